What follows belongs to an exercise in optimizing a design on an open flow for small area and a short achievable clock period; a production flow would make more cautious choices.
At most, simulation tests tie the RTL to the original design; equivalence was not proved.
The runs stand in the order in which they began. Some may have run side by side, so a run need not build on the results above it, and the first need not be the original design.
Not every run is shown, and edits may drop behaviour that the tests do not exercise.
The RTL of runs 1, 2, 4, 6, 19 and 20 was laid out without a check of its function.
The clock cells of runs 10 to 18 and 20 to 26 come from the design's own scripts or RTL, not from TritonCTS.
The clock input has no modelled driver; a real chip could not lean on it and would need a root buffer or a full tree.
Power figures rest on the tool's default switching activity, not on a simulated workload.

### flow/design.v
`timescale 1ns / 1ps
module alu_top (
	input clk,
	input [31:0] a, b,
	input cin, binv, sel1, sel0,
	output reg [31:0] result,
	output reg co, zero, ovr);
	reg [31:0] a_q, b_q;
	reg cin_q, binv_q, sel1_q, sel0_q;
	wire [31:0] result_d;
	wire co_d, zero_d, ovr_d;
	always @(posedge clk) begin
		a_q <= a;
		b_q <= b;
		cin_q <= cin;
		binv_q <= binv;
		sel1_q <= sel1;
		sel0_q <= sel0;
		result <= result_d;
		co <= co_d;
		zero <= zero_d;
		ovr <= ovr_d;
	end
	DRAP_ALU u_alu (.result(result_d), .co(co_d), .zero(zero_d), .ovr(ovr_d),
		.a(a_q), .b(b_q), .cin(cin_q), .binv(binv_q), .sel1(sel1_q), .sel0(sel0_q));
endmodule

`timescale 1ns / 1ps
module mux2_1 (
output bmux,
input binv, b);
wire w1, w2, binv_n, bn;
not M1 (bn, b);
not M2 (binv_n, binv);
and M3 (w1, b, binv_n);
and M4 (w2, bn, binv);
or M5 (bmux, w1, w2);
endmodule
`timescale 1ns / 1ps
module mux4_1 (
output result,
input and0, or0, sum, less, sel1, sel0);
wire sel1n, sel0n, mux0, mux1, mux2, mux3;
not M1 (sel1n, sel1);
not M2 (sel0n, sel0);
and M3 (mux0, and0, sel1n, sel0n);
and M4 (mux1, or0, sel1n, sel0);
and M5 (mux2, sum, sel1, sel0n);
and M6 (mux3, less, sel1, sel0);
or M7 (result, mux0, mux1, mux2, mux3);
endmodule
`timescale 1ns / 1ps
module full_adder (
output sum, co,
input a, bmux, cin);
assign {co, sum} = {1'b0, a} + {1'b0, bmux} + {1'b0, cin};
endmodule
`timescale 1ns / 1ps
module alu_1bit (
output result, co,
input a, b, cin, binv, less, sel1, sel0);
wire bmux, sum, and0, or0;
mux2_1 M1 (bmux, binv, b);
and M2 (and0, a, bmux);
or M3 (or0, a, bmux);
full_adder M4 (sum, co, a, bmux, cin);
mux4_1 M5 (result, and0, or0, sum, less, sel1, sel0);
endmodule
`timescale 1ns / 1ps
module alu_last_bit (
output result, co, set,
input a, b, cin, binv, less, sel1, sel0);
wire bmux, sum, and0, or0;
mux2_1 M1 (bmux, binv, b);
and M2 (and0, a, bmux);
or M3 (or0, a, bmux);
full_adder M4 (sum, co, a, bmux, cin);
mux4_1 M5 (result, and0, or0, sum, less, sel1, sel0);
assign set = sum;
endmodule
`timescale 1ns / 1ps
module alu_4bit (
output [3:0] result,
output co,
input [3:0] a, b,
input cin, binv,  
input [3:0] less,
input sel1, sel0);
wire cin1, cin2, cin3;
alu_1bit M1 ( result[0], cin1, a[0], b[0], cin, binv, less[0], sel1, sel0);
alu_1bit M2 ( result[1], cin2, a[1], b[1], cin1, binv, less[1], sel1, sel0);
alu_1bit M3 ( result[2], cin3, a[2], b[2], cin2, binv, less[2], sel1, sel0);
alu_1bit M4 ( result[3], co, a[3], b[3], cin3, binv, less[3], sel1, sel0);
endmodule
`timescale 1ns / 1ps
module alu_4bit_upper (
output [3:0] result,
output co, set, ovr,
input [3:0] a, b,
input [3:0] less,
input cin, binv, sel1, sel0 );
wire cin1, cin2, cin3,cin4;
alu_1bit M1 ( result[0], cin1, a[0], b[0], cin, binv, less[0], sel1, sel0);
alu_1bit M2 ( result[1], cin2, a[1], b[1], cin1, binv, less[1], sel1, sel0);
alu_1bit M3 ( result[2], cin3, a[2], b[2], cin2, binv, less[2], sel1, sel0);
alu_last_bit M4 ( result[3], cin4, set, a[3], b[3], cin3, binv, less[3], sel1, sel0);
xor M5 (ovr, cin3, cin4);
assign co = cin4;
endmodule
`timescale 1ns / 1ps
module alu_8bit (
output [7:0] result,
output co,
input [7:0] a, b,
input cin, binv,
input [7:0]less,
input sel1, sel0
);
wire cin1;
alu_4bit M1 ( result[3:0], cin1, a[3:0], b[3:0], cin, binv, less[3:0], sel1, sel0);
alu_4bit M2 ( result[7:4], co, a[7:4], b[7:4], cin1, binv, less[7:4], sel1, sel0);
endmodule
`timescale 1ns / 1ps
module alu_16bit (
output [15:0] result, output co, input [15:0] a, b,
input cin, binv,
input [15:0] less,
input sel1, sel0);
wire cin1;
alu_8bit M1 ( result[7:0], cin1, a[7:0], b[7:0], cin, binv, less[7:0], sel1, sel0);
alu_8bit M2 ( result[15:8], co, a[15:8], b[15:8], cin1, binv, less[15:8], sel1, sel0);
endmodule
`timescale 1ns / 1ps
module alu_24bit (
output [23:0] result,
output co,
input [23:0] a, b,
input cin, binv,
input [23:0] less,
input sel1, sel0);
wire cin1;
alu_16bit M1 ( result[15:0], cin1, a[15:0], b[15:0], cin, binv, less[15:0], sel1, sel0);
alu_8bit M2 ( result[23:16], co, a[23:16], b[23:16], cin1, binv, less[23:16], sel1, sel0);
endmodule
`timescale 1ns / 1ps
module alu_32bit (
	output [31:0] result,
	output co, set, ovr,
	input [31:0] a, b,
	input cin, binv,
	input [31:0] less,
	input sel1, sel0);
	wire cin1, cin2;
	alu_24bit M1 ( result[23:0], cin1, a[23:0], b[23:0], cin, binv, less[23:0], sel1, sel0);
	alu_4bit M2 ( result[27:24], cin2, a[27:24], b[27:24], cin1, binv, less[27:24], sel1, sel0);
	alu_4bit_upper M3 ( result[31:28], co, set, ovr, a[31:28], b[31:28], less[31:28], cin2, binv, sel1, sel0);
endmodule
`timescale 1ns / 1ps
module DRAP_ALU (
output [31:0] result,
output co, zero, ovr,
input [31:0] a, b,
input cin, binv,
input sel1, sel0);
wire [31:0]less;
wire set;
assign less[31:1] = 31'b0;
alu_32bit M1 (result[31:0], co, set, ovr, a[31:0] , b[31:0] , cin, binv, less[31:0], sel1, sel0);
assign less[0] = set;
nor M2 (zero,result[31],result[30],result[29],result[28],result[27],result[26],result[25],
result[24],result[23],result[22],result[21],result[20],result[19],
result[18],result[17],result[16],result[15],result[14],result[13],result[12],
result[11],result[10],result[9],result[8],result[7],result[6],result[5],result[4],
result[3],result[2],result[1],result[0]);
endmodule
### flow/constraint.sdc
create_clock -name core_clock -period 16.0 [get_ports {clk}]
set_input_delay 3.2000 -clock core_clock [delete_from_list [all_inputs] [get_ports {clk}]]
set_output_delay 3.2000 -clock core_clock [all_outputs]
set_load 0.01 [all_outputs]
### flow/config.mk
export PLATFORM = sky130hd
export DESIGN_NAME = alu_top
export DESIGN_NICKNAME = alu_top
export VERILOG_FILES = /design/flow/design.v
export SDC_FILE = /design/flow/constraint.sdc
export NUM_CORES = 4
export LEC_CHECK = 0
export CAP_MARGIN = 20
export CORE_MARGIN = 2
export CORE_UTILIZATION = 40
export SLEW_MARGIN = 20
### flow/run.sh
#!/bin/bash
# synth_recipe.tcl (not shown) runs the flow's synth.tcl, then flattens the netlist and writes it again
# the make line also repeats each setting of config.mk as NAME=value (left out here)
make -C /OpenROAD-flow-scripts/flow DESIGN_CONFIG=/design/flow/config.mk WORK_HOME=/design/flow/orfs CLKGATE_MAP_FILE= SYNTH_SCRIPT=/design/flow/synth_recipe.tcl finish
==> implementation parameters, run 1 <==
Parameter                              Value

Logic synthesis
  Netlist area before placement    3780 um2
  Async set or reset register ratio after synthesis    0
  Most frequently used cell type in the post-synthesis netlist    sky130_fd_sc_hd__dfxtp_1
  Number of register bits inferred by synthesis    103
  Area leader, netlist    sky130_fd_sc_hd__dfxtp_1
  List of most frequent post-synthesis cells    sky130_fd_sc_hd__dfxtp_1 (103), sky130_fd_sc_hd__xor2_1 (33), sky130_fd_sc_hd__fa_1 (32)
  Syn Nets    377
  Top area cells in the synthesized netlist    sky130_fd_sc_hd__dfxtp_1 (54%), sky130_fd_sc_hd__fa_1 (17%), sky130_fd_sc_hd__xor2_1 (7.6%)
  Number of distinct library cell variants in the gate-level netlist after synthesis    24
  Primary flip-flop cell chosen by synthesis mapping    sky130_fd_sc_hd__dfxtp_1
  Synthesized instance count    276
  Per-instance average area after synthesis    13.7 um2
  Synth warnings    1
  Post-synth EDFFs    0
  Sequential share of the synthesized area    0.545
  Area share of the leading cell type in the synthesized netlist    0.545

Routing
  First-pass iteration count of the detailed router    4
  Routed len/inst    15.1 um
  Post-detailed-route via-to-cell ratio    4.70
  Final wirelength    7530 um
  Met3 WL post-DR    378 um
  Top layer reached by signal wires    met4
  ANT nets after route    0
  Met2 routed wirelength    3720 um
  Via count    2347
  Length of routed wiring on met1    3330 um
  Number of DRC violations after detailed-routing iteration 0    38
  Number of remaining DRC errors    0

Clock tree
  Clock latency reported for the late side of the worst-skew pair    0.36 ns
  Clk Tree Root Cell    sky130_fd_sc_hd__clkbuf_8
  Total of hold buffers inserted after clock tree synthesis    0
  Post-CTS Setup Bufs    0
  TritonCTS clock tree    done
  Maximum level of the CTS H-tree    3
  Clock transition at path regs    0.09 ns
  Number of clock sinks seen by CTS    103
  Number of buffers added by the clock tree synthesis step    9
  Maximum clock insertion buffer count    2

Die
  Io pins    104
  Chip Width    101 um
  Std cell rows    35
  Starting utilization of the core area    0.412
  Full die area    10300 um2
  Y dimension of the die    101 um
  Placeable Area    9200 um2

Setup path
  Critical Path Fanout Max    2
  CP required    16.28 ns
  Cell seen most often among critical-path stages    sky130_fd_sc_hd__fa_2
  Arrival time of the worst setup path    15.64 ns
  Startpoint kind of the worst setup timing path    flop
  Sort of element at the end of the critical path    flop
  Master of the slowest instance on the critical path    sky130_fd_sc_hd__or4_1
  Delay-heaviest family, CP    adder cells
  Worst Setup Path Type    reg2reg
  Critical path buffers and inverters    2
  Delay of the slowest cell on the worst path    0.51 ns

Global route
  Maximum number of pins on one net before global-route repair    32
  Overall Global Routing Usage    0.156
  Antenna violations before repair    0
  Via count of the first global-routing pass    2489
  First-pass GRT wire length    12000 um
  Global route total overflow    0

Placement
  Gp weighted congestion    0.749
  Post-Place Cell Area    4930 um2
  Estimated wirelength of the detail-placed design    5500 um
  Port Buffers    103

Run
  Maximum capacitance violations    0

Pwr
  Part of the power in combinational logic    0.219
  Clk pwr share    0.281
  Sequential power share    0.500
  P_int    425 uW
  P_leak    0.00201 uW
  Switching power    153 uW
  Power density of the placed cells    111 nW/um2
  Net Sw Frac    0.264
  Peak supply drop    59.1 uV

STA
  Final clock period utilization by the worst path    0.960
  Final hold vios    0
  RSZ-0062 raised after global routing    false
  Fmax    0.0651 GHz
  Total of endpoints with negative setup slack in the final report    0
  Post-route worst hold slack    0.576 ns
  Total negative slack for setup checks    0 ns
  Actual transition at the worst max-transition pin    0.760 ns
  Slew Limit Headroom    0.491
  Final count of pins violating max slew    0
  Min Tclk post-route    15.36 ns
  Clock Skews    0.00785 ns

Layout
  ANT cells    0
  Final cell area excluding filler cells    5180 um2
  Share of layout cells above drive strength 1    0.121
  Nets@finish    484
  Area growth, synth to finish    36.9%
  Share of the core filled with cells    0.563

Worst hold path
  Min-delay worst type    reg2reg

Outcome
  Run status    finished clean
==> path summary, 6_finish.rpt <==
check | from | endpoint | slack, ns | depth (start not counted)
max reg2reg | binv_q | zero | 0.64 | 41
max | binv_q | zero | 0.64 | 41
min reg2reg | a_q[8] | result[8] | 0.58 | 2
min | a_q[8] | result[8] | 0.58 | 2
==> metal layers <==
layer,vias to the layer above,GRT usage
li1,1163,-
met1,1112,0.195
met2,62,0.262
met3,10,0.0469
met4,0,0.0468
met5,-,0
==> state kept, by name, indices dropped and copies added, names as in the netlist <==
signal  flops
result     32
sel1_q      1
co          1
sel0_q      1
binv_q      1
ovr         1
b_q        32
cin_q       1
a_q        32
zero        1
==> stage by stage <==
| step | cells | power, uW | setup WS (ns) |
|---|---|---|---|
| floorplan | 276 | 361 | 0.0238 |
| global placement | 482 | 418 | -0.204 |
| detailed placement | 482 | 420 | -0.310 |
| CTS | 498 | 585 | 0.000604 |
| global route | 499 | 611 | 0.0213 |
| finish | 499 | 577 | 0.639 |
==> final cells by class <==
type	instances	area, um2
well taps	111	139
fillers	793	4020
flip-flops and latches	103	2060
clock inverters	7	77.6
multi-input cells	154	1670
repair buffers	110	1090
inverters	5	18.8
clock buffers	9	124
==> repair_timing <==
item                                    4_1_cts  5_1_grt
endpoints found under the setup margin        1        1
pin swaps                                     0        1
resized for setup                             6        8
==> power groups by stage <==
stage                     sequential [uW]  clock (uW)  combinational (uW)
after floorplan                       300           0                61.2
after global placement                294           0                 124
after detailed placement              295           0                 126
after CTS                             289         169                 127
after global routing                  291         178                 142
final                                 289         163                 126
==> cell usage in the layout, fill, tap and decap left out <==
cell / n
sky130_fd_sc_hd__clkinvlp_4: 1
sky130_fd_sc_hd__bufinv_16: 1
sky130_fd_sc_hd__nand2_1: 12
sky130_fd_sc_hd__buf_8: 1
sky130_fd_sc_hd__a32oi_1: 8
sky130_fd_sc_hd__a22o_1: 22
sky130_fd_sc_hd__a22oi_1: 1
sky130_fd_sc_hd__clkinv_4: 1
sky130_fd_sc_hd__maj3_2: 3
sky130_fd_sc_hd__nor2b_2: 1
sky130_fd_sc_hd__fa_1: 14
sky130_fd_sc_hd__maj3_1: 19
sky130_fd_sc_hd__nor2b_1: 1
sky130_fd_sc_hd__o311ai_0: 1
sky130_fd_sc_hd__clkinv_2: 1
sky130_fd_sc_hd__or4_1: 2
sky130_fd_sc_hd__fa_2: 18
sky130_fd_sc_hd__nand4_1: 1
sky130_fd_sc_hd__clkbuf_8: 9
sky130_fd_sc_hd__buf_4: 6
sky130_fd_sc_hd__dfxtp_2: 1
sky130_fd_sc_hd__nor4_2: 1
sky130_fd_sc_hd__nor4_1: 6
sky130_fd_sc_hd__inv_1: 5
sky130_fd_sc_hd__o21ai_0: 10
sky130_fd_sc_hd__inv_6: 3
sky130_fd_sc_hd__xor2_1: 33
sky130_fd_sc_hd__clkdlybuf4s50_1: 103
sky130_fd_sc_hd__o211ai_1: 1
sky130_fd_sc_hd__dfxtp_1: 102
==> cell families after synthesis <==
logic type / after synthesis / share of synthesized area
AND/OR/NAND/NOR: 24 / 0.0340
AO/OA/AOI/OAI: 43 / 0.0889
flip-flops: 103 / 0.545
buffers and inverters: 19 / 0.0274
XOR/XNOR: 33 / 0.0764
adder cells (fa/ha/maj): 54 / 0.228
==> tightest hold or removal path: stages (launching register included) <==
cell,delay (ns)
sky130_fd_sc_hd__dfxtp_1,0.37
sky130_fd_sc_hd__a32oi_1,0.10
sky130_fd_sc_hd__nand2_1,0.07
==> run 2: changes to the inputs <==
==> flow/design.v (replaced) <==
`timescale 1ns / 1ps
module alu_top (
	input clk,
	input [31:0] a, b,
	input cin, binv, sel1, sel0,
	output reg [31:0] result,
	output reg co, zero, ovr);
	reg [31:0] a_q, b_q;
	reg cin_q, binv_q, sel1_q, sel0_q;
	wire [31:0] result_d;
	wire co_d, zero_d, ovr_d;
	always @(posedge clk) begin
		a_q <= a;
		b_q <= b;
		cin_q <= cin;
		binv_q <= binv;
		sel1_q <= sel1;
		sel0_q <= sel0;
		result <= result_d;
		co <= co_d;
		zero <= zero_d;
		ovr <= ovr_d;
	end
	DRAP_ALU u_alu (.result(result_d), .co(co_d), .zero(zero_d), .ovr(ovr_d),
		.a(a_q), .b(b_q), .cin(cin_q), .binv(binv_q), .sel1(sel1_q), .sel0(sel0_q));
endmodule

`timescale 1ns / 1ps
module DRAP_ALU (
output [31:0] result,
output co, zero, ovr,
input [31:0] a, b,
input cin, binv,
input sel1, sel0);
wire [31:0] bm = b ^ {32{binv}};
wire [32:0] s = {1'b0, a} + {1'b0, bm} + {32'b0, cin};
wire [31:0] sum = s[31:0];
wire set = sum[31];
wire c31 = a[31] ^ bm[31] ^ sum[31];
assign co = s[32];
assign ovr = c31 ^ co;
assign result = sel1 ? (sel0 ? {31'b0, set} : sum) : (sel0 ? (a | bm) : (a & bm));
assign zero = ~|result;
endmodule
==> implementation parameters, run 2 <==
Parameter                              Value

Global route
  First-pass GRT wire length    20700 um (was 12000 um)
  Maximum number of pins on one net before global-route repair    37 (was 32)
  Via count of the first global-routing pass    4215 (was 2489)
  Antenna violations before repair    0 (unchanged)
  Overall Global Routing Usage    0.182 (was 0.156)
  Global route total overflow    0 (unchanged)

Routing
  Via count    4419 (was 2347)
  ANT nets after route    0 (unchanged)
  Post-detailed-route via-to-cell ratio    5.11 (was 4.70)
  Final wirelength    13200 um (was 7530 um)
  Number of remaining DRC errors    0 (unchanged)
  Number of DRC violations after detailed-routing iteration 0    234 (was 38)
  First-pass iteration count of the detailed router    5 (was 4)
  Routed len/inst    15.3 um (was 15.1 um)

Setup path
  Startpoint kind of the worst setup timing path    flop (unchanged)
  Worst setup slack for register-to-register paths    10.93 ns (was 0.64 ns)
  Launching point of the worst reg2reg path    binv_q (unchanged)
  Logic depth of the worst register-to-register path    16 (was 41)
  Critical Path Fanout Max    32 (was 2)
  Endpoint of the worst register-to-register path    zero (unchanged)
  Arrival time of the worst setup path    5.34 ns (was 15.64 ns)
  CP required    16.28 ns (about the same)
  Sort of element at the end of the critical path    flop (unchanged)
  Worst Setup Path Type    reg2reg (unchanged)

Worst hold path
  Hold Path Stages    3 (was 2)
  Start point of the worst hold path    a_q[28] (was a_q[8])
  Worst hold path endpoint    result[28] (was result[8])
  Min-delay worst type    reg2reg (unchanged)

Clock tree
  TritonCTS clock tree    done (unchanged)
  # resized after CTS    0 (was 6)
  Total of hold buffers inserted after clock tree synthesis    0 (unchanged)
  Number of clock sinks seen by CTS    103 (unchanged)
  Clk Tree Root Cell    sky130_fd_sc_hd__clkbuf_16 (was sky130_fd_sc_hd__clkbuf_8)
  Maximum clock insertion buffer count    2 (unchanged)
  Clock latency reported for the late side of the worst-skew pair    0.36 ns (about the same)
  Clock transition at path regs    0.07 ns (was 0.09 ns)
  Number of buffers added by the clock tree synthesis step    9 (unchanged)
  Post-CTS Setup Bufs    0 (unchanged)
  Maximum level of the CTS H-tree    3 (unchanged)

Pwr
  Power density of the placed cells    105 nW/um2 (was 111 nW/um2)
  Tot Pwr    735 uW (was 577 uW)
  P_leak    0.00327 uW (was 0.00201 uW)
  Peak supply drop    49.2 uV (was 59.1 uV)

Die
  Starting utilization of the core area    0.412 (about the same)
  Chip Width    121 um (was 101 um)
  Full die area    14700 um2 (was 10300 um2)
  Placeable Area    13300 um2 (was 9200 um2)
  Y dimension of the die    121 um (was 101 um)
  Io pins    104 (unchanged)
  Std cell rows    42 (was 35)

STA
  Final count of pins violating max slew    0 (unchanged)
  Final clock period utilization by the worst path    0.317 (was 0.960)
  Total negative slack for setup checks    0 ns (unchanged)
  Min Tclk post-route    5.07 ns (was 15.36 ns)
  RSZ-0062 raised after global routing    false (unchanged)
  Total of endpoints with negative setup slack in the final report    0 (unchanged)
  Post-route worst hold slack    0.671 ns (was 0.576 ns)
  Fmax    0.197 GHz (was 0.0651 GHz)
  Slew Limit Headroom    0.576 (was 0.491)
  Final hold vios    0 (unchanged)
  Actual transition at the worst max-transition pin    0.628 ns (was 0.760 ns)
  Clock Skews    0.00699 ns (was 0.00785 ns)

Logic synthesis
  Number of register bits inferred by synthesis    103 (unchanged)
  Syn Nets    722 (was 377)
  List of most frequent post-synthesis cells    sky130_fd_sc_hd__dfxtp_1 (103), sky130_fd_sc_hd__inv_1 (74), sky130_fd_sc_hd__ha_1 (64) (was sky130_fd_sc_hd__dfxtp_1 (103), sky130_fd_sc_hd__xor2_1 (33), sky130_fd_sc_hd__fa_1 (32))
  Most frequently used cell type in the post-synthesis netlist    sky130_fd_sc_hd__dfxtp_1 (unchanged)
  Number of distinct library cell variants in the gate-level netlist after synthesis    61 (was 24)
  Area leader, netlist    sky130_fd_sc_hd__dfxtp_1 (unchanged)
  Top area cells in the synthesized netlist    sky130_fd_sc_hd__dfxtp_1 (37%), sky130_fd_sc_hd__ha_1 (15%), sky130_fd_sc_hd__xor2_1 (7.0%) (was sky130_fd_sc_hd__dfxtp_1 (54%), sky130_fd_sc_hd__fa_1 (17%), sky130_fd_sc_hd__xor2_1 (7.6%))
  Async set or reset register ratio after synthesis    0 (unchanged)
  Synthesized instance count    587 (was 276)
  Sequential share of the synthesized area    0.375 (was 0.545)
  Primary flip-flop cell chosen by synthesis mapping    sky130_fd_sc_hd__dfxtp_1 (unchanged)
  Area share of the leading cell type in the synthesized netlist    0.375 (was 0.545)
  Netlist area before placement    5500 um2 (was 3780 um2)
  Post-synth EDFFs    0 (unchanged)
  Per-instance average area after synthesis    9.37 um2 (was 13.7 um2)
  Synth warnings    1 (unchanged)

Layout
  Number of fill cells in the layout    1260 (was 793)
  Area growth, synth to finish    27.4% (was 36.9%)
  Area used by multi-input combinational logic    3080 um2 (was 1670 um2)
  ANT cells    0 (unchanged)
  Leading cell type in the layout, fill and taps excluded    sky130_fd_sc_hd__clkdlybuf4s50_1 (unchanged)
  Share of layout cells above drive strength 1    0.0464 (was 0.121)
  Most frequent cells in the layout    sky130_fd_sc_hd__clkdlybuf4s50_1 (103), sky130_fd_sc_hd__dfxtp_1 (102), sky130_fd_sc_hd__inv_1 (74) (was sky130_fd_sc_hd__clkdlybuf4s50_1 (103), sky130_fd_sc_hd__dfxtp_1 (102), sky130_fd_sc_hd__xor2_1 (33))
  Nets@finish    820 (was 484)
  Top flop regs    a_q x32, b_q x32, result x32 (unchanged)
  Area taken by flip-flops and latches    2060 um2 (unchanged)
  Final standard cell count with taps included and fillers excluded    865 (was 499)

Placement
  Port Buffers    103 (unchanged)
  Total instance count after detailed placement    850 (was 482)
  Gp weighted congestion    0.896 (was 0.749)
  Estimated wirelength of the detail-placed design    9920 um (was 5500 um)

Outcome
  Run status    finished clean (unchanged)

Run
  Maximum capacitance violations    0 (unchanged)
run 2: cell families (layout without fill, tap and decap cells):
logic type	after synthesis	after routing	share of synthesized area
AND/OR/NAND/NOR	109	109	0.101
AO/OA/AOI/OAI	136	136	0.176
adder cells (fa/ha/maj)	66	66	0.153
flip-flops	103	103	0.375
multiplexers	18	18	0.0350
XOR/XNOR	59	59	0.0939
buffers and inverters	96	198	0.0657
run 2: worst max-delay path by stage:
stage	depth (start not counted)	slack, ns	to	start
after floorplan	17	11.29	zero	binv_q
after global routing	16	10.70	zero	binv_q
after global placement	16	11.13	zero	binv_q
after CTS	16	10.94	zero	binv_q
final	16	10.93	zero	binv_q
after detailed placement	16	10.98	zero	binv_q
run 2: per-stage QoR:
stage          cell area [um2]  setup WS (ns)  utilization
6_report                  7010          10.93        0.525
5_1_grt                   7010          10.70        0.525
4_1_cts                   7010          10.94        0.525
3_5_place_dp              6710          10.98        0.503
3_3_place_gp              6710          11.13        0.503
2_1_floorplan             5500          11.29            -
run 2: report_power, final:
part           total (uW)  internal (uW)  switching [uW]
logic                 226            109             116
clock network         220            129            91.9
registers             289            280            9.28
total                 735            518             217
run 2: layout make-up:
type / count / share of cell area
Clock buffer: 12 / 0.0366
Clock inverter: 3 / 0.00607
Sequential cell: 103 / 0.294
Multi-Input combinational cell: 388 / 0.439
Timing Repair Buffer: 108 / 0.152
Tap cell: 176 / 0.0314
Inverter: 75 / 0.0402
run 2: critical path: stages, from the launching register on:
cell	delay [ns]
sky130_fd_sc_hd__dfxtp_2	0.31
sky130_fd_sc_hd__buf_4	0.42
sky130_fd_sc_hd__xor2_1	0.34
sky130_fd_sc_hd__fa_1	0.26
sky130_fd_sc_hd__inv_1	0.06
sky130_fd_sc_hd__fa_1	0.41
sky130_fd_sc_hd__nor2b_1	0.22
sky130_fd_sc_hd__o2111ai_2	0.16
sky130_fd_sc_hd__a21oi_1	0.45
sky130_fd_sc_hd__o21ai_1	0.13
sky130_fd_sc_hd__nor2b_1	0.17
sky130_fd_sc_hd__xnor2_1	0.13
sky130_fd_sc_hd__a221o_1	0.31
sky130_fd_sc_hd__or4_1	0.52
sky130_fd_sc_hd__or4_1	0.47
sky130_fd_sc_hd__or4_1	0.42
sky130_fd_sc_hd__nor4_2	0.13
run 2: layer usage:
layer / share of wire / track usage / vias to the layer above
met5: 0 / 0 / -
met1: 0.45 / 0.225 / 2074
met2: 0.48 / 0.306 / 117
met3: 0.052 / 0.0343 / 19
met4: 0.020 / 0.0812 / 0
li1: - / - / 2209
==> run 3: changes to the inputs <==
==> flow/design.v (replaced) <==
`timescale 1ns / 1ps
module alu_top (
	input clk,
	input [31:0] a, b,
	input cin, binv, sel1, sel0,
	output reg [31:0] result,
	output reg co, zero, ovr);
	reg [31:0] a_q, b_q;
	reg cin_q, binv_q, sel1_q, sel0_q;
	wire [31:0] result_d;
	wire co_d, zero_d, ovr_d;
	always @(posedge clk) begin
		a_q <= a;
		b_q <= b;
		cin_q <= cin;
		binv_q <= binv;
		sel1_q <= sel1;
		sel0_q <= sel0;
		result <= result_d;
		co <= co_d;
		zero <= zero_d;
		ovr <= ovr_d;
	end
	DRAP_ALU u_alu (.result(result_d), .co(co_d), .zero(zero_d), .ovr(ovr_d),
		.a(a_q), .b(b_q), .cin(cin_q), .binv(binv_q), .sel1(sel1_q), .sel0(sel0_q));
endmodule

`timescale 1ns / 1ps
module DRAP_ALU (
output [31:0] result,
output co, zero, ovr,
input [31:0] a, b,
input cin, binv,
input sel1, sel0);
wire isadd, isslt, nsand, nsor;
alu_dec u_dec (isadd, isslt, nsand, nsor, sel1, sel0);
wire [31:0] bm, gn, tn, p, lg, sum;
alu_xor2  u_bm [31:0] (bm, b, {32{binv}});    
alu_nand2 u_gn [31:0] (gn, a, bm);            
alu_nor2  u_tn [31:0] (tn, a, bm);            
alu_andn  u_p  [31:0] (p, gn, tn);            
alu_oai22 u_lg [31:0] (lg, nsand, gn, nsor, tn);  
wire n1;
alu_inv u_n1 (n1, cin);
wire G2;
alu_oai21 u_G2 (G2, gn[0], tn[0], n1);
wire G3;
alu_oai21 u_G3 (G3, gn[2], tn[2], gn[1]);
wire T4;
alu_nor2 u_T4 (T4, tn[2], tn[1]);
wire G5;
alu_oai21 u_G5 (G5, gn[4], tn[4], gn[3]);
wire T6;
alu_nor2 u_T6 (T6, tn[4], tn[3]);
wire G7;
alu_oai21 u_G7 (G7, gn[6], tn[6], gn[5]);
wire T8;
alu_nor2 u_T8 (T8, tn[6], tn[5]);
wire G9;
alu_oai21 u_G9 (G9, gn[8], tn[8], gn[7]);
wire T10;
alu_nor2 u_T10 (T10, tn[8], tn[7]);
wire G11;
alu_oai21 u_G11 (G11, gn[10], tn[10], gn[9]);
wire T12;
alu_nor2 u_T12 (T12, tn[10], tn[9]);
wire G13;
alu_oai21 u_G13 (G13, gn[12], tn[12], gn[11]);
wire T14;
alu_nor2 u_T14 (T14, tn[12], tn[11]);
wire G15;
alu_oai21 u_G15 (G15, gn[14], tn[14], gn[13]);
wire T16;
alu_nor2 u_T16 (T16, tn[14], tn[13]);
wire G17;
alu_oai21 u_G17 (G17, gn[16], tn[16], gn[15]);
wire T18;
alu_nor2 u_T18 (T18, tn[16], tn[15]);
wire G19;
alu_oai21 u_G19 (G19, gn[18], tn[18], gn[17]);
wire T20;
alu_nor2 u_T20 (T20, tn[18], tn[17]);
wire G21;
alu_oai21 u_G21 (G21, gn[20], tn[20], gn[19]);
wire T22;
alu_nor2 u_T22 (T22, tn[20], tn[19]);
wire G23;
alu_oai21 u_G23 (G23, gn[22], tn[22], gn[21]);
wire T24;
alu_nor2 u_T24 (T24, tn[22], tn[21]);
wire G25;
alu_oai21 u_G25 (G25, gn[24], tn[24], gn[23]);
wire T26;
alu_nor2 u_T26 (T26, tn[24], tn[23]);
wire G27;
alu_oai21 u_G27 (G27, gn[26], tn[26], gn[25]);
wire T28;
alu_nor2 u_T28 (T28, tn[26], tn[25]);
wire G29;
alu_oai21 u_G29 (G29, gn[28], tn[28], gn[27]);
wire T30;
alu_nor2 u_T30 (T30, tn[28], tn[27]);
wire G31;
alu_oai21 u_G31 (G31, gn[30], tn[30], gn[29]);
wire T32;
alu_nor2 u_T32 (T32, tn[30], tn[29]);
wire G33;
alu_aoi21 u_G33 (G33, G3, T4, G2);
wire G34;
alu_aoi21 u_G34 (G34, G7, T8, G5);
wire T35;
alu_nand2 u_T35 (T35, T8, T6);
wire G36;
alu_aoi21 u_G36 (G36, G11, T12, G9);
wire T37;
alu_nand2 u_T37 (T37, T12, T10);
wire G38;
alu_aoi21 u_G38 (G38, G15, T16, G13);
wire T39;
alu_nand2 u_T39 (T39, T16, T14);
wire G40;
alu_aoi21 u_G40 (G40, G19, T20, G17);
wire T41;
alu_nand2 u_T41 (T41, T20, T18);
wire G42;
alu_aoi21 u_G42 (G42, G23, T24, G21);
wire T43;
alu_nand2 u_T43 (T43, T24, T22);
wire G44;
alu_aoi21 u_G44 (G44, G27, T28, G25);
wire T45;
alu_nand2 u_T45 (T45, T28, T26);
wire G46;
alu_aoi21 u_G46 (G46, G31, T32, G29);
wire T47;
alu_nand2 u_T47 (T47, T32, T30);
wire G48;
alu_oai21 u_G48 (G48, G34, T35, G33);
wire G49;
alu_oai21 u_G49 (G49, G38, T39, G36);
wire T50;
alu_nor2 u_T50 (T50, T39, T37);
wire G51;
alu_oai21 u_G51 (G51, G42, T43, G40);
wire T52;
alu_nor2 u_T52 (T52, T43, T41);
wire G53;
alu_oai21 u_G53 (G53, G46, T47, G44);
wire T54;
alu_nor2 u_T54 (T54, T47, T45);
wire G55;
alu_aoi21 u_G55 (G55, G49, T50, G48);
wire G56;
alu_aoi21 u_G56 (G56, G53, T54, G51);
wire T57;
alu_nand2 u_T57 (T57, T54, T52);
wire G58;
alu_oai21 u_G58 (G58, G56, T57, G55);
wire n59;
alu_inv u_n59 (n59, G55);
wire G60;
alu_aoi21 u_G60 (G60, G51, T52, n59);
wire n61;
alu_inv u_n61 (n61, G48);
wire G62;
alu_oai21 u_G62 (G62, G36, T37, n61);
wire G63;
alu_oai21 u_G63 (G63, G40, T41, G55);
wire G64;
alu_oai21 u_G64 (G64, G44, T45, G60);
wire n65;
alu_inv u_n65 (n65, G33);
wire G66;
alu_aoi21 u_G66 (G66, G5, T6, n65);
wire G67;
alu_aoi21 u_G67 (G67, G9, T10, G48);
wire G68;
alu_aoi21 u_G68 (G68, G13, T14, G62);
wire G69;
alu_aoi21 u_G69 (G69, G17, T18, n59);
wire G70;
alu_aoi21 u_G70 (G70, G21, T22, G63);
wire n71;
alu_inv u_n71 (n71, G60);
wire G72;
alu_aoi21 u_G72 (G72, G25, T26, n71);
wire G73;
alu_aoi21 u_G73 (G73, G29, T30, G64);
wire n74;
alu_inv u_n74 (n74, G2);
wire G75;
alu_oai21 u_G75 (G75, gn[1], tn[1], n74);
wire G76;
alu_oai21 u_G76 (G76, gn[3], tn[3], G33);
wire G77;
alu_oai21 u_G77 (G77, gn[5], tn[5], G66);
wire G78;
alu_oai21 u_G78 (G78, gn[7], tn[7], n61);
wire G79;
alu_oai21 u_G79 (G79, gn[9], tn[9], G67);
wire n80;
alu_inv u_n80 (n80, G62);
wire G81;
alu_oai21 u_G81 (G81, gn[11], tn[11], n80);
wire G82;
alu_oai21 u_G82 (G82, gn[13], tn[13], G68);
wire G83;
alu_oai21 u_G83 (G83, gn[15], tn[15], G55);
wire G84;
alu_oai21 u_G84 (G84, gn[17], tn[17], G69);
wire n85;
alu_inv u_n85 (n85, G63);
wire G86;
alu_oai21 u_G86 (G86, gn[19], tn[19], n85);
wire G87;
alu_oai21 u_G87 (G87, gn[21], tn[21], G70);
wire G88;
alu_oai21 u_G88 (G88, gn[23], tn[23], G60);
wire G89;
alu_oai21 u_G89 (G89, gn[25], tn[25], G72);
wire n90;
alu_inv u_n90 (n90, G64);
wire G91;
alu_oai21 u_G91 (G91, gn[27], tn[27], n90);
wire G92;
alu_oai21 u_G92 (G92, gn[29], tn[29], G73);
alu_xor2 u_s0 (sum[0], p[0], cin);
alu_xor2 u_s1 (sum[1], p[1], G2);
alu_xor2 u_s2 (sum[2], p[2], G75);
alu_xnor2 u_s3 (sum[3], p[3], G33);
alu_xor2 u_s4 (sum[4], p[4], G76);
alu_xnor2 u_s5 (sum[5], p[5], G66);
alu_xor2 u_s6 (sum[6], p[6], G77);
alu_xor2 u_s7 (sum[7], p[7], G48);
alu_xor2 u_s8 (sum[8], p[8], G78);
alu_xnor2 u_s9 (sum[9], p[9], G67);
alu_xor2 u_s10 (sum[10], p[10], G79);
alu_xor2 u_s11 (sum[11], p[11], G62);
alu_xor2 u_s12 (sum[12], p[12], G81);
alu_xnor2 u_s13 (sum[13], p[13], G68);
alu_xor2 u_s14 (sum[14], p[14], G82);
alu_xnor2 u_s15 (sum[15], p[15], G55);
alu_xor2 u_s16 (sum[16], p[16], G83);
alu_xnor2 u_s17 (sum[17], p[17], G69);
alu_xor2 u_s18 (sum[18], p[18], G84);
alu_xor2 u_s19 (sum[19], p[19], G63);
alu_xor2 u_s20 (sum[20], p[20], G86);
alu_xnor2 u_s21 (sum[21], p[21], G70);
alu_xor2 u_s22 (sum[22], p[22], G87);
alu_xnor2 u_s23 (sum[23], p[23], G60);
alu_xor2 u_s24 (sum[24], p[24], G88);
alu_xnor2 u_s25 (sum[25], p[25], G72);
alu_xor2 u_s26 (sum[26], p[26], G89);
alu_xor2 u_s27 (sum[27], p[27], G64);
alu_xor2 u_s28 (sum[28], p[28], G91);
alu_xnor2 u_s29 (sum[29], p[29], G73);
alu_xor2 u_s30 (sum[30], p[30], G92);
alu_xor2 u_s31 (sum[31], p[31], G58);
alu_ao21 u_r1 (result[1], isadd, sum[1], lg[1]);
alu_ao21 u_r2 (result[2], isadd, sum[2], lg[2]);
alu_ao21 u_r3 (result[3], isadd, sum[3], lg[3]);
alu_ao21 u_r4 (result[4], isadd, sum[4], lg[4]);
alu_ao21 u_r5 (result[5], isadd, sum[5], lg[5]);
alu_ao21 u_r6 (result[6], isadd, sum[6], lg[6]);
alu_ao21 u_r7 (result[7], isadd, sum[7], lg[7]);
alu_ao21 u_r8 (result[8], isadd, sum[8], lg[8]);
alu_ao21 u_r9 (result[9], isadd, sum[9], lg[9]);
alu_ao21 u_r10 (result[10], isadd, sum[10], lg[10]);
alu_ao21 u_r11 (result[11], isadd, sum[11], lg[11]);
alu_ao21 u_r12 (result[12], isadd, sum[12], lg[12]);
alu_ao21 u_r13 (result[13], isadd, sum[13], lg[13]);
alu_ao21 u_r14 (result[14], isadd, sum[14], lg[14]);
alu_ao21 u_r15 (result[15], isadd, sum[15], lg[15]);
alu_ao21 u_r16 (result[16], isadd, sum[16], lg[16]);
alu_ao21 u_r17 (result[17], isadd, sum[17], lg[17]);
alu_ao21 u_r18 (result[18], isadd, sum[18], lg[18]);
alu_ao21 u_r19 (result[19], isadd, sum[19], lg[19]);
alu_ao21 u_r20 (result[20], isadd, sum[20], lg[20]);
alu_ao21 u_r21 (result[21], isadd, sum[21], lg[21]);
alu_ao21 u_r22 (result[22], isadd, sum[22], lg[22]);
alu_ao21 u_r23 (result[23], isadd, sum[23], lg[23]);
alu_ao21 u_r24 (result[24], isadd, sum[24], lg[24]);
alu_ao21 u_r25 (result[25], isadd, sum[25], lg[25]);
alu_ao21 u_r26 (result[26], isadd, sum[26], lg[26]);
alu_ao21 u_r27 (result[27], isadd, sum[27], lg[27]);
alu_ao21 u_r28 (result[28], isadd, sum[28], lg[28]);
alu_ao21 u_r29 (result[29], isadd, sum[29], lg[29]);
alu_ao21 u_r30 (result[30], isadd, sum[30], lg[30]);
alu_ao21 u_r31 (result[31], isadd, sum[31], lg[31]);
alu_ao221 u_r0 (result[0], isadd, sum[0], isslt, sum[31], lg[0]);
wire g31, t31;
alu_inv u_g31 (g31, gn[31]);
alu_inv u_t31 (t31, tn[31]);
alu_ao21 u_co (co, t31, G58, g31);
alu_mux2 u_ov (ovr, g31, tn[31], G58);
alu_zero32 u_zero (zero, result);
endmodule
module alu_dec (output isadd, isslt, nsand, nsor, input sel1, sel0);
assign isadd = sel1 & ~sel0;
assign isslt = sel1 & sel0;
assign nsand = sel1 | sel0;
assign nsor = sel1 | ~sel0;
endmodule
module alu_inv (output y, input a);
assign y = ~a;
endmodule
module alu_nand2 (output y, input a, b);
assign y = ~(a & b);
endmodule
module alu_nor2 (output y, input a, b);
assign y = ~(a | b);
endmodule
module alu_xor2 (output y, input a, b);
assign y = a ^ b;
endmodule
module alu_xnor2 (output y, input a, b);
assign y = ~(a ^ b);
endmodule
module alu_andn (output y, input gn, tn);
assign y = gn & ~tn;
endmodule
module alu_oai22 (output y, input a1, a2, b1, b2);
assign y = ~((a1 | a2) & (b1 | b2));
endmodule
module alu_aoi21 (output y, input gh, th, gl);
assign y = ~(gh | (th & gl));
endmodule
module alu_oai21 (output y, input ghn, thn, gln);
assign y = ~(ghn & (thn | gln));
endmodule
module alu_ao21 (output y, input a1, a2, b1);
assign y = (a1 & a2) | b1;
endmodule
module alu_ao221 (output y, input a1, a2, b1, b2, c1);
assign y = (a1 & a2) | (b1 & b2) | c1;
endmodule
module alu_mux2 (output y, input d0, d1, s);
assign y = s ? d1 : d0;
endmodule
module alu_zero32 (output z, input [31:0] r);
assign z = ~|r;
endmodule
==> flow/flow/run.sh (new file) <==
#!/bin/bash
# Layout flow: the standard ORFS flow (standard.sh, unchanged synthesis) with
#  - every non-sequential cell set to its smallest size right after synthesis, so that
#    the resizer sizes up only what timing needs (flow/downsize.tcl, before floorplan);
#  - port buffers buf_1 on inputs and buf_2 on outputs instead of the default cell
#    (flow/ports.tcl, before global placement; DONT_BUFFER_PORTS skips the default call);
#  - a setup margin for the resizer's timing repair (the clock and constraints are the standard flow's).
set -euo pipefail
HERE=$(pwd)
source "$HERE/flow/settings.sh"
export PRE_FLOORPLAN_TCL="$HERE/flow/downsize.tcl"
export PRE_GLOBAL_PLACE_TCL="$HERE/flow/ports.tcl"
export DONT_BUFFER_PORTS=1
bash standard.sh > "$HERE/standard_flow.log" 2>&1
==> flow/flow/downsize.tcl (new file) <==
# Set every combinational cell to the smallest drive strength of its kind that the
# library offers and the platform allows; flip-flops are left as synthesis made them.
set n 0
foreach inst [[ord::get_db_block] getInsts] {
  set m [[$inst getMaster] getName]
  if {![regexp {^(sky130_fd_sc_hd__)([a-z0-9]+)_(\d+)$} $m -> pre fn sz]} { continue }
  if {[string match "df*" $fn] || [string match "conb" $fn]} { continue }
  foreach s {0 1 2} {
    if {$s >= $sz} { break }
    set cand ${pre}${fn}_$s
    if {[lsearch -exact $::env(DONT_USE_CELLS) $cand] >= 0} { continue }
    if {[get_lib_cells -quiet */$cand] eq ""} { continue }
    replace_cell [$inst getName] $cand
    incr n
    break
  }
}
puts "downsize.tcl: $n cells set to a smaller size"
==> flow/flow/ports.tcl (new file) <==
# Buffer every input and output port (as the standard flow does), with a small cell.
buffer_ports -inputs -buffer_cell sky130_fd_sc_hd__buf_1
buffer_ports -outputs -buffer_cell sky130_fd_sc_hd__buf_2
==> flow/flow/settings.sh (new file) <==
export SETUP_SLACK_MARGIN=12.2
==> flow/standard.sh (new file) <==
#!/bin/bash
# synth_recipe.tcl (not shown) runs the flow's synth.tcl, then flattens the netlist and writes it again
# the make line also repeats each setting of config.mk as NAME=value (left out here)
make -C /OpenROAD-flow-scripts/flow DESIGN_CONFIG=/design/flow/config.mk WORK_HOME=/design/flow/orfs CLKGATE_MAP_FILE= SYNTH_SCRIPT=/design/flow/synth_recipe.tcl "${@:-finish}"
--- a/flow/config.mk
+++ b/flow/config.mk
@@ -9,3 +9,4 @@
 export CORE_MARGIN = 2
 export CORE_UTILIZATION = 40
 export SLEW_MARGIN = 20
+export SYNTH_HIERARCHICAL = 1
removed: flow/run.sh
==> implementation parameters, run 3 <==
Parameter                              Value

Die
  Y dimension of the die    105 um (was 121 um)
  Std cell rows    36 (was 42)
  Starting utilization of the core area    0.413 (was 0.412)
  Io pins    104 (unchanged)
  Placeable Area    9770 um2 (was 13300 um2)
  Full die area    10900 um2 (was 14700 um2)
  Chip Width    105 um (was 121 um)

Layout
  Most frequent cells in the layout    sky130_fd_sc_hd__dfxtp_1 (67), sky130_fd_sc_hd__xor2_1 (54), sky130_fd_sc_hd__nor2_1 (51) (was sky130_fd_sc_hd__clkdlybuf4s50_1 (103), sky130_fd_sc_hd__dfxtp_1 (102), sky130_fd_sc_hd__inv_1 (74))
  Top flop regs    a_q x32, b_q x32, result x32 (unchanged)
  Leading cell type in the layout, fill and taps excluded    sky130_fd_sc_hd__dfxtp_1 (was sky130_fd_sc_hd__clkdlybuf4s50_1)
  Nets@finish    524 (was 820)
  Share of the core filled with cells    0.469 (was 0.525)
  Number of fill cells in the layout    968 (was 1260)
  ANT cells    0 (unchanged)
  Share of layout cells above drive strength 1    0.135 (was 0.0464)
  Final cell area excluding filler cells    4580 um2 (was 7010 um2)

Routing
  First-pass iteration count of the detailed router    4 (was 5)
  Number of remaining DRC errors    0 (unchanged)
  Routed len/inst    14.6 um (was 15.3 um)
  Post-detailed-route via-to-cell ratio    5.01 (was 5.11)
  Final wirelength    8660 um (was 13200 um)
  Via count    2965 (was 4419)
  Number of DRC violations after detailed-routing iteration 0    82 (was 234)
  ANT nets after route    0 (unchanged)

Clock tree
  Maximum clock insertion buffer count    2 (unchanged)
  Clk Tree Root Cell    sky130_fd_sc_hd__clkbuf_8 (was sky130_fd_sc_hd__clkbuf_16)
  Total of hold buffers inserted after clock tree synthesis    0 (unchanged)
  Clock latency reported for the late side of the worst-skew pair    0.38 ns (was 0.36 ns)
  Number of buffers added by the clock tree synthesis step    9 (unchanged)
  Maximum level of the CTS H-tree    3 (unchanged)
  Clock transition at path regs    0.10 ns (was 0.07 ns)
  TritonCTS clock tree    done (unchanged)
  Number of clock sinks seen by CTS    103 (unchanged)

STA
  Total negative slack for setup checks    0 ns (unchanged)
  Final count of pins violating max slew    0 (unchanged)
  Slew Limit Headroom    0.694 (was 0.576)
  Post-route worst hold slack    0.626 ns (was 0.671 ns)
  RSZ-0062 raised after global routing    true (was false)
  Min Tclk post-route    3.95 ns (was 5.07 ns)
  Fmax    0.253 GHz (was 0.197 GHz)
  Final hold vios    0 (unchanged)
  Total of endpoints with negative setup slack in the final report    0 (unchanged)
  Clock Skews    0.0131 ns (was 0.00699 ns)
  Final clock period utilization by the worst path    0.247 (was 0.317)
  Actual transition at the worst max-transition pin    0.455 ns (was 0.628 ns)

Setup path
  Worst Setup Path Type    reg2out (was reg2reg)
  Worst setup slack for register-to-register paths    12.39 ns (was 10.93 ns)
  Critical Path Fanout Max    1 (was 32)
  Startpoint kind of the worst setup timing path    flop (unchanged)
  Sort of element at the end of the critical path    primary output (was flop)
  CP required    12.80 ns (was 16.28 ns)
  Arrival time of the worst setup path    0.75 ns (was 5.34 ns)

Logic synthesis
  Syn Nets    507 (was 722)
  Synthesized instance count    438 (was 587)
  Synth warnings    7 (was 1)

Pwr
  P_leak    0.00199 uW (was 0.00327 uW)
  Peak supply drop    60.5 uV (was 49.2 uV)
  Tot Pwr    596 uW (was 735 uW)
  Power density of the placed cells    130 nW/um2 (was 105 nW/um2)

Global route
  Maximum number of pins on one net before global-route repair    33 (was 37)
  Global route total overflow    0 (unchanged)
  Antenna violations before repair    1 (was 0)
  Overall Global Routing Usage    0.161 (was 0.182)
  First-pass GRT wire length    13800 um (was 20700 um)
  Via count of the first global-routing pass    2859 (was 4215)

Outcome
  Run status    finished clean (unchanged)

Placement
  Gp weighted congestion    0.803 (was 0.896)
  Estimated wirelength of the detail-placed design    6160 um (was 9920 um)
  Port Buffers    103 (unchanged)
  Post-Place Cell Area    4240 um2 (was 6710 um2)

Run
  Maximum capacitance violations    0 (unchanged)

Worst hold path
  Min-delay worst type    reg2reg (unchanged)
-- run 3: final timing paths --
kind,from,end,cells after the start
max,zero,zero,0
min,a_q[31],co,3
max reg2reg,binv_q,zero,17
min reg2reg,a_q[31],co,3
-- run 3: final cells by class --
type	count	area (um2)	share of cell area
clock buffers	10	138	0.0300
clock inverters	5	106	0.0232
inverters	11	41.3	0.00901
multi-input cells	324	1950	0.427
flip-flops and latches	103	2120	0.462
well taps	133	166	0.0363
repair buffers	6	57.6	0.0126
-- run 3: power breakdown --
part | total [uW] | internal [uW] | switching (uW)
registers | 299 | 282 | 16.6
logic | 106 | 43.6 | 62.5
clock network | 192 | 107 | 84.3
total | 596 | 433 | 163
-- run 3: stage by stage --
stage	setup WS, ns	std cells
2_1_floorplan	12.25	438
4_1_cts	12.01	590
5_1_grt	12.01	592
3_5_place_dp	11.60	575
3_3_place_gp	11.83	575
6_report	12.05	592
-- run 3: what timing repair did --
| action | CTS | global route |
|---|---|---|
| setup buffers | 0 | 2 |
| pin swaps | 0 | 1 |
| gates resized for setup | 42 | 6 |
| hold endpoints to repair | 0 | 0 |
| setup endpoints to repair | 37 | 36 |
-- run 3: per-layer routing --
layer / vias to the layer above / part of all wire / track usage / routed length [um]
met4: 2 / 0.016 / 0.0560 / 142
met5: - / 0.0015 / 0 / 13
met1: 1334 / 0.45 / 0.184 / 3890
li1: 1527 / - / - / -
met3: 15 / 0.068 / 0.0733 / 589
met2: 87 / 0.46 / 0.265 / 4020
==> run 4: changes to the inputs <==
--- a/flow/design.v
+++ b/flow/design.v
@@ -107,155 +107,253 @@
 wire G33;
 alu_aoi21 u_G33 (G33, G3, T4, G2);
 wire G34;
-alu_aoi21 u_G34 (G34, G7, T8, G5);
+alu_aoi21 u_G34 (G34, G5, T6, G3);
 wire T35;
-alu_nand2 u_T35 (T35, T8, T6);
+alu_nand2 u_T35 (T35, T6, T4);
 wire G36;
-alu_aoi21 u_G36 (G36, G11, T12, G9);
+alu_aoi21 u_G36 (G36, G7, T8, G5);
 wire T37;
-alu_nand2 u_T37 (T37, T12, T10);
+alu_nand2 u_T37 (T37, T8, T6);
 wire G38;
-alu_aoi21 u_G38 (G38, G15, T16, G13);
+alu_aoi21 u_G38 (G38, G9, T10, G7);
 wire T39;
-alu_nand2 u_T39 (T39, T16, T14);
+alu_nand2 u_T39 (T39, T10, T8);
 wire G40;
-alu_aoi21 u_G40 (G40, G19, T20, G17);
+alu_aoi21 u_G40 (G40, G11, T12, G9);
 wire T41;
-alu_nand2 u_T41 (T41, T20, T18);
+alu_nand2 u_T41 (T41, T12, T10);
 wire G42;
-alu_aoi21 u_G42 (G42, G23, T24, G21);
+alu_aoi21 u_G42 (G42, G13, T14, G11);
 wire T43;
-alu_nand2 u_T43 (T43, T24, T22);
+alu_nand2 u_T43 (T43, T14, T12);
 wire G44;
-alu_aoi21 u_G44 (G44, G27, T28, G25);
+alu_aoi21 u_G44 (G44, G15, T16, G13);
 wire T45;
-alu_nand2 u_T45 (T45, T28, T26);
+alu_nand2 u_T45 (T45, T16, T14);
 wire G46;
-alu_aoi21 u_G46 (G46, G31, T32, G29);
+alu_aoi21 u_G46 (G46, G17, T18, G15);
 wire T47;
-alu_nand2 u_T47 (T47, T32, T30);
+alu_nand2 u_T47 (T47, T18, T16);
 wire G48;
-alu_oai21 u_G48 (G48, G34, T35, G33);
-wire G49;
-alu_oai21 u_G49 (G49, G38, T39, G36);
-wire T50;
-alu_nor2 u_T50 (T50, T39, T37);
-wire G51;
-alu_oai21 u_G51 (G51, G42, T43, G40);
-wire T52;
-alu_nor2 u_T52 (T52, T43, T41);
-wire G53;
-alu_oai21 u_G53 (G53, G46, T47, G44);
-wire T54;
-alu_nor2 u_T54 (T54, T47, T45);
-wire G55;
-alu_aoi21 u_G55 (G55, G49, T50, G48);
+alu_aoi21 u_G48 (G48, G19, T20, G17);
+wire T49;
+alu_nand2 u_T49 (T49, T20, T18);
+wire G50;
+alu_aoi21 u_G50 (G50, G21, T22, G19);
+wire T51;
+alu_nand2 u_T51 (T51, T22, T20);
+wire G52;
+alu_aoi21 u_G52 (G52, G23, T24, G21);
+wire T53;
+alu_nand2 u_T53 (T53, T24, T22);
+wire G54;
+alu_aoi21 u_G54 (G54, G25, T26, G23);
+wire T55;
+alu_nand2 u_T55 (T55, T26, T24);
 wire G56;
-alu_aoi21 u_G56 (G56, G53, T54, G51);
+alu_aoi21 u_G56 (G56, G27, T28, G25);
 wire T57;
-alu_nand2 u_T57 (T57, T54, T52);
+alu_nand2 u_T57 (T57, T28, T26);
 wire G58;
-alu_oai21 u_G58 (G58, G56, T57, G55);
-wire n59;
-alu_inv u_n59 (n59, G55);
+alu_aoi21 u_G58 (G58, G29, T30, G27);
+wire T59;
+alu_nand2 u_T59 (T59, T30, T28);
 wire G60;
-alu_aoi21 u_G60 (G60, G51, T52, n59);
-wire n61;
-alu_inv u_n61 (n61, G48);
-wire G62;
-alu_oai21 u_G62 (G62, G36, T37, n61);
+alu_aoi21 u_G60 (G60, G31, T32, G29);
+wire T61;
+alu_nand2 u_T61 (T61, T32, T30);
+wire n62;
+alu_inv u_n62 (n62, G2);
 wire G63;
-alu_oai21 u_G63 (G63, G40, T41, G55);
+alu_oai21 u_G63 (G63, G34, T35, n62);
 wire G64;
-alu_oai21 u_G64 (G64, G44, T45, G60);
-wire n65;
-alu_inv u_n65 (n65, G33);
-wire G66;
-alu_aoi21 u_G66 (G66, G5, T6, n65);
+alu_oai21 u_G64 (G64, G36, T37, G33);
+wire G65;
+alu_oai21 u_G65 (G65, G38, T39, G34);
+wire T66;
+alu_nor2 u_T66 (T66, T39, T35);
 wire G67;
-alu_aoi21 u_G67 (G67, G9, T10, G48);
-wire G68;
-alu_aoi21 u_G68 (G68, G13, T14, G62);
+alu_oai21 u_G67 (G67, G40, T41, G36);
+wire T68;
+alu_nor2 u_T68 (T68, T41, T37);
 wire G69;
-alu_aoi21 u_G69 (G69, G17, T18, n59);
-wire G70;
-alu_aoi21 u_G70 (G70, G21, T22, G63);
-wire n71;
-alu_inv u_n71 (n71, G60);
-wire G72;
-alu_aoi21 u_G72 (G72, G25, T26, n71);
+alu_oai21 u_G69 (G69, G42, T43, G38);
+wire T70;
+alu_nor2 u_T70 (T70, T43, T39);
+wire G71;
+alu_oai21 u_G71 (G71, G44, T45, G40);
+wire T72;
+alu_nor2 u_T72 (T72, T45, T41);
 wire G73;
-alu_aoi21 u_G73 (G73, G29, T30, G64);
-wire n74;
-alu_inv u_n74 (n74, G2);
+alu_oai21 u_G73 (G73, G46, T47, G42);
+wire T74;
+alu_nor2 u_T74 (T74, T47, T43);
 wire G75;
-alu_oai21 u_G75 (G75, gn[1], tn[1], n74);
-wire G76;
-alu_oai21 u_G76 (G76, gn[3], tn[3], G33);
+alu_oai21 u_G75 (G75, G48, T49, G44);
+wire T76;
+alu_nor2 u_T76 (T76, T49, T45);
 wire G77;
-alu_oai21 u_G77 (G77, gn[5], tn[5], G66);
-wire G78;
-alu_oai21 u_G78 (G78, gn[7], tn[7], n61);
+alu_oai21 u_G77 (G77, G50, T51, G46);
+wire T78;
+alu_nor2 u_T78 (T78, T51, T47);
 wire G79;
-alu_oai21 u_G79 (G79, gn[9], tn[9], G67);
-wire n80;
-alu_inv u_n80 (n80, G62);
+alu_oai21 u_G79 (G79, G52, T53, G48);
+wire T80;
+alu_nor2 u_T80 (T80, T53, T49);
 wire G81;
-alu_oai21 u_G81 (G81, gn[11], tn[11], n80);
-wire G82;
-alu_oai21 u_G82 (G82, gn[13], tn[13], G68);
+alu_oai21 u_G81 (G81, G54, T55, G50);
+wire T82;
+alu_nor2 u_T82 (T82, T55, T51);
 wire G83;
-alu_oai21 u_G83 (G83, gn[15], tn[15], G55);
-wire G84;
-alu_oai21 u_G84 (G84, gn[17], tn[17], G69);
-wire n85;
-alu_inv u_n85 (n85, G63);
-wire G86;
-alu_oai21 u_G86 (G86, gn[19], tn[19], n85);
+alu_oai21 u_G83 (G83, G56, T57, G52);
+wire T84;
+alu_nor2 u_T84 (T84, T57, T53);
+wire G85;
+alu_oai21 u_G85 (G85, G58, T59, G54);
+wire T86;
+alu_nor2 u_T86 (T86, T59, T55);
 wire G87;
-alu_oai21 u_G87 (G87, gn[21], tn[21], G70);
-wire G88;
-alu_oai21 u_G88 (G88, gn[23], tn[23], G60);
+alu_oai21 u_G87 (G87, G60, T61, G56);
+wire T88;
+alu_nor2 u_T88 (T88, T61, T57);
 wire G89;
-alu_oai21 u_G89 (G89, gn[25], tn[25], G72);
+alu_aoi21 u_G89 (G89, G65, T66, G2);
 wire n90;
-alu_inv u_n90 (n90, G64);
+alu_inv u_n90 (n90, G33);
 wire G91;
-alu_oai21 u_G91 (G91, gn[27], tn[27], n90);
+alu_aoi21 u_G91 (G91, G67, T68, n90);
 wire G92;
-alu_oai21 u_G92 (G92, gn[29], tn[29], G73);
+alu_aoi21 u_G92 (G92, G69, T70, G63);
+wire G93;
+alu_aoi21 u_G93 (G93, G71, T72, G64);
+wire G94;
+alu_aoi21 u_G94 (G94, G73, T74, G65);
+wire T95;
+alu_nand2 u_T95 (T95, T74, T66);
+wire G96;
+alu_aoi21 u_G96 (G96, G75, T76, G67);
+wire T97;
+alu_nand2 u_T97 (T97, T76, T68);
+wire G98;
+alu_aoi21 u_G98 (G98, G77, T78, G69);
+wire T99;
+alu_nand2 u_T99 (T99, T78, T70);
+wire G100;
+alu_aoi21 u_G100 (G100, G79, T80, G71);
+wire T101;
+alu_nand2 u_T101 (T101, T80, T72);
+wire G102;
+alu_aoi21 u_G102 (G102, G81, T82, G73);
+wire T103;
+alu_nand2 u_T103 (T103, T82, T74);
+wire G104;
+alu_aoi21 u_G104 (G104, G83, T84, G75);
+wire T105;
+alu_nand2 u_T105 (T105, T84, T76);
+wire G106;
+alu_aoi21 u_G106 (G106, G85, T86, G77);
+wire T107;
+alu_nand2 u_T107 (T107, T86, T78);
+wire G108;
+alu_aoi21 u_G108 (G108, G87, T88, G79);
+wire T109;
+alu_nand2 u_T109 (T109, T88, T80);
+wire G110;
+alu_oai21 u_G110 (G110, G94, T95, n62);
+wire G111;
+alu_oai21 u_G111 (G111, G96, T97, G33);
+wire n112;
+alu_inv u_n112 (n112, G63);
+wire G113;
+alu_oai21 u_G113 (G113, G98, T99, n112);
+wire n114;
+alu_inv u_n114 (n114, G64);
+wire G115;
+alu_oai21 u_G115 (G115, G100, T101, n114);
+wire G116;
+alu_oai21 u_G116 (G116, G102, T103, G89);
+wire G117;
+alu_oai21 u_G117 (G117, G104, T105, G91);
+wire G118;
+alu_oai21 u_G118 (G118, G106, T107, G92);
+wire G119;
+alu_oai21 u_G119 (G119, G108, T109, G93);
+wire G120;
+alu_oai21 u_G120 (G120, gn[1], tn[1], n62);
+wire G121;
+alu_oai21 u_G121 (G121, gn[3], tn[3], G33);
+wire G122;
+alu_oai21 u_G122 (G122, gn[5], tn[5], n112);
+wire G123;
+alu_oai21 u_G123 (G123, gn[7], tn[7], n114);
+wire G124;
+alu_oai21 u_G124 (G124, gn[9], tn[9], G89);
+wire G125;
+alu_oai21 u_G125 (G125, gn[11], tn[11], G91);
+wire G126;
+alu_oai21 u_G126 (G126, gn[13], tn[13], G92);
+wire G127;
+alu_oai21 u_G127 (G127, gn[15], tn[15], G93);
+wire n128;
+alu_inv u_n128 (n128, G110);
+wire G129;
+alu_oai21 u_G129 (G129, gn[17], tn[17], n128);
+wire n130;
+alu_inv u_n130 (n130, G111);
+wire G131;
+alu_oai21 u_G131 (G131, gn[19], tn[19], n130);
+wire n132;
+alu_inv u_n132 (n132, G113);
+wire G133;
+alu_oai21 u_G133 (G133, gn[21], tn[21], n132);
+wire n134;
+alu_inv u_n134 (n134, G115);
+wire G135;
+alu_oai21 u_G135 (G135, gn[23], tn[23], n134);
+wire n136;
+alu_inv u_n136 (n136, G116);
+wire G137;
+alu_oai21 u_G137 (G137, gn[25], tn[25], n136);
+wire n138;
+alu_inv u_n138 (n138, G117);
+wire G139;
+alu_oai21 u_G139 (G139, gn[27], tn[27], n138);
+wire n140;
+alu_inv u_n140 (n140, G118);
+wire G141;
+alu_oai21 u_G141 (G141, gn[29], tn[29], n140);
 alu_xor2 u_s0 (sum[0], p[0], cin);
 alu_xor2 u_s1 (sum[1], p[1], G2);
-alu_xor2 u_s2 (sum[2], p[2], G75);
+alu_xor2 u_s2 (sum[2], p[2], G120);
 alu_xnor2 u_s3 (sum[3], p[3], G33);
-alu_xor2 u_s4 (sum[4], p[4], G76);
-alu_xnor2 u_s5 (sum[5], p[5], G66);
-alu_xor2 u_s6 (sum[6], p[6], G77);
-alu_xor2 u_s7 (sum[7], p[7], G48);
-alu_xor2 u_s8 (sum[8], p[8], G78);
-alu_xnor2 u_s9 (sum[9], p[9], G67);
-alu_xor2 u_s10 (sum[10], p[10], G79);
-alu_xor2 u_s11 (sum[11], p[11], G62);
-alu_xor2 u_s12 (sum[12], p[12], G81);
-alu_xnor2 u_s13 (sum[13], p[13], G68);
-alu_xor2 u_s14 (sum[14], p[14], G82);
-alu_xnor2 u_s15 (sum[15], p[15], G55);
-alu_xor2 u_s16 (sum[16], p[16], G83);
-alu_xnor2 u_s17 (sum[17], p[17], G69);
-alu_xor2 u_s18 (sum[18], p[18], G84);
-alu_xor2 u_s19 (sum[19], p[19], G63);
-alu_xor2 u_s20 (sum[20], p[20], G86);
-alu_xnor2 u_s21 (sum[21], p[21], G70);
-alu_xor2 u_s22 (sum[22], p[22], G87);
-alu_xnor2 u_s23 (sum[23], p[23], G60);
-alu_xor2 u_s24 (sum[24], p[24], G88);
-alu_xnor2 u_s25 (sum[25], p[25], G72);
-alu_xor2 u_s26 (sum[26], p[26], G89);
-alu_xor2 u_s27 (sum[27], p[27], G64);
-alu_xor2 u_s28 (sum[28], p[28], G91);
-alu_xnor2 u_s29 (sum[29], p[29], G73);
-alu_xor2 u_s30 (sum[30], p[30], G92);
-alu_xor2 u_s31 (sum[31], p[31], G58);
+alu_xor2 u_s4 (sum[4], p[4], G121);
+alu_xor2 u_s5 (sum[5], p[5], G63);
+alu_xor2 u_s6 (sum[6], p[6], G122);
+alu_xor2 u_s7 (sum[7], p[7], G64);
+alu_xor2 u_s8 (sum[8], p[8], G123);
+alu_xnor2 u_s9 (sum[9], p[9], G89);
+alu_xor2 u_s10 (sum[10], p[10], G124);
+alu_xnor2 u_s11 (sum[11], p[11], G91);
+alu_xor2 u_s12 (sum[12], p[12], G125);
+alu_xnor2 u_s13 (sum[13], p[13], G92);
+alu_xor2 u_s14 (sum[14], p[14], G126);
+alu_xnor2 u_s15 (sum[15], p[15], G93);
+alu_xor2 u_s16 (sum[16], p[16], G127);
+alu_xor2 u_s17 (sum[17], p[17], G110);
+alu_xor2 u_s18 (sum[18], p[18], G129);
+alu_xor2 u_s19 (sum[19], p[19], G111);
+alu_xor2 u_s20 (sum[20], p[20], G131);
+alu_xor2 u_s21 (sum[21], p[21], G113);
+alu_xor2 u_s22 (sum[22], p[22], G133);
+alu_xor2 u_s23 (sum[23], p[23], G115);
+alu_xor2 u_s24 (sum[24], p[24], G135);
+alu_xor2 u_s25 (sum[25], p[25], G116);
+alu_xor2 u_s26 (sum[26], p[26], G137);
+alu_xor2 u_s27 (sum[27], p[27], G117);
+alu_xor2 u_s28 (sum[28], p[28], G139);
+alu_xor2 u_s29 (sum[29], p[29], G118);
+alu_xor2 u_s30 (sum[30], p[30], G141);
+alu_xor2 u_s31 (sum[31], p[31], G119);
 alu_ao21 u_r1 (result[1], isadd, sum[1], lg[1]);
 alu_ao21 u_r2 (result[2], isadd, sum[2], lg[2]);
 alu_ao21 u_r3 (result[3], isadd, sum[3], lg[3]);
@@ -291,9 +389,16 @@
 wire g31, t31;
 alu_inv u_g31 (g31, gn[31]);
 alu_inv u_t31 (t31, tn[31]);
-alu_ao21 u_co (co, t31, G58, g31);
-alu_mux2 u_ov (ovr, g31, tn[31], G58);
-alu_zero32 u_zero (zero, result);
+alu_ao21 u_co (co, t31, G119, g31);
+alu_mux2 u_ov (ovr, g31, tn[31], G119);
+wire [31:0] zx;
+alu_xnor2 u_zx [31:0] (zx, p, {tn[30:0], ~cin});   
+wire zadd, zlog, zoth, s31n;
+alu_zero32 u_zadd (zadd, zx);
+alu_zero32 u_zlog (zlog, lg);
+alu_mux2 u_zoth (zoth, zlog, zadd, isadd);
+alu_inv u_s31n (s31n, sum[31]);
+alu_mux2 u_z (zero, zoth, s31n, isslt);
 endmodule
 module alu_dec (output isadd, isslt, nsand, nsor, input sel1, sel0);
 assign isadd = sel1 & ~sel0;
==> implementation parameters, run 4 <==
Parameter                              Value

Worst hold path
  Hold Path Stages    3 (unchanged)
  Start point of the worst hold path    a_q[31] (unchanged)
  Worst hold path endpoint    co (unchanged)
  Min-delay worst type    reg2reg (unchanged)

Routing
  Final wirelength    11600 um (was 8660 um)
  Number of remaining DRC errors    0 (unchanged)
  First-pass iteration count of the detailed router    4 (unchanged)
  Post-detailed-route via-to-cell ratio    5.29 (was 5.01)
  Number of DRC violations after detailed-routing iteration 0    204 (was 82)
  ANT nets after route    0 (unchanged)
  Via count    3683 (was 2965)
  Routed len/inst    16.6 um (was 14.6 um)

Layout
  Final standard cell count with taps included and fillers excluded    696 (was 592)
  Top flop regs    a_q x32, b_q x32, result x32 (unchanged)
  Nets@finish    617 (was 524)
  Share of layout cells above drive strength 1    0.101 (was 0.135)
  Final cell area excluding filler cells    5210 um2 (was 4580 um2)
  ANT cells    0 (unchanged)
  Most frequent cells in the layout    sky130_fd_sc_hd__dfxtp_1 (67), sky130_fd_sc_hd__nor2_1 (61), sky130_fd_sc_hd__xor2_1 (59) (was sky130_fd_sc_hd__dfxtp_1 (67), sky130_fd_sc_hd__xor2_1 (54), sky130_fd_sc_hd__nor2_1 (51))
  Leading cell type in the layout, fill and taps excluded    sky130_fd_sc_hd__dfxtp_1 (unchanged)
  Number of fill cells in the layout    1152 (was 968)

Placement
  Port Buffers    103 (unchanged)
  Total instance count after detailed placement    680 (was 575)
  Estimated wirelength of the detail-placed design    8640 um (was 6160 um)
  Post-Place Cell Area    4830 um2 (was 4240 um2)
  Worst slack at placement    11.93 ns (was 11.60 ns)
  Gp weighted congestion    0.848 (was 0.803)

Die
  Starting utilization of the core area    0.407 (was 0.413)
  Chip Width    112 um (was 105 um)
  Placeable Area    11400 um2 (was 9770 um2)
  Y dimension of the die    112 um (was 105 um)
  Std cell rows    39 (was 36)
  Full die area    12500 um2 (was 10900 um2)
  Io pins    104 (unchanged)

STA
  Total negative slack for setup checks    0 ns (unchanged)
  Min Tclk post-route    3.90 ns (was 3.95 ns)
  Clock Skews    0.00820 ns (was 0.0131 ns)
  Total of endpoints with negative setup slack in the final report    0 (unchanged)
  Setup slack after layout    12.10 ns (was 12.05 ns)
  Actual transition at the worst max-transition pin    0.559 ns (was 0.455 ns)
  Final count of pins violating max slew    0 (unchanged)
  Slew Limit Headroom    0.624 (was 0.694)
  Final clock period utilization by the worst path    0.244 (was 0.247)
  Final hold vios    0 (unchanged)
  Fmax    0.256 GHz (was 0.253 GHz)
  RSZ-0062 raised after global routing    true (unchanged)

Setup path
  Sort of element at the end of the critical path    primary output (unchanged)
  Critical Path Fanout Max    1 (unchanged)
  Worst Setup Path Type    reg2out (unchanged)
  Worst setup slack for register-to-register paths    12.61 ns (was 12.39 ns)
  Logic depth of the worst register-to-register path    10 (was 17)
  Arrival time of the worst setup path    0.70 ns (was 0.75 ns)
  Launching point of the worst reg2reg path    binv_q (unchanged)
  Endpoint of the worst register-to-register path    zero (unchanged)
  Startpoint kind of the worst setup timing path    flop (unchanged)
  CP required    12.80 ns (about the same)

Pwr
  P_int    482 uW (was 433 uW)
  Part of the power in combinational logic    0.210 (was 0.178)
  Sequential power share    0.444 (was 0.501)
  Switching power    196 uW (was 163 uW)
  Clk pwr share    0.346 (was 0.321)
  Power density of the placed cells    130 nW/um2 (about the same)
  Net Sw Frac    0.289 (was 0.274)
  Tot Pwr    678 uW (was 596 uW)
  P_leak    0.00220 uW (was 0.00199 uW)
  Peak supply drop    92.2 uV (was 60.5 uV)

Clock tree
  Number of clock sinks seen by CTS    103 (unchanged)
  Clock transition at path regs    0.06 ns (was 0.10 ns)
  Clock latency reported for the late side of the worst-skew pair    0.35 ns (was 0.38 ns)
  Total of hold buffers inserted after clock tree synthesis    0 (unchanged)
  Number of buffers added by the clock tree synthesis step    9 (unchanged)
  Maximum level of the CTS H-tree    3 (unchanged)
  Maximum clock insertion buffer count    2 (unchanged)
  Clk Tree Root Cell    sky130_fd_sc_hd__clkbuf_16 (was sky130_fd_sc_hd__clkbuf_8)
  TritonCTS clock tree    done (unchanged)
  Post-CTS Setup Bufs    0 (unchanged)

Global route
  Global route total overflow    0 (unchanged)
  First-pass GRT wire length    18300 um (was 13800 um)
  Antenna violations before repair    0 (was 1)
  Via count of the first global-routing pass    3709 (was 2859)
  Maximum number of pins on one net before global-route repair    34 (was 33)
  Overall Global Routing Usage    0.188 (was 0.161)

Logic synthesis
  Synth warnings    7 (unchanged)
  Synthesized instance count    534 (was 438)
  Syn Nets    603 (was 507)

Run
  Maximum capacitance violations    0 (unchanged)

Outcome
  Run status    finished clean (unchanged)
run 4: worst max path at each step:
| stage | cells after the start | from | slack (ns) | end |
|---|---|---|---|---|
| 2_1_floorplan | 10 | binv_q | 12.41 | zero |
| 3_3_place_gp | 10 | binv_q | 12.19 | zero |
| 3_5_place_dp | 10 | binv_q | 11.93 | zero |
| 4_1_cts | 0 | ovr | 12.08 | ovr |
| 5_1_grt | 0 | ovr | 12.07 | ovr |
| 6_report | 0 | ovr | 12.10 | ovr |
run 4: power groups by stage:
| stage | registers [uW] | logic (uW) | clock network (uW) |
|---|---|---|---|
| global route | 304 | 159 | 250 |
| finish | 301 | 143 | 235 |
| detailed placement | 304 | 141 | 0 |
| CTS | 302 | 142 | 240 |
| floorplan | 301 | 110 | 0 |
| global placement | 304 | 140 | 0 |
run 4: through the flow:
stage / util / hold slack, ns
after floorplan: - / 0.528
after global placement: 0.425 / 0.584
after detailed placement: 0.425 / 0.601
after CTS: 0.459 / 0.615
after global routing: 0.459 / 0.651
final: 0.459 / 0.607
run 4: repair_timing:
action | in CTS | in global routing
endpoints found under the hold margin | 0 | 0
gates resized for setup | 36 | 2
setup endpoints to repair | 38 | 39
run 4: layout make-up:
class / count / area (um2) / area share
Multi-Input combinational cell: 415 / 2510 / 0.481
Sequential cell: 103 / 2110 / 0.405
Clock buffer: 11 / 253 / 0.0485
Tap cell: 143 / 179 / 0.0343
Clock inverter: 5 / 80.1 / 0.0154
Inverter: 16 / 60.1 / 0.0115
Timing Repair Buffer: 3 / 22.5 / 0.00432
run 4: routing by layer:
| metal | track usage | routed length [um] |
|---|---|---|
| met5 | 0 | 0 |
| met4 | 0.0881 | 335 |
| met2 | 0.304 | 5410 |
| met1 | 0.232 | 5280 |
| met3 | 0.0539 | 537 |
==> run 5: changes to the inputs <==
==> flow/design.v: back to that of run 3 <==
==> flow/flow/run.sh (replaced) <==
#!/bin/bash
# Layout flow: the standard ORFS flow (standard.sh, unchanged synthesis) with
#  - every non-sequential cell set to its smallest size right after synthesis, so that
#    the resizer sizes up only what timing needs (flow/downsize.tcl, before floorplan);
#  - port buffers buf_1 on inputs (BUFFER_PORTS_ARGS) and buf_2 on outputs
#    (flow/outbuf.tcl, right after global placement) instead of the default cell;
#  - a setup margin for the resizer's timing repair (the clock and constraints are the standard flow's).
set -euo pipefail
HERE=$(pwd)
source "$HERE/flow/settings.sh"
export PRE_FLOORPLAN_TCL="$HERE/flow/downsize.tcl"
export BUFFER_PORTS_ARGS="-inputs -buffer_cell sky130_fd_sc_hd__buf_1"
export POST_GLOBAL_PLACE_TCL="$HERE/flow/outbuf.tcl"
bash standard.sh > "$HERE/standard_flow.log" 2>&1
==> flow/flow/outbuf.tcl (new file) <==
# Buffer every output port (the inputs were buffered just before global placement).
buffer_ports -outputs -buffer_cell sky130_fd_sc_hd__buf_2
removed: flow/flow/ports.tcl
==> implementation parameters, run 5 <==
Parameter                              Value

Routing
  ANT nets after route    0 (unchanged)
  First-pass iteration count of the detailed router    4 (unchanged)
  Routed len/inst    12.8 um (was 16.6 um)
  Final wirelength    8930 um (was 11600 um)
  Post-detailed-route via-to-cell ratio    4.74 (was 5.29)
  Number of remaining DRC errors    0 (unchanged)
  Via count    3297 (was 3683)
  Number of DRC violations after detailed-routing iteration 0    100 (was 204)

Die
  Placeable Area    9770 um2 (was 11400 um2)
  Io pins    104 (unchanged)
  Chip Width    105 um (was 112 um)
  Std cell rows    36 (was 39)
  Starting utilization of the core area    0.413 (was 0.407)
  Y dimension of the die    105 um (was 112 um)
  Full die area    10900 um2 (was 12500 um2)

STA
  Total of endpoints with negative setup slack in the final report    0 (unchanged)
  Setup slack after layout    11.98 ns (was 12.10 ns)
  Total negative slack for setup checks    0 ns (unchanged)
  Fmax    0.249 GHz (was 0.256 GHz)
  Final clock period utilization by the worst path    0.251 (was 0.244)
  Min Tclk post-route    4.02 ns (was 3.90 ns)
  Slew Limit Headroom    0.710 (was 0.624)
  Clock Skews    0.00973 ns (was 0.00820 ns)
  Final hold vios    0 (unchanged)
  Actual transition at the worst max-transition pin    0.431 ns (was 0.559 ns)
  RSZ-0062 raised after global routing    true (unchanged)
  Final count of pins violating max slew    0 (unchanged)

Clock tree
  TritonCTS clock tree    done (unchanged)
  Number of clock sinks seen by CTS    103 (unchanged)
  Clock latency reported for the late side of the worst-skew pair    0.36 ns (was 0.35 ns)
  Clock transition at path regs    0.09 ns (was 0.06 ns)
  Maximum clock insertion buffer count    2 (unchanged)
  Number of buffers added by the clock tree synthesis step    9 (unchanged)
  Clk Tree Root Cell    sky130_fd_sc_hd__clkbuf_8 (was sky130_fd_sc_hd__clkbuf_16)
  Maximum level of the CTS H-tree    3 (unchanged)

Placement
  Estimated wirelength of the detail-placed design    6380 um (was 8640 um)
  Port Buffers    103 (unchanged)
  Total instance count after detailed placement    678 (was 680)
  Worst slack at placement    11.63 ns (was 11.93 ns)
  Post-Place Cell Area    4670 um2 (was 4830 um2)

Pwr
  Peak supply drop    56.6 uV (was 92.2 uV)
  P_leak    0.00222 uW (was 0.00220 uW)
  Power density of the placed cells    115 nW/um2 (was 130 nW/um2)

Setup path
  Cell chain of the critical path    buf_6
  Critical path buffers and inverters    1
  Arrival time of the worst setup path    0.82 ns (was 0.70 ns)
  Startpoint kind of the worst setup timing path    flop (unchanged)
  Sort of element at the end of the critical path    primary output (unchanged)
  Worst Setup Path Type    reg2out (unchanged)
  Critical Path Fanout Max    1 (unchanged)
  Master of the slowest instance on the critical path    sky130_fd_sc_hd__dfxtp_2
  Delay of the slowest cell on the worst path    0.34 ns
  Delay-heaviest family, CP    flip-flops
  CP required    12.80 ns (about the same)

Layout
  Leading cell type in the layout, fill and taps excluded    sky130_fd_sc_hd__dfxtp_1 (unchanged)
  Number of fill cells in the layout    957 (was 1152)
  Top flop regs    a_q x32, b_q x32, result x32 (unchanged)
  ANT cells    0 (unchanged)
  Nets@finish    626 (was 617)
  Final cell area excluding filler cells    5030 um2 (was 5210 um2)
  Most frequent cells in the layout    sky130_fd_sc_hd__dfxtp_1 (84), sky130_fd_sc_hd__buf_1 (68), sky130_fd_sc_hd__xor2_1 (54) (was sky130_fd_sc_hd__dfxtp_1 (67), sky130_fd_sc_hd__nor2_1 (61), sky130_fd_sc_hd__xor2_1 (59))
  Share of layout cells above drive strength 1    0.141 (was 0.101)
  Final standard cell count with taps included and fillers excluded    695 (was 696)

Global route
  First-pass GRT wire length    14700 um (was 18300 um)
  Via count of the first global-routing pass    3261 (was 3709)
  Global route total overflow    0 (unchanged)
  Maximum number of pins on one net before global-route repair    33 (was 34)
  Overall Global Routing Usage    0.167 (was 0.188)
  Antenna violations before repair    0 (unchanged)

Outcome
  Run status    finished clean (unchanged)

Logic synthesis
  Syn Nets    507 (was 603)
  Synth warnings    7 (unchanged)
  Synthesized instance count    438 (was 534)

Run
  Maximum capacitance violations    0 (unchanged)

Worst hold path
  Min-delay worst type    reg2reg (unchanged)
==> run 5: final cells by class <==
cell class / count / area (um2) / area share
Clock buffer: 12 / 165 / 0.0329
Clock inverter: 4 / 28.8 / 0.00573
Inverter: 11 / 41.3 / 0.00822
Multi-Input combinational cell: 324 / 1950 / 0.388
Sequential cell: 103 / 2090 / 0.415
Tap cell: 133 / 166 / 0.0331
Timing Repair Buffer: 108 / 588 / 0.117
==> run 5: through the flow <==
stage	hold slack [ns]	total power [uW]	utilization
after global placement	0.633	408	0.460
after detailed placement	0.643	420	0.478
after floorplan	0.528	381	-
after global routing	0.687	615	0.514
after CTS	0.660	578	0.507
final	0.636	580	0.514
==> run 5: routing by layer <==
layer	part of all wire	global-route usage	wire [um]	vias up
met2	0.47	0.287	4230	85
met4	0.015	0.0598	136	0
met1	0.46	0.202	4110	1473
li1	-	-	-	1730
met5	0	0	0	-
met3	0.051	0.0432	453	9
==> run 5: what timing repair did <==
item                                    4_1_cts  5_1_grt
endpoints found under the setup margin       37       37
buffers inserted                              0        1
hold buffers                                  0        0
gates cloned                                  0        0
gates resized for setup                      24       22
endpoints found under the hold margin         0        0
pin swaps                                     0        1
==> run 5: final timing paths <==
kind                               from  endpoint  cells past startpoint  slack, ns
worst min-delay path            a_q[31]        co                      3       0.64
worst max-delay path               zero      zero                      1      11.98
worst max register to register   binv_q      zero                     17      12.34
worst min register to register  a_q[31]        co                      3       0.64
==> run 5: power breakdown <==
group / total, uW / switching (uW) / leakage (uW) / internal (uW)
clock: 152 / 82.8 / 0.0000946 / 69.3
combinational: 139 / 76.3 / 0.00126 / 62.3
sequential: 289 / 9.11 / 0.000871 / 280
==> run 6: changes to the inputs <==
--- a/flow/design.v
+++ b/flow/design.v
@@ -293,7 +293,14 @@
 alu_inv u_t31 (t31, tn[31]);
 alu_ao21 u_co (co, t31, G58, g31);
 alu_mux2 u_ov (ovr, g31, tn[31], G58);
-alu_zero32 u_zero (zero, result);
+wire [31:0] zx;
+alu_xnor2 u_zx [31:0] (zx, p, {tn[30:0], ~cin});   
+wire zadd, zlog, zoth, s31n;
+alu_zero32 u_zadd (zadd, zx);
+alu_zero32 u_zlog (zlog, lg);
+alu_mux2 u_zoth (zoth, zlog, zadd, isadd);
+alu_inv u_s31n (s31n, sum[31]);
+alu_mux2 u_z (zero, zoth, s31n, isslt);
 endmodule
 module alu_dec (output isadd, isslt, nsand, nsor, input sel1, sel0);
 assign isadd = sel1 & ~sel0;
==> flow/flow/settings.sh (replaced) <==
export SETUP_SLACK_MARGIN=12.0
==> implementation parameters, run 6 <==
Parameter                              Value

Outcome
  Run status    finished clean (unchanged)

Worst hold path
  Worst hold path endpoint    co (unchanged)
  Hold Path Stages    3 (unchanged)
  Start point of the worst hold path    a_q[31] (unchanged)
  Min-delay worst type    reg2reg (unchanged)

Setup path
  Endpoint of the worst register-to-register path    result[30] (was zero)
  Sort of element at the end of the critical path    primary output (unchanged)
  Master of the slowest instance on the critical path    sky130_fd_sc_hd__dfxtp_2 (unchanged)
  Launching point of the worst reg2reg path    binv_q (unchanged)
  Worst setup slack for register-to-register paths    12.39 ns (was 12.34 ns)
  Logic depth of the worst register-to-register path    13 (was 17)
  Delay-heaviest family, CP    flip-flops (unchanged)
  Critical Path Fanout Max    1 (unchanged)
  CP required    12.80 ns (about the same)
  Worst Setup Path Type    reg2out (unchanged)
  Arrival time of the worst setup path    0.82 ns (about the same)
  Cell chain of the critical path    buf_6 (unchanged)
  Startpoint kind of the worst setup timing path    flop (unchanged)
  Delay of the slowest cell on the worst path    0.34 ns (about the same)
  Critical path buffers and inverters    1 (unchanged)

Global route
  Overall Global Routing Usage    0.170 (was 0.167)
  Via count of the first global-routing pass    3505 (was 3261)
  First-pass GRT wire length    15600 um (was 14700 um)
  Antenna violations before repair    0 (unchanged)
  Maximum number of pins on one net before global-route repair    34 (was 33)
  Global route total overflow    0 (unchanged)

Routing
  Routed len/inst    13.3 um (was 12.8 um)
  Via count    3612 (was 3297)
  Number of DRC violations after detailed-routing iteration 0    151 (was 100)
  ANT nets after route    0 (unchanged)
  Final wirelength    9930 um (was 8930 um)
  Post-detailed-route via-to-cell ratio    4.84 (was 4.74)
  First-pass iteration count of the detailed router    4 (unchanged)
  Number of remaining DRC errors    0 (unchanged)

Clock tree
  Clock transition at path regs    0.09 ns (about the same)
  TritonCTS clock tree    done (unchanged)
  Number of buffers added by the clock tree synthesis step    9 (unchanged)
  Clk Tree Root Cell    sky130_fd_sc_hd__clkbuf_8 (unchanged)
  Total of hold buffers inserted after clock tree synthesis    0 (unchanged)
  Maximum level of the CTS H-tree    3 (unchanged)
  Maximum clock insertion buffer count    2 (unchanged)
  Clock latency reported for the late side of the worst-skew pair    0.37 ns (was 0.36 ns)
  Number of clock sinks seen by CTS    103 (unchanged)

Die
  Full die area    11900 um2 (was 10900 um2)
  Io pins    104 (unchanged)
  Chip Width    109 um (was 105 um)
  Starting utilization of the core area    0.409 (was 0.413)
  Std cell rows    38 (was 36)
  Y dimension of the die    109 um (was 105 um)
  Placeable Area    10800 um2 (was 9770 um2)

STA
  Total of endpoints with negative setup slack in the final report    0 (unchanged)
  Clock Skews    0.00554 ns (was 0.00973 ns)
  Final clock period utilization by the worst path    0.251 (about the same)
  Final count of pins violating max slew    0 (unchanged)
  Fmax    0.249 GHz (about the same)
  Actual transition at the worst max-transition pin    0.713 ns (was 0.431 ns)
  RSZ-0062 raised after global routing    true (unchanged)
  Slew Limit Headroom    0.525 (was 0.710)
  Min Tclk post-route    4.02 ns (about the same)
  Final hold vios    0 (unchanged)
  Total negative slack for setup checks    0 ns (unchanged)

Layout
  Share of the core filled with cells    0.504 (was 0.514)
  Share of layout cells above drive strength 1    0.125 (was 0.141)
  ANT cells    0 (unchanged)
  Final cell area excluding filler cells    5440 um2 (was 5030 um2)
  Leading cell type in the layout, fill and taps excluded    sky130_fd_sc_hd__dfxtp_1 (unchanged)
  Most frequent cells in the layout    sky130_fd_sc_hd__dfxtp_1 (84), sky130_fd_sc_hd__buf_1 (68), sky130_fd_sc_hd__xor2_1 (54) (unchanged)
  Number of fill cells in the layout    1034 (was 957)
  Top flop regs    a_q x32, b_q x32, result x32 (unchanged)
  Nets@finish    671 (was 626)

Logic synthesis
  Synthesized instance count    485 (was 438)
  Syn Nets    554 (was 507)
  Synth warnings    7 (unchanged)

Placement
  Estimated wirelength of the detail-placed design    7240 um (was 6380 um)
  Post-Place Cell Area    5040 um2 (was 4670 um2)
  Port Buffers    103 (unchanged)

Run
  Maximum capacitance violations    0 (unchanged)

Pwr
  Peak supply drop    81.8 uV (was 56.6 uV)
  Tot Pwr    626 uW (was 580 uW)
  Power density of the placed cells    115 nW/um2 (about the same)
  P_leak    0.00232 uW (was 0.00222 uW)
[run 6: power by group]
group          internal [uW]  total, uW  leakage [uW]  switching (uW)
clock network           92.7        178      0.000105            85.1
logic                   72.1        158       0.00134            85.5
registers                280        291      0.000871            10.6
[run 6: through the flow]
stage / hold slack, ns / setup WS [ns] / cells
3_5_place_dp: 0.638 / 11.75 / 730
6_report: 0.659 / 11.98 / 747
5_1_grt: 0.718 / 11.95 / 747
4_1_cts: 0.672 / 11.95 / 746
2_1_floorplan: 0.528 / 12.11 / 485
3_3_place_gp: 0.652 / 11.92 / 695
[run 6: timing repair]
item,CTS,global route
endpoints found under the setup margin,39,41
setup buffers,0,1
gates resized for setup,15,23
[run 6: area by class of cell]
class                   count  area, um2  share of cell area
clock buffers              10        138              0.0253
clock inverters             6       91.3              0.0168
multi-input cells         369       2310               0.425
well taps                 140        175              0.0322
repair buffers            106        586               0.108
inverters                  13       48.8             0.00897
flip-flops and latches    103       2090               0.384
[run 6: per-layer routing]
metal / global-route usage / wire [um] / vias up
li1: - / - / 1888
met1: 0.216 / 4640 / 1600
met5: 0 / 0 / -
met3: 0.0424 / 565 / 15
met2: 0.279 / 4570 / 109
met4: 0.0586 / 151 / 0
[run 6: worst max-delay path by stage]
stage / startpoint / end / slack [ns] / cells past startpoint
after CTS: zero / zero / 11.95 / 1
after floorplan: binv_q / result[30] / 12.11 / 13
final: zero / zero / 11.98 / 1
after global routing: zero / zero / 11.95 / 1
after detailed placement: binv_q / result[30] / 11.75 / 13
after global placement: binv_q / result[30] / 11.92 / 13
==> run 7: changes to the inputs <==
--- a/flow/design.v
+++ b/flow/design.v
@@ -293,14 +293,7 @@
 alu_inv u_t31 (t31, tn[31]);
 alu_ao21 u_co (co, t31, G58, g31);
 alu_mux2 u_ov (ovr, g31, tn[31], G58);
-wire [31:0] zx;
-alu_xnor2 u_zx [31:0] (zx, p, {tn[30:0], ~cin});   
-wire zadd, zlog, zoth, s31n;
-alu_zero32 u_zadd (zadd, zx);
-alu_zero32 u_zlog (zlog, lg);
-alu_mux2 u_zoth (zoth, zlog, zadd, isadd);
-alu_inv u_s31n (s31n, sum[31]);
-alu_mux2 u_z (zero, zoth, s31n, isslt);
+alu_zero32 u_zero (zero, result);
 endmodule
 module alu_dec (output isadd, isslt, nsand, nsor, input sel1, sel0);
 assign isadd = sel1 & ~sel0;
==> flow/flow/settings.sh (replaced) <==
export SETUP_SLACK_MARGIN=11.8
==> implementation parameters, run 7 <==
Parameter                              Value

STA
  Setup slack after layout    11.94 ns (was 11.98 ns)
  Post-route worst hold slack    0.631 ns (was 0.659 ns)
  Min Tclk post-route    4.06 ns (was 4.02 ns)
  RSZ-0062 raised after global routing    false (was true)
  Fmax    0.246 GHz (was 0.249 GHz)
  Final clock period utilization by the worst path    0.254 (was 0.251)
  Total negative slack for setup checks    0 ns (unchanged)
  Clock Skews    0.00880 ns (was 0.00554 ns)
  Final count of pins violating max slew    0 (unchanged)
  Final hold vios    0 (unchanged)
  Total of endpoints with negative setup slack in the final report    0 (unchanged)
  Actual transition at the worst max-transition pin    0.444 ns (was 0.713 ns)
  Slew Limit Headroom    0.701 (was 0.525)

Placement
  Port Buffers    103 (unchanged)
  Total instance count after detailed placement    678 (was 730)
  Estimated wirelength of the detail-placed design    6380 um (was 7240 um)
  Post-Place Cell Area    4670 um2 (was 5040 um2)
  Worst slack at placement    11.63 ns (was 11.75 ns)

Die
  Io pins    104 (unchanged)
  Y dimension of the die    105 um (was 109 um)
  Starting utilization of the core area    0.413 (was 0.409)
  Placeable Area    9770 um2 (was 10800 um2)
  Std cell rows    36 (was 38)
  Full die area    10900 um2 (was 11900 um2)
  Chip Width    105 um (was 109 um)

Pwr
  Peak supply drop    56.5 uV (was 81.8 uV)
  Power density of the placed cells    116 nW/um2 (was 115 nW/um2)
  Switching power    166 uW (was 181 uW)
  Sequential power share    0.504 (was 0.465)
  P_int    402 uW (was 445 uW)
  Net Sw Frac    0.292 (was 0.289)
  Clk pwr share    0.268 (was 0.284)
  P_leak    0.00219 uW (was 0.00232 uW)
  Part of the power in combinational logic    0.229 (was 0.252)

Routing
  Number of remaining DRC errors    0 (unchanged)
  Final wirelength    8890 um (was 9930 um)
  Via count    3285 (was 3612)
  Routed len/inst    12.8 um (was 13.3 um)
  First-pass iteration count of the detailed router    4 (unchanged)
  Number of DRC violations after detailed-routing iteration 0    110 (was 151)
  Post-detailed-route via-to-cell ratio    4.73 (was 4.84)
  ANT nets after route    0 (unchanged)

Logic synthesis
  Synth warnings    7 (unchanged)
  Synthesized instance count    438 (was 485)
  Syn Nets    507 (was 554)

Clock tree
  Number of buffers added by the clock tree synthesis step    9 (unchanged)
  Number of clock sinks seen by CTS    103 (unchanged)
  Maximum clock insertion buffer count    2 (unchanged)
  Post-CTS Setup Bufs    0 (unchanged)
  Maximum level of the CTS H-tree    3 (unchanged)
  Clock transition at path regs    0.09 ns (about the same)
  Clock latency reported for the late side of the worst-skew pair    0.36 ns (was 0.37 ns)
  TritonCTS clock tree    done (unchanged)
  Clk Tree Root Cell    sky130_fd_sc_hd__clkbuf_8 (unchanged)

Layout
  Final standard cell count with taps included and fillers excluded    694 (was 747)
  Share of layout cells above drive strength 1    0.107 (was 0.125)
  Top flop regs    a_q x32, b_q x32, result x32 (unchanged)
  ANT cells    0 (unchanged)
  Most frequent cells in the layout    sky130_fd_sc_hd__dfxtp_1 (102), sky130_fd_sc_hd__buf_1 (68), sky130_fd_sc_hd__xor2_1 (54) (was sky130_fd_sc_hd__dfxtp_1 (84), sky130_fd_sc_hd__buf_1 (68), sky130_fd_sc_hd__xor2_1 (54))
  Nets@finish    625 (was 671)
  Final cell area excluding filler cells    4880 um2 (was 5440 um2)
  Leading cell type in the layout, fill and taps excluded    sky130_fd_sc_hd__dfxtp_1 (unchanged)

Setup path
  Sort of element at the end of the critical path    primary output (unchanged)
  Critical path buffers and inverters    1 (unchanged)
  Delay of the slowest cell on the worst path    0.36 ns (was 0.34 ns)
  Arrival time of the worst setup path    0.86 ns (was 0.82 ns)
  Cell chain of the critical path    buf_2 (was buf_6)
  Startpoint kind of the worst setup timing path    flop (unchanged)
  Master of the slowest instance on the critical path    sky130_fd_sc_hd__dfxtp_1 (was sky130_fd_sc_hd__dfxtp_2)
  Critical Path Fanout Max    1 (unchanged)
  Launching point of the worst reg2reg path    binv_q (unchanged)
  Worst setup path start    zero (unchanged)
  Delay-heaviest family, CP    flip-flops (unchanged)
  Worst Setup Path Type    reg2out (unchanged)
  CP required    12.80 ns (about the same)

Global route
  Antenna violations before repair    0 (unchanged)
  Via count of the first global-routing pass    3254 (was 3505)
  First-pass GRT wire length    14600 um (was 15600 um)
  Overall Global Routing Usage    0.167 (was 0.170)
  Global route total overflow    0 (unchanged)
  Maximum number of pins on one net before global-route repair    33 (was 34)

Worst hold path
  Start point of the worst hold path    a_q[31] (unchanged)
  Min-delay worst type    reg2reg (unchanged)

Run
  Maximum capacitance violations    0 (unchanged)

Outcome
  Run status    finished clean (unchanged)
==> run 7: final cells by class <==
class	instances	area [um2]
Fill cell	972	4890
Sequential cell	103	2060
Multi-Input combinational cell	324	1950
Timing Repair Buffer	107	467
Tap cell	133	166
Clock buffer	12	165
Inverter	11	41.3
Clock inverter	4	28.8
==> run 7: what timing repair did <==
| action | in CTS | in global routing |
|---|---|---|
| gates resized for setup | 3 | 4 |
| setup endpoints to repair | 1 | 1 |
| hold buffers | 0 | 0 |
| pin swaps | 0 | 0 |
==> run 7: metrics by stage <==
step | power [uW] | utilization
5_1_grt | 602 | 0.499
6_report | 569 | 0.499
4_1_cts | 573 | 0.498
3_5_place_dp | 420 | 0.478
3_3_place_gp | 408 | 0.460
2_1_floorplan | 381 | -
==> run 7: power groups by stage <==
stage               Sequential, uW  Clock (uW)  Combinational (uW)
finish                         286         152                 130
global route                   289         168                 145
CTS                            287         157                 129
detailed placement             292           0                 128
global placement               302           0                 106
floorplan                      300           0                81.2
==> run 7: metal layers <==
metal / vias up / share of wire / GRT usage
met1: 1473 / 0.46 / 0.201
met3: 9 / 0.048 / 0.0432
met2: 76 / 0.47 / 0.285
li1: 1727 / - / -
met4: 0 / 0.015 / 0.0598
met5: - / 0 / 0
==> run 7: final timing paths <==
path | slack [ns] | depth (start not counted) | end
worst max-delay path | 11.94 | 1 | zero
worst min-delay path | 0.63 | 3 | co
worst max register to register | 12.20 | 17 | zero
worst min register to register | 0.63 | 3 | co
==> run 8: changes to the inputs <==
--- a/flow/flow/run.sh
+++ b/flow/flow/run.sh
@@ -4,6 +4,8 @@
 #    the resizer sizes up only what timing needs (flow/downsize.tcl, before floorplan);
 #  - port buffers buf_1 on inputs (BUFFER_PORTS_ARGS) and buf_2 on outputs
 #    (flow/outbuf.tcl, right after global placement) instead of the default cell;
+#  - a one-level clock tree: the clock port drives 4 clock buffers, each driving a
+#    cluster of flip-flops (flow/clocktree.tcl, right after CTS);
 #  - a setup margin for the resizer's timing repair (the clock and constraints are the standard flow's).
 set -euo pipefail
 HERE=$(pwd)
@@ -11,4 +13,5 @@
 export PRE_FLOORPLAN_TCL="$HERE/flow/downsize.tcl"
 export BUFFER_PORTS_ARGS="-inputs -buffer_cell sky130_fd_sc_hd__buf_1"
 export POST_GLOBAL_PLACE_TCL="$HERE/flow/outbuf.tcl"
+export POST_CTS_TCL="$HERE/flow/clocktree.tcl"
 bash standard.sh > "$HERE/standard_flow.log" 2>&1
==> flow/flow/clocktree.tcl (new file) <==
set nbuf 4
if {[info exists ::env(CLK_NBUF)]} { set nbuf $::env(CLK_NBUF) }
set bufcell sky130_fd_sc_hd__clkbuf_8
if {[info exists ::env(CLK_BUFCELL)]} { set bufcell $::env(CLK_BUFCELL) }
set block [ord::get_db_block]
set db [ord::get_db]
set clknet [$block findNet clk]
# walk the tree from the port: collect buffers, nets and flip-flop clock pins
set bufs {}
set nets {}
set sinks {}
set todo [list $clknet]
while {[llength $todo]} {
  set net [lindex $todo 0]
  set todo [lrange $todo 1 end]
  foreach it [$net getITerms] {
    if {![$it isInputSignal]} { continue }
    set inst [$it getInst]
    set m [[$inst getMaster] getName]
    if {[string match "*clkbuf*" $m] || [string match "*__buf_*" $m] || [string match "*clkinv*" $m] || [string match "*__inv_*" $m]} {
      if {[string match "*inv*" $m]} { error "clocktree.tcl: inverter $m in the clock tree" }
      lappend bufs $inst
      foreach o [$inst getITerms] {
        if {[$o isOutputSignal] && [$o getNet] ne "NULL"} { lappend todo [$o getNet]; lappend nets [$o getNet] }
      }
    } else {
      lappend sinks $it
    }
  }
}
puts "clocktree.tcl: [llength $bufs] clock buffers, [llength $sinks] sinks"
foreach it $sinks {
  if {![string match "*dfxtp*" [[[$it getInst] getMaster] getName]]} { error "clocktree.tcl: unexpected clock sink [[$it getInst] getName]" }
}
# remove the old tree
foreach it $sinks { $it disconnect }
foreach inst $bufs { odb::dbInst_destroy $inst }
foreach net $nets { odb::dbNet_destroy $net }
# k-means on sink locations
set pts {}
foreach it $sinks {
  set bb [[$it getInst] getBBox]
  lappend pts [list [expr {([$bb xMin] + [$bb xMax]) / 2.0}] [expr {([$bb yMin] + [$bb yMax]) / 2.0}]]
}
set n [llength $pts]
set cent {}
set sorted [lsort -real -index 0 $pts]
for {set k 0} {$k < $nbuf} {incr k} { lappend cent [lindex $sorted [expr {int(($k + 0.5) * $n / $nbuf)}]] }
for {set iter 0} {$iter < 50} {incr iter} {
  set asg {}
  foreach p $pts {
    set best 0; set bd 1e30
    for {set k 0} {$k < $nbuf} {incr k} {
      set c [lindex $cent $k]
      set d [expr {pow([lindex $p 0] - [lindex $c 0], 2) + pow([lindex $p 1] - [lindex $c 1], 2)}]
      if {$d < $bd} { set bd $d; set best $k }
    }
    lappend asg $best
  }
  set nc {}
  for {set k 0} {$k < $nbuf} {incr k} {
    set sx 0; set sy 0; set c 0
    foreach p $pts a $asg { if {$a == $k} { set sx [expr {$sx + [lindex $p 0]}]; set sy [expr {$sy + [lindex $p 1]}]; incr c } }
    if {$c} { lappend nc [list [expr {$sx / $c}] [expr {$sy / $c}]] } else { lappend nc [lindex $cent $k] }
  }
  set cent $nc
}
set master [$db findMaster $bufcell]
for {set k 0} {$k < $nbuf} {incr k} {
  set inst [odb::dbInst_create $block $master "clkbuf_flat_$k"]
  set net [odb::dbNet_create $block "clknet_flat_$k"]
  $net setSigType CLOCK
  [$inst findITerm A] connect $clknet
  [$inst findITerm X] connect $net
  set c [lindex $cent $k]
  $inst setLocation [expr {int([lindex $c 0])}] [expr {int([lindex $c 1])}]
  $inst setPlacementStatus PLACED
  set cnt 0
  foreach it $sinks a $asg { if {$a == $k} { $it connect $net; incr cnt } }
  puts "clocktree.tcl: buffer $k at [lindex $c 0] [lindex $c 1] drives $cnt flip-flops"
}
detailed_placement
check_placement -verbose
estimate_parasitics -placement
report_clock_skew
report_worst_slack -max
report_worst_slack -min
==> flow/flow/settings.sh (replaced) <==
export SETUP_SLACK_MARGIN=12.1
export CLK_BUFCELL=sky130_fd_sc_hd__clkbuf_8
==> implementation parameters, run 8 <==
Parameter                              Value

Outcome
  First error    Error: cts.tcl, 90 clocktree.tcl: inverter sky130_fd_sc_hd__clkinvlp_4 in the clock tree
  Run status    aborted with a tool error (was finished clean)
  Last stage reached    clock tree synthesis (4_1_cts)

Logic synthesis
  Syn Nets    507 (unchanged)
  Synthesized instance count    438 (unchanged)
  Synth warnings    7 (unchanged)

Placement
  Port Buffers    103 (unchanged)
  Estimated wirelength of the detail-placed design    6380 um (unchanged)
  Total instance count after detailed placement    678 (unchanged)

Die
  Y dimension of the die    105 um (unchanged)
  Io pins    104 (unchanged)
  Std cell rows    36 (unchanged)
  Starting utilization of the core area    0.413 (unchanged)
  Chip Width    105 um (unchanged)
-- run 8: how the worst max path moves through the flow --
stage | startpoint | end | slack, ns
after floorplan | binv_q | zero | 12.25
after global placement | binv_q | zero | 11.87
after detailed placement | binv_q | zero | 11.63
-- run 8: power by group through the flow --
stage                     Sequential [uW]  Combinational, uW  Clock (uW)
after detailed placement              292                128           0
after global placement                302                106           0
after floorplan                       300               81.2           0
-- run 8: through the flow --
step | worst slack [ns] | hold WS (ns) | power (uW) | instance area [um2]
after detailed placement | 11.63 | 0.643 | 420 | 4670
after floorplan | 12.25 | 0.528 | 381 | 4040
after global placement | 11.87 | 0.633 | 408 | 4500
==> run 9: changes to the inputs <==
==> flow/flow/settings.sh (replaced) <==
export SETUP_SLACK_MARGIN=12.1
export CLK_BUFCELL=sky130_fd_sc_hd__clkbuf_16
==> implementation parameters, run 9 <==
Parameter                              Value

Logic synthesis
  Synthesized instance count    438 (unchanged)
  Synth warnings    7 (unchanged)
  Syn Nets    507 (unchanged)

Outcome
  Last stage reached    clock tree synthesis (4_1_cts) (unchanged)
  First error    Error: cts.tcl, 90 clocktree.tcl: inverter sky130_fd_sc_hd__clkinvlp_4 in the clock tree (unchanged)
  Run status    aborted with a tool error (unchanged)

Placement
  Estimated wirelength of the detail-placed design    6380 um (unchanged)
  Post-Place Cell Area    4670 um2 (unchanged)
  Port Buffers    103 (unchanged)

Die
  Chip Width    105 um (unchanged)
  Starting utilization of the core area    0.413 (unchanged)
  Y dimension of the die    105 um (unchanged)
  Io pins    104 (unchanged)
  Std cell rows    36 (unchanged)
[run 9: how the worst min path moves through the flow]
stage | end | slack, ns | cells after the start
floorplan | co | 0.53 | 3
global placement | co | 0.63 | 3
detailed placement | co | 0.64 | 3
[run 9: through the flow]
step                 util  worst slack, ns  cells  power, uW
floorplan               -            12.25    438        381
detailed placement  0.478            11.63    678        420
global placement    0.460            11.87    643        408
[run 9: power by group through the flow]
stage	clock (uW)	sequential [uW]	combinational, uW
after detailed placement	0	292	128
after global placement	0	302	106
after floorplan	0	300	81.2
==> run 10: changes to the inputs <==
--- a/flow/flow/clocktree.tcl
+++ b/flow/flow/clocktree.tcl
@@ -18,7 +18,11 @@
     set inst [$it getInst]
     set m [[$inst getMaster] getName]
     if {[string match "*clkbuf*" $m] || [string match "*__buf_*" $m] || [string match "*clkinv*" $m] || [string match "*__inv_*" $m]} {
-      if {[string match "*inv*" $m]} { error "clocktree.tcl: inverter $m in the clock tree" }
+      set drives 0
+      foreach o [$inst getITerms] {
+        if {[$o isOutputSignal] && [$o getNet] ne "NULL"} { set drives 1 }
+      }
+      if {[string match "*inv*" $m] && $drives} { error "clocktree.tcl: inverter $m in the clock tree" }
       lappend bufs $inst
       foreach o [$inst getITerms] {
         if {[$o isOutputSignal] && [$o getNet] ne "NULL"} { lappend todo [$o getNet]; lappend nets [$o getNet] }
==> implementation parameters, run 10 <==
Parameter                              Value

Setup path
  Launching point of the worst reg2reg path    binv_q
  Startpoint kind of the worst setup timing path    flop
  Arrival time of the worst setup path    0.62 ns
  Delay-heaviest family, CP    flip-flops
  Logic depth of the worst register-to-register path    17
  Sort of element at the end of the critical path    primary output
  Delay of the slowest cell on the worst path    0.35 ns
  Critical path buffers and inverters    1
  Cell chain of the critical path    buf_6
  Master of the slowest instance on the critical path    sky130_fd_sc_hd__dfxtp_2
  Worst Setup Path Type    reg2out
  Worst setup slack for register-to-register paths    12.38 ns
  Critical Path Fanout Max    1
  CP required    12.80 ns
  Endpoint of the worst register-to-register path    zero
  Instance count on the critical path    1

STA
  Slew Limit Headroom    0.705
  Fmax    0.262 GHz
  Actual transition at the worst max-transition pin    0.439 ns
  Total negative slack for setup checks    0 ns
  Final clock period utilization by the worst path    0.239
  Final count of pins violating max slew    0
  Total of endpoints with negative setup slack in the final report    0
  Min Tclk post-route    3.82 ns
  RSZ-0062 raised after global routing    false
  Clock Skews    0.0127 ns
  Setup slack after layout    12.18 ns
  Final hold vios    0

Die
  Chip Width    105 um (unchanged)
  Io pins    104 (unchanged)
  Std cell rows    36 (unchanged)
  Placeable Area    9770 um2
  Full die area    10900 um2
  Starting utilization of the core area    0.413 (unchanged)
  Y dimension of the die    105 um (unchanged)

Logic synthesis
  Syn Nets    507 (unchanged)
  Synthesized instance count    438 (unchanged)
  Synth warnings    7 (unchanged)

Routing
  Routed len/inst    12.8 um
  Post-detailed-route via-to-cell ratio    4.75
  Number of DRC violations after detailed-routing iteration 0    97
  First-pass iteration count of the detailed router    4
  ANT nets after route    0
  Final wirelength    8790 um
  Via count    3250
  Number of remaining DRC errors    0

Layout
  Share of the core filled with cells    0.500
  Most frequent cells in the layout    sky130_fd_sc_hd__dfxtp_1 (92), sky130_fd_sc_hd__buf_1 (68), sky130_fd_sc_hd__xor2_1 (54)
  Nets@finish    622
  Area taken by flip-flops and latches    2080 um2
  Leading cell type in the layout, fill and taps excluded    sky130_fd_sc_hd__dfxtp_1
  Final cell area excluding filler cells    4890 um2
  Area used by multi-input combinational logic    1950 um2
  Top flop regs    a_q x32, b_q x32, result x32
  Number of fill cells in the layout    954
  ANT cells    0
  Final standard cell count with taps included and fillers excluded    684
  Share of layout cells above drive strength 1    0.111

Worst hold path
  Min-delay worst type    reg2reg
  Hold Path Stages    3
  Worst hold path endpoint    co
  Start point of the worst hold path    a_q[31]

Global route
  Overall Global Routing Usage    0.163
  Maximum number of pins on one net before global-route repair    33
  First-pass GRT wire length    14500 um
  Antenna violations before repair    0
  Via count of the first global-routing pass    3208
  Global route total overflow    0

Run
  Maximum capacitance violations    0

Clock tree
  Clock latency reported for the late side of the worst-skew pair    0.16 ns
  Number of clock sinks seen by CTS    103
  Clock transition at path regs    0.10 ns

Placement
  Port Buffers    103 (unchanged)
  Post-Place Cell Area    4670 um2 (unchanged)
  Estimated wirelength of the detail-placed design    6380 um (unchanged)
  Total instance count after detailed placement    678 (unchanged)
  Worst slack at placement    11.63 ns (unchanged)

Pwr
  P_leak    0.00217 uW
  Peak supply drop    58.4 uV
  Power density of the placed cells    108 nW/um2

Outcome
  Run status    finished clean (was aborted with a tool error)
[run 10: worst reg2reg max path, delay by kind of cell (launching register included)]
kind                   cells  cell delay, ns
AND/OR/NAND/NOR            4            0.68
buffers and inverters      2            0.33
XOR/XNOR                   2            0.35
flip-flops                 1            0.35
AO/OA/AOI/OAI              9            1.86
[run 10: power by group]
group	total, uW	switching [uW]	internal, uW
Combinational	136	76.1	59.6
Sequential	288	8.57	279
Clock	105	59.1	45.8
[run 10: how the worst max path moves through the flow]
stage / to / from
global route: zero / binv_q
floorplan: zero / binv_q
detailed placement: zero / binv_q
finish: zero / zero
global placement: zero / binv_q
[run 10: final cells by class]
class | count | share of cell area
sequential | 103 | 0.425
multi-input combinational | 324 | 0.400
timing repair buffer | 109 | 0.113
tap | 133 | 0.0341
buffer | 4 | 0.0205
inverter | 11 | 0.00845
[run 10: stage by stage]
stage          power [uW]  hold WS, ns
2_1_floorplan         381        0.528
3_3_place_gp          408        0.633
3_5_place_dp          420        0.643
5_1_grt               560        0.708
6_report              529        0.660
[run 10: layer usage]
| metal | share of wire | routed length (um) | GRT usage | vias up |
|---|---|---|---|---|
| met1 | 0.47 | 4100 | 0.204 | 1446 |
| met3 | 0.052 | 457 | 0.0401 | 7 |
| met2 | 0.47 | 4130 | 0.280 | 76 |
| met4 | 0.012 | 103 | 0.0405 | 0 |
| met5 | 0 | 0 | 0 | - |
| li1 | - | - | - | 1721 |
==> run 11: changes to the inputs <==
--- a/flow/flow/run.sh
+++ b/flow/flow/run.sh
@@ -14,4 +14,6 @@
 export BUFFER_PORTS_ARGS="-inputs -buffer_cell sky130_fd_sc_hd__buf_1"
 export POST_GLOBAL_PLACE_TCL="$HERE/flow/outbuf.tcl"
 export POST_CTS_TCL="$HERE/flow/clocktree.tcl"
+# timing is repaired after the clock tree is replaced (global route step), not before
+export SKIP_CTS_REPAIR_TIMING=1
 bash standard.sh > "$HERE/standard_flow.log" 2>&1
--- a/flow/flow/clocktree.tcl
+++ b/flow/flow/clocktree.tcl
@@ -1,6 +1,6 @@
 set nbuf 4
 if {[info exists ::env(CLK_NBUF)]} { set nbuf $::env(CLK_NBUF) }
-set bufcell sky130_fd_sc_hd__clkbuf_8
+set bufcell sky130_fd_sc_hd__clkbuf_16
 if {[info exists ::env(CLK_BUFCELL)]} { set bufcell $::env(CLK_BUFCELL) }
 set block [ord::get_db_block]
 set db [ord::get_db]
==> flow/flow/settings.sh (replaced) <==
export SETUP_SLACK_MARGIN=12.15
==> implementation parameters, run 11 <==
Parameter                              Value

Outcome
  Run status    finished clean (unchanged)

Layout
  Area taken by flip-flops and latches    2070 um2 (was 2080 um2)
  Share of layout cells above drive strength 1    0.103 (was 0.111)
  Nets@finish    622 (unchanged)
  Leading cell type in the layout, fill and taps excluded    sky130_fd_sc_hd__dfxtp_1 (unchanged)
  Top flop regs    a_q x32, b_q x32, result x32 (unchanged)
  Most frequent cells in the layout    sky130_fd_sc_hd__dfxtp_1 (96), sky130_fd_sc_hd__buf_1 (68), sky130_fd_sc_hd__xor2_1 (54) (was sky130_fd_sc_hd__dfxtp_1 (92), sky130_fd_sc_hd__buf_1 (68), sky130_fd_sc_hd__xor2_1 (54))
  Area used by multi-input combinational logic    1950 um2 (unchanged)
  Number of fill cells in the layout    977 (was 954)
  ANT cells    0 (unchanged)

STA
  Total negative slack for setup checks    0 ns (unchanged)
  Setup slack after layout    12.17 ns (was 12.18 ns)
  Actual transition at the worst max-transition pin    0.440 ns (was 0.439 ns)
  Fmax    0.261 GHz (was 0.262 GHz)
  Clock Skews    0.0142 ns (was 0.0127 ns)
  Final clock period utilization by the worst path    0.239 (about the same)
  Final hold vios    0 (unchanged)
  Final count of pins violating max slew    0 (unchanged)
  Slew Limit Headroom    0.704 (was 0.705)
  Total of endpoints with negative setup slack in the final report    0 (unchanged)
  RSZ-0062 raised after global routing    true (was false)
  Min Tclk post-route    3.83 ns (was 3.82 ns)

Pwr
  Peak supply drop    57.0 uV (was 58.4 uV)
  P_leak    0.00216 uW (was 0.00217 uW)
  Clk pwr share    0.199 (about the same)
  Sequential power share    0.548 (was 0.545)
  P_int    382 uW (was 385 uW)
  Switching power    142 uW (was 144 uW)
  Part of the power in combinational logic    0.253 (was 0.257)
  Power density of the placed cells    108 nW/um2 (about the same)
  Net Sw Frac    0.272 (about the same)

Setup path
  Cell chain of the critical path    buf_2 (was buf_6)
  Sort of element at the end of the critical path    primary output (unchanged)
  Arrival time of the worst setup path    0.63 ns (was 0.62 ns)
  Delay of the slowest cell on the worst path    0.35 ns (about the same)
  Endpoint of the worst register-to-register path    zero (unchanged)
  Delay-heaviest family, CP    flip-flops (unchanged)
  Critical path buffers and inverters    1 (unchanged)
  Worst setup slack for register-to-register paths    12.41 ns (was 12.38 ns)
  Startpoint kind of the worst setup timing path    flop (unchanged)
  Critical Path Fanout Max    1 (unchanged)
  CP required    12.80 ns (about the same)
  Launching point of the worst reg2reg path    binv_q (unchanged)
  Master of the slowest instance on the critical path    sky130_fd_sc_hd__dfxtp_2 (unchanged)
  Worst Setup Path Type    reg2out (unchanged)
  Logic depth of the worst register-to-register path    17 (unchanged)

Logic synthesis
  Syn Nets    507 (unchanged)
  Synth warnings    7 (unchanged)
  Synthesized instance count    438 (unchanged)

Routing
  Via count    3268 (was 3250)
  Routed len/inst    12.7 um (was 12.8 um)
  Final wirelength    8720 um (was 8790 um)
  Number of remaining DRC errors    0 (unchanged)
  Post-detailed-route via-to-cell ratio    4.78 (was 4.75)
  ANT nets after route    0 (unchanged)
  Number of DRC violations after detailed-routing iteration 0    135 (was 97)
  First-pass iteration count of the detailed router    5 (was 4)

Die
  Placeable Area    9770 um2 (unchanged)
  Starting utilization of the core area    0.413 (unchanged)
  Y dimension of the die    105 um (unchanged)
  Chip Width    105 um (unchanged)
  Full die area    10900 um2 (unchanged)
  Io pins    104 (unchanged)
  Std cell rows    36 (unchanged)

Global route
  First-pass GRT wire length    14400 um (was 14500 um)
  Global route total overflow    0 (unchanged)
  Antenna violations before repair    0 (unchanged)
  Maximum number of pins on one net before global-route repair    33 (unchanged)
  Overall Global Routing Usage    0.162 (was 0.163)
  Via count of the first global-routing pass    3175 (was 3208)

Placement
  Port Buffers    103 (unchanged)
  Worst slack at placement    11.63 ns (unchanged)
  Estimated wirelength of the detail-placed design    6380 um (unchanged)

Clock tree
  Clock latency reported for the late side of the worst-skew pair    0.16 ns (about the same)
  Number of clock sinks seen by CTS    103 (unchanged)
  Clock transition at path regs    0.10 ns (about the same)

Worst hold path
  Start point of the worst hold path    a_q[31] (unchanged)
  Hold Path Stages    3 (unchanged)
  Min-delay worst type    reg2reg (unchanged)
  Worst hold path endpoint    co (unchanged)

Run
  Maximum capacitance violations    0 (unchanged)
## run 11: power groups by stage
stage | Combinational, uW | Clock [uW] | Sequential [uW]
floorplan | 81.2 | 0 | 300
global placement | 106 | 0 | 302
detailed placement | 128 | 0 | 292
global route | 148 | 118 | 290
finish | 132 | 104 | 287
## run 11: cell type report
cell class / instances / share of cell area
sequential: 103 / 0.428
multi-input combinational: 324 / 0.404
timing repair buffer: 109 / 0.105
tap: 133 / 0.0344
buffer: 4 / 0.0207
inverter: 11 / 0.00853
## run 11: stage by stage
stage | instances | util | total power, uW | hold slack [ns] | cell area, um2
2_1_floorplan | 438 | - | 381 | 0.528 | 4040
5_1_grt | 684 | 0.495 | 555 | 0.704 | 4840
3_5_place_dp | 678 | 0.478 | 420 | 0.643 | 4670
3_3_place_gp | 643 | 0.460 | 408 | 0.633 | 4500
6_report | 684 | 0.495 | 524 | 0.659 | 4840
## run 11: tightest hold or removal path, delay by kind of cell (launching register included)
kind / cells / cell delay [ns]
buffers and inverters: 1 / 0.07
AND/OR/NAND/NOR: 1 / 0.09
AO/OA/AOI/OAI: 1 / 0.10
flip-flops: 1 / 0.36
## run 11: worst max-delay path by stage
stage / from / cells past startpoint / endpoint
after floorplan: binv_q / 16 / zero
after global placement: binv_q / 17 / zero
after detailed placement: binv_q / 17 / zero
after global routing: binv_q / 17 / zero
final: result[0] / 1 / result[0]
## run 11: routing by layer
layer / vias to the layer above / GRT usage / part of all wire
li1: 1723 / - / -
met3: 7 / 0.0414 / 0.048
met5: - / 0 / 0
met2: 81 / 0.278 / 0.47
met4: 0 / 0.0396 / 0.013
met1: 1457 / 0.202 / 0.47
==> run 12: changes to the inputs <==
--- a/flow/config.mk
+++ b/flow/config.mk
@@ -7,6 +7,6 @@
 export LEC_CHECK = 0
 export CAP_MARGIN = 20
 export CORE_MARGIN = 2
-export CORE_UTILIZATION = 40
+export CORE_UTILIZATION = 60
 export SLEW_MARGIN = 20
 export SYNTH_HIERARCHICAL = 1
==> implementation parameters, run 12 <==
Parameter                              Value

Outcome
  Run status    finished clean (unchanged)

STA
  Final count of pins violating max slew    0 (unchanged)
  Total negative slack for setup checks    0 ns (unchanged)
  Final hold vios    0 (unchanged)
  RSZ-0062 raised after global routing    false (was true)
  Total of endpoints with negative setup slack in the final report    0 (unchanged)
  Final clock period utilization by the worst path    0.239 (about the same)
  Fmax    0.261 GHz (about the same)
  Slew Limit Headroom    0.478 (was 0.704)
  Min Tclk post-route    3.82 ns (was 3.83 ns)
  Actual transition at the worst max-transition pin    0.782 ns (was 0.440 ns)
  Clock Skews    0.0143 ns (was 0.0142 ns)

Routing
  Number of remaining DRC errors    0 (unchanged)
  First-pass iteration count of the detailed router    4 (was 5)
  Via count    3393 (was 3268)
  Number of DRC violations after detailed-routing iteration 0    120 (was 135)
  Final wirelength    8850 um (was 8720 um)
  Post-detailed-route via-to-cell ratio    5.39 (was 4.78)
  ANT nets after route    0 (unchanged)
  Routed len/inst    14.1 um (was 12.7 um)

Placement
  Post-Place Cell Area    4590 um2 (was 4670 um2)
  Port Buffers    103 (unchanged)
  Estimated wirelength of the detail-placed design    6270 um (was 6380 um)
  Total instance count after detailed placement    620 (was 678)

Global route
  Global route total overflow    0 (unchanged)
  First-pass GRT wire length    14000 um (was 14400 um)
  Via count of the first global-routing pass    3162 (was 3175)
  Antenna violations before repair    0 (unchanged)
  Overall Global Routing Usage    0.238 (was 0.162)
  Maximum number of pins on one net before global-route repair    33 (unchanged)

Layout
  Area taken by flip-flops and latches    2070 um2 (about the same)
  Final standard cell count with taps included and fillers excluded    629 (was 684)
  Area used by multi-input combinational logic    1950 um2 (about the same)
  Share of the core filled with cells    0.746 (was 0.495)
  Top flop regs    a_q x32, b_q x32, result x32 (unchanged)
  Most frequent cells in the layout    sky130_fd_sc_hd__dfxtp_1 (96), sky130_fd_sc_hd__buf_1 (68), sky130_fd_sc_hd__xor2_1 (54) (unchanged)
  Number of fill cells in the layout    512 (was 977)
  Share of layout cells above drive strength 1    0.107 (was 0.103)
  Final cell area excluding filler cells    4790 um2 (was 4840 um2)
  Leading cell type in the layout, fill and taps excluded    sky130_fd_sc_hd__dfxtp_1 (unchanged)
  ANT cells    0 (unchanged)
  Nets@finish    623 (was 622)

Setup path
  Master of the slowest instance on the critical path    sky130_fd_sc_hd__dfxtp_2 (unchanged)
  Logic depth of the worst register-to-register path    13 (was 17)
  Critical Path Fanout Max    1 (unchanged)
  Delay-heaviest family, CP    flip-flops (unchanged)
  Critical path buffers and inverters    1 (unchanged)
  Startpoint kind of the worst setup timing path    flop (unchanged)
  Instance count on the critical path    1 (unchanged)
  Cell chain of the critical path    buf_6 (was buf_2)
  Delay of the slowest cell on the worst path    0.36 ns (was 0.35 ns)
  Worst Setup Path Type    reg2out (unchanged)
  CP required    12.80 ns (about the same)
  Arrival time of the worst setup path    0.62 ns (was 0.63 ns)
  Sort of element at the end of the critical path    primary output (unchanged)

Logic synthesis
  Synthesized instance count    438 (unchanged)
  Synth warnings    7 (unchanged)
  Syn Nets    507 (unchanged)

Die
  Y dimension of the die    86.1 um (was 105 um)
  Full die area    7410 um2 (was 10900 um2)
  Std cell rows    29 (was 36)
  Chip Width    86.1 um (was 105 um)
  Placeable Area    6420 um2 (was 9770 um2)
  Io pins    104 (unchanged)
  Starting utilization of the core area    0.629 (was 0.413)

Pwr
  P_leak    0.00217 uW (was 0.00216 uW)
  Tot Pwr    529 uW (was 524 uW)
  Peak supply drop    86.8 uV (was 57.0 uV)
  Power density of the placed cells    110 nW/um2 (was 108 nW/um2)

Clock tree
  Clock latency reported for the late side of the worst-skew pair    0.16 ns (about the same)
  Number of clock sinks seen by CTS    103 (unchanged)
  Clock transition at path regs    0.10 ns (about the same)

Worst hold path
  Hold Path Stages    3 (unchanged)
  Min-delay worst type    reg2reg (unchanged)

Run
  Maximum capacitance violations    0 (unchanged)
## run 12: area by class of cell
class	count	share of cell area
plain buffers	4	0.0209
flip-flops and latches	103	0.433
well taps	77	0.0201
multi-input cells	324	0.408
repair buffers	110	0.110
inverters	11	0.00861
## run 12: final timing paths
check / slack [ns] / end / start
min reg2reg: 0.61 / co / a_q[31]
max reg2reg: 12.50 / zero / binv_q
min: 0.61 / co / a_q[31]
max: 12.18 / result[27] / result[27]
## run 12: power breakdown
part | switching [uW] | internal, uW
clock | 60.0 | 45.9
combinational | 77.0 | 57.7
sequential | 9.32 | 279
total | 146 | 383
## run 12: stage by stage
stage               setup slack [ns]  hold WS [ns]
global route                   12.14         0.641
floorplan                      12.25         0.528
detailed placement             11.41         0.572
finish                         12.18         0.612
global placement               11.57         0.568
## run 12: routing by layer
layer  share of wire  up-vias  global-route usage
li1                -     1729                   -
met5               0        -                   0
met2            0.49      117               0.409
met4           0.018        0              0.0909
met3           0.053       12              0.0318
met1            0.44     1535               0.303
==> run 13: changes to the inputs <==
==> flow/flow/settings.sh (replaced) <==
export SETUP_SLACK_MARGIN=12.0
--- a/flow/config.mk
+++ b/flow/config.mk
@@ -7,6 +7,6 @@
 export LEC_CHECK = 0
 export CAP_MARGIN = 20
 export CORE_MARGIN = 2
-export CORE_UTILIZATION = 60
+export CORE_UTILIZATION = 40
 export SLEW_MARGIN = 20
 export SYNTH_HIERARCHICAL = 1
==> implementation parameters, run 13 <==
Parameter                              Value

Outcome
  Run status    finished clean (unchanged)

Clock tree
  Clock latency reported for the late side of the worst-skew pair    0.16 ns (about the same)
  Number of clock sinks seen by CTS    103 (unchanged)
  Clock transition at path regs    0.10 ns (about the same)

STA
  RSZ-0062 raised after global routing    false (unchanged)
  Actual transition at the worst max-transition pin    0.426 ns (was 0.782 ns)
  Total of endpoints with negative setup slack in the final report    0 (unchanged)
  Clock Skews    0.0149 ns (was 0.0143 ns)
  Post-route worst hold slack    0.662 ns (was 0.612 ns)
  Final hold vios    0 (unchanged)
  Min Tclk post-route    3.86 ns (was 3.82 ns)
  Slew Limit Headroom    0.714 (was 0.478)
  Final clock period utilization by the worst path    0.241 (was 0.239)
  Total negative slack for setup checks    0 ns (unchanged)
  Fmax    0.259 GHz (was 0.261 GHz)
  Final count of pins violating max slew    0 (unchanged)

Global route
  Via count of the first global-routing pass    3175 (was 3162)
  Overall Global Routing Usage    0.162 (was 0.238)
  Antenna violations before repair    0 (unchanged)
  Global route total overflow    0 (unchanged)
  First-pass GRT wire length    14400 um (was 14000 um)
  Maximum number of pins on one net before global-route repair    33 (unchanged)

Layout
  Leading cell type in the layout, fill and taps excluded    sky130_fd_sc_hd__dfxtp_1 (unchanged)
  Top flop regs    a_q x32, b_q x32, result x32 (unchanged)
  Nets@finish    621 (was 623)
  Most frequent cells in the layout    sky130_fd_sc_hd__dfxtp_1 (102), sky130_fd_sc_hd__buf_1 (68), sky130_fd_sc_hd__xor2_1 (54) (was sky130_fd_sc_hd__dfxtp_1 (96), sky130_fd_sc_hd__buf_1 (68), sky130_fd_sc_hd__xor2_1 (54))
  Share of layout cells above drive strength 1    0.0891 (was 0.107)
  ANT cells    0 (unchanged)
  Final standard cell count with taps included and fillers excluded    683 (was 629)

Routing
  ANT nets after route    0 (unchanged)
  Post-detailed-route via-to-cell ratio    4.78 (was 5.39)
  Final wirelength    8670 um (was 8850 um)
  Via count    3262 (was 3393)
  Number of DRC violations after detailed-routing iteration 0    100 (was 120)
  First-pass iteration count of the detailed router    5 (was 4)
  Routed len/inst    12.7 um (was 14.1 um)
  Number of remaining DRC errors    0 (unchanged)

Logic synthesis
  Synthesized instance count    438 (unchanged)
  Syn Nets    507 (unchanged)
  Synth warnings    7 (unchanged)

Die
  Chip Width    105 um (was 86.1 um)
  Starting utilization of the core area    0.413 (was 0.629)
  Io pins    104 (unchanged)
  Full die area    10900 um2 (was 7410 um2)
  Std cell rows    36 (was 29)
  Y dimension of the die    105 um (was 86.1 um)
  Placeable Area    9770 um2 (was 6420 um2)

Setup path
  Master of the slowest instance on the critical path    sky130_fd_sc_hd__dfxtp_1 (was sky130_fd_sc_hd__dfxtp_2)
  Delay-heaviest family, CP    flip-flops (unchanged)
  Instance count on the critical path    1 (unchanged)
  Arrival time of the worst setup path    0.66 ns (was 0.62 ns)
  Delay of the slowest cell on the worst path    0.36 ns (about the same)
  Startpoint kind of the worst setup timing path    flop (unchanged)
  Sort of element at the end of the critical path    primary output (unchanged)
  Cell chain of the critical path    buf_2 (was buf_6)
  Worst Setup Path Type    reg2out (unchanged)
  CP required    12.80 ns (about the same)
  Logic depth of the worst register-to-register path    17 (was 13)
  Critical Path Fanout Max    1 (unchanged)
  Critical path buffers and inverters    1 (unchanged)

Placement
  Estimated wirelength of the detail-placed design    6380 um (was 6270 um)
  Total instance count after detailed placement    678 (was 620)
  Port Buffers    103 (unchanged)

Run
  Maximum capacitance violations    0 (unchanged)

Worst hold path
  Min-delay worst type    reg2reg (unchanged)
  Hold Path Stages    3 (unchanged)

Pwr
  Peak supply drop    64.6 uV (was 86.8 uV)
  P_leak    0.00215 uW (was 0.00217 uW)
  Power density of the placed cells    109 nW/um2 (was 110 nW/um2)
run 13: changes by cell type in the layout (fill, tap and decap cells not counted):
cell | before | now
sky130_fd_sc_hd__buf_16 | 1 | 0
sky130_fd_sc_hd__buf_2 | 31 | 35
sky130_fd_sc_hd__buf_4 | 6 | 4
sky130_fd_sc_hd__buf_6 | 4 | 0
sky130_fd_sc_hd__buf_8 | 0 | 1
sky130_fd_sc_hd__dfxtp_1 | 96 | 102
sky130_fd_sc_hd__dfxtp_2 | 6 | 1
sky130_fd_sc_hd__dfxtp_4 | 1 | 0
sky130_fd_sc_hd__o21ai_0 | 36 | 34
sky130_fd_sc_hd__o21ai_1 | 2 | 5
sky130_fd_sc_hd__o21ai_2 | 1 | 0
sky130_fd_sc_hd__or2_1 | 0 | 1
sky130_fd_sc_hd__or2_2 | 1 | 0
run 13: final cells by class:
type / count / area (um2)
sequential: 103 / 2060
fill: 975 / 4980
inverter: 11 / 41.3
tap: 133 / 166
multi-input combinational: 324 / 1950
timing repair buffer: 108 / 475
buffer: 4 / 100
run 13: per-stage QoR:
step | setup slack (ns) | power (uW) | instance area (um2) | util
after floorplan | 12.25 | 381 | 4040 | -
after global placement | 11.87 | 408 | 4500 | 0.460
after detailed placement | 11.63 | 420 | 4670 | 0.478
after global routing | 11.99 | 553 | 4800 | 0.491
final | 12.14 | 521 | 4800 | 0.491
run 13: tightest hold or removal path: stages, from the launching register on:
cell	delay, ns
sky130_fd_sc_hd__dfxtp_1	0.36
sky130_fd_sc_hd__nor2_1	0.08
sky130_fd_sc_hd__inv_1	0.06
sky130_fd_sc_hd__a21o_1	0.12
run 13: worst paths after layout:
path	start	to	slack (ns)
worst max-delay path	zero	zero	12.14
worst min-delay path	a_q[31]	co	0.66
worst max register to register	binv_q	zero	12.34
worst min register to register	a_q[31]	co	0.66
run 13: report_power, final:
part           internal (uW)  switching, uW  total, uW  leakage, uW
sequential               279           7.78        287     0.000867
clock                   45.8           58.1        104    0.0000493
combinational           55.1           75.6        131      0.00123
run 13: per-layer routing:
| metal | vias to the layer above | track usage | routed length, um |
|---|---|---|---|
| li1 | 1720 | - | - |
| met1 | 1446 | 0.202 | 3980 |
| met2 | 89 | 0.278 | 4130 |
| met3 | 7 | 0.0414 | 450 |
| met4 | 0 | 0.0396 | 109 |
| met5 | - | 0 | 0 |
==> run 14: changes to the inputs <==
==> flow/flow/settings.sh (replaced) <==
export SETUP_SLACK_MARGIN=12.25
==> implementation parameters, run 14 <==
Parameter                              Value

Outcome
  Run status    finished clean (unchanged)

Layout
  Top flop regs    a_q x32, b_q x32, result x32 (unchanged)
  Leading cell type in the layout, fill and taps excluded    sky130_fd_sc_hd__dfxtp_1 (unchanged)
  Nets@finish    625 (was 621)
  Most frequent cells in the layout    sky130_fd_sc_hd__dfxtp_1 (87), sky130_fd_sc_hd__buf_1 (68), sky130_fd_sc_hd__xor2_1 (54) (was sky130_fd_sc_hd__dfxtp_1 (102), sky130_fd_sc_hd__buf_1 (68), sky130_fd_sc_hd__xor2_1 (54))
  Share of layout cells above drive strength 1    0.123 (was 0.0891)
  Final standard cell count with taps included and fillers excluded    687 (was 683)
  ANT cells    0 (unchanged)

STA
  Total of endpoints with negative setup slack in the final report    0 (unchanged)
  Final count of pins violating max slew    0 (unchanged)
  Actual transition at the worst max-transition pin    0.423 ns (was 0.426 ns)
  Total negative slack for setup checks    0 ns (unchanged)
  Min Tclk post-route    3.82 ns (was 3.86 ns)
  Clock Skews    0.0174 ns (was 0.0149 ns)
  Slew Limit Headroom    0.715 (was 0.714)
  Final clock period utilization by the worst path    0.239 (was 0.241)
  Setup slack after layout    12.18 ns (was 12.14 ns)
  RSZ-0062 raised after global routing    true (was false)
  Fmax    0.262 GHz (was 0.259 GHz)
  Final hold vios    0 (unchanged)

Pwr
  P_leak    0.00220 uW (was 0.00215 uW)
  Power density of the placed cells    107 nW/um2 (was 109 nW/um2)
  Peak supply drop    74.7 uV (was 64.6 uV)
  Tot Pwr    531 uW (was 521 uW)

Setup path
  Cell chain of the critical path    buf_6 (was buf_2)
  Launching point of the worst reg2reg path    binv_q (unchanged)
  Delay of the slowest cell on the worst path    0.36 ns (about the same)
  Worst setup path start    result[30] (was zero)
  Arrival time of the worst setup path    0.62 ns (was 0.66 ns)
  Startpoint kind of the worst setup timing path    flop (unchanged)
  Critical Path Fanout Max    1 (unchanged)
  CP required    12.80 ns (about the same)
  Sort of element at the end of the critical path    primary output (unchanged)
  Delay-heaviest family, CP    flip-flops (unchanged)
  Worst Setup Path Type    reg2out (unchanged)
  Master of the slowest instance on the critical path    sky130_fd_sc_hd__dfxtp_2 (was sky130_fd_sc_hd__dfxtp_1)
  Critical path buffers and inverters    1 (unchanged)

Logic synthesis
  Synth warnings    7 (unchanged)
  Syn Nets    507 (unchanged)
  Synthesized instance count    438 (unchanged)

Routing
  ANT nets after route    0 (unchanged)
  Routed len/inst    12.7 um (about the same)
  Post-detailed-route via-to-cell ratio    4.76 (was 4.78)
  Final wirelength    8760 um (was 8670 um)
  Number of remaining DRC errors    0 (unchanged)
  First-pass iteration count of the detailed router    4 (was 5)
  Number of DRC violations after detailed-routing iteration 0    149 (was 100)
  Via count    3270 (was 3262)

Die
  Y dimension of the die    105 um (unchanged)
  Io pins    104 (unchanged)
  Full die area    10900 um2 (unchanged)
  Placeable Area    9770 um2 (unchanged)
  Std cell rows    36 (unchanged)
  Starting utilization of the core area    0.413 (unchanged)
  Chip Width    105 um (unchanged)

Clock tree
  Number of clock sinks seen by CTS    103 (unchanged)
  Clock transition at path regs    0.10 ns (about the same)
  Clock latency reported for the late side of the worst-skew pair    0.16 ns (about the same)

Global route
  Maximum number of pins on one net before global-route repair    33 (unchanged)
  Global route total overflow    0 (unchanged)
  Antenna violations before repair    0 (unchanged)
  Overall Global Routing Usage    0.161 (was 0.162)
  Via count of the first global-routing pass    3200 (was 3175)
  First-pass GRT wire length    14300 um (was 14400 um)

Placement
  Estimated wirelength of the detail-placed design    6310 um (was 6380 um)
  Port Buffers    103 (unchanged)
  Total instance count after detailed placement    677 (was 678)
  Worst slack at placement    11.67 ns (was 11.63 ns)

Worst hold path
  Start point of the worst hold path    a_q[31] (unchanged)
  Min-delay worst type    reg2reg (unchanged)

Run
  Maximum capacitance violations    0 (unchanged)
==> run 14: worst min-delay path, delay by kind of cell, from the launching register on <==
family,cells,cell delay (ns)
DFF,1,0.36
AOI/OAI and AO/OA,1,0.11
and+or+nand+nor,1,0.09
buffers and inverters,1,0.07
==> run 14: per-stage QoR <==
stage	utilization	area (um2)	hold WS, ns
after detailed placement	0.477	4670	0.633
after global routing	0.508	4970	0.685
final	0.508	4970	0.638
after floorplan	-	4040	0.528
after global placement	0.459	4490	0.633
==> run 14: final cells by class <==
| type | count | area (um2) |
|---|---|---|
| buffer | 4 | 100 |
| fill | 942 | 4810 |
| inverter | 11 | 41.3 |
| multi-input combinational | 324 | 1950 |
| sequential | 103 | 2080 |
| tap | 133 | 166 |
| timing repair buffer | 112 | 624 |
==> run 14: final timing paths <==
check | slack [ns] | cells past startpoint | endpoint
setup / recovery | 12.18 | 1 | result[30]
hold / removal | 0.64 | 3 | co
setup reg to reg | 12.49 | 15 | zero
hold reg to reg | 0.64 | 3 | co
==> run 14: metal layers <==
layer,share of wire,wire length (um),track usage,vias to the layer above
met5,0,0,0,-
met4,0.0096,84,0.0396,0
met3,0.043,375,0.0382,5
met2,0.47,4160,0.283,59
met1,0.47,4140,0.198,1483
li1,-,-,-,1723
==> run 14: power breakdown <==
part / internal [uW] / switching [uW] / leakage [uW]
clock network: 45.8 / 58.0 / 0.0000493
registers: 280 / 9.71 / 0.000870
logic: 62.7 / 75.1 / 0.00128
total: 388 / 143 / 0.00220
==> run 15: changes to the inputs <==
==> flow/design.v (replaced) <==
`timescale 1ns / 1ps
module alu_top (
	input clk,
	input [31:0] a, b,
	input cin, binv, sel1, sel0,
	output reg [31:0] result,
	output reg co, zero, ovr);
	reg [31:0] a_q, b_q;
	reg cin_q, binv_q, sel1_q, sel0_q;
	wire [31:0] result_d;
	wire co_d, zero_d, ovr_d;
	always @(posedge clk) begin
		a_q <= a;
		b_q <= b;
		cin_q <= cin;
		binv_q <= binv;
		sel1_q <= sel1;
		sel0_q <= sel0;
		result <= result_d;
		co <= co_d;
		zero <= zero_d;
		ovr <= ovr_d;
	end
	DRAP_ALU u_alu (.result(result_d), .co(co_d), .zero(zero_d), .ovr(ovr_d),
		.a(a_q), .b(b_q), .cin(cin_q), .binv(binv_q), .sel1(sel1_q), .sel0(sel0_q));
endmodule

`timescale 1ns / 1ps
module DRAP_ALU (
output [31:0] result,
output co, zero, ovr,
input [31:0] a, b,
input cin, binv,
input sel1, sel0);
wire isadd, isslt, nisadd, nsel1, sor;
alu_dec u_dec (isadd, isslt, nisadd, nsel1, sor, sel1, sel0);
wire [31:0] bm, g, p, lgn, sumn;
alu_xor2  u_bm [31:0] (bm, b, {32{binv}});    
alu_ha    u_pg [31:0] (p, g, a, bm);          
alu_aoi22 u_lg [31:0] (lgn, nsel1, g, sor, p);  
wire G1;
alu_aoi21 u_G1 (G1, g[0], p[0], cin);
wire G2;
alu_aoi21 u_G2 (G2, g[2], p[2], g[1]);
wire T3;
alu_nand2 u_T3 (T3, p[2], p[1]);
wire G4;
alu_aoi21 u_G4 (G4, g[4], p[4], g[3]);
wire T5;
alu_nand2 u_T5 (T5, p[4], p[3]);
wire G6;
alu_aoi21 u_G6 (G6, g[6], p[6], g[5]);
wire T7;
alu_nand2 u_T7 (T7, p[6], p[5]);
wire G8;
alu_aoi21 u_G8 (G8, g[8], p[8], g[7]);
wire T9;
alu_nand2 u_T9 (T9, p[8], p[7]);
wire G10;
alu_aoi21 u_G10 (G10, g[10], p[10], g[9]);
wire T11;
alu_nand2 u_T11 (T11, p[10], p[9]);
wire G12;
alu_aoi21 u_G12 (G12, g[12], p[12], g[11]);
wire T13;
alu_nand2 u_T13 (T13, p[12], p[11]);
wire G14;
alu_aoi21 u_G14 (G14, g[14], p[14], g[13]);
wire T15;
alu_nand2 u_T15 (T15, p[14], p[13]);
wire G16;
alu_aoi21 u_G16 (G16, g[16], p[16], g[15]);
wire T17;
alu_nand2 u_T17 (T17, p[16], p[15]);
wire G18;
alu_aoi21 u_G18 (G18, g[18], p[18], g[17]);
wire T19;
alu_nand2 u_T19 (T19, p[18], p[17]);
wire G20;
alu_aoi21 u_G20 (G20, g[20], p[20], g[19]);
wire T21;
alu_nand2 u_T21 (T21, p[20], p[19]);
wire G22;
alu_aoi21 u_G22 (G22, g[22], p[22], g[21]);
wire T23;
alu_nand2 u_T23 (T23, p[22], p[21]);
wire G24;
alu_aoi21 u_G24 (G24, g[24], p[24], g[23]);
wire T25;
alu_nand2 u_T25 (T25, p[24], p[23]);
wire G26;
alu_aoi21 u_G26 (G26, g[26], p[26], g[25]);
wire T27;
alu_nand2 u_T27 (T27, p[26], p[25]);
wire G28;
alu_aoi21 u_G28 (G28, g[28], p[28], g[27]);
wire T29;
alu_nand2 u_T29 (T29, p[28], p[27]);
wire G30;
alu_aoi21 u_G30 (G30, g[30], p[30], g[29]);
wire T31;
alu_nand2 u_T31 (T31, p[30], p[29]);
wire G32;
alu_oai21 u_G32 (G32, G2, T3, G1);
wire G33;
alu_oai21 u_G33 (G33, G6, T7, G4);
wire T34;
alu_nor2 u_T34 (T34, T7, T5);
wire G35;
alu_oai21 u_G35 (G35, G10, T11, G8);
wire T36;
alu_nor2 u_T36 (T36, T11, T9);
wire G37;
alu_oai21 u_G37 (G37, G14, T15, G12);
wire T38;
alu_nor2 u_T38 (T38, T15, T13);
wire G39;
alu_oai21 u_G39 (G39, G18, T19, G16);
wire T40;
alu_nor2 u_T40 (T40, T19, T17);
wire G41;
alu_oai21 u_G41 (G41, G22, T23, G20);
wire T42;
alu_nor2 u_T42 (T42, T23, T21);
wire G43;
alu_oai21 u_G43 (G43, G26, T27, G24);
wire T44;
alu_nor2 u_T44 (T44, T27, T25);
wire G45;
alu_oai21 u_G45 (G45, G30, T31, G28);
wire T46;
alu_nor2 u_T46 (T46, T31, T29);
wire G47;
alu_aoi21 u_G47 (G47, G33, T34, G32);
wire G48;
alu_aoi21 u_G48 (G48, G37, T38, G35);
wire T49;
alu_nand2 u_T49 (T49, T38, T36);
wire G50;
alu_aoi21 u_G50 (G50, G41, T42, G39);
wire T51;
alu_nand2 u_T51 (T51, T42, T40);
wire G52;
alu_aoi21 u_G52 (G52, G45, T46, G43);
wire T53;
alu_nand2 u_T53 (T53, T46, T44);
wire G54;
alu_oai21 u_G54 (G54, G48, T49, G47);
wire G55;
alu_oai21 u_G55 (G55, G52, T53, G50);
wire T56;
alu_nor2 u_T56 (T56, T53, T51);
wire G57;
alu_aoi21 u_G57 (G57, G55, T56, G54);
wire n58;
alu_inv u_n58 (n58, G54);
wire G59;
alu_oai21 u_G59 (G59, G50, T51, n58);
wire n60;
alu_inv u_n60 (n60, G47);
wire G61;
alu_aoi21 u_G61 (G61, G35, T36, n60);
wire G62;
alu_aoi21 u_G62 (G62, G39, T40, G54);
wire G63;
alu_aoi21 u_G63 (G63, G43, T44, G59);
wire n64;
alu_inv u_n64 (n64, G32);
wire G65;
alu_oai21 u_G65 (G65, G4, T5, n64);
wire G66;
alu_oai21 u_G66 (G66, G8, T9, G47);
wire G67;
alu_oai21 u_G67 (G67, G12, T13, G61);
wire G68;
alu_oai21 u_G68 (G68, G16, T17, n58);
wire G69;
alu_oai21 u_G69 (G69, G20, T21, G62);
wire n70;
alu_inv u_n70 (n70, G59);
wire G71;
alu_oai21 u_G71 (G71, G24, T25, n70);
wire G72;
alu_oai21 u_G72 (G72, G28, T29, G63);
wire n73;
alu_inv u_n73 (n73, G1);
wire G74;
alu_aoi21 u_G74 (G74, g[1], p[1], n73);
wire G75;
alu_aoi21 u_G75 (G75, g[3], p[3], G32);
wire G76;
alu_aoi21 u_G76 (G76, g[5], p[5], G65);
wire G77;
alu_aoi21 u_G77 (G77, g[7], p[7], n60);
wire G78;
alu_aoi21 u_G78 (G78, g[9], p[9], G66);
wire n79;
alu_inv u_n79 (n79, G61);
wire G80;
alu_aoi21 u_G80 (G80, g[11], p[11], n79);
wire G81;
alu_aoi21 u_G81 (G81, g[13], p[13], G67);
wire G82;
alu_aoi21 u_G82 (G82, g[15], p[15], G54);
wire G83;
alu_aoi21 u_G83 (G83, g[17], p[17], G68);
wire n84;
alu_inv u_n84 (n84, G62);
wire G85;
alu_aoi21 u_G85 (G85, g[19], p[19], n84);
wire G86;
alu_aoi21 u_G86 (G86, g[21], p[21], G69);
wire G87;
alu_aoi21 u_G87 (G87, g[23], p[23], G59);
wire G88;
alu_aoi21 u_G88 (G88, g[25], p[25], G71);
wire n89;
alu_inv u_n89 (n89, G63);
wire G90;
alu_aoi21 u_G90 (G90, g[27], p[27], n89);
wire G91;
alu_aoi21 u_G91 (G91, g[29], p[29], G72);
alu_xnor2 u_s0 (sumn[0], p[0], cin);
alu_xor2 u_s1 (sumn[1], p[1], G1);
alu_xor2 u_s2 (sumn[2], p[2], G74);
alu_xnor2 u_s3 (sumn[3], p[3], G32);
alu_xor2 u_s4 (sumn[4], p[4], G75);
alu_xnor2 u_s5 (sumn[5], p[5], G65);
alu_xor2 u_s6 (sumn[6], p[6], G76);
alu_xor2 u_s7 (sumn[7], p[7], G47);
alu_xor2 u_s8 (sumn[8], p[8], G77);
alu_xnor2 u_s9 (sumn[9], p[9], G66);
alu_xor2 u_s10 (sumn[10], p[10], G78);
alu_xor2 u_s11 (sumn[11], p[11], G61);
alu_xor2 u_s12 (sumn[12], p[12], G80);
alu_xnor2 u_s13 (sumn[13], p[13], G67);
alu_xor2 u_s14 (sumn[14], p[14], G81);
alu_xnor2 u_s15 (sumn[15], p[15], G54);
alu_xor2 u_s16 (sumn[16], p[16], G82);
alu_xnor2 u_s17 (sumn[17], p[17], G68);
alu_xor2 u_s18 (sumn[18], p[18], G83);
alu_xor2 u_s19 (sumn[19], p[19], G62);
alu_xor2 u_s20 (sumn[20], p[20], G85);
alu_xnor2 u_s21 (sumn[21], p[21], G69);
alu_xor2 u_s22 (sumn[22], p[22], G86);
alu_xnor2 u_s23 (sumn[23], p[23], G59);
alu_xor2 u_s24 (sumn[24], p[24], G87);
alu_xnor2 u_s25 (sumn[25], p[25], G71);
alu_xor2 u_s26 (sumn[26], p[26], G88);
alu_xor2 u_s27 (sumn[27], p[27], G63);
alu_xor2 u_s28 (sumn[28], p[28], G90);
alu_xnor2 u_s29 (sumn[29], p[29], G72);
alu_xor2 u_s30 (sumn[30], p[30], G91);
alu_xor2 u_s31 (sumn[31], p[31], G57);
alu_oai21 u_r1 (result[1], lgn[1], nisadd, sumn[1]);
alu_oai21 u_r2 (result[2], lgn[2], nisadd, sumn[2]);
alu_oai21 u_r3 (result[3], lgn[3], nisadd, sumn[3]);
alu_oai21 u_r4 (result[4], lgn[4], nisadd, sumn[4]);
alu_oai21 u_r5 (result[5], lgn[5], nisadd, sumn[5]);
alu_oai21 u_r6 (result[6], lgn[6], nisadd, sumn[6]);
alu_oai21 u_r7 (result[7], lgn[7], nisadd, sumn[7]);
alu_oai21 u_r8 (result[8], lgn[8], nisadd, sumn[8]);
alu_oai21 u_r9 (result[9], lgn[9], nisadd, sumn[9]);
alu_oai21 u_r10 (result[10], lgn[10], nisadd, sumn[10]);
alu_oai21 u_r11 (result[11], lgn[11], nisadd, sumn[11]);
alu_oai21 u_r12 (result[12], lgn[12], nisadd, sumn[12]);
alu_oai21 u_r13 (result[13], lgn[13], nisadd, sumn[13]);
alu_oai21 u_r14 (result[14], lgn[14], nisadd, sumn[14]);
alu_oai21 u_r15 (result[15], lgn[15], nisadd, sumn[15]);
alu_oai21 u_r16 (result[16], lgn[16], nisadd, sumn[16]);
alu_oai21 u_r17 (result[17], lgn[17], nisadd, sumn[17]);
alu_oai21 u_r18 (result[18], lgn[18], nisadd, sumn[18]);
alu_oai21 u_r19 (result[19], lgn[19], nisadd, sumn[19]);
alu_oai21 u_r20 (result[20], lgn[20], nisadd, sumn[20]);
alu_oai21 u_r21 (result[21], lgn[21], nisadd, sumn[21]);
alu_oai21 u_r22 (result[22], lgn[22], nisadd, sumn[22]);
alu_oai21 u_r23 (result[23], lgn[23], nisadd, sumn[23]);
alu_oai21 u_r24 (result[24], lgn[24], nisadd, sumn[24]);
alu_oai21 u_r25 (result[25], lgn[25], nisadd, sumn[25]);
alu_oai21 u_r26 (result[26], lgn[26], nisadd, sumn[26]);
alu_oai21 u_r27 (result[27], lgn[27], nisadd, sumn[27]);
alu_oai21 u_r28 (result[28], lgn[28], nisadd, sumn[28]);
alu_oai21 u_r29 (result[29], lgn[29], nisadd, sumn[29]);
alu_oai21 u_r30 (result[30], lgn[30], nisadd, sumn[30]);
alu_oai21 u_r31 (result[31], lgn[31], nisadd, sumn[31]);
wire sum0, sum31, lg0;
alu_inv u_sum0 (sum0, sumn[0]);
alu_inv u_sum31 (sum31, sumn[31]);
alu_inv u_lg0 (lg0, lgn[0]);
alu_ao221 u_r0 (result[0], isadd, sum0, isslt, sum31, lg0);
wire nt31;
alu_nor2 u_nt31 (nt31, g[31], p[31]);
wire gn31, pn31;
alu_inv u_gn31 (gn31, g[31]);
alu_inv u_pn31 (pn31, p[31]);
alu_oai21 u_co (co, gn31, pn31, G57);
alu_mux2 u_ov (ovr, nt31, g[31], G57);
alu_zero32 u_zero (zero, result);
endmodule
module alu_dec (output isadd, isslt, nisadd, nsel1, sor, input sel1, sel0);
assign isadd = sel1 & ~sel0;
assign isslt = sel1 & sel0;
assign nisadd = ~sel1 | sel0;
assign nsel1 = ~sel1;
assign sor = ~sel1 & sel0;
endmodule
module alu_ha (output s, c, input a, b);
assign s = a ^ b;
assign c = a & b;
endmodule
module alu_aoi22 (output y, input a1, a2, b1, b2);
assign y = ~((a1 & a2) | (b1 & b2));
endmodule
module alu_inv (output y, input a);
assign y = ~a;
endmodule
module alu_nand2 (output y, input a, b);
assign y = ~(a & b);
endmodule
module alu_nor2 (output y, input a, b);
assign y = ~(a | b);
endmodule
module alu_xor2 (output y, input a, b);
assign y = a ^ b;
endmodule
module alu_xnor2 (output y, input a, b);
assign y = ~(a ^ b);
endmodule
module alu_andn (output y, input gn, tn);
assign y = gn & ~tn;
endmodule
module alu_oai22 (output y, input a1, a2, b1, b2);
assign y = ~((a1 | a2) & (b1 | b2));
endmodule
module alu_aoi21 (output y, input gh, th, gl);
assign y = ~(gh | (th & gl));
endmodule
module alu_oai21 (output y, input ghn, thn, gln);
assign y = ~(ghn & (thn | gln));
endmodule
module alu_ao21 (output y, input a1, a2, b1);
assign y = (a1 & a2) | b1;
endmodule
module alu_ao221 (output y, input a1, a2, b1, b2, c1);
assign y = (a1 & a2) | (b1 & b2) | c1;
endmodule
module alu_mux2 (output y, input d0, d1, s);
assign y = s ? d1 : d0;
endmodule
module alu_zero32 (output z, input [31:0] r);
assign z = ~|r;
endmodule
==> flow/flow/settings.sh (replaced) <==
export SETUP_SLACK_MARGIN=12.0
==> implementation parameters, run 15 <==
Parameter                              Value

Layout
  Most frequent cells in the layout    sky130_fd_sc_hd__dfxtp_1 (102), sky130_fd_sc_hd__buf_1 (68), sky130_fd_sc_hd__xor2_1 (53) (was sky130_fd_sc_hd__dfxtp_1 (87), sky130_fd_sc_hd__buf_1 (68), sky130_fd_sc_hd__xor2_1 (54))
  ANT cells    0 (unchanged)
  Share of the core filled with cells    0.486 (was 0.508)
  Top flop regs    a_q x32, b_q x32, result x32 (unchanged)
  Share of layout cells above drive strength 1    0.0986 (was 0.123)
  Nets@finish    590 (was 625)
  Leading cell type in the layout, fill and taps excluded    sky130_fd_sc_hd__dfxtp_1 (unchanged)
  Number of fill cells in the layout    926 (was 942)

STA
  Final hold vios    0 (unchanged)
  Total of endpoints with negative setup slack in the final report    0 (unchanged)
  Actual transition at the worst max-transition pin    1.11 ns (was 0.423 ns)
  Min Tclk post-route    3.87 ns (was 3.82 ns)
  Final clock period utilization by the worst path    0.242 (was 0.239)
  Final count of pins violating max slew    0 (unchanged)
  Slew Limit Headroom    0.261 (was 0.715)
  RSZ-0062 raised after global routing    false (was true)
  Total negative slack for setup checks    0 ns (unchanged)
  Clock Skews    0.0224 ns (was 0.0174 ns)
  Fmax    0.258 GHz (was 0.262 GHz)

Logic synthesis
  Synthesized instance count    378 (was 438)
  Synth warnings    7 (unchanged)
  Syn Nets    479 (was 507)

Routing
  Post-detailed-route via-to-cell ratio    4.90 (was 4.76)
  Number of DRC violations after detailed-routing iteration 0    107 (was 149)
  Via count    3039 (was 3270)
  First-pass iteration count of the detailed router    4 (unchanged)
  Final wirelength    8550 um (was 8760 um)
  Routed len/inst    13.8 um (was 12.7 um)
  ANT nets after route    0 (unchanged)
  Number of remaining DRC errors    0 (unchanged)

Setup path
  Critical path buffers and inverters    1 (unchanged)
  Master of the slowest instance on the critical path    sky130_fd_sc_hd__dfxtp_1 (was sky130_fd_sc_hd__dfxtp_2)
  Startpoint kind of the worst setup timing path    flop (unchanged)
  Delay-heaviest family, CP    flip-flops (unchanged)
  Sort of element at the end of the critical path    primary output (unchanged)
  Delay of the slowest cell on the worst path    0.37 ns (was 0.36 ns)
  Critical Path Fanout Max    1 (unchanged)
  Launching point of the worst reg2reg path    binv_q (unchanged)
  Arrival time of the worst setup path    0.67 ns (was 0.62 ns)
  Cell chain of the critical path    buf_2 (was buf_6)
  Worst Setup Path Type    reg2out (unchanged)
  Worst setup path start    result[7] (was result[30])
  CP required    12.80 ns (about the same)

Clock tree
  Clock latency reported for the late side of the worst-skew pair    0.17 ns (was 0.16 ns)
  Number of clock sinks seen by CTS    103 (unchanged)
  Clock transition at path regs    0.10 ns (about the same)

Pwr
  P_int    386 uW (was 388 uW)
  Switching power    148 uW (was 143 uW)
  Power density of the placed cells    113 nW/um2 (was 107 nW/um2)
  Net Sw Frac    0.278 (was 0.269)
  P_leak    0.00199 uW (was 0.00220 uW)
  Peak supply drop    112 uV (was 74.7 uV)
  Clk pwr share    0.195 (about the same)
  Sequential power share    0.545 (about the same)
  Part of the power in combinational logic    0.260 (about the same)

Global route
  Global route total overflow    0 (unchanged)
  Overall Global Routing Usage    0.155 (was 0.161)
  Antenna violations before repair    0 (unchanged)
  Maximum number of pins on one net before global-route repair    34 (was 33)
  Via count of the first global-routing pass    3006 (was 3200)
  First-pass GRT wire length    13500 um (was 14300 um)

Outcome
  Run status    finished clean (unchanged)

Run
  Maximum capacitance violations    0 (unchanged)

Die
  Y dimension of the die    104 um (was 105 um)
  Full die area    10800 um2 (was 10900 um2)
  Io pins    104 (unchanged)
  Placeable Area    9730 um2 (was 9770 um2)
  Starting utilization of the core area    0.409 (was 0.413)
  Chip Width    104 um (was 105 um)
  Std cell rows    36 (unchanged)

Worst hold path
  Min-delay worst type    reg2reg (unchanged)
  Start point of the worst hold path    a_q[31] (unchanged)

Placement
  Estimated wirelength of the detail-placed design    6080 um (was 6310 um)
  Port Buffers    103 (unchanged)
[run 15: metal layers]
layer	GRT usage	wire length, um
met1	0.200	4110
met2	0.261	3930
met3	0.0384	428
met4	0.0386	82
met5	0	0
[run 15: power groups by stage]
stage	Sequential (uW)	Clock [uW]	Combinational (uW)
global placement	308	0	109
floorplan	303	0	84.8
finish	291	104	139
global route	293	116	154
detailed placement	297	0	133
[run 15: worst min-delay path: cells and delay by family, from the launching register on]
kind                     cells  cell delay [ns]
buffers and inverters        1             0.06
flip-flops                   1             0.32
adder cells (fa/ha/maj)      1             0.20
AO/OA/AOI/OAI                1             0.07
[run 15: area by class of cell]
type / instances / area, um2 / share of cell area
multi-input cells: 261 / 1880 / 0.398
plain buffers: 4 / 100 / 0.0211
inverters: 14 / 52.6 / 0.0111
well taps: 133 / 166 / 0.0352
repair buffers: 105 / 465 / 0.0983
flip-flops and latches: 103 / 2070 / 0.436
[run 15: worst paths after layout]
check | end | slack (ns) | cells past startpoint
worst max-delay path | result[7] | 12.13 | 1
worst min-delay path | co | 0.68 | 3
worst max register to register | zero | 12.31 | 16
worst min register to register | co | 0.68 | 3
[run 15: stage by stage]
| stage | total power (uW) | setup slack (ns) | instances | instance area (um2) | hold slack (ns) |
|---|---|---|---|---|---|
| 3_5_place_dp | 430 | 11.19 | 615 | 4590 | 0.665 |
| 5_1_grt | 563 | 12.04 | 620 | 4730 | 0.739 |
| 2_1_floorplan | 388 | 12.12 | 378 | 3980 | 0.596 |
| 3_3_place_gp | 417 | 11.45 | 580 | 4410 | 0.638 |
| 6_report | 534 | 12.13 | 620 | 4730 | 0.682 |
==> run 16: changes to the inputs <==
==> flow/flow/settings.sh (replaced) <==
export SETUP_SLACK_MARGIN=12.2
==> implementation parameters, run 16 <==
Parameter                              Value

Die
  Full die area    10800 um2 (unchanged)
  Chip Width    104 um (unchanged)
  Io pins    104 (unchanged)
  Std cell rows    36 (unchanged)
  Placeable Area    9730 um2 (unchanged)
  Y dimension of the die    104 um (unchanged)
  Starting utilization of the core area    0.409 (unchanged)

Pwr
  P_leak    0.00207 uW (was 0.00199 uW)
  Peak supply drop    90.3 uV (was 112 uV)
  Net Sw Frac    0.276 (was 0.278)
  P_int    401 uW (was 386 uW)
  Part of the power in combinational logic    0.276 (was 0.260)
  Clk pwr share    0.191 (was 0.195)
  Sequential power share    0.533 (was 0.545)
  Power density of the placed cells    111 nW/um2 (was 113 nW/um2)
  Switching power    153 uW (was 148 uW)

Setup path
  End point of the critical path    result[2] (was result[7])
  Logic depth of the worst register-to-register path    14 (was 16)
  Worst setup path start    result[2] (was result[7])
  Critical Path Fanout Max    1 (unchanged)
  Delay of the slowest cell on the worst path    0.33 ns (was 0.37 ns)
  Sort of element at the end of the critical path    primary output (unchanged)
  Worst setup slack for register-to-register paths    12.49 ns (was 12.31 ns)
  Master of the slowest instance on the critical path    sky130_fd_sc_hd__dfxtp_1 (unchanged)
  Launching point of the worst reg2reg path    binv_q (unchanged)
  Critical path buffers and inverters    1 (unchanged)
  CP required    12.80 ns (about the same)
  Arrival time of the worst setup path    0.62 ns (was 0.67 ns)
  Instance count on the critical path    1 (unchanged)
  Endpoint of the worst register-to-register path    zero (unchanged)
  Cell chain of the critical path    buf_2 (unchanged)
  Worst Setup Path Type    reg2out (unchanged)
  Startpoint kind of the worst setup timing path    flop (unchanged)
  Delay-heaviest family, CP    flip-flops (unchanged)

STA
  RSZ-0062 raised after global routing    true (was false)
  Min Tclk post-route    3.82 ns (was 3.87 ns)
  Clock Skews    0.0242 ns (was 0.0224 ns)
  Final hold vios    0 (unchanged)
  Total negative slack for setup checks    0 ns (unchanged)
  Slew Limit Headroom    0.328 (was 0.261)
  Total of endpoints with negative setup slack in the final report    0 (unchanged)
  Actual transition at the worst max-transition pin    1.00 ns (was 1.11 ns)
  Setup slack after layout    12.18 ns (was 12.13 ns)
  Final clock period utilization by the worst path    0.238 (was 0.242)
  Post-route worst hold slack    0.687 ns (was 0.682 ns)
  Fmax    0.262 GHz (was 0.258 GHz)
  Final count of pins violating max slew    0 (unchanged)

Clock tree
  Clock transition at path regs    0.11 ns (was 0.10 ns)
  Clock latency reported for the late side of the worst-skew pair    0.17 ns (about the same)
  Number of clock sinks seen by CTS    103 (unchanged)

Outcome
  Run status    finished clean (unchanged)

Run
  Maximum capacitance violations    0 (unchanged)

Routing
  Number of remaining DRC errors    0 (unchanged)
  Number of DRC violations after detailed-routing iteration 0    99 (was 107)
  ANT nets after route    0 (unchanged)
  First-pass iteration count of the detailed router    4 (unchanged)
  Routed len/inst    13.9 um (was 13.8 um)
  Via count    3086 (was 3039)
  Final wirelength    8730 um (was 8550 um)
  Post-detailed-route via-to-cell ratio    4.91 (was 4.90)

Layout
  ANT cells    0 (unchanged)
  Share of layout cells above drive strength 1    0.164 (was 0.0986)
  Leading cell type in the layout, fill and taps excluded    sky130_fd_sc_hd__dfxtp_1 (unchanged)
  Final cell area excluding filler cells    4980 um2 (was 4730 um2)
  Number of fill cells in the layout    944 (was 926)
  Top flop regs    a_q x32, b_q x32, result x32 (unchanged)
  Final standard cell count with taps included and fillers excluded    628 (was 620)
  Most frequent cells in the layout    sky130_fd_sc_hd__dfxtp_1 (78), sky130_fd_sc_hd__buf_1 (68), sky130_fd_sc_hd__xor2_1 (53) (was sky130_fd_sc_hd__dfxtp_1 (102), sky130_fd_sc_hd__buf_1 (68), sky130_fd_sc_hd__xor2_1 (53))
  Nets@finish    598 (was 590)

Global route
  Overall Global Routing Usage    0.160 (was 0.155)
  First-pass GRT wire length    14100 um (was 13500 um)
  Global route total overflow    0 (unchanged)
  Via count of the first global-routing pass    3023 (was 3006)
  Antenna violations before repair    0 (unchanged)
  Maximum number of pins on one net before global-route repair    33 (was 34)

Logic synthesis
  Synth warnings    7 (unchanged)
  Syn Nets    479 (unchanged)
  Synthesized instance count    378 (unchanged)

Placement
  Total instance count after detailed placement    615 (unchanged)
  Post-Place Cell Area    4590 um2 (unchanged)
  Estimated wirelength of the detail-placed design    6180 um (was 6080 um)
  Port Buffers    103 (unchanged)
  Worst slack at placement    11.47 ns (was 11.19 ns)

Worst hold path
  Min-delay worst type    reg2reg (unchanged)
[run 16: cell count changes in the layout (fill, tap and decap cells not counted)]
| cell | delta |
|---|---|
| sky130_fd_sc_hd__inv_1 | -1 |
| sky130_fd_sc_hd__buf_2 | -24 |
| sky130_fd_sc_hd__nand2b_1 | -1 |
| sky130_fd_sc_hd__buf_6 | +24 |
| sky130_fd_sc_hd__dfxtp_2 | +24 |
| sky130_fd_sc_hd__buf_4 | +8 |
| sky130_fd_sc_hd__dfxtp_1 | -24 |
| sky130_fd_sc_hd__o21ai_0 | -2 |
| sky130_fd_sc_hd__o21ai_1 | +2 |
| sky130_fd_sc_hd__clkinv_1 | +1 |
| sky130_fd_sc_hd__nand2b_2 | +1 |
[run 16: metrics by stage]
stage | utilization | total power [uW]
floorplan | - | 388
global placement | 0.453 | 417
detailed placement | 0.471 | 431
global route | 0.511 | 586
finish | 0.511 | 553
[run 16: routing by layer]
layer / wire, um / track usage / share of wire / vias to the layer above
li1: - / - / - / 1574
met5: 0 / 0 / 0 / -
met3: 460 / 0.0384 / 0.053 / 7
met1: 3910 / 0.206 / 0.45 / 1417
met2: 4280 / 0.274 / 0.49 / 88
met4: 77 / 0.0328 / 0.0088 / 0
[run 16: power groups by stage]
stage | sequential (uW) | combinational [uW] | clock, uW
2_1_floorplan | 303 | 84.9 | 0
3_5_place_dp | 297 | 134 | 0
6_report | 295 | 153 | 106
5_1_grt | 298 | 170 | 117
3_3_place_gp | 308 | 109 | 0
[run 16: worst min-delay path by stage]
stage               cells after the start  end  startpoint
floorplan                               3   co     a_q[31]
global placement                        3   co     a_q[31]
finish                                  3   co     a_q[31]
detailed placement                      3   co     a_q[31]
global route                            3   co     a_q[31]
[run 16: area by class of cell]
type	count	area (um2)	area share
sequential	103	2100	0.421
multi-input combinational	261	1890	0.379
timing repair buffer	113	676	0.136
tap	133	166	0.0334
buffer	4	100	0.0201
inverter	14	52.6	0.0106
==> run 17: changes to the inputs <==
==> flow/flow/settings.sh (replaced) <==
export SETUP_SLACK_MARGIN=12.0
--- a/flow/config.mk
+++ b/flow/config.mk
@@ -7,6 +7,6 @@
 export LEC_CHECK = 0
 export CAP_MARGIN = 20
 export CORE_MARGIN = 2
-export CORE_UTILIZATION = 40
+export CORE_UTILIZATION = 60
 export SLEW_MARGIN = 20
 export SYNTH_HIERARCHICAL = 1
==> implementation parameters, run 17 <==
Parameter                              Value

Setup path
  Cell chain of the critical path    buf_2 (unchanged)
  Delay-heaviest family, CP    flip-flops (unchanged)
  Critical path buffers and inverters    1 (unchanged)
  Delay of the slowest cell on the worst path    0.35 ns (was 0.33 ns)
  Launching point of the worst reg2reg path    binv_q (unchanged)
  CP required    12.80 ns (about the same)
  Worst Setup Path Type    reg2out (unchanged)
  Worst setup path start    result[27] (was result[2])
  Worst setup slack for register-to-register paths    12.34 ns (was 12.49 ns)
  Logic depth of the worst register-to-register path    14 (unchanged)
  Critical Path Fanout Max    1 (unchanged)
  Sort of element at the end of the critical path    primary output (unchanged)
  Arrival time of the worst setup path    0.65 ns (was 0.62 ns)
  Master of the slowest instance on the critical path    sky130_fd_sc_hd__dfxtp_1 (unchanged)
  Instance count on the critical path    1 (unchanged)
  End point of the critical path    result[27] (was result[2])
  Endpoint of the worst register-to-register path    zero (unchanged)
  Startpoint kind of the worst setup timing path    flop (unchanged)

Placement
  Port Buffers    103 (unchanged)
  Worst slack at placement    11.23 ns (was 11.47 ns)
  Estimated wirelength of the detail-placed design    5730 um (was 6180 um)
  Post-Place Cell Area    4520 um2 (was 4590 um2)

Layout
  Number of fill cells in the layout    478 (was 944)
  ANT cells    0 (unchanged)
  Top flop regs    a_q x32, b_q x32, result x32 (unchanged)
  Share of layout cells above drive strength 1    0.118 (was 0.164)
  Nets@finish    601 (was 598)
  Most frequent cells in the layout    sky130_fd_sc_hd__dfxtp_1 (102), sky130_fd_sc_hd__buf_1 (68), sky130_fd_sc_hd__xor2_1 (53) (was sky130_fd_sc_hd__dfxtp_1 (78), sky130_fd_sc_hd__buf_1 (68), sky130_fd_sc_hd__xor2_1 (53))
  Final cell area excluding filler cells    4750 um2 (was 4980 um2)
  Area used by multi-input combinational logic    1880 um2 (was 1890 um2)
  Leading cell type in the layout, fill and taps excluded    sky130_fd_sc_hd__dfxtp_1 (unchanged)
  Area taken by flip-flops and latches    2070 um2 (was 2100 um2)

Outcome
  Run status    finished clean (unchanged)

Routing
  ANT nets after route    0 (unchanged)
  Post-detailed-route via-to-cell ratio    5.49 (was 4.91)
  First-pass iteration count of the detailed router    5 (was 4)
  Number of DRC violations after detailed-routing iteration 0    171 (was 99)
  Via count    3158 (was 3086)
  Routed len/inst    14.5 um (was 13.9 um)
  Number of remaining DRC errors    0 (unchanged)
  Final wirelength    8360 um (was 8730 um)

Clock tree
  Clock latency reported for the late side of the worst-skew pair    0.16 ns (was 0.17 ns)
  Clock transition at path regs    0.10 ns (was 0.11 ns)
  Number of clock sinks seen by CTS    103 (unchanged)

Die
  Io pins    104 (unchanged)
  Y dimension of the die    85.4 um (was 104 um)
  Starting utilization of the core area    0.623 (was 0.409)
  Full die area    7290 um2 (was 10800 um2)
  Placeable Area    6390 um2 (was 9730 um2)
  Chip Width    85.4 um (was 104 um)
  Std cell rows    29 (was 36)

STA
  Total of endpoints with negative setup slack in the final report    0 (unchanged)
  Post-route worst hold slack    0.678 ns (was 0.687 ns)
  Final clock period utilization by the worst path    0.241 (was 0.238)
  Clock Skews    0.0150 ns (was 0.0242 ns)
  Actual transition at the worst max-transition pin    1.08 ns (was 1.00 ns)
  Fmax    0.260 GHz (was 0.262 GHz)
  Slew Limit Headroom    0.278 (was 0.328)
  RSZ-0062 raised after global routing    false (was true)
  Min Tclk post-route    3.85 ns (was 3.82 ns)
  Final count of pins violating max slew    0 (unchanged)
  Final hold vios    0 (unchanged)
  Setup slack after layout    12.15 ns (was 12.18 ns)
  Total negative slack for setup checks    0 ns (unchanged)

Global route
  Via count of the first global-routing pass    2905 (was 3023)
  First-pass GRT wire length    13100 um (was 14100 um)
  Maximum number of pins on one net before global-route repair    33 (unchanged)
  Overall Global Routing Usage    0.226 (was 0.160)
  Global route total overflow    0 (unchanged)
  Antenna violations before repair    0 (unchanged)

Worst hold path
  Min-delay worst type    reg2reg (unchanged)

Run
  Maximum capacitance violations    0 (unchanged)

Logic synthesis
  Syn Nets    479 (unchanged)
  Synth warnings    7 (unchanged)
  Synthesized instance count    378 (unchanged)

Pwr
  P_leak    0.00205 uW (was 0.00207 uW)
  Power density of the placed cells    113 nW/um2 (was 111 nW/um2)
  Peak supply drop    117 uV (was 90.3 uV)
  Tot Pwr    537 uW (was 553 uW)
run 17: where the power goes:
group          internal [uW]  switching, uW  total [uW]
registers                281           8.84         290
logic                   60.7           81.1         142
clock network           45.9           59.8         106
total                    388            150         537
run 17: area by class of cell:
class                      instances  share of cell area
sequential                       103               0.435
buffer                             4              0.0211
multi-input combinational        261               0.396
tap                               77              0.0203
inverter                          14              0.0111
timing repair buffer             116               0.117
run 17: through the flow:
stage | utilization | std cells
2_1_floorplan | - | 378
3_3_place_gp | 0.680 | 524
6_report | 0.744 | 575
5_1_grt | 0.744 | 575
3_5_place_dp | 0.707 | 559
run 17: worst min-delay path by stage:
stage / from / to / slack (ns) / cells past startpoint
2_1_floorplan: a_q[31] / co / 0.60 / 3
3_3_place_gp: a_q[31] / co / 0.65 / 3
3_5_place_dp: a_q[31] / co / 0.64 / 3
5_1_grt: a_q[31] / co / 0.73 / 3
6_report: a_q[31] / co / 0.68 / 3
run 17: metal layers:
layer | routed length (um) | global-route usage | part of all wire
met5 | 0 | 0 | 0
met4 | 78 | 0.0476 | 0.0093
met3 | 517 | 0.0321 | 0.062
met2 | 3930 | 0.379 | 0.47
met1 | 3830 | 0.313 | 0.46
==> run 18: changes to the inputs <==
==> flow/flow/settings.sh (replaced) <==
export SETUP_SLACK_MARGIN=11.0
--- a/flow/config.mk
+++ b/flow/config.mk
@@ -7,6 +7,6 @@
 export LEC_CHECK = 0
 export CAP_MARGIN = 20
 export CORE_MARGIN = 2
-export CORE_UTILIZATION = 60
+export CORE_UTILIZATION = 40
 export SLEW_MARGIN = 20
 export SYNTH_HIERARCHICAL = 1
==> implementation parameters, run 18 <==
Parameter                              Value

Worst hold path
  Hold Path Stages    3 (unchanged)
  Min-delay worst type    reg2reg (unchanged)

Clock tree
  Clock latency reported for the late side of the worst-skew pair    0.16 ns (about the same)
  Number of clock sinks seen by CTS    103 (unchanged)
  Clock transition at path regs    0.09 ns (was 0.10 ns)

Routing
  Final wirelength    8420 um (was 8360 um)
  Number of remaining DRC errors    0 (unchanged)
  Number of DRC violations after detailed-routing iteration 0    93 (was 171)
  ANT nets after route    0 (unchanged)
  First-pass iteration count of the detailed router    6 (was 5)
  Via count    3033 (was 3158)
  Post-detailed-route via-to-cell ratio    4.88 (was 5.49)
  Routed len/inst    13.6 um (was 14.5 um)

Die
  Chip Width    104 um (was 85.4 um)
  Y dimension of the die    104 um (was 85.4 um)
  Io pins    104 (unchanged)
  Std cell rows    36 (was 29)
  Full die area    10800 um2 (was 7290 um2)
  Placeable Area    9730 um2 (was 6390 um2)
  Starting utilization of the core area    0.409 (was 0.623)

Setup path
  Arrival time of the worst setup path    4.48 ns (was 0.65 ns)
  Delay of the slowest cell on the worst path    0.43 ns (was 0.35 ns)
  Startpoint kind of the worst setup timing path    flop (unchanged)
  Cell chain of the critical path    buf_4 > xor2_1 > ha_1 > a21oi_1 > o21ai_0 > a21oi_1 > o21ai_1 > inv_1 > o21ai_1 > a21oi_1 > o21ai_0 > a21oi_1 > xor2_1 > o21ai_0 > nor4_1 > nand4_1 > nor2_1 (was buf_2)
  CP required    16.10 ns (was 12.80 ns)
  Worst Setup Path Type    reg2reg (was reg2out)
  Critical Path Fanout Max    32 (was 1)
  Master of the slowest instance on the critical path    sky130_fd_sc_hd__buf_4 (was sky130_fd_sc_hd__dfxtp_1)
  Logic depth of the worst register-to-register path    17 (was 14)
  Sort of element at the end of the critical path    flop (was primary output)
  Cell seen most often among critical-path stages    sky130_fd_sc_hd__a21oi_1

STA
  Clock Skews    0.0200 ns (was 0.0150 ns)
  Final clock period utilization by the worst path    0.274 (was 0.241)
  Total of endpoints with negative setup slack in the final report    0 (unchanged)
  Slew Limit Headroom    0.288 (was 0.278)
  Min Tclk post-route    4.38 ns (was 3.85 ns)
  Actual transition at the worst max-transition pin    1.07 ns (was 1.08 ns)
  Final count of pins violating max slew    0 (unchanged)
  RSZ-0062 raised after global routing    false (unchanged)
  Post-route worst hold slack    0.663 ns (was 0.678 ns)
  Fmax    0.228 GHz (was 0.260 GHz)
  Total negative slack for setup checks    0 ns (unchanged)
  Final hold vios    0 (unchanged)

Layout
  ANT cells    0 (unchanged)
  Leading cell type in the layout, fill and taps excluded    sky130_fd_sc_hd__dfxtp_1 (unchanged)
  Nets@finish    591 (was 601)
  Top flop regs    a_q x32, b_q x32, result x32 (unchanged)
  Share of layout cells above drive strength 1    0.0902 (was 0.118)
  Share of the core filled with cells    0.485 (was 0.744)
  Final cell area excluding filler cells    4720 um2 (was 4750 um2)
  Most frequent cells in the layout    sky130_fd_sc_hd__dfxtp_1 (102), sky130_fd_sc_hd__buf_1 (68), sky130_fd_sc_hd__xor2_1 (53) (unchanged)

Placement
  Post-Place Cell Area    4590 um2 (was 4520 um2)
  Estimated wirelength of the detail-placed design    6260 um (was 5730 um)
  Port Buffers    103 (unchanged)

Pwr
  Power density of the placed cells    113 nW/um2 (about the same)
  Peak supply drop    92.5 uV (was 117 uV)
  P_leak    0.00199 uW (was 0.00205 uW)
  Tot Pwr    532 uW (was 537 uW)

Logic synthesis
  Synth warnings    7 (unchanged)
  Syn Nets    479 (unchanged)
  Synthesized instance count    378 (unchanged)

Global route
  First-pass GRT wire length    13600 um (was 13100 um)
  Via count of the first global-routing pass    2985 (was 2905)
  Peak-usage layer in the global routing report    met2 (unchanged)
  Global routing usage on met2    0.272 (was 0.379)
  GR met3 Demand/Resource    0.0365 (was 0.0321)
  Fraction of met1 tracks used by global routing    0.201 (was 0.313)
  Overall Global Routing Usage    0.157 (was 0.226)
  Global route total overflow    0 (unchanged)
  Antenna violations before repair    0 (unchanged)
  Maximum number of pins on one net before global-route repair    33 (unchanged)

Outcome
  Run status    finished clean (unchanged)

Run
  Maximum capacitance violations    0 (unchanged)
-- run 18: final cells by class --
type	instances	area, um2
Fill cell	957	5010
Sequential cell	103	2060
Multi-Input combinational cell	261	1860
Timing Repair Buffer	106	473
Tap cell	133	166
Buffer	4	100
Inverter	14	52.6
-- run 18: critical path, delay by kind of cell (launching register included) --
family                     cells  cell delay [ns]
AOI/OAI and AO/OA              9             2.26
xor gates and xnor gates       2             0.29
adders and majority gates      1             0.34
buffers and inverters          2             0.54
DFF                            1             0.32
and+or+nand+nor                3             0.58
-- run 18: report_power, final --
group          total, uW  switching (uW)  leakage, uW  internal (uW)
Sequential           289            8.28     0.000867            281
Combinational        138            79.7      0.00108           58.3
Clock                105            58.9    0.0000493           45.8
Total                532             147      0.00199            385
-- run 18: routing by layer --
layer | wire length (um) | share of wire
met1 | 3850 | 0.46
met2 | 4040 | 0.48
met3 | 464 | 0.055
met4 | 70 | 0.0083
met5 | 0 | 0
-- run 18: final timing paths --
| check | startpoint | end | slack (ns) |
|---|---|---|---|
| min reg2reg | a_q[31] | co | 0.66 |
| min | a_q[31] | co | 0.66 |
| max | binv_q | zero | 11.62 |
| max reg2reg | binv_q | zero | 11.62 |
-- run 18: stage by stage --
stage                     worst slack, ns  std cells
after floorplan                     11.43        378
after global placement              11.41        581
after detailed placement            11.23        616
after global routing                11.18        621
final                               11.62        621
==> run 19: changes to the inputs <==
--- a/flow/design.v
+++ b/flow/design.v
@@ -295,7 +295,12 @@
 alu_inv u_pn31 (pn31, p[31]);
 alu_oai21 u_co (co, gn31, pn31, G57);
 alu_mux2 u_ov (ovr, nt31, g[31], G57);
-alu_zero32 u_zero (zero, result);
+wire zsn, zl, zln, en;
+alu_nand32 u_zs (zsn, sumn);           
+alu_and32 u_zl (zl, lgn);              
+alu_inv u_zln (zln, zl);
+alu_mux2 u_en (en, zln, sum31, isslt);   
+alu_mux2i u_z (zero, en, zsn, isadd);
 endmodule
 module alu_dec (output isadd, isslt, nisadd, nsel1, sor, input sel1, sel0);
 assign isadd = sel1 & ~sel0;
@@ -347,6 +352,26 @@
 module alu_mux2 (output y, input d0, d1, s);
 assign y = s ? d1 : d0;
 endmodule
-module alu_zero32 (output z, input [31:0] r);
-assign z = ~|r;
+module alu_mux2i (output y, input d0, d1, s);
+assign y = ~(s ? d1 : d0);
+endmodule
+module alu_and32 (output z, input [31:0] r);
+assign z = &r;
+endmodule
+module alu_nand32 (output z, input [31:0] r);
+wire [15:0] l1;
+wire [7:0] l2;
+wire [3:0] l3;
+wire [1:0] l4;
+alu_tnand2 u_l1 [15:0] (l1, r[31:16], r[15:0]);
+alu_tnor2 u_l2 [7:0] (l2, l1[15:8], l1[7:0]);
+alu_tnand2 u_l3 [3:0] (l3, l2[7:4], l2[3:0]);
+alu_tnor2 u_l4 [1:0] (l4, l3[3:2], l3[1:0]);
+alu_tnand2 u_l5 (z, l4[1], l4[0]);
+endmodule
+module alu_tnand2 (output y, input a, b);
+assign y = ~(a & b);
+endmodule
+module alu_tnor2 (output y, input a, b);
+assign y = ~(a | b);
 endmodule
==> flow/flow/settings.sh (replaced) <==
export SETUP_SLACK_MARGIN=12.0
==> implementation parameters, run 19 <==
Parameter                              Value

Placement
  Estimated wirelength of the detail-placed design    7060 um (was 6260 um)
  Port Buffers    103 (unchanged)

Outcome
  Run status    aborted with a tool error (was finished clean)
  Last stage reached    clock tree synthesis (4_1_cts)
  First error    Error: cts.tcl, 90 clocktree.tcl: unexpected clock sink clkload0

Die
  Chip Width    105 um (was 104 um)
  Starting utilization of the core area    0.406 (was 0.409)
  Y dimension of the die    105 um (was 104 um)
  Io pins    104 (unchanged)
  Std cell rows    37 (was 36)

Logic synthesis
  Syn Nets    513 (was 479)
  Synth warnings    7 (unchanged)
  Synthesized instance count    412 (was 378)
-- run 19: worst min path at each step --
stage / to / cells after the start / startpoint / slack [ns]
global placement: co / 3 / a_q[31] / 0.64
detailed placement: co / 3 / a_q[31] / 0.64
floorplan: result[0] / 3 / cin_q / 0.59
-- run 19: power by group through the flow --
stage	Combinational, uW	Sequential [uW]	Clock (uW)
after floorplan	95.3	304	0
after global placement	130	306	0
after detailed placement	154	295	0
-- run 19: stage by stage --
step                worst slack (ns)  area [um2]  power [uW]  cells  hold WS (ns)
floorplan                      12.01        4120         399    412         0.593
global placement               11.66        4560         436    617         0.637
detailed placement             11.51        4740         450    652         0.645
==> run 20: changes to the inputs <==
--- a/flow/flow/clocktree.tcl
+++ b/flow/flow/clocktree.tcl
@@ -27,6 +27,12 @@
       foreach o [$inst getITerms] {
         if {[$o isOutputSignal] && [$o getNet] ne "NULL"} { lappend todo [$o getNet]; lappend nets [$o getNet] }
       }
+    } elseif {![string match "*dfxtp*" $m] && [string match "clkload*" [$inst getName]]} {
+      # a dummy load that CTS added for balancing: its output drives nothing
+      foreach o [$inst getITerms] {
+        if {[$o isOutputSignal] && [$o getNet] ne "NULL"} { error "clocktree.tcl: clock load [$inst getName] drives a net" }
+      }
+      lappend bufs $inst
     } else {
       lappend sinks $it
     }
==> implementation parameters, run 20 <==
Parameter                              Value

Die
  Full die area    11100 um2
  Placeable Area    10100 um2
  Chip Width    105 um (unchanged)
  Io pins    104 (unchanged)
  Starting utilization of the core area    0.406 (unchanged)
  Std cell rows    37 (unchanged)
  Y dimension of the die    105 um (unchanged)

Worst hold path
  Hold Path Stages    3
  Min-delay worst type    reg2reg

STA
  Final clock period utilization by the worst path    0.242
  Clock Skews    0.0190 ns
  Slew Limit Headroom    0.289
  Fmax    0.259 GHz
  Final count of pins violating max slew    0
  Min Tclk post-route    3.86 ns
  RSZ-0062 raised after global routing    false
  Actual transition at the worst max-transition pin    1.07 ns
  Setup slack after layout    12.14 ns
  Total negative slack for setup checks    0 ns
  Total of endpoints with negative setup slack in the final report    0
  Final hold vios    0

Setup path
  Critical path buffers and inverters    1
  Startpoint kind of the worst setup timing path    flop
  Logic depth of the worst register-to-register path    19
  Cell chain of the critical path    buf_2
  Master of the slowest instance on the critical path    sky130_fd_sc_hd__dfxtp_1
  Sort of element at the end of the critical path    primary output
  Worst Setup Path Type    reg2out
  Delay of the slowest cell on the worst path    0.36 ns
  Delay-heaviest family, CP    flip-flops
  Critical Path Fanout Max    1
  Instance count on the critical path    1
  CP required    12.80 ns
  Arrival time of the worst setup path    0.66 ns

Routing
  First-pass iteration count of the detailed router    5
  Post-detailed-route via-to-cell ratio    4.89
  Number of DRC violations after detailed-routing iteration 0    211
  ANT nets after route    0
  Routed len/inst    14.0 um
  Via count    3207
  Final wirelength    9180 um
  Number of remaining DRC errors    0

Logic synthesis
  Synth warnings    7 (unchanged)
  Syn Nets    513 (unchanged)
  Synthesized instance count    412 (unchanged)

Global route
  First-pass GRT wire length    14800 um
  Maximum number of pins on one net before global-route repair    33
  Via count of the first global-routing pass    3140
  Overall Global Routing Usage    0.167
  Global route total overflow    0
  Antenna violations before repair    0

Clock tree
  Clock latency reported for the late side of the worst-skew pair    0.16 ns
  Number of clock sinks seen by CTS    103
  Clock transition at path regs    0.10 ns

Layout
  Area used by multi-input combinational logic    2020 um2
  Leading cell type in the layout, fill and taps excluded    sky130_fd_sc_hd__dfxtp_1
  Top flop regs    a_q x32, b_q x32, result x32
  ANT cells    0
  Most frequent cells in the layout    sky130_fd_sc_hd__dfxtp_1 (102), sky130_fd_sc_hd__buf_1 (68), sky130_fd_sc_hd__xor2_1 (53)
  Area taken by flip-flops and latches    2060 um2
  Final cell area excluding filler cells    4860 um2
  Share of layout cells above drive strength 1    0.0885
  Share of the core filled with cells    0.479
  Number of fill cells in the layout    986
  Nets@finish    623

Pwr
  Peak supply drop    94.4 uV
  P_leak    0.00205 uW
  Tot Pwr    550 uW
  Power density of the placed cells    113 nW/um2

Run
  Maximum capacitance violations    0

Outcome
  Run status    finished clean (was aborted with a tool error)

Placement
  Estimated wirelength of the detail-placed design    7060 um (unchanged)
  Post-Place Cell Area    4740 um2 (unchanged)
  Worst slack at placement    11.51 ns (unchanged)
  Port Buffers    103 (unchanged)
==> run 20: worst register-to-register path: stages, from the launching register on <==
cell and delay (ns):
sky130_fd_sc_hd__dfxtp_2 0.33, sky130_fd_sc_hd__clkbuf_8 0.32, sky130_fd_sc_hd__xor2_1 0.20, sky130_fd_sc_hd__ha_1 0.28
sky130_fd_sc_hd__a21oi_1 0.33, sky130_fd_sc_hd__o21ai_2 0.16, sky130_fd_sc_hd__a21oi_2 0.25, sky130_fd_sc_hd__o21ai_2 0.15
sky130_fd_sc_hd__inv_1 0.11, sky130_fd_sc_hd__o21ai_2 0.09, sky130_fd_sc_hd__a21oi_1 0.26, sky130_fd_sc_hd__o21ai_0 0.19
sky130_fd_sc_hd__a21oi_1 0.20, sky130_fd_sc_hd__xor2_1 0.19, sky130_fd_sc_hd__nand2_1 0.07, sky130_fd_sc_hd__nor2_1 0.10
sky130_fd_sc_hd__nand2_1 0.06, sky130_fd_sc_hd__nor2_1 0.10, sky130_fd_sc_hd__nand2_1 0.06, sky130_fd_sc_hd__mux2i_1 0.12
==> run 20: final cells by class <==
class	count	share of cell area
buffer	4	0.0206
inverter	15	0.0116
multi-input combinational	294	0.417
sequential	103	0.425
tap	136	0.0350
timing repair buffer	104	0.0914
==> run 20: through the flow <==
| step | std cells | hold WS [ns] |
|---|---|---|
| after floorplan | 412 | 0.593 |
| after global placement | 617 | 0.637 |
| final | 656 | 0.651 |
| after global routing | 656 | 0.709 |
| after detailed placement | 652 | 0.645 |
==> run 20: final timing paths <==
kind | start | slack [ns] | to
min | a_q[31] | 0.65 | co
max reg2reg | binv_q | 12.37 | zero
max | zero | 12.14 | zero
min reg2reg | a_q[31] | 0.65 | co
==> run 20: metal layers <==
| metal | vias up | global-route usage | wire length [um] |
|---|---|---|---|
| li1 | 1661 | - | - |
| met1 | 1386 | 0.229 | 4190 |
| met2 | 144 | 0.263 | 4120 |
| met3 | 16 | 0.0377 | 703 |
| met4 | 0 | 0.0489 | 167 |
| met5 | - | 0 | 0 |
==> run 20: where the power goes <==
| part | switching [uW] | total (uW) | internal (uW) | leakage, uW |
|---|---|---|---|---|
| clock | 57.7 | 103 | 45.8 | 0.0000493 |
| combinational | 95.7 | 158 | 61.9 | 0.00114 |
| sequential | 7.78 | 289 | 281 | 0.000867 |
==> run 21: changes to the inputs <==
--- a/flow/design.v
+++ b/flow/design.v
@@ -295,12 +295,7 @@
 alu_inv u_pn31 (pn31, p[31]);
 alu_oai21 u_co (co, gn31, pn31, G57);
 alu_mux2 u_ov (ovr, nt31, g[31], G57);
-wire zsn, zl, zln, en;
-alu_nand32 u_zs (zsn, sumn);           
-alu_and32 u_zl (zl, lgn);              
-alu_inv u_zln (zln, zl);
-alu_mux2 u_en (en, zln, sum31, isslt);   
-alu_mux2i u_z (zero, en, zsn, isadd);
+alu_zero32 u_zero (zero, result);
 endmodule
 module alu_dec (output isadd, isslt, nisadd, nsel1, sor, input sel1, sel0);
 assign isadd = sel1 & ~sel0;
@@ -352,26 +347,6 @@
 module alu_mux2 (output y, input d0, d1, s);
 assign y = s ? d1 : d0;
 endmodule
-module alu_mux2i (output y, input d0, d1, s);
-assign y = ~(s ? d1 : d0);
-endmodule
-module alu_and32 (output z, input [31:0] r);
-assign z = &r;
-endmodule
-module alu_nand32 (output z, input [31:0] r);
-wire [15:0] l1;
-wire [7:0] l2;
-wire [3:0] l3;
-wire [1:0] l4;
-alu_tnand2 u_l1 [15:0] (l1, r[31:16], r[15:0]);
-alu_tnor2 u_l2 [7:0] (l2, l1[15:8], l1[7:0]);
-alu_tnand2 u_l3 [3:0] (l3, l2[7:4], l2[3:0]);
-alu_tnor2 u_l4 [1:0] (l4, l3[3:2], l3[1:0]);
-alu_tnand2 u_l5 (z, l4[1], l4[0]);
-endmodule
-module alu_tnand2 (output y, input a, b);
-assign y = ~(a & b);
-endmodule
-module alu_tnor2 (output y, input a, b);
-assign y = ~(a | b);
+module alu_zero32 (output z, input [31:0] r);
+assign z = ~|r;
 endmodule
==> flow/flow/settings.sh (replaced) <==
export SETUP_SLACK_MARGIN=11.5
==> implementation parameters, run 21 <==
Parameter                              Value

Pwr
  Peak supply drop    105 uV (was 94.4 uV)
  P_int    385 uW (was 389 uW)
  P_leak    0.00200 uW (was 0.00205 uW)
  Net Sw Frac    0.275 (was 0.293)
  Tot Pwr    532 uW (was 550 uW)
  Part of the power in combinational logic    0.261 (was 0.287)
  Switching power    146 uW (was 161 uW)
  Clk pwr share    0.195 (was 0.188)
  Sequential power share    0.544 (was 0.525)
  Power density of the placed cells    112 nW/um2 (was 113 nW/um2)

Setup path
  Launching point of the worst reg2reg path    binv_q (unchanged)
  Worst setup slack for register-to-register paths    11.99 ns (was 12.37 ns)
  CP required    16.10 ns (was 12.80 ns)
  Worst Setup Path Type    reg2reg (was reg2out)
  Logic depth of the worst register-to-register path    17 (was 19)
  Arrival time of the worst setup path    4.10 ns (was 0.66 ns)
  Critical Path Fanout Max    32 (was 1)
  Startpoint kind of the worst setup timing path    flop (unchanged)
  Endpoint of the worst register-to-register path    zero (unchanged)
  Sort of element at the end of the critical path    flop (was primary output)

Global route
  Overall Global Routing Usage    0.159 (was 0.167)
  First-pass GRT wire length    13900 um (was 14800 um)
  Antenna violations before repair    0 (unchanged)
  Maximum number of pins on one net before global-route repair    33 (unchanged)
  Via count of the first global-routing pass    2998 (was 3140)
  Global route total overflow    0 (unchanged)

Run
  Maximum capacitance violations    0 (unchanged)

STA
  Final count of pins violating max slew    0 (unchanged)
  Total negative slack for setup checks    0 ns (unchanged)
  Slew Limit Headroom    0.279 (was 0.289)
  Final clock period utilization by the worst path    0.250 (was 0.242)
  RSZ-0062 raised after global routing    false (unchanged)
  Actual transition at the worst max-transition pin    1.08 ns (was 1.07 ns)
  Fmax    0.250 GHz (was 0.259 GHz)
  Post-route worst hold slack    0.687 ns (was 0.651 ns)
  Min Tclk post-route    4.01 ns (was 3.86 ns)
  Total of endpoints with negative setup slack in the final report    0 (unchanged)
  Final hold vios    0 (unchanged)
  Clock Skews    0.0174 ns (was 0.0190 ns)

Logic synthesis
  Synth warnings    7 (unchanged)
  Syn Nets    479 (was 513)
  Synthesized instance count    378 (was 412)

Die
  Starting utilization of the core area    0.409 (was 0.406)
  Y dimension of the die    104 um (was 105 um)
  Chip Width    104 um (was 105 um)
  Io pins    104 (unchanged)
  Full die area    10800 um2 (was 11100 um2)
  Std cell rows    36 (was 37)
  Placeable Area    9730 um2 (was 10100 um2)

Worst hold path
  Hold Path Stages    3 (unchanged)
  Min-delay worst type    reg2reg (unchanged)
  Start point of the worst hold path    a_q[30] (was a_q[31])
  Worst hold path endpoint    result[30] (was co)

Routing
  Number of remaining DRC errors    0 (unchanged)
  First-pass iteration count of the detailed router    4 (was 5)
  Via count    3043 (was 3207)
  ANT nets after route    0 (unchanged)
  Final wirelength    8460 um (was 9180 um)
  Number of DRC violations after detailed-routing iteration 0    126 (was 211)
  Post-detailed-route via-to-cell ratio    4.90 (was 4.89)
  Routed len/inst    13.6 um (was 14.0 um)

Layout
  Top flop regs    a_q x32, b_q x32, result x32 (unchanged)
  ANT cells    0 (unchanged)
  Share of the core filled with cells    0.486 (was 0.479)
  Nets@finish    591 (was 623)
  Share of layout cells above drive strength 1    0.0922 (was 0.0885)
  Most frequent cells in the layout    sky130_fd_sc_hd__dfxtp_1 (102), sky130_fd_sc_hd__buf_1 (68), sky130_fd_sc_hd__xor2_1 (53) (unchanged)
  Leading cell type in the layout, fill and taps excluded    sky130_fd_sc_hd__dfxtp_1 (unchanged)

Clock tree
  Number of clock sinks seen by CTS    103 (unchanged)
  Clock latency reported for the late side of the worst-skew pair    0.16 ns (about the same)
  Clock transition at path regs    0.09 ns (was 0.10 ns)

Placement
  Estimated wirelength of the detail-placed design    6290 um (was 7060 um)
  Port Buffers    103 (unchanged)

Outcome
  Run status    finished clean (unchanged)
run 21: worst max path at each step:
stage	startpoint	endpoint	slack, ns	cells after the start
2_1_floorplan	binv_q	zero	11.89	16
3_5_place_dp	binv_q	zero	11.22	17
3_3_place_gp	binv_q	zero	11.40	17
6_report	binv_q	zero	11.99	17
5_1_grt	binv_q	zero	11.55	17
run 21: power groups by stage:
| stage | combinational (uW) | sequential, uW | clock [uW] |
|---|---|---|---|
| 2_1_floorplan | 84.8 | 303 | 0 |
| 3_3_place_gp | 111 | 306 | 0 |
| 3_5_place_dp | 136 | 295 | 0 |
| 5_1_grt | 156 | 292 | 117 |
| 6_report | 139 | 289 | 104 |
run 21: cell type report:
type                            instances  area [um2]
Fill cell                             957        5000
Buffer                                  4         100
Multi-Input combinational cell        261        1870
Inverter                               14        52.6
Tap cell                              133         166
Sequential cell                       103        2060
Timing Repair Buffer                  106         477
run 21: metal layers:
| metal | share of wire | wire, um | vias to the layer above | GRT usage |
|---|---|---|---|---|
| met5 | 0 | 0 | - | 0 |
| met4 | 0.011 | 92 | 0 | 0.0367 |
| met3 | 0.059 | 499 | 6 | 0.0409 |
| met2 | 0.48 | 4070 | 92 | 0.274 |
| met1 | 0.45 | 3800 | 1381 | 0.201 |
| li1 | - | - | 1564 | - |
run 21: per-stage QoR:
step | std cells | cell area, um2 | setup WS, ns
3_5_place_dp | 616 | 4590 | 11.22
5_1_grt | 621 | 4730 | 11.55
2_1_floorplan | 378 | 3980 | 11.89
6_report | 621 | 4730 | 11.99
3_3_place_gp | 581 | 4420 | 11.40
run 21: worst max-delay path, cell delays in order (launching register included):
cell and delay [ns]:
sky130_fd_sc_hd__dfxtp_2 0.33, sky130_fd_sc_hd__buf_6 0.32, sky130_fd_sc_hd__xor2_1 0.12, sky130_fd_sc_hd__ha_1 0.34
sky130_fd_sc_hd__a21oi_1 0.12, sky130_fd_sc_hd__o21ai_1 0.31, sky130_fd_sc_hd__a21oi_1 0.21, sky130_fd_sc_hd__o21ai_2 0.29
sky130_fd_sc_hd__inv_1 0.09, sky130_fd_sc_hd__o21ai_1 0.33, sky130_fd_sc_hd__a21oi_1 0.18, sky130_fd_sc_hd__o21ai_0 0.31
sky130_fd_sc_hd__a21oi_1 0.13, sky130_fd_sc_hd__xor2_1 0.15, sky130_fd_sc_hd__o21ai_0 0.12, sky130_fd_sc_hd__nor4_1 0.34
sky130_fd_sc_hd__nand4_1 0.12, sky130_fd_sc_hd__nor2_1 0.12
==> run 22: changes to the inputs <==
--- a/flow/flow/clocktree.tcl
+++ b/flow/flow/clocktree.tcl
@@ -27,12 +27,6 @@
       foreach o [$inst getITerms] {
         if {[$o isOutputSignal] && [$o getNet] ne "NULL"} { lappend todo [$o getNet]; lappend nets [$o getNet] }
       }
-    } elseif {![string match "*dfxtp*" $m] && [string match "clkload*" [$inst getName]]} {
-      # a dummy load that CTS added for balancing: its output drives nothing
-      foreach o [$inst getITerms] {
-        if {[$o isOutputSignal] && [$o getNet] ne "NULL"} { error "clocktree.tcl: clock load [$inst getName] drives a net" }
-      }
-      lappend bufs $inst
     } else {
       lappend sinks $it
     }
==> flow/flow/settings.sh (replaced) <==
export SETUP_SLACK_MARGIN=11.8
==> implementation parameters, run 22 <==
Parameter                              Value

Layout
  Share of layout cells above drive strength 1    0.0984 (was 0.0922)
  Nets@finish    591 (unchanged)
  Number of fill cells in the layout    953 (was 957)
  Most frequent cells in the layout    sky130_fd_sc_hd__dfxtp_1 (102), sky130_fd_sc_hd__buf_1 (68), sky130_fd_sc_hd__xor2_1 (53) (unchanged)
  Area used by multi-input combinational logic    1880 um2 (was 1870 um2)
  Leading cell type in the layout, fill and taps excluded    sky130_fd_sc_hd__dfxtp_1 (unchanged)
  Area taken by flip-flops and latches    2060 um2 (unchanged)
  ANT cells    0 (unchanged)
  Top flop regs    a_q x32, b_q x32, result x32 (unchanged)

STA
  Final hold vios    0 (unchanged)
  Fmax    0.260 GHz (was 0.250 GHz)
  Actual transition at the worst max-transition pin    1.09 ns (was 1.08 ns)
  Final clock period utilization by the worst path    0.240 (was 0.250)
  Total negative slack for setup checks    0 ns (unchanged)
  Post-route worst hold slack    0.685 ns (was 0.687 ns)
  Total of endpoints with negative setup slack in the final report    0 (unchanged)
  Final count of pins violating max slew    0 (unchanged)
  Slew Limit Headroom    0.276 (was 0.279)
  Min Tclk post-route    3.84 ns (was 4.01 ns)
  RSZ-0062 raised after global routing    false (unchanged)
  Clock Skews    0.0171 ns (was 0.0174 ns)

Die
  Std cell rows    36 (unchanged)
  Y dimension of the die    104 um (unchanged)
  Full die area    10800 um2 (unchanged)
  Starting utilization of the core area    0.409 (unchanged)
  Io pins    104 (unchanged)
  Chip Width    104 um (unchanged)
  Placeable Area    9730 um2 (unchanged)

Global route
  Antenna violations before repair    0 (unchanged)
  Maximum number of pins on one net before global-route repair    33 (unchanged)
  Peak-usage layer in the global routing report    met2 (unchanged)
  First-pass GRT wire length    13900 um (unchanged)
  GR met3 Demand/Resource    0.0409 (unchanged)
  Via count of the first global-routing pass    2998 (unchanged)
  Global route total overflow    0 (unchanged)
  Global routing usage on met2    0.274 (unchanged)
  Overall Global Routing Usage    0.159 (unchanged)
  Fraction of met1 tracks used by global routing    0.201 (unchanged)

Setup path
  Master of the slowest instance on the critical path    sky130_fd_sc_hd__dfxtp_1 (was sky130_fd_sc_hd__ha_1)
  Delay-heaviest family, CP    flip-flops (was compound AO/OA/AOI/OAI gates)
  Sort of element at the end of the critical path    primary output (was flop)
  Arrival time of the worst setup path    0.64 ns (was 4.10 ns)
  Startpoint kind of the worst setup timing path    flop (unchanged)
  Critical path buffers and inverters    1 (was 2)
  Worst Setup Path Type    reg2out (was reg2reg)
  Critical Path Fanout Max    1 (was 32)
  Cell chain of the critical path    buf_2 (was buf_6 > xor2_1 > ha_1 > a21oi_1 > o21ai_1 > a21oi_1 > o21ai_2 > inv_1 > o21ai_1 > a21oi_1 > o21ai_0 > a21oi_1 > xor2_1 > o21ai_0 > nor4_1 > nand4_1 > nor2_1)
  Delay of the slowest cell on the worst path    0.35 ns (was 0.34 ns)
  CP required    12.80 ns (was 16.10 ns)

Placement
  Estimated wirelength of the detail-placed design    6290 um (unchanged)
  Port Buffers    103 (unchanged)

Clock tree
  Clock transition at path regs    0.09 ns (about the same)
  Number of clock sinks seen by CTS    103 (unchanged)
  Clock latency reported for the late side of the worst-skew pair    0.16 ns (about the same)

Outcome
  Run status    finished clean (unchanged)

Worst hold path
  Min-delay worst type    reg2reg (unchanged)

Pwr
  Tot Pwr    533 uW (was 532 uW)
  Peak supply drop    105 uV (about the same)
  P_leak    0.00200 uW (about the same)
  Power density of the placed cells    112 nW/um2 (about the same)

Routing
  Via count    3035 (was 3043)
  Number of DRC violations after detailed-routing iteration 0    102 (was 126)
  Final wirelength    8470 um (was 8460 um)
  Number of remaining DRC errors    0 (unchanged)
  Routed len/inst    13.6 um (about the same)
  First-pass iteration count of the detailed router    4 (unchanged)
  ANT nets after route    0 (unchanged)
  Post-detailed-route via-to-cell ratio    4.89 (was 4.90)

Logic synthesis
  Synth warnings    7 (unchanged)
  Synthesized instance count    378 (unchanged)
  Syn Nets    479 (unchanged)

Run
  Maximum capacitance violations    0 (unchanged)
==> run 22: per-layer routing <==
| metal | part of all wire | up-vias | wire length, um |
|---|---|---|---|
| li1 | - | 1565 | - |
| met1 | 0.45 | 1363 | 3800 |
| met2 | 0.48 | 101 | 4050 |
| met3 | 0.062 | 6 | 524 |
| met4 | 0.011 | 0 | 92 |
| met5 | 0 | - | 0 |
==> run 22: layout make-up <==
| type | count | share of cell area |
|---|---|---|
| timing repair buffer | 106 | 0.101 |
| multi-input combinational | 261 | 0.396 |
| sequential | 103 | 0.435 |
| buffer | 4 | 0.0211 |
| inverter | 14 | 0.0111 |
| tap | 133 | 0.0351 |
==> run 22: worst paths after layout <==
check | start | end | slack [ns] | cells past startpoint
hold / removal | a_q[30] | result[30] | 0.69 | 3
setup reg to reg | binv_q | zero | 12.25 | 17
hold reg to reg | a_q[30] | result[30] | 0.69 | 3
setup / recovery | result[30] | result[30] | 12.16 | 1
==> run 22: power breakdown <==
group	internal, uW	leakage [uW]	switching (uW)	total (uW)
Combinational	58.9	0.00108	80.8	140
Clock	45.8	0.0000493	57.9	104
Sequential	281	0.000867	8.07	289
==> run 22: per-stage QoR <==
| stage | setup slack, ns | util | area (um2) | instances |
|---|---|---|---|---|
| 5_1_grt | 11.86 | 0.487 | 4740 | 621 |
| 3_3_place_gp | 11.40 | 0.454 | 4420 | 581 |
| 3_5_place_dp | 11.22 | 0.472 | 4590 | 616 |
| 2_1_floorplan | 11.89 | - | 3980 | 378 |
| 6_report | 12.16 | 0.487 | 4740 | 621 |
==> run 23: changes to the inputs <==
--- a/flow/flow/clocktree.tcl
+++ b/flow/flow/clocktree.tcl
@@ -27,6 +27,12 @@
       foreach o [$inst getITerms] {
         if {[$o isOutputSignal] && [$o getNet] ne "NULL"} { lappend todo [$o getNet]; lappend nets [$o getNet] }
       }
+    } elseif {![string match "*dfxtp*" $m] && [string match "clkload*" [$inst getName]]} {
+      # a dummy load that CTS added for balancing: its output drives nothing
+      foreach o [$inst getITerms] {
+        if {[$o isOutputSignal] && [$o getNet] ne "NULL"} { error "clocktree.tcl: clock load [$inst getName] drives a net" }
+      }
+      lappend bufs $inst
     } else {
       lappend sinks $it
     }
==> flow/flow/outbuf.tcl (replaced) <==
# Buffer every output port (the inputs were buffered just before global placement).
set cell sky130_fd_sc_hd__buf_2
if {[info exists ::env(OUTBUF_CELL)]} { set cell $::env(OUTBUF_CELL) }
buffer_ports -outputs -buffer_cell $cell
==> flow/flow/settings.sh (replaced) <==
export SETUP_SLACK_MARGIN=11.8
export CLK_NBUF=3
==> implementation parameters, run 23 <==
Parameter                              Value

Outcome
  Run status    finished clean (unchanged)

Setup path
  Critical Path Fanout Max    1 (unchanged)
  CP required    12.80 ns (about the same)
  Sort of element at the end of the critical path    primary output (unchanged)
  Critical path buffers and inverters    1 (unchanged)
  Arrival time of the worst setup path    0.67 ns (was 0.64 ns)
  Delay of the slowest cell on the worst path    0.36 ns (was 0.35 ns)
  Startpoint kind of the worst setup timing path    flop (unchanged)
  Cell chain of the critical path    buf_2 (unchanged)
  Worst Setup Path Type    reg2out (unchanged)
  Delay-heaviest family, CP    flip-flops (unchanged)
  Master of the slowest instance on the critical path    sky130_fd_sc_hd__dfxtp_1 (unchanged)

Logic synthesis
  Synth warnings    7 (unchanged)
  Syn Nets    479 (unchanged)
  Synthesized instance count    378 (unchanged)

STA
  Total negative slack for setup checks    0 ns (unchanged)
  Clock Skews    0.0238 ns (was 0.0171 ns)
  Min Tclk post-route    3.87 ns (was 3.84 ns)
  RSZ-0062 raised after global routing    false (unchanged)
  Final clock period utilization by the worst path    0.242 (was 0.240)
  Total of endpoints with negative setup slack in the final report    0 (unchanged)
  Actual transition at the worst max-transition pin    1.08 ns (was 1.09 ns)
  Final hold vios    0 (unchanged)
  Fmax    0.259 GHz (was 0.260 GHz)
  Final count of pins violating max slew    0 (unchanged)
  Slew Limit Headroom    0.282 (was 0.276)
  Post-route worst hold slack    0.700 ns (was 0.685 ns)
  Setup slack after layout    12.13 ns (was 12.16 ns)

Layout
  Top flop regs    a_q x32, b_q x32, result x32 (unchanged)
  ANT cells    0 (unchanged)
  Share of layout cells above drive strength 1    0.0965 (was 0.0984)
  Final standard cell count with taps included and fillers excluded    620 (was 621)
  Nets@finish    590 (was 591)
  Most frequent cells in the layout    sky130_fd_sc_hd__dfxtp_1 (102), sky130_fd_sc_hd__buf_1 (68), sky130_fd_sc_hd__xor2_1 (53) (unchanged)
  Leading cell type in the layout, fill and taps excluded    sky130_fd_sc_hd__dfxtp_1 (unchanged)

Routing
  Routed len/inst    13.6 um (about the same)
  Post-detailed-route via-to-cell ratio    4.91 (was 4.89)
  Via count    3042 (was 3035)
  First-pass iteration count of the detailed router    4 (unchanged)
  Number of remaining DRC errors    0 (unchanged)
  Final wirelength    8440 um (was 8470 um)
  ANT nets after route    0 (unchanged)
  Number of DRC violations after detailed-routing iteration 0    140 (was 102)

Pwr
  Peak supply drop    116 uV (was 105 uV)
  P_leak    0.00199 uW (was 0.00200 uW)
  Power density of the placed cells    111 nW/um2 (was 112 nW/um2)

Global route
  Antenna violations before repair    0 (unchanged)
  First-pass GRT wire length    13800 um (was 13900 um)
  Maximum number of pins on one net before global-route repair    40 (was 33)
  Overall Global Routing Usage    0.158 (was 0.159)
  Global route total overflow    0 (unchanged)
  Via count of the first global-routing pass    2990 (was 2998)

Placement
  Total instance count after detailed placement    616 (unchanged)
  Worst slack at placement    11.22 ns (unchanged)
  Port Buffers    103 (unchanged)
  Estimated wirelength of the detail-placed design    6290 um (unchanged)

Die
  Std cell rows    36 (unchanged)
  Full die area    10800 um2 (unchanged)
  Io pins    104 (unchanged)
  Starting utilization of the core area    0.409 (unchanged)
  Y dimension of the die    104 um (unchanged)
  Placeable Area    9730 um2 (unchanged)
  Chip Width    104 um (unchanged)

Clock tree
  Clock transition at path regs    0.12 ns (was 0.09 ns)
  Number of clock sinks seen by CTS    103 (unchanged)
  Clock latency reported for the late side of the worst-skew pair    0.18 ns (was 0.16 ns)

Worst hold path
  Min-delay worst type    reg2reg (unchanged)

Run
  Maximum capacitance violations    0 (unchanged)
==> run 23: worst reg2reg max path: stages, from the launching register on <==
cell and delay, ns:
sky130_fd_sc_hd__dfxtp_2 0.33, sky130_fd_sc_hd__clkbuf_8 0.25, sky130_fd_sc_hd__xor2_1 0.23, sky130_fd_sc_hd__ha_1 0.33
sky130_fd_sc_hd__a21oi_1 0.13, sky130_fd_sc_hd__o21ai_2 0.26, sky130_fd_sc_hd__a21oi_2 0.13, sky130_fd_sc_hd__o21ai_2 0.27
sky130_fd_sc_hd__inv_1 0.11, sky130_fd_sc_hd__o21ai_2 0.25, sky130_fd_sc_hd__a21oi_1 0.15, sky130_fd_sc_hd__o21ai_0 0.30
sky130_fd_sc_hd__a21oi_1 0.13, sky130_fd_sc_hd__xor2_1 0.15, sky130_fd_sc_hd__o21ai_0 0.12, sky130_fd_sc_hd__nor4_1 0.34
sky130_fd_sc_hd__nand4_1 0.12, sky130_fd_sc_hd__nor2_1 0.12
==> run 23: cell type report <==
class	count	area, um2
sequential	103	2060
buffer	3	75.1
tap	133	166
multi-input combinational	261	1880
inverter	14	52.6
fill	956	5010
timing repair buffer	106	479
==> run 23: path summary, 6_finish.rpt <==
path / end / from / slack [ns] / depth (start not counted)
worst min-delay path: result[30] / a_q[30] / 0.70 / 3
worst max-delay path: result[27] / result[27] / 12.13 / 1
worst min register to register: result[30] / a_q[30] / 0.70 / 3
worst max register to register: zero / binv_q / 12.22 / 17
==> run 23: through the flow <==
stage / instance area (um2) / util / total power [uW]
2_1_floorplan: 3980 / - / 388
3_3_place_gp: 4420 / 0.454 / 417
3_5_place_dp: 4590 / 0.472 / 431
5_1_grt: 4720 / 0.485 / 555
6_report: 4720 / 0.485 / 522
==> run 23: power by group <==
group          leakage [uW]  switching [uW]  internal, uW
logic               0.00108            80.7          58.9
clock network     0.0000370            58.5          35.0
registers          0.000867            7.99           281
total               0.00199             147           375
==> run 23: layer usage <==
metal	global-route usage	routed length, um	vias to the layer above
met1	0.204	3840	1395
met5	0	0	-
met4	0.0347	40	0
li1	-	-	1564
met2	0.270	4080	79
met3	0.0390	481	4
==> run 24: changes to the inputs <==
==> flow/flow/settings.sh (replaced) <==
export SETUP_SLACK_MARGIN=11.8
export OUTBUF_CELL=sky130_fd_sc_hd__buf_1
==> implementation parameters, run 24 <==
Parameter                              Value

Worst hold path
  Worst hold path endpoint    co (was result[30])
  Start point of the worst hold path    a_q[31] (was a_q[30])
  Hold Path Stages    3 (unchanged)
  Min-delay worst type    reg2reg (unchanged)

Layout
  Leading cell type in the layout, fill and taps excluded    sky130_fd_sc_hd__buf_1 (was sky130_fd_sc_hd__dfxtp_1)
  Nets@finish    590 (unchanged)
  Share of layout cells above drive strength 1    0.0246 (was 0.0965)
  Top flop regs    a_q x32, b_q x32, result x32 (unchanged)
  ANT cells    0 (unchanged)
  Share of the core filled with cells    0.480 (was 0.485)
  Most frequent cells in the layout    sky130_fd_sc_hd__buf_1 (103), sky130_fd_sc_hd__dfxtp_1 (102), sky130_fd_sc_hd__xor2_1 (53) (was sky130_fd_sc_hd__dfxtp_1 (102), sky130_fd_sc_hd__buf_1 (68), sky130_fd_sc_hd__xor2_1 (53))

Setup path
  Critical path buffers and inverters    1 (unchanged)
  CP required    12.80 ns (about the same)
  Cell chain of the critical path    buf_1 (was buf_2)
  Master of the slowest instance on the critical path    sky130_fd_sc_hd__dfxtp_1 (unchanged)
  Endpoint of the worst register-to-register path    zero (unchanged)
  Delay-heaviest family, CP    flip-flops (unchanged)
  Instance count on the critical path    1 (unchanged)
  Sort of element at the end of the critical path    primary output (unchanged)
  Launching point of the worst reg2reg path    binv_q (unchanged)
  Worst Setup Path Type    reg2out (unchanged)
  Logic depth of the worst register-to-register path    17 (unchanged)
  Delay of the slowest cell on the worst path    0.36 ns (about the same)
  Critical Path Fanout Max    1 (unchanged)
  Startpoint kind of the worst setup timing path    flop (unchanged)
  Arrival time of the worst setup path    0.67 ns (about the same)
  Worst setup slack for register-to-register paths    12.22 ns (about the same)

Pwr
  Tot Pwr    528 uW (was 522 uW)
  Power density of the placed cells    113 nW/um2 (was 111 nW/um2)
  Peak supply drop    84.5 uV (was 116 uV)
  P_leak    0.00187 uW (was 0.00199 uW)

STA
  Min Tclk post-route    3.87 ns (about the same)
  Final count of pins violating max slew    0 (unchanged)
  Total of endpoints with negative setup slack in the final report    0 (unchanged)
  Final clock period utilization by the worst path    0.242 (about the same)
  Clock Skews    0.0158 ns (was 0.0238 ns)
  Post-route worst hold slack    0.672 ns (was 0.700 ns)
  Total negative slack for setup checks    0 ns (unchanged)
  RSZ-0062 raised after global routing    false (unchanged)
  Actual transition at the worst max-transition pin    1.08 ns (about the same)
  Final hold vios    0 (unchanged)
  Slew Limit Headroom    0.280 (was 0.282)
  Fmax    0.258 GHz (was 0.259 GHz)

Global route
  Overall Global Routing Usage    0.160 (was 0.158)
  First-pass GRT wire length    14000 um (was 13800 um)
  Via count of the first global-routing pass    2971 (was 2990)
  Global route total overflow    0 (unchanged)
  Antenna violations before repair    0 (unchanged)
  Maximum number of pins on one net before global-route repair    33 (was 40)

Die
  Io pins    104 (unchanged)
  Y dimension of the die    104 um (unchanged)
  Chip Width    104 um (unchanged)
  Placeable Area    9730 um2 (unchanged)
  Starting utilization of the core area    0.409 (unchanged)
  Std cell rows    36 (unchanged)
  Full die area    10800 um2 (unchanged)

Clock tree
  Number of clock sinks seen by CTS    103 (unchanged)
  Clock latency reported for the late side of the worst-skew pair    0.16 ns (was 0.18 ns)
  Clock transition at path regs    0.09 ns (was 0.12 ns)

Routing
  Post-detailed-route via-to-cell ratio    4.90 (was 4.91)
  Routed len/inst    13.6 um (about the same)
  Final wirelength    8450 um (was 8440 um)
  Via count    3038 (was 3042)
  First-pass iteration count of the detailed router    5 (was 4)
  Number of DRC violations after detailed-routing iteration 0    120 (was 140)
  Number of remaining DRC errors    0 (unchanged)
  ANT nets after route    0 (unchanged)

Run
  Maximum capacitance violations    0 (unchanged)

Logic synthesis
  Synthesized instance count    378 (unchanged)
  Syn Nets    479 (unchanged)
  Synth warnings    7 (unchanged)

Outcome
  Run status    finished clean (unchanged)

Placement
  Estimated wirelength of the detail-placed design    6230 um (was 6290 um)
  Port Buffers    103 (unchanged)
[run 24: through the flow]
step                cell area (um2)  cells  setup slack, ns
floorplan                      3980    378            11.89
global placement               4420    581            11.40
detailed placement             4550    616            11.22
global route                   4670    620            11.90
finish                         4670    620            12.13
[run 24: worst max path at each step]
stage / startpoint / endpoint / slack, ns
floorplan: binv_q / zero / 11.89
global placement: binv_q / zero / 11.40
detailed placement: binv_q / zero / 11.22
global route: binv_q / zero / 11.90
finish: zero / zero / 12.13
[run 24: final cells by class]
cell class	instances	area (um2)
fill	952	5060
sequential	103	2060
multi-input combinational	261	1880
timing repair buffer	105	408
tap	133	166
buffer	4	100
inverter	14	52.6
[run 24: report_power, final]
group	switching [uW]	total, uW	internal, uW	leakage, uW
registers	8.46	290	281	0.000867
clock network	58.3	104	45.8	0.0000493
logic	80.4	134	54.1	0.000950
[run 24: routing by layer]
metal	track usage	share of wire
met4	0.0473	0.014
met5	0	0
met2	0.266	0.47
met1	0.214	0.46
met3	0.0289	0.057
==> run 25: changes to the inputs <==
==> flow/flow/settings.sh (replaced) <==
export SETUP_SLACK_MARGIN=12.0
export OUTBUF_CELL=sky130_fd_sc_hd__buf_1
==> implementation parameters, run 25 <==
Parameter                              Value

Outcome
  Run status    finished clean (unchanged)

Setup path
  Master of the slowest instance on the critical path    sky130_fd_sc_hd__dfxtp_1 (unchanged)
  Critical Path Fanout Max    1 (unchanged)
  Worst Setup Path Type    reg2out (unchanged)
  Critical path buffers and inverters    1 (unchanged)
  Delay of the slowest cell on the worst path    0.34 ns (was 0.36 ns)
  Instance count on the critical path    1 (unchanged)
  Cell chain of the critical path    buf_1 (unchanged)
  Worst setup slack for register-to-register paths    12.37 ns (was 12.22 ns)
  Delay-heaviest family, CP    flip-flops (unchanged)
  Endpoint of the worst register-to-register path    zero (unchanged)
  Sort of element at the end of the critical path    primary output (unchanged)
  Startpoint kind of the worst setup timing path    flop (unchanged)
  Logic depth of the worst register-to-register path    17 (unchanged)
  Arrival time of the worst setup path    0.68 ns (was 0.67 ns)
  CP required    12.80 ns (about the same)
  Launching point of the worst reg2reg path    binv_q (unchanged)

Routing
  Post-detailed-route via-to-cell ratio    4.96 (was 4.90)
  Number of DRC violations after detailed-routing iteration 0    102 (was 120)
  Final wirelength    8700 um (was 8450 um)
  Number of remaining DRC errors    0 (unchanged)
  Via count    3131 (was 3038)
  Routed len/inst    13.8 um (was 13.6 um)
  First-pass iteration count of the detailed router    5 (unchanged)
  ANT nets after route    0 (unchanged)

STA
  Total negative slack for setup checks    0 ns (unchanged)
  Clock Skews    0.0221 ns (was 0.0158 ns)
  RSZ-0062 raised after global routing    false (unchanged)
  Final hold vios    0 (unchanged)
  Final clock period utilization by the worst path    0.243 (was 0.242)
  Setup slack after layout    12.12 ns (was 12.13 ns)
  Fmax    0.257 GHz (was 0.258 GHz)
  Slew Limit Headroom    0.297 (was 0.280)
  Final count of pins violating max slew    0 (unchanged)
  Actual transition at the worst max-transition pin    1.05 ns (was 1.08 ns)
  Total of endpoints with negative setup slack in the final report    0 (unchanged)
  Min Tclk post-route    3.88 ns (was 3.87 ns)

Die
  Starting utilization of the core area    0.409 (unchanged)
  Y dimension of the die    104 um (unchanged)
  Io pins    104 (unchanged)
  Placeable Area    9730 um2 (unchanged)
  Chip Width    104 um (unchanged)
  Std cell rows    36 (unchanged)
  Full die area    10800 um2 (unchanged)

Worst hold path
  Worst hold path endpoint    result[30] (was co)
  Start point of the worst hold path    a_q[30] (was a_q[31])
  Hold Path Stages    3 (unchanged)
  Min-delay worst type    reg2reg (unchanged)

Pwr
  Power density of the placed cells    111 nW/um2 (was 113 nW/um2)
  Sequential power share    0.545 (was 0.548)
  Clk pwr share    0.196 (was 0.197)
  Peak supply drop    86.0 uV (was 84.5 uV)
  P_leak    0.00194 uW (was 0.00187 uW)
  P_int    384 uW (was 381 uW)
  Part of the power in combinational logic    0.259 (was 0.255)
  Switching power    149 uW (was 147 uW)
  Net Sw Frac    0.280 (was 0.279)

Global route
  First-pass GRT wire length    13800 um (was 14000 um)
  Global route total overflow    0 (unchanged)
  Via count of the first global-routing pass    3011 (was 2971)
  Maximum number of pins on one net before global-route repair    33 (unchanged)
  Overall Global Routing Usage    0.157 (was 0.160)
  Antenna violations before repair    0 (unchanged)

Layout
  Top flop regs    a_q x32, b_q x32, result x32 (unchanged)
  Share of layout cells above drive strength 1    0.0462 (was 0.0246)
  ANT cells    0 (unchanged)
  Leading cell type in the layout, fill and taps excluded    sky130_fd_sc_hd__buf_1 (unchanged)
  Most frequent cells in the layout    sky130_fd_sc_hd__buf_1 (103), sky130_fd_sc_hd__dfxtp_1 (102), sky130_fd_sc_hd__xor2_1 (53) (unchanged)
  Number of fill cells in the layout    962 (was 952)
  Nets@finish    601 (was 590)

Clock tree
  Clock latency reported for the late side of the worst-skew pair    0.16 ns (about the same)
  Number of clock sinks seen by CTS    103 (unchanged)
  Clock transition at path regs    0.10 ns (was 0.09 ns)

Placement
  Worst slack at placement    11.18 ns (was 11.22 ns)
  Estimated wirelength of the detail-placed design    6080 um (was 6230 um)
  Port Buffers    103 (unchanged)

Run
  Maximum capacitance violations    0 (unchanged)

Logic synthesis
  Synth warnings    7 (unchanged)
  Syn Nets    479 (unchanged)
  Synthesized instance count    378 (unchanged)
[run 25: layout make-up]
| type | count | area (um2) | area share |
|---|---|---|---|
| flip-flops and latches | 103 | 2070 | 0.431 |
| inverters | 14 | 52.6 | 0.0110 |
| plain buffers | 4 | 100 | 0.0209 |
| well taps | 133 | 166 | 0.0348 |
| multi-input cells | 261 | 1880 | 0.392 |
| repair buffers | 116 | 524 | 0.109 |
[run 25: power groups by stage]
stage          Clock, uW  Combinational (uW)  Sequential [uW]
5_1_grt              117                 154              293
2_1_floorplan          0                84.8              303
3_3_place_gp           0                 109              308
6_report             104                 138              291
3_5_place_dp           0                 130              297
[run 25: stage by stage]
step | cells | util | cell area, um2 | total power (uW) | hold WS [ns]
after floorplan | 378 | - | 3980 | 388 | 0.596
after global placement | 580 | 0.453 | 4410 | 417 | 0.638
after detailed placement | 615 | 0.467 | 4540 | 427 | 0.656
after global routing | 631 | 0.492 | 4790 | 564 | 0.735
final | 631 | 0.492 | 4790 | 533 | 0.679
[run 25: worst max path at each step]
stage                from         end  slack (ns)
3_3_place_gp       binv_q        zero       11.45
2_1_floorplan      binv_q        zero       12.12
6_report       result[27]  result[27]       12.12
3_5_place_dp       binv_q        zero       11.18
5_1_grt            binv_q        zero       11.99
[run 25: layer usage]
layer,GRT usage,vias to the layer above,part of all wire
met3,0.0302,16,0.053
met1,0.200,1410,0.46
li1,-,1582,-
met2,0.264,123,0.46
met4,0.0560,0,0.024
met5,0,-,0
==> run 26: changes to the inputs <==
--- a/flow/flow/run.sh
+++ b/flow/flow/run.sh
@@ -2,11 +2,13 @@
 # Layout flow: the standard ORFS flow (standard.sh, unchanged synthesis) with
 #  - every non-sequential cell set to its smallest size right after synthesis, so that
 #    the resizer sizes up only what timing needs (flow/downsize.tcl, before floorplan);
-#  - port buffers buf_1 on inputs (BUFFER_PORTS_ARGS) and buf_2 on outputs
-#    (flow/outbuf.tcl, right after global placement) instead of the default cell;
+#  - port buffers buf_1 on inputs (BUFFER_PORTS_ARGS) and on outputs (flow/outbuf.tcl,
+#    right after global placement, cell from OUTBUF_CELL) instead of the default cell;
 #  - a one-level clock tree: the clock port drives 4 clock buffers, each driving a
 #    cluster of flip-flops (flow/clocktree.tcl, right after CTS);
 #  - a setup margin for the resizer's timing repair (the clock and constraints are the standard flow's).
+# flow/settings.sh sets the margin and the output buffer cell. All tool output goes to
+# standard_flow.log here and to ORFS's own logs under orfs/logs.
 set -euo pipefail
 HERE=$(pwd)
 source "$HERE/flow/settings.sh"
==> flow/flow/settings.sh (replaced) <==
export SETUP_SLACK_MARGIN=11.8
export OUTBUF_CELL=sky130_fd_sc_hd__buf_1
==> implementation parameters, run 26 <==
Parameter                              Value

STA
  Total negative slack for setup checks    0 ns (unchanged)
  Slew Limit Headroom    0.280 (was 0.297)
  RSZ-0062 raised after global routing    false (unchanged)
  Total of endpoints with negative setup slack in the final report    0 (unchanged)
  Fmax    0.258 GHz (was 0.257 GHz)
  Min Tclk post-route    3.87 ns (was 3.88 ns)
  Clock Skews    0.0158 ns (was 0.0221 ns)
  Actual transition at the worst max-transition pin    1.08 ns (was 1.05 ns)
  Final count of pins violating max slew    0 (unchanged)
  Final hold vios    0 (unchanged)
  Final clock period utilization by the worst path    0.242 (was 0.243)

Setup path
  Delay-heaviest family, CP    flip-flops (unchanged)
  Worst Setup Path Type    reg2out (unchanged)
  Delay of the slowest cell on the worst path    0.36 ns (was 0.34 ns)
  Critical path buffers and inverters    1 (unchanged)
  Critical Path Fanout Max    1 (unchanged)
  CP required    12.80 ns (about the same)
  Master of the slowest instance on the critical path    sky130_fd_sc_hd__dfxtp_1 (unchanged)
  Arrival time of the worst setup path    0.67 ns (was 0.68 ns)
  Sort of element at the end of the critical path    primary output (unchanged)
  Startpoint kind of the worst setup timing path    flop (unchanged)
  Cell chain of the critical path    buf_1 (unchanged)

Layout
  Leading cell type in the layout, fill and taps excluded    sky130_fd_sc_hd__buf_1 (unchanged)
  Most frequent cells in the layout    sky130_fd_sc_hd__buf_1 (103), sky130_fd_sc_hd__dfxtp_1 (102), sky130_fd_sc_hd__xor2_1 (53) (unchanged)
  ANT cells    0 (unchanged)
  Share of layout cells above drive strength 1    0.0246 (was 0.0462)
  Top flop regs    a_q x32, b_q x32, result x32 (unchanged)
  Number of fill cells in the layout    952 (was 962)
  Final cell area excluding filler cells    4670 um2 (was 4790 um2)
  Nets@finish    590 (was 601)

Logic synthesis
  Synth warnings    7 (unchanged)
  Syn Nets    479 (unchanged)
  Synthesized instance count    378 (unchanged)

Pwr
  P_leak    0.00187 uW (was 0.00194 uW)
  Peak supply drop    84.5 uV (was 86.0 uV)
  Tot Pwr    528 uW (was 533 uW)
  Power density of the placed cells    113 nW/um2 (was 111 nW/um2)

Clock tree
  Clock transition at path regs    0.09 ns (was 0.10 ns)
  Number of clock sinks seen by CTS    103 (unchanged)
  Clock latency reported for the late side of the worst-skew pair    0.16 ns (about the same)

Routing
  ANT nets after route    0 (unchanged)
  Via count    3038 (was 3131)
  First-pass iteration count of the detailed router    5 (unchanged)
  Post-detailed-route via-to-cell ratio    4.90 (was 4.96)
  Routed len/inst    13.6 um (was 13.8 um)
  Number of remaining DRC errors    0 (unchanged)
  Final wirelength    8450 um (was 8700 um)
  Number of DRC violations after detailed-routing iteration 0    120 (was 102)

Outcome
  Run status    finished clean (unchanged)

Global route
  Maximum number of pins on one net before global-route repair    33 (unchanged)
  Overall Global Routing Usage    0.160 (was 0.157)
  First-pass GRT wire length    14000 um (was 13800 um)
  Global route total overflow    0 (unchanged)
  Via count of the first global-routing pass    2971 (was 3011)
  Antenna violations before repair    0 (unchanged)

Placement
  Port Buffers    103 (unchanged)
  Estimated wirelength of the detail-placed design    6230 um (was 6080 um)
  Post-Place Cell Area    4550 um2 (was 4540 um2)

Die
  Starting utilization of the core area    0.409 (unchanged)
  Io pins    104 (unchanged)
  Std cell rows    36 (unchanged)
  Full die area    10800 um2 (unchanged)
  Y dimension of the die    104 um (unchanged)
  Chip Width    104 um (unchanged)
  Placeable Area    9730 um2 (unchanged)

Run
  Maximum capacitance violations    0 (unchanged)

Worst hold path
  Min-delay worst type    reg2reg (unchanged)
## run 26: worst paths after layout
check	depth (start not counted)	slack, ns	from	endpoint
setup / recovery	1	12.13	zero	zero
hold / removal	3	0.67	a_q[31]	co
setup reg to reg	17	12.22	binv_q	zero
hold reg to reg	3	0.67	a_q[31]	co
## run 26: layout make-up
cell class	instances	area, um2	share of cell area
plain buffers	4	100	0.0214
multi-input cells	261	1880	0.402
well taps	133	166	0.0356
flip-flops and latches	103	2060	0.442
repair buffers	105	408	0.0874
inverters	14	52.6	0.0113
## run 26: through the flow
stage	hold WS (ns)	instances	utilization	worst slack, ns
after floorplan	0.596	378	-	11.89
after global placement	0.637	581	0.454	11.40
after detailed placement	0.664	616	0.467	11.22
after global routing	0.724	620	0.480	11.90
final	0.672	620	0.480	12.13
## run 26: power breakdown
group	total (uW)	leakage, uW	internal, uW	switching, uW
Combinational	134	0.000950	54.1	80.4
Sequential	290	0.000867	281	8.46
Clock	104	0.0000493	45.8	58.3
## run 26: routing by layer
metal	track usage	wire length, um	share of wire	up-vias
met5	0	0	0	-
met4	0.0473	121	0.014	0
met3	0.0289	483	0.057	8
met2	0.266	3960	0.47	96
met1	0.214	3880	0.46	1375
li1	-	-	-	1559

==> separate check: timing with driven ports <==
How much do the figures lean on ideal ports? The routed layouts below were timed once more, with nothing changed but the port constraints. Step 1 assumes that a clkbuf_16 drives the clock port and a buf_2 every other input. Step 2 also shifts input and output timing later by t, the mid clock arrival at the registers, as if the neighbouring blocks saw the same clock. a / b / c = no drivers / after step 1 / after step 2; a / b = the first two.
| run | t (ns) | setup slack, ns | hold slack, ns |
|---|---|---|---|
| run 1 | 0.388 | 0.639 / 0.639 / 0.639 | 0.576 / 0.576 / 0.576 |
| run 2 | 0.396 | 10.933 / 10.933 / 10.933 | 0.671 / 0.671 / 0.671 |
| run 3 | 0.401 | 12.047 / 12.015 / 12.388 | 0.626 / 0.626 / 0.626 |
| run 4 | 0.386 | 12.098 / 12.058 / 12.444 | 0.607 / 0.607 / 0.607 |
| run 5 | 0.385 | 11.983 / 11.952 / 12.337 | 0.636 / 0.636 / 0.636 |
| run 6 | 0.397 | 11.982 / 11.951 / 12.348 | 0.659 / 0.659 / 0.659 |
| run 7 | 0.386 | 11.941 / 11.910 / 12.197 | 0.631 / 0.631 / 0.631 |
| run 10 | 0.237 | 12.180 / 12.097 / 12.335 | 0.660 / 0.660 / 0.660 |
| run 11 | 0.238 | 12.174 / 12.091 / 12.329 | 0.659 / 0.659 / 0.659 |
| run 12 | 0.235 | 12.175 / 12.095 / 12.330 | 0.612 / 0.612 / 0.612 |
| run 13 | 0.237 | 12.140 / 12.058 / 12.295 | 0.662 / 0.662 / 0.662 |
| run 14 | 0.234 | 12.177 / 12.096 / 12.330 | 0.638 / 0.638 / 0.638 |
| run 15 | 0.234 | 12.130 / 12.050 / 12.284 | 0.682 / 0.682 / 0.682 |
| run 16 | 0.236 | 12.185 / 12.105 / 12.341 | 0.687 / 0.687 / 0.687 |
| run 17 | 0.232 | 12.151 / 12.074 / 12.306 | 0.678 / 0.678 / 0.678 |
| run 18 | 0.233 | 11.622 / 11.622 / 11.622 | 0.663 / 0.663 / 0.663 |
| run 20 | 0.234 | 12.136 / 12.056 / 12.290 | 0.651 / 0.651 / 0.651 |
| run 21 | 0.234 | 11.995 / 11.995 / 11.995 | 0.687 / 0.687 / 0.687 |
| run 22 | 0.234 | 12.156 / 12.075 / 12.251 | 0.685 / 0.685 / 0.685 |
| run 23 | 0.238 | 12.134 / 12.067 / 12.220 | 0.700 / 0.700 / 0.700 |
| run 24 | 0.233 | 12.128 / 12.048 / 12.218 | 0.672 / 0.672 / 0.672 |
| run 25 | 0.233 | 12.115 / 12.035 / 12.268 | 0.679 / 0.679 / 0.679 |
| run 26 | 0.233 | 12.128 / 12.048 / 12.218 | 0.672 / 0.672 / 0.672 |
After both steps setup and hold are still met in every run listed.
